This is an optimization exercise on Yosys and OpenROAD, whose aim is small area, not a production implementation.
At most, simulation tests tie the RTL to the original design; equivalence was not proved.
Runs are listed by start time; runs that overlapped did not see each other's results, and the first one shown may already differ from the original design.
Not every run is shown, and edits may drop behaviour that the tests do not exercise.
Only the layout flow was run in runs 3 to 7; the RTL was not checked for function there.
Power and IR drop assume default switching activity.

===== flow/run.sh =====
#!/bin/bash
# synth_recipe.tcl (not shown) runs the flow's synth.tcl, then flattens the netlist and writes it again
# the make line also repeats each setting of config.mk as NAME=value (left out here)
make -C /OpenROAD-flow-scripts/flow DESIGN_CONFIG=/design/flow/config.mk WORK_HOME=/design/flow/orfs CLKGATE_MAP_FILE= SYNTH_SCRIPT=/design/flow/synth_recipe.tcl finish

===== flow/config.mk =====
export PLATFORM = sky130hd
export DESIGN_NAME = uart_frame_top
export DESIGN_NICKNAME = uart_frame_top
export VERILOG_FILES = /design/flow/design.v
export SDC_FILE = /design/flow/constraint.sdc
export NUM_CORES = 4
export LEC_CHECK = 0
export CAP_MARGIN = 20
export CORE_MARGIN = 2
export CORE_UTILIZATION = 40
export SLEW_MARGIN = 20

===== flow/constraint.sdc =====
create_clock -name core_clock -period 10.0 [get_ports {clk}]
set_input_delay 2.0000 -clock core_clock [delete_from_list [all_inputs] [get_ports {clk}]]
set_output_delay 2.0000 -clock core_clock [all_outputs]
set_load 0.01 [all_outputs]

===== flow/design.v =====
module uart_frame_top (
  input  logic        clk,
  input  logic        rst,        
  input  logic        key0,       
  input  logic        key1,       
  input  logic        sw0,        
  output logic        uart_tx
);
  logic [1:0] d;       
  logic [2:0] e;       
  logic [4:0] b;       
  logic [4:0] c;       
  logic [5:0] f;       
  logic [3:0] bidx;    
  wire d_wrap  = &d;
  wire e_wrap  = d_wrap & (&e);
  wire tick_ball   = e_wrap & (&b);
  wire tick_ai     = e_wrap & (&c);
  wire tick_paddle = tick_ball | (d == 2'd1 && e == 3'd5 && b == 5'd19);
  wire cap         = (d == 2'd2) && (f == 6'd23);
  always_ff @(posedge clk) begin
    if (rst) begin
      d <= 2'd0; e <= 3'd3; b <= 5'd7; c <= 5'd0; f <= 6'd62; bidx <= 4'd7;
    end else begin
      d <= d + 2'd1;
      if (d_wrap) begin
        e <= (&e) ? 3'd3 : e + 3'd1;
        f <= (&f) ? 6'd13 : f + 6'd1;
      end
      if (e_wrap) begin
        b <= (&b) ? 5'd7 : b + 5'd1;
        c <= c + 5'd1;
      end
      if (cap) bidx <= (&bidx) ? 4'd7 : bidx + 4'd1;
    end
  end
  logic [7:0] lfsr;
  logic       lfsr_fb;
  always_ff @(posedge clk) begin
    if (rst) begin
      lfsr    <= 8'hA5;
      lfsr_fb <= 1'b0;
    end else if (tick_ball) begin
      lfsr_fb <= lfsr[7] ^ lfsr[5] ^ lfsr[4] ^ lfsr[3];
      lfsr    <= {lfsr[6:0], lfsr_fb};
    end
  end
  logic       prev_sw;                
  logic [7:0] p1, p2;
  logic [8:0] bx;
  logic [7:0] by;                      
  logic       vxn, vyn;                
  logic [7:0] score1, score2;
  wire play_en = ~sw0;
  wire release_ev = play_en & prev_sw;
  always_ff @(posedge clk) begin
    if (rst) prev_sw <= 1'b1;
    else     prev_sw <= sw0;
  end
  wire [8:0] dp1 = {1'b0, by} - {1'b0, p1};    
  wire [8:0] dp2 = {1'b0, by} - {1'b0, p2};    
  wire hit1 = ~dp1[8] && dp1[7:0] < 8'd50;
  wire hit2 = ~dp2[8] && dp2[7:0] < 8'd50;
  wire miss_l = vxn & (bx == 9'd0);
  wire miss_r = ~vxn & (bx == 9'd399);
  always_ff @(posedge clk) begin
    if (rst) begin
      score1 <= 0; score2 <= 0;
      bx <= 9'd200; by <= 8'd128;
      vxn <= 1'b0; vyn <= 1'b0;
    end else if (release_ev) begin
      score1 <= 0; score2 <= 0;
      bx <= 9'd200; by <= 8'd128;
      vxn <= 1'b0; vyn <= ~lfsr[0];
    end else if (tick_ball && play_en) begin
      if (miss_l | miss_r) begin
        if (miss_l) score2 <= score2 + 8'd1;
        else        score1 <= score1 + 8'd1;
        bx <= 9'd200; by <= 8'd128;
        vxn <= miss_r; vyn <= ~lfsr[0];
      end else begin
        bx <= vxn ? bx - 9'd1 : bx + 9'd1;
        if (vyn ? (by == 8'd0) : (by == 8'd255))
          vyn <= ~vyn;
        else
          by <= vyn ? by - 8'd1 : by + 8'd1;
        if (vxn && bx == 9'd26 && hit1)
          vxn <= 1'b0;
        if (!vxn && bx >= 9'd373 && hit2)
          vxn <= 1'b1;
      end
    end
  end
  always_ff @(posedge clk) begin
    if (rst) begin
      p1 <= 8'd128;
    end else if (tick_paddle && play_en) begin
      if (~key0 && p1 < 8'd206)
        p1 <= p1 + 8'd1;
      else if (~key1 && p1 != 8'd0)
        p1 <= p1 - 8'd1;
    end
  end
  wire by_gt = ~dp2[8] && dp2[7:0] > 8'd25;    
  wire by_lt = dp2[8] || dp2[7:0] < 8'd25;     
  always_ff @(posedge clk) begin
    if (rst) begin
      p2 <= 8'd128;
    end else if (tick_ai && play_en && lfsr[0] && lfsr[1]) begin
      if (by_gt && p2 < 8'd206)
        p2 <= p2 + 8'd1;
      else if (by_lt && p2 != 8'd0)
        p2 <= p2 - 8'd1;
    end
  end
  logic [7:0] frame_byte;
  always_comb begin
    case (bidx)
      4'd7:    frame_byte = 8'hAA;
      4'd8:    frame_byte = p1;
      4'd9:    frame_byte = p2;
      4'd10:   frame_byte = {7'd0, bx[8]};
      4'd11:   frame_byte = bx[7:0];
      4'd12:   frame_byte = 8'h00;
      4'd13:   frame_byte = by;
      4'd14:   frame_byte = score1;
      default: frame_byte = score2;
    endcase
  end
  logic [7:0] hold;
  always_ff @(posedge clk) begin
    if (rst)      hold[7] <= 1'b1;
    else if (cap) hold[7] <= frame_byte[7];
  end
  always_ff @(posedge clk)
    if (cap) hold[6:0] <= frame_byte[6:0];
  assign uart_tx = f[5] ? hold[f[4:2]] : ~(&f[4:2]);
endmodule

==> results.tsv, run 1 <==
metric	value	unit
setup_viol	0	
die_y	129	um
ir_drop	0.106	mV
synth_area	6270	sq um
firstDrtPassIters	6	
worstHoldPathType	flip-flop to flip-flop	
drt_iter0_markers	477	
async_flop_share	0	%
critical_path_class	flip-flop to flip-flop	
critPathMaxStageDelay	550	ps
cts.sinks	94	
clockBufferDepth	2	
gr-usage-met1	24.3	%
hpwl	10.9	mm
mostFrequentLayoutCell	dfxtp_1	
post-route-period-util	45.6	%
post_synth.cell_area_avg	8.40	sq um
layout_min_cycle_time	4560	ps
worst_pin_slew	843	ps
stdcell_area	6820	sq um
core_area	15300	sq um
grt_max_degree	37	
path_cells	ha_1 -> inv_1 -> fa_1 -> a211oi_2 -> o21bai_2 -> a2111oi_4 -> o311a_1 -> o21ai_1 -> nand2_1 -> ha_1 -> a21oi_1 -> nor2b_1 -> o31a_1 -> nor2_1 -> o21bai_1 -> a21oi_1 -> mux2i_4 -> mux2i_1	
synthCells	747	
grtUsageMet2	30.6	%
yosys_warnings	1	
cp-start-kind	flip-flop	
clk_pin_slew_worst_paths	70	ps
powerDensity	117	nW/um^2
grtUsageMet3	4.38	%
synth_seq_cells	94	
ant_nets	0	
die_x	129	um
ys_seq_area_share	31.1	%
synth_flop_cell	dfxtp_1	
cts-root-buf	clkbuf_16	
drc	0	
track_usage	18.8	%
io_pins	6	
final_cells	950	
cap_violations	0	
grt_pass1_wl	25.2	mm
clock.fmax	219	MHz
total_leakage_power	2.67	nW
setup_ws	5440	ps
first_global_vias	5203	
antenna_found_initial	0	
grt.overflow.total	0	
rsz0062_at_grt	false	
wl	15.0	mm
area_growth	8.78	%
cp_num_buf_inv	1	
ys_types	70	
crit_fanout	7	
slowest_stage	dfxtp_1	
worst_setup_path_end_kind	flip-flop	
num_rows	45	
cp.required	10280	ps
cts_resized	0	
total_power	0.796	mW
dr_total_vias	5374	
final_nets	802	
setup_tns	0	ps
post-cts-setup-buffers	0	
finalClockSkew	6.71	ps
insertedDiodeCount	0	
timing.hold.ws	459	ps
cts_buffers	9	
slew_headroom	43.7	%
synthesis.nets	815	
finish.utilization	44.7	%
clkLatencyLatePin	350	ps
place_congestion	0.850	
vias_per_cell	5.66	
slew_viol_final	0	
place_inst	934	
fillerInstances	1436	
cts_max_level	3	
wl_per_cell	15.8	um
cts_tree	done	
pre_cts_slack	5070	ps
status	complete, no violations	
cp_data_arrival_time	4840	ps
io_buffers	5	
dieArea	16700	sq um
synth_edf_count	7	
top_usage_layer	met2	
hold_buffers	0	
hold_violations	0	
final_cell_mix	87 x dfxtp_1, 75 x nor2_1, 67 x a21oi_1, 67 x nand2_1, 57 x ha_1	
post_dp_cell_area	6480	sq um
drive_gt1_share	5.14	%
crit_family	compound AO/OA/AOI/OAI gates	
start_util	41.1	%
power by group:
group,leakage (nW),internal (mW),total (mW),switching [mW]
Combinational,1.75,0.0101,0.0269,0.0168
Sequential,0.756,0.381,0.384,0.00309
Clock,0.165,0.235,0.385,0.150
registers in the layout, summed over array words and instances (netlist names), 2 cells and up:
register / flops
p1: 8
lfsr: 8
hold: 8
score1: 8
bx: 9
f: 6
by: 8
e: 3
b: 5
score2: 8
p2: 8
d: 2
bidx: 4
c: 5
routing by layer:
layer  routed length (um)  share of wire (%)
met1                 7110                 47
met2                 6900                 46
met3                  626                4.2
met4                  362                2.4
met5                    0                  0
final cells by class:
| class | count | area (sq um) | share of cell area [%] |
|---|---|---|---|
| inverter | 35 | 131 | 1.93 |
| tap | 211 | 264 | 3.87 |
| clock inverter | 6 | 90.1 | 1.32 |
| clock buffer | 10 | 250 | 3.67 |
| sequential | 94 | 1950 | 28.6 |
| timing repair buffer | 8 | 72.6 | 1.06 |
| multi-input combinational | 586 | 4060 | 59.6 |
final timing paths:
kind / from / to / slack, ps / depth (start not counted)
setup / recovery: p2[0] / p2[7] / 5440 / 18
setup reg to reg: p2[0] / p2[7] / 5440 / 18
hold reg to reg: lfsr[2] / lfsr[3] / 460 / 2
hold / removal: lfsr[2] / lfsr[3] / 460 / 2
cells by family after synthesis:
family | count (synthesis) | synth area share, %
AND/OR/NAND/NOR | 252 | 19.1
multiplexers | 14 | 2.85
flip-flops | 94 | 31.1
adder cells (fa/ha/maj) | 63 | 13.3
XOR/XNOR | 50 | 6.98
buffers and inverters | 67 | 4.21
AO/OA/AOI/OAI | 207 | 22.5
cell usage after synthesis, types with 5 or more instances:
cell | instances | area (sq um)
nor2_1 | 75 | 282
xnor2_1 | 31 | 272
a211oi_1 | 7 | 52.6
nand2b_1 | 6 | 37.5
a222oi_1 | 7 | 70.1
dfxtp_1 | 87 | 1740
nand4_1 | 10 | 62.6
inv_1 | 35 | 131
fa_1 | 6 | 120
and2_1 | 5 | 31.3
o21ai_1 | 8 | 40.0
and3_1 | 10 | 62.6
a21oi_1 | 68 | 340
o21bai_1 | 5 | 37.5
o22ai_1 | 5 | 31.3
nor4_1 | 7 | 43.8
ha_1 | 57 | 713
a21o_1 | 15 | 113
mux2i_1 | 10 | 100
nand2_1 | 68 | 255
a22oi_1 | 11 | 82.6
clkbuf_1 | 24 | 90.1
nor3_1 | 13 | 65.1
nand3_1 | 28 | 140
o21a_1 | 6 | 45.0
edfxtp_1 | 7 | 210
a31oi_1 | 5 | 31.3
xor2_1 | 19 | 166
or3_1 | 7 | 43.8
o21ai_0 | 28 | 140
nor2b_1 | 9 | 56.3
worst min-delay path, delay by kind of cell (launching register included):
| kind | cells | cell delay (ps) |
|---|---|---|
| flip-flops | 1 | 310 |
| AND/OR/NAND/NOR | 1 | 50 |
| AO/OA/AOI/OAI | 1 | 50 |
==> run 2, diff against run 1 <==
==> flow/design.v (replaced) <==
module uart_frame_top (
  input  logic        clk,
  input  logic        rst,        
  input  logic        key0,       
  input  logic        key1,       
  input  logic        sw0,        
  output logic        uart_tx
);
  logic [3:0] k;       
  logic       h;       
  logic [4:0] b;       
  logic [4:0] c;       
  logic [6:0] f;       
  logic [3:0] bidx;    
  wire k9          = k[3] & k[0];
  wire w20         = k9 & h;
  wire tick_ball   = w20 & (&b);
  wire tick_ai     = w20 & (&c);
  wire tick_paddle = tick_ball | (k9 & ~h & (b == 5'd19));
  wire cap_end = k9 & (f == 7'd47 || f[6:2] == 5'b01100);
  wire t0      = (f == 7'd47) & ~k[0];
  logic capt;          
  always_ff @(posedge clk) begin
    if (rst) begin
      k <= 4'd0; h <= 1'b0; b <= 5'd7; c <= 5'd0; f <= 7'd124; bidx <= 4'd7;
      capt <= 1'b0;
    end else begin
      k <= k9 ? 4'd0 : k + 4'd1;
      if (k9) h <= ~h;
      if (w20) begin
        b <= (&b) ? 5'd7 : b + 5'd1;
        c <= c + 5'd1;
      end
      if (k[0]) f <= (&f) ? 7'd26 : f + 7'd1;
      if (k9) capt <= cap_end;
      if (k9 & capt) bidx <= (&bidx) ? 4'd7 : bidx + 4'd1;
    end
  end
  logic [7:0] lfsr;
  logic       lfsr_fb;
  always_ff @(posedge clk) begin
    if (rst) begin
      lfsr    <= 8'hA5;
      lfsr_fb <= 1'b0;
    end else if (tick_ball) begin
      lfsr_fb <= lfsr[7] ^ lfsr[5] ^ lfsr[4] ^ lfsr[3];
      lfsr    <= {lfsr[6:0], lfsr_fb};
    end
  end
  logic [9:0] rp1, rp2, rbx, rby, rs1, rs2;
  wire [7:0] p1v = rp1[8:1];
  wire [7:0] p2v = rp2[8:1];
  wire [8:0] bxv = rbx[9:1];
  wire [7:0] byv = rby[8:1];
  wire k_7   = (k == 4'd7);
  wire k_200 = k_7 | (k == 4'd3) | (k == 4'd6);
  logic prev_sw;       
  logic relp;          
  logic vxn, vyn;      
  logic hit1, hit2, gt2, lt2;    
  wire play_en = ~sw0;
  wire rel_now = play_en & prev_sw;
  wire p1_up = ~key0 && p1v != 8'd206;
  wire p1_dn = ~p1_up && ~key1 && p1v != 8'd0;
  wire p2_up = gt2 && p2v != 8'd206;
  wire p2_dn = ~p2_up && lt2 && p2v != 8'd0;
  wire miss_l = ~relp & vxn & (bxv == 9'd0);
  wire miss_r = ~relp & ~vxn & (bxv == 9'd399);
  wire miss   = miss_l | miss_r;
  wire bounce = ~relp & (vyn ? (byv == 8'd0) : (byv == 8'd255));
  wire h1     = ~relp & vxn & (bxv == 9'd26) & hit1;
  wire h2     = ~relp & ~vxn & (bxv >= 9'd373) & hit2;
  wire tbe    = tick_ball & play_en & ~rel_now;
  wire pad_go = tick_paddle & play_en & (p1_up | p1_dn);
  wire ai_go  = tick_ai & play_en & lfsr[0] & lfsr[1] & (p2_up | p2_dn);
  always_ff @(posedge clk) begin
    if (rst) begin
      prev_sw <= 1'b1;
      relp    <= 1'b0;
      vxn     <= 1'b0;
      vyn     <= 1'b0;
    end else begin
      prev_sw <= sw0;
      relp    <= ~k9 & (relp | rel_now);
      if (rel_now) begin
        vxn <= 1'b0;
        vyn <= ~lfsr[0];
      end else if (tbe) begin
        if (miss) begin
          vxn <= miss_r;
          vyn <= ~lfsr[0];
        end else begin
          if (bounce) vyn <= ~vyn;
          if (h1) vxn <= 1'b0;
          if (h2) vxn <= 1'b1;
        end
      end
    end
  end
  logic init;                  
  logic ballc, sclr;           
  logic bxdir, bydir, p1dir, p2dir;
  logic cy_p1, cy_p2, cy_bx, cy_by, cy_s1, cy_s2;
  always_ff @(posedge clk) begin
    if (rst) init <= 1'b1;
    else if (k9) init <= 1'b0;
  end
  always_ff @(posedge clk) begin
    if (k9) begin
      ballc <= rel_now | relp | (tbe & miss);
      sclr  <= rel_now | relp;
      bxdir <= vxn;
      bydir <= vyn;
      p1dir <= ~p1_up;
      p2dir <= ~p2_up;
    end
  end
  wire src_p = init;
  wire src_b = init | ballc;
  wire src_s = init | sclr;
  wire x_p1 = src_p ? k_7   : rp1[0];
  wire x_p2 = src_p ? k_7   : rp2[0];
  wire x_bx = src_b ? k_200 : rbx[0];
  wire x_by = src_b ? k_7   : rby[0];
  wire x_s1 = ~src_s & rs1[0];
  wire x_s2 = ~src_s & rs2[0];
  logic bw1, lt50a, bw2, lt50b, lt25, gt25;
  wire o_p1 = x_p1 ^ cy_p1;
  wire o_p2 = x_p2 ^ cy_p2;
  wire o_by = x_by ^ cy_by;
  wire dd1  = o_by ^ o_p1 ^ bw1;
  wire dd2  = o_by ^ o_p2 ^ bw2;
  wire k_50 = (k == 4'd1) | (k == 4'd4) | (k == 4'd5);
  wire k_25 = (k == 4'd0) | (k == 4'd3) | (k == 4'd4);
  always_ff @(posedge clk) begin
    if (k9) begin
      bw1 <= 1'b0; lt50a <= 1'b0; bw2 <= 1'b0; lt50b <= 1'b0; lt25 <= 1'b0; gt25 <= 1'b0;
    end else if (~k[3]) begin
      bw1   <= (~o_by & o_p1) | (~(o_by ^ o_p1) & bw1);
      bw2   <= (~o_by & o_p2) | (~(o_by ^ o_p2) & bw2);
      lt50a <= k_50 ? (~dd1 | lt50a) : (~dd1 & lt50a);
      lt50b <= k_50 ? (~dd2 | lt50b) : (~dd2 & lt50b);
      lt25  <= k_25 ? (~dd2 | lt25) : (~dd2 & lt25);
      gt25  <= k_25 ? (dd2 & gt25) : (dd2 | gt25);
    end
  end
  assign hit1 = ~bw1 & lt50a;
  assign hit2 = ~bw2 & lt50b;
  assign gt2  = relp ? (p2v < 8'd103) : (~bw2 & gt25);
  assign lt2  = relp ? (p2v > 8'd103) : (bw2 | lt25);
  always_ff @(posedge clk) begin
    if (rst) begin
      cy_p1 <= 1'b0; cy_p2 <= 1'b0; cy_bx <= 1'b0;
      cy_by <= 1'b0; cy_s1 <= 1'b0; cy_s2 <= 1'b0;
    end else if (k9) begin
      cy_p1 <= pad_go;
      cy_p2 <= ai_go;
      cy_bx <= tbe & ~miss;
      cy_by <= tbe & ~miss & ~bounce;
      cy_s1 <= tbe & miss_r;
      cy_s2 <= tbe & miss_l;
    end else begin
      cy_p1 <= cy_p1 & (x_p1 ^ p1dir);
      cy_p2 <= cy_p2 & (x_p2 ^ p2dir);
      cy_bx <= cy_bx & (x_bx ^ bxdir);
      cy_by <= cy_by & (x_by ^ bydir);
      cy_s1 <= cy_s1 & x_s1;
      cy_s2 <= cy_s2 & x_s2;
    end
  end
  always_ff @(posedge clk) begin
    rp1 <= {x_p1 ^ cy_p1, rp1[9:1]};
    rp2 <= {x_p2 ^ cy_p2, rp2[9:1]};
    rbx <= {x_bx ^ cy_bx, rbx[9:1]};
    rby <= {x_by ^ cy_by, rby[9:1]};
    rs1 <= {x_s1 ^ cy_s1, rs1[9:1]};
    rs2 <= {x_s2 ^ cy_s2, rs2[9:1]};
  end
  logic ovr;
  always_ff @(posedge clk)
    if (t0) ovr <= relp;
  logic stream;
  always_comb begin
    case (bidx)
      4'd7:    stream = k[0];                           
      4'd8:    stream = rp1[0];
      4'd9:    stream = rp2[0];
      4'd10:   stream = ~ovr & (k == 4'd0) & rbx[8];    
      4'd11:   stream = ovr ? k_200 : rbx[0];
      4'd12:   stream = 1'b0;                           
      4'd13:   stream = ovr ? k_7 : rby[0];
      4'd14:   stream = ~ovr & rs1[0];
      default: stream = ~ovr & rs2[0];
    endcase
  end
  logic [7:0] hold;
  wire hold_sh = (capt & ~k[3]) | (f[6] & (&f[2:0]) & k[0]);
  always_ff @(posedge clk) begin
    if (rst)          hold[0] <= 1'b1;
    else if (hold_sh) hold[0] <= hold[1];
  end
  always_ff @(posedge clk)
    if (hold_sh) hold[7:1] <= {stream, hold[7:2]};
  assign uart_tx = f[6] ? hold[0] : ~(&f[5:3]);
endmodule
==> run 2 against run 1 <==
Net effect: final cell count decreased by 34%; worst hold slack got worse by 130 ps; total power increased by 55%; still clean on timing, DRC and antenna; sequential power increased by 44%; largest power group unchanged.
==> results.tsv, run 2 <==
metric	value	unit
yosys.area.top_type	dfxtp_1	
synth_common_cells	114 x dfxtp_1, 55 x nand2_1, 42 x nor2_1	
worst_setup_path_end_kind	primary output	
hold_buffers	0	
crit_fanout	9	
multi_input_area	1930	sq um
drc	0	
cap_violations	0	
synth_area_leaders	dfxtp_1 48%, edfxtp_1 8.8%, nand2_1 4.3%	
rr_worst_depth	10	
final_cell_mix	114 x dfxtp_1, 55 x nand2_1, 42 x nor2_1, 21 x nand3_1	
post-cts-setup-buffers	0	
timing.hold.ws	324	ps
synth_top_family_by_area	simple AND/OR/NAND/NOR gates	
final_cells	630	
fillerInstances	1072	
startpoint	f[4]	
cp_data_arrival_time	1790	ps
synth_area	4750	sq um
r2r_end	lt25	
clkLatencyLatePin	420	ps
start_util	41.3	%
ir_drop	0.0933	mV
worstSetupEndpoint	uart_tx	
yosys.area.top_type_share	48.0	%
grt.overflow.total	0	
synthesis.nets	489	
grt_max_degree	34	
cts-root-buf	clkbuf_16	
antenna_found_initial	0	
drt_iter0_markers	157	
synth_seq_cells	128	
synth-xor-area-share	3.32	%
firstDrtPassIters	4	
slew_viol_final	0	
synth.area.mux_share	1.74	%
final_nets	497	
wl	9.01	mm
setup_viol	0	
slew_headroom	51.4	%
synthSimpleGateAreaFrac	19.4	%
finalClockSkew	7.56	ps
num_rows	39	
place_inst	598	
pre_cts_slack	6360	ps
status	complete, no violations	
grt_pass1_wl	15.5	mm
synthAdderAreaFrac	5.06	%
synth_flop_cell	dfxtp_1	
drive_gt1_share	8.83	%
reg2reg_slack	6790	ps
critical_path_class	flip-flop to primary output	
dr_total_vias	3319	
ys_types	63	
cts_max_level	4	
synth_compound_area_share	11.0	%
synthMostInstantiatedCell	dfxtp_1	
core_area	11500	sq um
ff_latch_area	2700	sq um
layout_min_cycle_time	3790	ps
cp-start-kind	flip-flop	
clk_pin_slew_worst_paths	60	ps
cp.required	8000	ps
clock.fmax	264	MHz
first_global_vias	3237	
worst_pin_slew	728	ps
path_cells	nand3_1 -> mux2_2 -> clkdlybuf4s50_1	
ant_nets	0	
post_synth.cell_area_avg	10.2	sq um
yosys_warnings	1	
worstHoldPathType	flip-flop to flip-flop	
die_y	113	um
synthCells	466	
mostFrequentLayoutCell	dfxtp_1	
setup_ws	6210	ps
total_power	1.24	mW
hold_violations	0	
critPathMaxStageDelay	490	ps
reg2reg_from	k[0]	
die_x	113	um
area_growth	16.4	%
total_leakage_power	2.16	nW
cts_buffers	17	
setup_tns	0	ps
place_congestion	0.809	
slowest_stage	dfxtp_1	
cts_resized	0	
dieArea	12800	sq um
vias_per_cell	5.27	
async_flop_share	0	%
io_pins	6	
powerDensity	223	nW/um^2
io_buffers	5	
cts_tree	done	
hpwl	5.97	mm
wl_per_cell	14.3	um
track_usage	15.6	%
synth_edf_count	14	
rsz0062_at_grt	false	
insertedDiodeCount	0	
ys_seq_area_share	56.9	%
clockBufferDepth	2	
cts.sinks	128	
post-route-period-util	37.9	%
-- run 2: cell count changes after synthesis, sizes merged, moves of 11 or more --
cell | previous run | this run
a21oi | 68 | 21
ha | 57 | 16
nor2 | 76 | 42
dfxtp | 87 | 114
inv | 35 | 12
xnor2 | 31 | 14
o21ai | 36 | 21
xor2 | 19 | 4
nand2 | 69 | 55
a21o | 15 | 2
clkbuf | 24 | 13
-- run 2: worst min-delay path by stage --
| stage | from | endpoint | slack, ps | cells after the start |
|---|---|---|---|---|
| floorplan | rby[9] | rby[8] | 310 | 0 |
| global placement | rs2[8] | rs2[7] | 310 | 0 |
| detailed placement | rs1[5] | rs1[4] | 310 | 0 |
| CTS | rs1[6] | rs1[5] | 320 | 0 |
| global route | rs1[8] | rs1[7] | 330 | 0 |
| finish | rs2[4] | rs2[3] | 320 | 0 |
-- run 2: report_power, final --
| part | switching [mW] | internal (mW) | leakage [nW] |
|---|---|---|---|
| Clock | 0.222 | 0.412 | 0.305 |
| Combinational | 0.0261 | 0.0227 | 0.804 |
| Sequential | 0.0172 | 0.536 | 1.05 |
-- run 2: worst max-delay path, delay by kind of cell, from the launching register on --
family / cells / cell delay [ps]
multiplexers: 1 / 280
buffers and inverters: 1 / 480
AND/OR/NAND/NOR: 1 / 130
flip-flops: 1 / 490
-- run 2: cell families after synthesis --
logic type / count (synthesis)
simple gates: 184
flops: 128
compound gates: 81
buf+inv: 29
xor+xnor: 18
fa+ha+maj: 18
mux: 8
-- run 2: metrics by stage --
step / instance area, sq um / utilization, %
floorplan: 4750 / -
global placement: 4910 / 42.7
detailed placement: 4910 / 42.7
CTS: 5530 / 48.0
global route: 5530 / 48.0
finish: 5530 / 48.0
-- run 2: cell type report --
type,count,share of cell area (%)
sequential,128,48.8
clock buffer,19,8.39
tap,143,3.23
timing repair buffer,6,1.04
multi-input combinational,309,34.8
clock inverter,13,2.83
inverter,12,0.814
-- run 2: per-layer routing --
metal  up-vias  share of wire (%)  GRT usage, %
met2        71                 44          23.7
met5         -                  0             0
met4         0                2.3          6.99
met1      1553                 49          20.2
met3        19                4.5          5.41
li1       1676                  -             -
==> run 3, diff against run 2 <==
--- a/flow/design.v
+++ b/flow/design.v
@@ -21,4 +21,26 @@
   wire t0      = (f == 7'd47) & ~k[0];
   logic capt;          
+  wire [3:0] tk = {k9 | (&k[2:0]), ~k[3] & (&k[1:0]), k[0] & ~k[3], 1'b1};
+  wire [4:0] tb, tc;
+  wire [6:0] tf;
+  wire [3:0] ti;
+  wire       ie = k9 & capt;
+  assign tb[0] = w20;
+  assign tc[0] = w20;
+  assign tf[0] = k[0];
+  assign ti[0] = ie;
+  for (genvar i = 1; i < 5; i++) begin : g_tb
+    assign tb[i] = tb[i-1] & b[i-1];
+    assign tc[i] = tc[i-1] & c[i-1];
+  end
+  for (genvar i = 1; i < 7; i++) begin : g_tf
+    assign tf[i] = tf[i-1] & f[i-1];
+  end
+  for (genvar i = 1; i < 4; i++) begin : g_ti
+    assign ti[i] = ti[i-1] & bidx[i-1];
+  end
+  wire wb = w20 & (&b);
+  wire wf = k[0] & (&f);
+  wire wi = ie & (&bidx);
   always_ff @(posedge clk) begin
     if (rst) begin
@@ -26,13 +48,11 @@
       capt <= 1'b0;
     end else begin
-      k <= k9 ? 4'd0 : k + 4'd1;
-      if (k9) h <= ~h;
-      if (w20) begin
-        b <= (&b) ? 5'd7 : b + 5'd1;
-        c <= c + 5'd1;
-      end
-      if (k[0]) f <= (&f) ? 7'd26 : f + 7'd1;
+      k    <= k ^ tk;
+      h    <= h ^ k9;
+      b    <= (b ^ tb) | {2'b0, {3{wb}}};
+      c    <= c ^ tc;
+      f    <= (f ^ tf) | {2'b0, wf, wf, 1'b0, wf, 1'b0};
+      bidx <= (bidx ^ ti) | {1'b0, {3{wi}}};
       if (k9) capt <= cap_end;
-      if (k9 & capt) bidx <= (&bidx) ? 4'd7 : bidx + 4'd1;
     end
   end
--- a/flow/config.mk
+++ b/flow/config.mk
@@ -9,3 +9,4 @@
 export CORE_MARGIN = 2
 export CORE_UTILIZATION = 40
+export CTS_BUF_LIST = sky130_fd_sc_hd__clkbuf_4
 export SLEW_MARGIN = 20
==> run 3 against run 2 <==
Net effect: synthesized area shrank 4.0%; worst hold slack gained 13 ps; combinational power shrank 22%; register-to-register slack lost 50 ps; synthesized cell count shrank 10%; setup slack gained 32 ps; clock skew grew 5.5 ps; routed wire length shrank 11%; flip-flop and latch count is the same; clock power shrank 39%; final cell count shrank 7.0%; total power shrank 21%; critical endpoint unchanged.
==> results.tsv, run 3 <==
metric	value	unit
finalClockSkew	13.1	ps
place_congestion	0.804	
yosys.area.top_type_share	50.0	%
cp.required	8000	ps
slew_viol_final	0	
status	complete, no violations	
powerDensity	193	nW/um^2
synth_area_leaders	dfxtp_1 50%, edfxtp_1 9.2%, ha_1 5.8%	
synth_edf_count	14	
total_leakage_power	1.97	nW
critPathMaxStageDelay	550	ps
post_synth.cell_area_avg	10.9	sq um
final_cell_mix	114 x dfxtp_1, 40 x nor2_1, 31 x nand2_1, 21 x ha_1, 20 x a21oi_1	
drive_gt1_share	10.6	%
clockBufferDepth	2	
layout_min_cycle_time	3760	ps
mostFrequentLayoutCell	dfxtp_1	
dr_total_vias	2954	
ir_drop	0.132	mV
yosys.area.top_type	dfxtp_1	
synthesis.nets	446	
post-cts-setup-buffers	0	
wl_per_cell	13.7	um
final_nets	459	
path_cells	nor2_1 -> a21oi_1 -> clkdlybuf4s50_1	
ff_latch_area	2700	sq um
hold_violations	0	
clkLatencyLatePin	520	ps
io_buffers	5	
rr_worst_depth	9	
worstHoldPathCells	0	
drt_iter0_markers	125	
setup_viol	0	
cts-root-buf	clkbuf_4	
hpwl	5.45	mm
first_global_vias	2795	
yosys_warnings	1	
hold_buffers	0	
ys_types	56	
cts_tree	done	
worstHoldPathType	flip-flop to flip-flop	
post_dp_cell_area	4740	sq um
synthMostInstantiatedCell	dfxtp_1	
grt_pass1_wl	13.7	mm
synthCells	418	
wl_met3	251	um
wl_met1	4.07	mm
synth_seq_cells	128	
vias_per_cell	5.04	
crit_fanout	6	
grt_max_degree	46	
dr_wl_met2	3.64	mm
total_power	0.974	mW
area_growth	10.8	%
die_x	111	um
cts_buffers	17	
ant_nets	0	
cts.sinks	128	
synth_area	4560	sq um
setup_tns	0	ps
clock.fmax	266	MHz
wl	8.05	mm
slowest_stage	clkdlybuf4s50_1	
worst_setup_path_end_kind	primary output	
core_area	11300	sq um
synth_common_cells	114 x dfxtp_1, 40 x nor2_1, 31 x nand2_1	
num_rows	39	
cap_violations	0	
antenna_found_initial	0	
rsz0062_at_grt	false	
top_layer_used	met4	
async_flop_share	0	%
ys_seq_area_share	59.2	%
worst_pin_slew	755	ps
multi_input_area	1760	sq um
clk_pin_slew_worst_paths	110	ps
dieArea	12300	sq um
synth_flop_cell	dfxtp_1	
grt.overflow.total	0	
firstDrtPassIters	4	
fillerInstances	1063	
crit_family	buffers and inverters	
cp_data_arrival_time	1760	ps
io_pins	6	
drc	0	
post-route-period-util	37.6	%
die_y	111	um
start_util	40.5	%
cts_resized	0	
stdcell_area	5060	sq um
cts_max_level	4	
insertedDiodeCount	0	
crit_cells	3	
cp_num_buf_inv	1	
critical_path_class	flip-flop to primary output	
track_usage	14.2	%
cp-start-kind	flip-flop	
slew_headroom	49.5	%
==> run 3: cell count changes in the layout (fill, tap and decap cells not counted), moves of 4 or more <==
cell and change:
o21ai_0 -13, or2_2 +4, ha_1 +5, nand3_1 -10, nor2b_1 +4, nor3_1 -7, or3_1 +6, nand2_1 -24
clkbuf_4 +17, clkbuf_16 -18
==> run 3: logic make-up (layout without fill, tap and decap cells) <==
logic type	count (synthesis)	count (layout)	synth area share [%]
compound gates	60	60	8.64
fa+ha+maj	23	23	6.64
flops	128	128	59.2
xor+xnor	16	16	3.07
simple gates	160	160	18.5
buf+inv	24	49	2.30
mux	7	7	1.59
==> run 3: per-layer routing <==
metal	GRT usage, %	vias up
met4	5.50	0
met2	20.9	32
li1	-	1508
met1	19.0	1406
met5	0	-
met3	5.25	8
==> run 3: worst register-to-register path: cells and delay by family (launching register included) <==
kind	cells	cell delay, ps
buffers and inverters	1	450
AOI/OAI and AO/OA	2	490
adders and majority gates	1	360
and+or+nand+nor	4	1080
muxes	1	80
DFF	1	730
==> run 3: cell type report <==
cell class              instances  area share, %
flip-flops and latches        128           53.4
multi-input cells             266           34.7
clock inverters                14           3.76
well taps                     143           3.54
clock buffers                  17           2.52
repair buffers                  6           1.14
inverters                      12          0.891
==> run 3: per-stage QoR <==
step	setup slack [ps]	hold slack, ps	std cells	util (%)
floorplan	6890	310	418	-
global placement	6330	310	555	42.0
detailed placement	6280	313	555	42.0
CTS	6170	337	586	44.9
global route	6100	344	586	44.9
finish	6240	338	586	44.9
==> run 3: worst paths after layout <==
| check | slack [ps] | to | from |
|---|---|---|---|
| worst max-delay path | 6240 | uart_tx | f[6] |
| worst min-delay path | 340 | rs1[4] | rs1[5] |
| worst max register to register | 6740 | vyn | k[3] |
| worst min register to register | 340 | rs1[4] | rs1[5] |
==> run 3: where the power goes <==
group / total, mW / switching, mW / internal (mW)
sequential: 0.546 / 0.0156 / 0.531
combinational: 0.0383 / 0.0196 / 0.0187
clock: 0.389 / 0.193 / 0.196
total: 0.974 / 0.228 / 0.746
==> run 4, diff against run 3 <==
--- a/flow/config.mk
+++ b/flow/config.mk
@@ -8,5 +8,5 @@
 export CAP_MARGIN = 20
 export CORE_MARGIN = 2
-export CORE_UTILIZATION = 40
+export CORE_UTILIZATION = 60
 export CTS_BUF_LIST = sky130_fd_sc_hd__clkbuf_4
 export SLEW_MARGIN = 20
==> run 4 against run 3 <==
Net effect: via count unchanged; fmax up 0.28%; clock-buffer cell count up 3; final area down 1.1%; synthesized cell count unchanged; total power down 0.91%; die area down 32%; flip-flop and latch count unchanged; sequential power about the same; critical path type unchanged; non-clock buffer count unchanged.
==> results.tsv, run 4 <==
metric	value	unit
drc	0	
synthesis.nets	446	
io_buffers	5	
hold_buffers	0	
status	complete, no violations	
io_pins	6	
insertedDiodeCount	0	
dr_wl_met2	3.67	mm
ff_latch_area	2700	sq um
timing.hold.ws	321	ps
clkLatencyLatePin	490	ps
hold_violations	0	
wl_per_cell	14.2	um
stdcell_area	5000	sq um
cts_tree	done	
clock.fmax	267	MHz
final_cell_mix	114 x dfxtp_1, 40 x nor2_1, 31 x nand2_1, 21 x ha_1	
wl	7.70	mm
worstHoldPathType	flip-flop to flip-flop	
first_global_vias	2890	
slew_viol_final	0	
yosys.area.top_type_share	50.0	%
drt_iter0_markers	194	
crit_fanout	5	
yosys.area.top_type	dfxtp_1	
critical_path_class	flip-flop to primary output	
top_layer_used	met4	
cts_resized	0	
synth_area_leaders	dfxtp_1 50%, edfxtp_1 9.2%, ha_1 5.8%	
place_congestion	0.792	
grt.overflow.total	0	
vias_per_cell	5.44	
synth_area	4560	sq um
slew_headroom	41.2	%
fillerInstances	604	
start_util	62.6	%
setup_tns	0	ps
grt_max_degree	46	
cts-root-buf	clkbuf_4	
post_dp_cell_area	4680	sq um
clockBufferDepth	2	
area_growth	9.57	%
mostFrequentLayoutCell	dfxtp_1	
wl_met3	236	um
cts_max_level	4	
powerDensity	193	nW/um^2
ys_seq_area_share	59.2	%
die_x	91.2	um
firstDrtPassIters	4	
grt_pass1_wl	13.2	mm
final_nets	459	
async_flop_share	0	%
drive_gt1_share	10.6	%
synth_common_cells	114 x dfxtp_1, 40 x nor2_1, 31 x nand2_1	
worst_setup_path_end_kind	primary output	
rsz0062_at_grt	false	
dieArea	8320	sq um
total_leakage_power	1.99	nW
cts_buffers	17	
cp.required	8000	ps
post-cts-setup-buffers	0	
ys_types	56	
ant_nets	0	
dr_total_vias	2954	
multi_input_area	1760	sq um
post-route-period-util	37.5	%
track_usage	20.3	%
synth_seq_cells	128	
post_synth.cell_area_avg	10.9	sq um
num_rows	31	
finalClockSkew	17.0	ps
cts.sinks	128	
synthCells	418	
die_y	91.2	um
cap_violations	0	
core_area	7290	sq um
wl_met1	3.66	mm
yosys_warnings	1	
synthMostInstantiatedCell	dfxtp_1	
antenna_found_initial	0	
synth_flop_cell	dfxtp_1	
cp_data_arrival_time	1750	ps
cp-start-kind	flip-flop	
worst_pin_slew	879	ps
synth_edf_count	14	
ir_drop	0.140	mV
clk_pin_slew_worst_paths	110	ps
setup_viol	0	
hpwl	5.39	mm
layout_min_cycle_time	3750	ps
==> run 4: cell counts after synthesis <==
No cell type changed its count.
==> run 4: layout make-up <==
cell class                 instances  share of cell area [%]
multi-input combinational        266                    35.1
clock inverter                    12                    3.30
tap                               99                    2.48
clock buffer                      20                    3.00
timing repair buffer               6                    1.15
inverter                          12                   0.901
sequential                       128                    54.1
==> run 4: power by group <==
group / internal (mW) / switching [mW] / total (mW)
Sequential: 0.531 / 0.0144 / 0.545
Combinational: 0.0187 / 0.0209 / 0.0396
Clock: 0.205 / 0.175 / 0.381
Total: 0.754 / 0.211 / 0.965
==> run 4: per-layer routing <==
metal / GRT usage (%) / up-vias
li1: - / 1521
met1: 25.9 / 1380
met2: 32.6 / 38
met3: 4.81 / 15
met4: 9.97 / 0
met5: 0 / -
==> run 4: stage by stage <==
stage	power (mW)	utilization, %	setup slack [ps]	cells
after floorplan	0.584	-	6890	418
after global placement	0.595	64.2	6310	511
after detailed placement	0.596	64.2	6260	511
after CTS	0.973	68.6	6210	543
after global routing	1.00	68.6	6160	543
final	0.965	68.6	6250	543
==> run 4: kinds of logic after synthesis <==
| kind of cell | count (synthesis) | share of synthesized area (%) |
|---|---|---|
| simple gates | 160 | 18.5 |
| flops | 128 | 59.2 |
| compound gates | 60 | 8.64 |
| buf+inv | 24 | 2.30 |
| fa+ha+maj | 23 | 6.64 |
| xor+xnor | 16 | 3.07 |
| mux | 7 | 1.59 |
==> run 4: worst max-delay path, stage by stage (launching register included) <==
cell and delay, ps:
dfxtp_1 360, nand3_1 110, nor2_1 50, a21oi_1 160, clkdlybuf4s50_1 590
==> run 4: worst paths after layout <==
kind,startpoint,to,slack (ps),depth (start not counted)
max,f[3],uart_tx,6250,4
min,rs2[7],rs2[6],320,0
max reg2reg,k[3],vyn,6810,9
min reg2reg,rs2[7],rs2[6],320,0
==> run 5, diff against run 4 <==
--- a/flow/config.mk
+++ b/flow/config.mk
@@ -8,5 +8,7 @@
 export CAP_MARGIN = 20
 export CORE_MARGIN = 2
-export CORE_UTILIZATION = 60
-export CTS_BUF_LIST = sky130_fd_sc_hd__clkbuf_4
+export CORE_UTILIZATION = 40
+export CTS_BUF_LIST = sky130_fd_sc_hd__clkbuf_8
+export CTS_CLUSTER_DIAMETER = 100
+export CTS_CLUSTER_SIZE = 50
 export SLEW_MARGIN = 20
==> run 5 against run 4 <==
Net effect: register-to-register slack got worse by 70 ps; final area rose by 3.3%; still clean; routed wire length increased by 5.1%; final cell count rose by 7.9%; critical path type unchanged; fmax up 2.5%; global-route usage fell by 6.2 points; first-iteration DRC count down 47%.
==> results.tsv, run 5 <==
metric	value	unit
core_area	11300	sq um
synth_flop_cell	dfxtp_1	
ys_seq_area_share	59.2	%
synth_area_leaders	dfxtp_1 50%, edfxtp_1 9.2%, ha_1 5.8%	
track_usage	14.1	%
antenna_found_initial	0	
synthesis.nets	446	
dieArea	12300	sq um
firstDrtPassIters	4	
cts_tree	done	
dr_total_vias	2941	
num_rows	39	
hold_violations	0	
synth_edf_count	14	
yosys.area.top_type	dfxtp_1	
cap_violations	0	
critPathMaxStageDelay	550	ps
die_x	111	um
vias_per_cell	5.02	
grt.overflow.total	0	
p_clk_share	44.8	%
synth_area	4560	sq um
die_y	111	um
fillerInstances	1048	
grt_max_degree	46	
critical_path_class	flip-flop to primary output	
slew_viol_final	0	
finish.utilization	45.8	%
drc	0	
synthCells	418	
clkLatencyLatePin	440	ps
clockBufferDepth	2	
wl_per_cell	13.8	um
clk_pin_slew_worst_paths	70	ps
io_buffers	5	
pwr-share-seq	51.6	%
yosys_warnings	1	
slew_headroom	50.0	%
final_nets	459	
cts_max_level	4	
ys_types	56	
yosys.area.top_type_share	50.0	%
setup_tns	0	ps
powerDensity	205	nW/um^2
synth_seq_cells	128	
grt_pass1_wl	13.6	mm
p_sw_share	22.6	%
area_growth	13.2	%
cp.required	8000	ps
worst_pin_slew	747	ps
insertedDiodeCount	0	
status	complete, no violations	
p_switching	0.240	mW
pre_cts_slack	6280	ps
setup_viol	0	
stdcell_area	5160	sq um
post_dp_cell_area	4740	sq um
worstHoldPathType	flip-flop to flip-flop	
start_util	40.5	%
drive_gt1_share	10.6	%
final_cells	586	
post-route-period-util	36.6	%
mostFrequentLayoutCell	dfxtp_1	
rsz0062_at_grt	false	
path_cells	nor2_1 -> a21oi_1 -> clkdlybuf4s50_1	
ant_nets	0	
slowest_stage	clkdlybuf4s50_1	
cp_num_buf_inv	1	
final_cell_mix	114 x dfxtp_1, 40 x nor2_1, 31 x nand2_1, 21 x ha_1, 20 x a21oi_1	
cts.sinks	128	
hpwl	5.45	mm
first_global_vias	2823	
cp-start-kind	flip-flop	
setup_ws	6340	ps
power_frac_comb	3.6	%
synth_common_cells	114 x dfxtp_1, 40 x nor2_1, 31 x nand2_1	
layout_min_cycle_time	3660	ps
total_leakage_power	2.02	nW
wl	8.10	mm
synthMostInstantiatedCell	dfxtp_1	
worst_setup_path_end_kind	primary output	
finalClockSkew	12.0	ps
cts_buffers	17	
async_flop_share	0	%
io_pins	6	
cp_data_arrival_time	1660	ps
cell_internal_pwr	0.819	mW
post-cts-setup-buffers	0	
place_congestion	0.804	
place_inst	555	
hold_buffers	0	
crit_fanout	6	
cts_resized	0	
drt_iter0_markers	102	
clock.fmax	273	MHz
crit_family	buffers and inverters	
post_synth.cell_area_avg	10.9	sq um
cts-root-buf	clkbuf_8	
ir_drop	0.132	mV
[run 5: cell counts after synthesis]
Identical to the previous run, type by type.
[run 5: worst register-to-register path: stages (launching register included)]
cell and delay [ps]:
dfxtp_1 730, nand2_1 400, inv_1 450, ha_1 350, nand3_1 180, or3_1 420
a2111o_1 310, nand3_1 80, mux2i_1 80, a211oi_2 180
[run 5: per-layer routing]
layer / part of all wire [%] / up-vias / global-route usage (%)
li1: - / 1508 / -
met1: 50 / 1382 / 18.8
met2: 45 / 37 / 21.1
met3: 3.2 / 14 / 4.59
met4: 1.7 / 0 / 6.25
met5: 0 / - / 0
[run 5: cell type report]
class,instances,area (sq um),share of cell area [%]
clock buffer,17,234,4.53
multi-input combinational,266,1760,34.0
inverter,12,45.0,0.872
tap,143,179,3.46
timing repair buffer,6,57.6,1.11
sequential,128,2700,52.3
clock inverter,14,190,3.68
[run 5: path summary, 6_finish.rpt]
kind                from      end  slack (ps)  depth (start not counted)
hold reg to reg   rs2[3]   rs2[2]         330                          0
setup / recovery    f[6]  uart_tx        6340                          3
hold / removal    rs2[3]   rs2[2]         330                          0
setup reg to reg    k[3]      vyn        6740                          9
[run 5: cell families (layout without fill, tap and decap cells)]
| family | after synthesis | count (layout) | share of synthesized area (%) |
|---|---|---|---|
| xor+xnor | 16 | 16 | 3.07 |
| fa+ha+maj | 23 | 23 | 6.64 |
| buf+inv | 24 | 49 | 2.30 |
| compound gates | 60 | 60 | 8.64 |
| simple gates | 160 | 160 | 18.5 |
| mux | 7 | 7 | 1.59 |
| flops | 128 | 128 | 59.2 |
[run 5: power by group through the flow]
stage / sequential (mW) / clock, mW / combinational [mW]
after global routing: 0.548 / 0.509 / 0.0440
after CTS: 0.546 / 0.486 / 0.0391
after global placement: 0.557 / 0 / 0.0377
after detailed placement: 0.558 / 0 / 0.0388
final: 0.546 / 0.474 / 0.0385
after floorplan: 0.551 / 0 / 0.0328
[run 5: through the flow]
stage	hold slack [ps]	total power, mW
after floorplan	310	0.584
after global placement	310	0.595
after detailed placement	313	0.596
after CTS	331	1.07
after global routing	333	1.10
final	328	1.06
==> run 6, diff against run 5 <==
--- a/flow/config.mk
+++ b/flow/config.mk
@@ -9,6 +9,6 @@
 export CORE_MARGIN = 2
 export CORE_UTILIZATION = 40
-export CTS_BUF_LIST = sky130_fd_sc_hd__clkbuf_8
-export CTS_CLUSTER_DIAMETER = 100
-export CTS_CLUSTER_SIZE = 50
+export CTS_BUF_LIST = sky130_fd_sc_hd__clkbuf_16
+export CTS_CLUSTER_DIAMETER = 200
+export CTS_CLUSTER_SIZE = 100
 export SLEW_MARGIN = 20
==> run 6 against run 5 <==
Net effect: first-iteration DRC count up 11%; die area unchanged; final area up 3.4%; routed wire length up 1.4%; setup slack better by 22 ps; via count up 0.27%; largest cell class unchanged; highest routed layer unchanged.
==> results.tsv, run 6 <==
metric	value	unit
status	complete, no violations	
synth_top_family_by_area	simple AND/OR/NAND/NOR gates	
worst_pin_slew	774	ps
yosys.area.top_type_share	50.0	%
worst_setup_path_end_kind	primary output	
area_growth	17.0	%
post_dp_cell_area	4740	sq um
first_global_vias	2887	
drive_gt1_share	10.6	%
clk_pin_slew_worst_paths	60	ps
ir_drop	0.151	mV
final_cells	586	
clockBufferDepth	2	
hold_path_end	rs1[4]	
synth_area_leaders	dfxtp_1 50%, edfxtp_1 9.2%, ha_1 5.8%	
vias_per_cell	5.03	
synth_edf_count	14	
stdcell_area	5340	sq um
slew_headroom	48.2	%
synthMostInstantiatedCell	dfxtp_1	
reg2reg_from	k[3]	
die_y	111	um
final_cell_mix	114 x dfxtp_1, 40 x nor2_1, 31 x nand2_1, 21 x ha_1	
cp_data_arrival_time	1640	ps
synthSimpleGateAreaFrac	18.5	%
hold_buffers	0	
place_congestion	0.804	
track_usage	14.4	%
insertedDiodeCount	0	
wl_per_cell	14.0	um
synth_common_cells	114 x dfxtp_1, 40 x nor2_1, 31 x nand2_1	
cp-start-kind	flip-flop	
r2r_end	vyn	
worstHoldPathCells	0	
cts_resized	0	
place_inst	555	
core_area	11300	sq um
cts_tree	done	
grt_max_degree	46	
hold_violations	0	
synth_seq_cells	128	
die_x	111	um
post-cts-setup-buffers	0	
antenna_found_initial	0	
synth_flop_cell	dfxtp_1	
rsz0062_at_grt	false	
worstHoldPathType	flip-flop to flip-flop	
synthCells	418	
reg2reg_slack	6760	ps
cts.sinks	128	
synth_compound_area_share	8.64	%
cts-root-buf	clkbuf_16	
setup_tns	0	ps
post_synth.cell_area_avg	10.9	sq um
ant_nets	0	
num_rows	39	
io_buffers	5	
total_power	1.19	mW
powerDensity	224	nW/um^2
rr_worst_depth	9	
synth.area.mux_share	1.59	%
cap_violations	0	
hpwl	5.45	mm
start_util	40.5	%
ys_types	56	
synthesis.nets	446	
slew_viol_final	0	
async_flop_share	0	%
wl	8.21	mm
setup_ws	6360	ps
drc	0	
grt.overflow.total	0	
mostFrequentLayoutCell	dfxtp_1	
clkLatencyLatePin	410	ps
yosys_warnings	1	
dieArea	12300	sq um
ys_seq_area_share	59.2	%
grt_pass1_wl	13.9	mm
synth-xor-area-share	3.07	%
firstDrtPassIters	4	
synth_area	4560	sq um
yosys.area.top_type	dfxtp_1	
finalClockSkew	9.62	ps
hold_start	rs1[5]	
crit_fanout	6	
synthAdderAreaFrac	6.64	%
total_leakage_power	2.10	nW
setup_viol	0	
drt_iter0_markers	113	
io_pins	6	
post-route-period-util	36.4	%
cts_max_level	4	
pre_cts_slack	6280	ps
layout_min_cycle_time	3640	ps
clock.fmax	275	MHz
cp.required	8000	ps
cts_buffers	17	
critical_path_class	flip-flop to primary output	
dr_total_vias	2949	
final_nets	459	
-- run 6: cell count changes in the layout (fill, tap and decap cells not counted) --
cell       change
clkbuf_8      -17
bufinv_16      -3
clkbuf_16     +20
-- run 6: how the worst max path moves through the flow --
stage	start	end	slack, ps	cells past startpoint
detailed placement	sw0	vyn	6280	6
floorplan	sw0	vyn	6890	5
CTS	f[6]	uart_tx	6340	3
finish	f[6]	uart_tx	6360	3
global route	f[5]	uart_tx	6320	4
global placement	sw0	vyn	6330	6
-- run 6: critical path: stages (launching register included) --
cell	delay [ps]
dfxtp_1	450
nor2_1	90
a21oi_1	140
clkdlybuf4s50_1	560
-- run 6: layout make-up --
class / instances / area, sq um
Clock buffer: 20 / 500
Clock inverter: 11 / 100
Fill cell: 1024 / 5930
Inverter: 12 / 45.0
Multi-Input combinational cell: 266 / 1760
Sequential cell: 128 / 2700
Tap cell: 143 / 179
Timing Repair Buffer: 6 / 57.6
-- run 6: through the flow --
stage | hold WS, ps | utilization, %
floorplan | 310 | -
global route | 328 | 47.4
global placement | 310 | 42.0
CTS | 326 | 47.4
finish | 325 | 47.4
detailed placement | 313 | 42.0
-- run 6: power breakdown --
part | switching (mW) | internal [mW]
combinational | 0.0198 | 0.0187
sequential | 0.0157 | 0.531
clock | 0.224 | 0.384
-- run 6: kinds of logic after synthesis --
kind of cell             Yosys count
AO/OA/AOI/OAI                     60
AND/OR/NAND/NOR                  160
XOR/XNOR                          16
buffers and inverters             24
multiplexers                       7
adder cells (fa/ha/maj)           23
flip-flops                       128
-- run 6: layer usage --
layer  wire, um  GRT usage [%]
met1       4140           19.0
met3        182           3.94
met4         98           6.75
met2       3790           21.9
met5          0              0
==> run 7, diff against run 6 <==
==> flow/flow/run.sh (new file) <==
#!/bin/bash
set -euo pipefail
export CTS_ARGS="-sink_clustering_enable -repair_clock_nets -dont_use_dummy_load -buf_list sky130_fd_sc_hd__clkbuf_4"
bash standard.sh > standard.log 2>&1
==> flow/standard.sh (new file) <==
#!/bin/bash
# synth_recipe.tcl (not shown) runs the flow's synth.tcl, then flattens the netlist and writes it again
# the make line also repeats each setting of config.mk as NAME=value (left out here)
make -C /OpenROAD-flow-scripts/flow DESIGN_CONFIG=/design/flow/config.mk WORK_HOME=/design/flow/orfs CLKGATE_MAP_FILE= SYNTH_SCRIPT=/design/flow/synth_recipe.tcl "${@:-finish}"
--- a/flow/config.mk
+++ b/flow/config.mk
@@ -9,6 +9,4 @@
 export CORE_MARGIN = 2
 export CORE_UTILIZATION = 40
-export CTS_BUF_LIST = sky130_fd_sc_hd__clkbuf_16
-export CTS_CLUSTER_DIAMETER = 200
-export CTS_CLUSTER_SIZE = 100
+export CTS_BUF_LIST = sky130_fd_sc_hd__clkbuf_4
 export SLEW_MARGIN = 20
removed: flow/run.sh
==> run 7 against run 6 <==
Net effect: critical path type unchanged; largest cell class unchanged; final area is 8.9% lower; final cell count decreased by 2.4%; worst hold slack got worse by 9.2 ps.
==> results.tsv, run 7 <==
metric	value	unit
synthesis.nets	446	
synthMostInstantiatedCell	dfxtp_1	
powerDensity	167	nW/um^2
vias_per_cell	5.10	
core_area	11300	sq um
clock.fmax	268	MHz
cp_num_buf_inv	1	
insertedDiodeCount	0	
cts_resized	0	
slew_viol_final	0	
worstHoldPathType	flip-flop to flip-flop	
worst_pin_slew	771	ps
critPathMaxStageDelay	550	ps
clkLatencyLatePin	510	ps
num_rows	39	
slowest_stage	clkdlybuf4s50_1	
synth_area	4560	sq um
ys_types	56	
yosys.area.top_type_share	50.0	%
cp-start-kind	flip-flop	
firstDrtPassIters	4	
wl	7.92	mm
hold_buffers	0	
hold_violations	0	
crit_family	buffers and inverters	
cts_max_level	4	
p_clk_share	28.0	%
setup_viol	0	
drc	0	
cts_buffers	17	
post-route-period-util	37.3	%
yosys.area.top_type	dfxtp_1	
drt_iter0_markers	100	
clk_pin_slew_worst_paths	90	ps
synthCells	418	
slew_headroom	48.4	%
cts-root-buf	clkbuf_4	
ir_drop	0.0868	mV
cts.sinks	128	
synth_flop_cell	dfxtp_1	
yosys_warnings	1	
finish.utilization	43.2	%
final_cells	572	
die_y	111	um
finalClockSkew	44.7	ps
synth_common_cells	114 x dfxtp_1, 40 x nor2_1, 31 x nand2_1	
hpwl	5.45	mm
area_growth	6.66	%
dr_total_vias	2916	
ant_nets	0	
wl_per_cell	13.8	um
async_flop_share	0	%
p_sw_share	22.7	%
pwr-share-seq	67.3	%
cap_violations	0	
power_frac_comb	4.7	%
antenna_found_initial	0	
post_synth.cell_area_avg	10.9	sq um
layout_min_cycle_time	3730	ps
cts_tree	done	
io_buffers	5	
synth_edf_count	14	
mostFrequentLayoutCell	dfxtp_1	
start_util	40.5	%
setup_tns	0	ps
post-cts-setup-buffers	0	
place_congestion	0.804	
final_nets	459	
cp.required	8000	ps
cp_data_arrival_time	1730	ps
final_cell_mix	114 x dfxtp_1, 40 x nor2_1, 31 x nand2_1, 21 x ha_1, 20 x a21oi_1	
dieArea	12300	sq um
post_dp_cell_area	4740	sq um
track_usage	13.8	%
crit_fanout	6	
synth_seq_cells	128	
p_switching	0.184	mW
die_x	111	um
fillerInstances	1073	
cell_internal_pwr	0.627	mW
path_cells	nor2_1 -> a21oi_1 -> clkdlybuf4s50_1	
io_pins	6	
status	complete, no violations	
critical_path_class	flip-flop to primary output	
first_global_vias	2774	
drive_gt1_share	7.69	%
grt_max_degree	46	
total_leakage_power	1.89	nW
clockBufferDepth	2	
stdcell_area	4870	sq um
grt.overflow.total	0	
rsz0062_at_grt	false	
ys_seq_area_share	59.2	%
worst_setup_path_end_kind	primary output	
grt_pass1_wl	13.4	mm
synth_area_leaders	dfxtp_1 50%, edfxtp_1 9.2%, ha_1 5.8%	
place_inst	555	
-- run 7: cell types whose count changed in the layout (fill, tap and decap cells not counted), moves of 3 or more --
| cell | delta |
|---|---|
| clkbuf_16 | -20 |
| clkinv_2 | -3 |
| clkbuf_4 | +17 |
| clkinvlp_4 | -5 |
-- run 7: per-layer routing --
| layer | track usage, % | vias to the layer above | share of wire [%] |
|---|---|---|---|
| met5 | 0 | - | 0 |
| met3 | 5.25 | 2 | 3.7 |
| met1 | 18.8 | 1374 | 50 |
| met2 | 20.3 | 43 | 46 |
| li1 | - | 1497 | - |
| met4 | 4.75 | 0 | 0.44 |
-- run 7: power by group through the flow --
stage	combinational (mW)	clock (mW)	sequential (mW)
2_1_floorplan	0.0328	0	0.551
6_report	0.0383	0.227	0.546
4_1_cts	0.0391	0.241	0.546
3_5_place_dp	0.0388	0	0.558
3_3_place_gp	0.0377	0	0.557
5_1_grt	0.0440	0.262	0.549
-- run 7: cell families after synthesis --
| logic type | after synthesis | share of synthesized area [%] |
|---|---|---|
| muxes | 7 | 1.59 |
| adders and majority gates | 23 | 6.64 |
| AOI/OAI and AO/OA | 60 | 8.64 |
| xor gates and xnor gates | 16 | 3.07 |
| DFF | 128 | 59.2 |
| and+or+nand+nor | 160 | 18.5 |
| buffers and inverters | 24 | 2.30 |
-- run 7: final timing paths --
kind / startpoint / endpoint / slack (ps) / cells after the start
max: f[6] / uart_tx / 6270 / 3
max reg2reg: k[3] / vyn / 6760 / 9
min: rs1[8] / rs1[7] / 320 / 0
min reg2reg: rs1[8] / rs1[7] / 320 / 0
-- run 7: final cells by class --
type / instances / area [sq um] / area share [%]
flip-flops and latches: 128 / 2700 / 55.5
inverters: 12 / 45.0 / 0.925
clock buffers: 17 / 128 / 2.62
multi-input cells: 266 / 1760 / 36.1
well taps: 143 / 179 / 3.68
repair buffers: 6 / 57.6 / 1.18
-- run 7: through the flow --
step	power [mW]	hold slack, ps	worst slack, ps
floorplan	0.584	310	6890
global placement	0.595	310	6330
detailed placement	0.596	313	6280
CTS	0.826	322	6210
global route	0.855	317	6160
finish	0.811	316	6270
-- run 7: worst register-to-register path, stage by stage, from the launching register on --
cell      delay, ps
dfxtp_1         730
nand2_1         380
inv_1           450
ha_1            350
nand3_1         180
or3_1           420
a2111o_1        310
nand3_1          80
mux2i_1          80
a211oi_2        180
==> run 8, diff against run 7 <==
==> flow/design.v (replaced) <==
module uart_frame_top (
  input  logic        clk,
  input  logic        rst,        
  input  logic        key0,       
  input  logic        key1,       
  input  logic        sw0,        
  output logic        uart_tx
);
  logic [3:0] k;       
  logic       h;       
  logic [6:0] f;       
  logic [3:0] bidx;    
  logic       capt;    
  wire k9 = k[3] & k[0];
  wire k0 = (k == 4'd0);
  wire k4 = (k == 4'd4);
  wire cap_end = k9 & (f == 7'd47 || f[6:2] == 5'b01100);
  wire t0      = (f == 7'd47) & ~k[0];
  wire [3:0] tk = {k9 | (&k[2:0]), ~k[3] & (&k[1:0]), k[0] & ~k[3], 1'b1};
  wire [6:0] tf;
  wire [3:0] ti;
  wire       ie = k9 & capt;
  assign tf[0] = k[0];
  assign ti[0] = ie;
  for (genvar i = 1; i < 7; i++) begin : g_tf
    assign tf[i] = tf[i-1] & f[i-1];
  end
  for (genvar i = 1; i < 4; i++) begin : g_ti
    assign ti[i] = ti[i-1] & bidx[i-1];
  end
  wire wf = k[0] & (&f);
  wire wi = ie & (&bidx);
  always_ff @(posedge clk) begin
    if (rst) begin
      k <= 4'd0; h <= 1'b0; f <= 7'd124; bidx <= 4'd7; capt <= 1'b0;
    end else begin
      k    <= k ^ tk;
      h    <= h ^ k9;
      f    <= (f ^ tf) | {2'b0, wf, wf, 1'b0, wf, 1'b0};
      bidx <= (bidx ^ ti) | {1'b0, {3{wi}}};
      if (k9) capt <= cap_end;
    end
  end
  logic [9:0] rt;
  logic       cyt;
  logic       bstep;       
  logic       init;        
  wire [4:0] bv = rt[5:1];
  wire [4:0] cv = {rt[0], rt[9:6]};
  wire tick_ball   = k9 & h & (&bv);
  wire tick_ai     = k9 & h & (&cv);
  wire tick_paddle = tick_ball | (k9 & ~h & (bv == 5'd19));
  wire x_t = init | rt[0];
  wire k_le2 = ~k[3] & ~k[2] & ~(k[1] & k[0]);
  always_ff @(posedge clk) begin
    if (rst)     cyt <= 1'b1;
    else if (k9) cyt <= h;
    else if (k4) cyt <= ~h;
    else         cyt <= cyt & x_t;
  end
  always_ff @(posedge clk)
    rt <= {(bstep & ~k[3] & ~(k[2] & (k[1] | k[0]))) ? k_le2 : (x_t ^ cyt), rt[9:1]};
  logic [9:0] rl;
  logic       rl_d;
  wire lf0 = rl[2];                    
  wire lf1 = rl[3];                    
  wire k_a5 = (k == 4'd1) | (k == 4'd3) | (k == 4'd6) | (k == 4'd8);
  always_ff @(posedge clk) begin
    rl_d <= rl[0];
    rl   <= {init ? k_a5 : (bstep ? (k0 ? (rl[4] ^ rl[5] ^ rl[6] ^ rl[8]) : rl_d) : rl[0]),
             rl[9:1]};
  end
  logic [9:0] rp1, rp2, rbx, rby, rs1, rs2;
  wire [7:0] p1v = rp1[8:1];
  wire [7:0] p2v = rp2[8:1];
  wire [8:0] bxv = rbx[9:1];
  wire [7:0] byv = rby[8:1];
  wire k_7   = (k == 4'd7);
  wire k_200 = k_7 | (k == 4'd3) | (k == 4'd6);
  logic prev_sw;       
  logic relp;          
  logic vxn, vyn;      
  logic hit1, hit2, gt2, lt2;    
  wire play_en = ~sw0;
  wire rel_now = play_en & prev_sw;
  wire rel_any = relp | rel_now;
  wire p1_up = ~key0 && p1v != 8'd206;
  wire p1_dn = ~p1_up && ~key1 && p1v != 8'd0;
  wire p2_up = gt2 && p2v != 8'd206;
  wire p2_dn = ~p2_up && lt2 && p2v != 8'd0;
  wire miss_l = ~relp & vxn & (bxv == 9'd0);
  wire miss_r = ~relp & ~vxn & (bxv == 9'd399);
  wire miss   = miss_l | miss_r;
  wire bounce = ~relp & (vyn ? (byv == 8'd0) : (byv == 8'd255));
  wire h1     = ~relp & vxn & (bxv == 9'd26) & hit1;
  wire h2     = ~relp & ~vxn & (bxv >= 9'd373) & hit2;
  wire tbe    = tick_ball & play_en & ~rel_now;
  wire pad_go = tick_paddle & play_en & (p1_up | p1_dn);
  wire ai_go  = tick_ai & play_en & lf0 & lf1 & (p2_up | p2_dn);
  always_ff @(posedge clk) begin
    if (rst) begin
      prev_sw <= 1'b1;
      relp    <= 1'b0;
      vxn     <= 1'b0;
      vyn     <= 1'b0;
    end else begin
      prev_sw <= sw0;
      relp    <= ~k9 & rel_any;
      if (k9) begin
        if (rel_now) begin
          vxn <= 1'b0;
          vyn <= ~lf0;
        end else if (tbe & miss) begin
          vxn <= miss_r;
          vyn <= ~lf0;
        end else begin
          if (relp) begin
            vxn <= 1'b0;
            vyn <= ~lf0;
          end
          if (tbe & bounce) vyn <= ~vyn;
          if (tbe & h1) vxn <= 1'b0;
          if (tbe & h2) vxn <= 1'b1;
        end
      end
    end
  end
  logic ballc, sclr;           
  logic bxdir, p1dir, p2dir;
  logic cy_p1, cy_p2, cy_bx, cy_by, cy_s1, cy_s2;
  always_ff @(posedge clk) begin
    if (rst) begin
      init  <= 1'b1;
      bstep <= 1'b1;
    end else if (k9) begin
      init  <= 1'b0;
      bstep <= tick_ball;
    end
  end
  always_ff @(posedge clk) begin
    if (k9) begin
      ballc <= rel_any | (tbe & miss);
      sclr  <= rel_any;
      bxdir <= ~relp & vxn;
      p1dir <= ~p1_up;
      p2dir <= ~p2_up;
    end
  end
  wire src_p = init;
  wire src_b = init | ballc;
  wire src_s = init | sclr;
  wire x_p1 = src_p ? k_7   : rp1[0];
  wire x_p2 = src_p ? k_7   : rp2[0];
  wire x_bx = src_b ? k_200 : rbx[0];
  wire x_by = src_b ? k_7   : rby[0];
  wire x_s1 = ~src_s & rs1[0];
  wire x_s2 = ~src_s & rs2[0];
  always_ff @(posedge clk) begin
    if (rst) begin
      cy_p1 <= 1'b0; cy_p2 <= 1'b0; cy_bx <= 1'b0;
      cy_by <= 1'b0; cy_s1 <= 1'b0; cy_s2 <= 1'b0;
    end else if (k9) begin
      cy_p1 <= pad_go;
      cy_p2 <= ai_go;
      cy_bx <= tbe & ~miss;
      cy_by <= tbe & ~miss & ~bounce;
      cy_s1 <= tbe & miss_r;
      cy_s2 <= tbe & miss_l;
    end else begin
      cy_p1 <= cy_p1 & (x_p1 ^ p1dir);
      cy_p2 <= cy_p2 & (x_p2 ^ p2dir);
      cy_bx <= cy_bx & (x_bx ^ bxdir);
      cy_by <= cy_by & (x_by ^ vyn);
      cy_s1 <= cy_s1 & x_s1;
      cy_s2 <= cy_s2 & x_s2;
    end
  end
  wire o_p1 = x_p1 ^ cy_p1;
  wire o_p2 = x_p2 ^ cy_p2;
  wire o_by = x_by ^ cy_by;
  always_ff @(posedge clk) begin
    rp1 <= {o_p1, rp1[9:1]};
    rp2 <= {o_p2, rp2[9:1]};
    rbx <= {x_bx ^ cy_bx, rbx[9:1]};
    rby <= {o_by, rby[9:1]};
    rs1 <= {x_s1 ^ cy_s1, rs1[9:1]};
    rs2 <= {x_s2 ^ cy_s2, rs2[9:1]};
  end
  logic bw1, lt50a, bw2, lt50b, lt25, gt25;
  wire dd1  = o_by ^ o_p1 ^ bw1;
  wire dd2  = o_by ^ o_p2 ^ bw2;
  wire k_50 = (k == 4'd1) | (k == 4'd4) | (k == 4'd5);
  wire k_25 = k0 | (k == 4'd3) | k4;
  always_ff @(posedge clk) begin
    if (k9) begin
      bw1 <= 1'b0; lt50a <= 1'b0; bw2 <= 1'b0; lt50b <= 1'b0; lt25 <= 1'b0; gt25 <= 1'b0;
    end else if (~k[3]) begin
      bw1   <= (~o_by & o_p1) | (~(o_by ^ o_p1) & bw1);
      bw2   <= (~o_by & o_p2) | (~(o_by ^ o_p2) & bw2);
      lt50a <= k_50 ? (~dd1 | lt50a) : (~dd1 & lt50a);
      lt50b <= k_50 ? (~dd2 | lt50b) : (~dd2 & lt50b);
      lt25  <= k_25 ? (~dd2 | lt25) : (~dd2 & lt25);
      gt25  <= k_25 ? (dd2 & gt25) : (dd2 | gt25);
    end
  end
  assign hit1 = ~bw1 & lt50a;
  assign hit2 = ~bw2 & lt50b;
  assign gt2  = relp ? (p2v < 8'd103) : (~bw2 & gt25);
  assign lt2  = relp ? (p2v > 8'd103) : (bw2 | lt25);
  logic ovr;
  always_ff @(posedge clk)
    if (t0) ovr <= relp;
  logic stream;
  always_comb begin
    case (bidx)
      4'd7:    stream = k[0];                           
      4'd8:    stream = rp1[0];
      4'd9:    stream = rp2[0];
      4'd10:   stream = ~ovr & k0 & rbx[8];             
      4'd11:   stream = ovr ? k_200 : rbx[0];
      4'd12:   stream = 1'b0;                           
      4'd13:   stream = ovr ? k_7 : rby[0];
      4'd14:   stream = ~ovr & rs1[0];
      default: stream = ~ovr & rs2[0];
    endcase
  end
  logic [7:0] hold;
  wire hold_sh = (capt & ~k[3]) | (f[6] & (&f[2:0]) & k[0]);
  always_ff @(posedge clk) begin
    if (rst)          hold[0] <= 1'b1;
    else if (hold_sh) hold[0] <= hold[1];
  end
  always_ff @(posedge clk)
    if (hold_sh) hold[7:1] <= {stream, hold[7:2]};
  assign uart_tx = f[6] ? hold[0] : ~(&f[5:3]);
endmodule
==> run 8 against run 7 <==
Net effect: still clean; clock power is essentially flat; via count shrank 2.7%; first-iteration DRC count grew 75%; clock-buffer cell count is the same; synthesized area shrank 2.2%; final area shrank 1.8%; fmax grew 1.6%; utilization grew 0.72 points; routed wire length shrank 0.27%; global-route usage grew 1.1 points; worst hold slack lost 17 ps; total power grew 5.2%; critical path type unchanged; highest routed layer unchanged.
==> results.tsv, run 8 <==
metric	value	unit
hpwl	5.57	mm
grt.overflow.total	0	
ant_nets	0	
cp.required	8000	ps
status	complete, no violations	
clock.fmax	273	MHz
first_global_vias	2680	
ff_latch_area	2750	sq um
ir_drop	0.0818	mV
post_synth.cell_area_avg	11.4	sq um
pre_cts_slack	6160	ps
finalClockSkew	35.6	ps
stdcell_area	4780	sq um
reg2reg_from	k[3]	
r2r_end	vyn	
grt_pass1_wl	13.1	mm
startpoint	f[5]	
cts-root-buf	clkbuf_4	
firstDrtPassIters	4	
ys_types	61	
p_switching	0.199	mW
p_sw_share	23.3	%
layout_min_cycle_time	3670	ps
grt_max_degree	31	
worstHoldPathType	flip-flop to flip-flop	
wl_per_cell	14.5	um
dieArea	12000	sq um
core_area	10900	sq um
p_clk_share	26.7	%
clkLatencyLatePin	510	ps
cts_max_level	4	
synth_flop_cell	dfxtp_1	
fillerInstances	1010	
final_cell_mix	118 x dfxtp_1, 32 x nor2_1, 21 x a21oi_1, 19 x nand2_1, 17 x clkbuf_4	
synthMostInstantiatedCell	dfxtp_1	
gr-usage-met1	19.3	%
synthesis.nets	414	
area_growth	7.06	%
antenna_found_initial	0	
top_usage_layer	met2	
track_usage	14.9	%
post-route-period-util	36.7	%
vias_per_cell	5.20	
yosys.area.top_type	dfxtp_1	
hold_violations	0	
post_dp_cell_area	4650	sq um
io_pins	6	
hold_buffers	0	
setup_ws	6330	ps
cts_buffers	17	
timing.hold.ws	299	ps
synth_seq_cells	131	
insertedDiodeCount	0	
setup_tns	0	ps
setup_viol	0	
cell_internal_pwr	0.655	mW
grtUsageMet2	21.1	%
io_buffers	5	
cts_tree	done	
die_y	110	um
async_flop_share	0	%
clk_pin_slew_worst_paths	110	ps
cts_resized	0	
worstHoldPathCells	0	
synthCells	393	
drive_gt1_share	8.64	%
cts.sinks	131	
powerDensity	179	nW/um^2
total_leakage_power	1.79	nW
grtUsageMet3	6.11	%
drt_iter0_markers	175	
die_x	110	um
dr_total_vias	2836	
rr_worst_depth	7	
slew_viol_final	0	
num_rows	38	
start_util	41.0	%
worstSetupEndpoint	uart_tx	
clockBufferDepth	2	
final_nets	428	
power_frac_comb	6.0	%
reg2reg_slack	6590	ps
ys_seq_area_share	61.7	%
synth_area	4460	sq um
synth_common_cells	118 x dfxtp_1, 32 x nor2_1, 21 x a21oi_1	
drc	0	
slew_headroom	43.8	%
worst_pin_slew	841	ps
multi_input_area	1610	sq um
critical_path_class	flip-flop to primary output	
cp_data_arrival_time	1670	ps
yosys_warnings	1	
yosys.area.top_type_share	52.9	%
pwr-share-seq	67.3	%
finish.utilization	43.9	%
synth_area_leaders	dfxtp_1 53%, edfxtp_1 8.7%, ha_1 3.9%	
synth_edf_count	13	
cp-start-kind	flip-flop	
crit_fanout	4	
cap_violations	0	
wl	7.90	mm
rsz0062_at_grt	false	
post-cts-setup-buffers	0	
mostFrequentLayoutCell	dfxtp_1	
place_congestion	0.797	
worst_setup_path_end_kind	primary output	
run 8: logic make-up (layout without fill, tap and decap cells):
family / Yosys count / in the layout / synth area share, %
simple gates: 136 / 136 / 17.0
flops: 131 / 131 / 61.7
compound gates: 65 / 65 / 9.92
buf+inv: 25 / 37 / 2.19
fa+ha+maj: 16 / 16 / 4.82
xor+xnor: 14 / 14 / 2.75
mux: 6 / 6 / 1.68
run 8: layout make-up:
cell class | instances | area share [%]
Sequential cell | 131 | 57.6
Multi-Input combinational cell | 237 | 33.8
Tap cell | 140 | 3.66
Clock buffer | 17 | 2.67
Timing Repair Buffer | 6 | 1.20
Inverter | 14 | 1.10
run 8: worst max-delay path, stage by stage, from the launching register on:
cell and delay (ps):
dfxtp_1 340, nand3_1 130, nor2_1 60, a21oi_1 110, clkdlybuf4s50_1 540
run 8: through the flow:
stage	std cells	power [mW]
global route	545	0.898
global placement	528	0.635
detailed placement	528	0.637
CTS	545	0.867
finish	545	0.853
floorplan	393	0.619
run 8: power groups by stage:
stage               sequential, mW  combinational, mW  clock, mW
finish                       0.574             0.0514      0.228
global route                 0.578             0.0589      0.262
CTS                          0.574             0.0514      0.241
detailed placement           0.586             0.0513          0
global placement             0.586             0.0494          0
floorplan                    0.577             0.0427          0
run 8: how the worst min path moves through the flow:
stage / slack [ps] / to / start
floorplan: 310 / rby[8] / rby[9]
global route: 300 / rs1[3] / rs1[4]
detailed placement: 310 / rs2[8] / rs2[9]
finish: 300 / rs1[3] / rs1[4]
CTS: 300 / rs1[3] / rs1[4]
global placement: 310 / rs1[1] / rs1[2]
run 8: per-layer routing:
metal / routed length, um / up-vias
li1: - / 1429
met1: 3800 / 1340
met2: 3510 / 53
met3: 389 / 14
met4: 201 / 0
met5: 0 / -
==> run 9, diff against run 8 <==
==> flow/flow/run.sh (replaced) <==
#!/bin/bash
set -euo pipefail
export CTS_ARGS="-sink_clustering_enable -repair_clock_nets -dont_use_dummy_load -sink_clustering_size 32 -sink_clustering_max_diameter 200 -buf_list sky130_fd_sc_hd__clkbuf_8"
bash standard.sh > standard.log 2>&1
==> run 9 against run 8 <==
Net effect: still clean on timing, DRC and antenna; worst hold slack improved by 9.7 ps; synthesized area did not move; register-to-register slack worse by 20 ps; total power up 9.9%; clock-buffer cell count did not move; global-route usage increased by 0.18 points; utilization is 0.98 points higher; synthesized cell count unchanged; largest power group unchanged; highest routed layer unchanged.
==> results.tsv, run 9 <==
metric	value	unit
status	complete, no violations	
post-cts-setup-buffers	0	
synth_area	4460	sq um
pwr-share-seq	61.3	%
ff_latch_area	2750	sq um
cp_data_arrival_time	1570	ps
synthMostInstantiatedCell	dfxtp_1	
slew_headroom	43.9	%
drt_iter0_markers	186	
rr_worst_depth	7	
area_growth	9.45	%
grt_pass1_wl	13.2	mm
ys_types	61	
critPathMaxStageDelay	540	ps
clkLatencyLatePin	430	ps
place_congestion	0.797	
total_leakage_power	1.83	nW
wl_per_cell	14.5	um
ir_drop	0.0833	mV
die_y	110	um
worst_setup_path_end_kind	primary output	
fillerInstances	993	
hold_violations	0	
dieArea	12000	sq um
layout_min_cycle_time	3570	ps
synth_area_leaders	dfxtp_1 53%, edfxtp_1 8.7%, ha_1 3.9%	
cts_buffers	17	
cts.sinks	131	
slew_viol_final	0	
finalClockSkew	25.2	ps
io_buffers	5	
cts_tree	done	
path_cells	nand3_1 -> nor2_1 -> a21oi_1 -> clkdlybuf4s50_1	
num_rows	38	
reg2reg_slack	6570	ps
cp-start-kind	flip-flop	
synthCells	393	
clock.fmax	280	MHz
core_area	10900	sq um
synth_seq_cells	131	
clk_pin_slew_worst_paths	70	ps
p_sw_share	22.5	%
insertedDiodeCount	0	
r2r_end	cy_by	
synth_edf_count	13	
yosys_warnings	1	
yosys.area.top_type_share	52.9	%
mostFrequentLayoutCell	dfxtp_1	
setup_tns	0	ps
grt.overflow.total	0	
critical_path_class	flip-flop to primary output	
place_inst	528	
track_usage	15.1	%
io_pins	6	
startpoint	f[5]	
clockBufferDepth	2	
first_global_vias	2674	
synth_flop_cell	dfxtp_1	
final_nets	428	
power_frac_comb	5.5	%
crit_fanout	4	
firstDrtPassIters	5	
worstSetupEndpoint	uart_tx	
dr_total_vias	2823	
p_clk_share	33.3	%
setup_viol	0	
worst_pin_slew	840	ps
p_switching	0.211	mW
wl	7.91	mm
hold_buffers	0	
start_util	41.0	%
post_synth.cell_area_avg	11.4	sq um
cts_max_level	4	
cell_internal_pwr	0.727	mW
yosys.area.top_type	dfxtp_1	
drc	0	
rsz0062_at_grt	false	
cap_violations	0	
worstHoldPathType	flip-flop to flip-flop	
cp.required	8000	ps
drive_gt1_share	8.64	%
cts_resized	0	
grt_max_degree	31	
multi_input_area	1610	sq um
ant_nets	0	
reg2reg_from	k[3]	
die_x	110	um
final_cell_mix	118 x dfxtp_1, 32 x nor2_1, 21 x a21oi_1, 19 x nand2_1, 17 x clkbuf_8	
antenna_found_initial	0	
vias_per_cell	5.18	
hpwl	5.57	mm
powerDensity	192	nW/um^2
ys_seq_area_share	61.7	%
synthesis.nets	414	
slowest_stage	clkdlybuf4s50_1	
post-route-period-util	35.7	%
final_cells	545	
synth_common_cells	118 x dfxtp_1, 32 x nor2_1, 21 x a21oi_1	
total_power	0.938	mW
async_flop_share	0	%
cts-root-buf	clkbuf_8	
run 9: cell counts after synthesis:
No cell type changed its count.
run 9: stage by stage:
stage	area, sq um	util [%]	hold slack, ps	setup slack (ps)
6_report	4890	44.9	309	6430
5_1_grt	4890	44.9	305	6230
4_1_cts	4890	44.9	307	6380
3_5_place_dp	4650	42.7	312	6160
3_3_place_gp	4650	42.7	310	6230
2_1_floorplan	4460	-	310	7000
run 9: how the worst min path moves through the flow:
stage	start	to	cells past startpoint	slack, ps
after floorplan	rby[9]	rby[8]	0	310
after global placement	rs1[2]	rs1[1]	0	310
after detailed placement	rs2[9]	rs2[8]	0	310
after CTS	rs1[4]	rs1[3]	0	310
after global routing	rs1[4]	rs1[3]	0	310
final	rs1[4]	rs1[3]	0	310
run 9: critical path: cells and delay by family, from the launching register on:
family	cells	cell delay (ps)
DFF	1	340
and+or+nand+nor	2	170
buffers and inverters	1	540
AOI/OAI and AO/OA	1	110
run 9: power groups by stage:
| stage | Clock (mW) | Combinational [mW] | Sequential [mW] |
|---|---|---|---|
| floorplan | 0 | 0.0427 | 0.577 |
| global placement | 0 | 0.0494 | 0.586 |
| detailed placement | 0 | 0.0513 | 0.586 |
| CTS | 0.325 | 0.0514 | 0.575 |
| global route | 0.345 | 0.0588 | 0.578 |
| finish | 0.312 | 0.0513 | 0.575 |
run 9: kinds of logic (layout without fill, tap and decap cells):
family	after synthesis	after routing	synth area share, %
simple gates	136	136	17.0
buf+inv	25	37	2.19
compound gates	65	65	9.92
flops	131	131	61.7
mux	6	6	1.68
fa+ha+maj	16	16	4.82
xor+xnor	14	14	2.75
run 9: area by class of cell:
| cell class | count | share of cell area, % |
|---|---|---|
| multi-input combinational | 237 | 33.0 |
| clock buffer | 17 | 4.79 |
| sequential | 131 | 56.3 |
| tap | 140 | 3.59 |
| timing repair buffer | 6 | 1.18 |
| inverter | 14 | 1.08 |
run 9: metal layers:
layer / GRT usage [%] / vias to the layer above / wire (um)
li1: - / 1422 / -
met1: 19.4 / 1326 / 3820
met2: 21.4 / 61 / 3530
met3: 6.28 / 14 / 374
met4: 8.50 / 0 / 180
met5: 0 / - / 0
==> run 10, diff against run 9 <==
==> flow/flow/run.sh (replaced) <==
#!/bin/bash
set -euo pipefail
export CTS_ARGS="-sink_clustering_enable -repair_clock_nets -dont_use_dummy_load -sink_buffer_max_cap_derate 0.05 -buf_list sky130_fd_sc_hd__clkbuf_4"
bash standard.sh > standard.log 2>&1
==> run 10 against run 9 <==
Net effect: final cell count did not move; utilization down 0.98 points; fmax is 2.5% lower; sequential share of layout area is 1.3 points higher; via count rose by 0.46%; worst hold slack lost 9.7 ps; critical endpoint unchanged; register-to-register slack gained 20 ps.
==> results.tsv, run 10 <==
metric	value	unit
grt.overflow.total	0	
cap_violations	0	
grt_max_degree	31	
area_growth	7.06	%
dr_total_vias	2836	
setup_tns	0	ps
final_cell_mix	118 x dfxtp_1, 32 x nor2_1, 21 x a21oi_1, 19 x nand2_1, 17 x clkbuf_4	
start_util	41.0	%
synthesis.nets	414	
clk_pin_slew_worst_paths	110	ps
post-route-period-util	36.7	%
yosys_warnings	1	
total_leakage_power	1.79	nW
post_synth.cell_area_avg	11.4	sq um
die_y	110	um
wl	7.90	mm
multi_input_area	1610	sq um
slew_headroom	43.8	%
critical_path_class	flip-flop to primary output	
ys_types	61	
synth_flop_cell	dfxtp_1	
vias_per_cell	5.20	
worst_pin_slew	841	ps
post-cts-setup-buffers	0	
crit_cells	4	
finalClockSkew	35.6	ps
worst_setup_path_end_kind	primary output	
setup_ws	6330	ps
antenna_found_initial	0	
drc	0	
layout_min_cycle_time	3670	ps
rsz0062_at_grt	false	
dieArea	12000	sq um
synth_area_leaders	dfxtp_1 53%, edfxtp_1 8.7%, ha_1 3.9%	
cp_data_arrival_time	1670	ps
path_cells	nand3_1 -> nor2_1 -> a21oi_1 -> clkdlybuf4s50_1	
num_rows	38	
clockBufferDepth	2	
cts_resized	0	
ir_drop	0.0818	mV
cts_tree	done	
powerDensity	179	nW/um^2
status	complete, no violations	
fillerInstances	1010	
io_buffers	5	
slowest_stage	clkdlybuf4s50_1	
slew_viol_final	0	
synth_seq_cells	131	
track_usage	14.9	%
cp.required	8000	ps
crit_fanout	4	
clock.fmax	273	MHz
clkLatencyLatePin	510	ps
cp-start-kind	flip-flop	
firstDrtPassIters	4	
hold_violations	0	
ant_nets	0	
synthMostInstantiatedCell	dfxtp_1	
cp_num_buf_inv	1	
ys_seq_area_share	61.7	%
drive_gt1_share	8.64	%
grtUsageMet2	21.1	%
mostFrequentLayoutCell	dfxtp_1	
rr_worst_depth	7	
gr-usage-met1	19.3	%
async_flop_share	0	%
cts_max_level	4	
synthCells	393	
stdcell_area	4780	sq um
wl_per_cell	14.5	um
hold_buffers	0	
cts.sinks	131	
cts-root-buf	clkbuf_4	
setup_viol	0	
synth_edf_count	13	
die_x	110	um
cts_buffers	17	
final_nets	428	
drt_iter0_markers	175	
ff_latch_area	2750	sq um
worstHoldPathCells	0	
yosys.area.top_type	dfxtp_1	
place_congestion	0.797	
crit_family	buffers and inverters	
insertedDiodeCount	0	
grtUsageMet3	6.11	%
top_usage_layer	met2	
pre_cts_slack	6160	ps
core_area	10900	sq um
grt_pass1_wl	13.1	mm
hpwl	5.57	mm
post_dp_cell_area	4650	sq um
io_pins	6	
yosys.area.top_type_share	52.9	%
worstHoldPathType	flip-flop to flip-flop	
critPathMaxStageDelay	540	ps
total_power	0.853	mW
synth_common_cells	118 x dfxtp_1, 32 x nor2_1, 21 x a21oi_1	
first_global_vias	2680	
synth_area	4460	sq um
[run 10: logic make-up (layout without fill, tap and decap cells)]
group,Yosys count,after routing,synth area share [%]
fa+ha+maj,16,16,4.82
flops,131,131,61.7
buf+inv,25,37,2.19
compound gates,65,65,9.92
mux,6,6,1.68
simple gates,136,136,17.0
xor+xnor,14,14,2.75
[run 10: final cells by class]
| cell class | count | share of cell area (%) |
|---|---|---|
| clock buffer | 17 | 2.67 |
| timing repair buffer | 6 | 1.20 |
| inverter | 14 | 1.10 |
| tap | 140 | 3.66 |
| multi-input combinational | 237 | 33.8 |
| sequential | 131 | 57.6 |
[run 10: path summary, 6_finish.rpt]
path           from  endpoint  slack [ps]
max            f[5]   uart_tx        6330
min          rs1[4]    rs1[3]         300
max reg2reg    k[3]       vyn        6590
min reg2reg  rs1[4]    rs1[3]         300
[run 10: metrics by stage]
| step | utilization (%) | hold slack (ps) | std cells |
|---|---|---|---|
| after global routing | 43.9 | 297 | 545 |
| after floorplan | - | 310 | 393 |
| after global placement | 42.7 | 310 | 528 |
| after CTS | 43.9 | 304 | 545 |
| after detailed placement | 42.7 | 312 | 528 |
| final | 43.9 | 299 | 545 |
[run 10: report_power, final]
group / internal [mW] / total [mW] / leakage, nW / switching, mW
Clock: 0.0776 / 0.228 / 0.0782 / 0.150
Combinational: 0.0253 / 0.0514 / 0.632 / 0.0261
Sequential: 0.552 / 0.574 / 1.08 / 0.0222
Total: 0.655 / 0.853 / 1.79 / 0.199
[run 10: per-layer routing]
metal,vias to the layer above,share of wire [%]
met4,0,2.5
li1,1429,-
met1,1340,48
met3,14,4.9
met5,-,0
met2,53,44
==> run 11, diff against run 10 <==
==> flow/flow/run.sh (replaced) <==
#!/bin/bash
set -euo pipefail
export CTS_ARGS="-sink_clustering_enable -repair_clock_nets -dont_use_dummy_load -sink_buffer_max_cap_derate 1.0 -buf_list sky130_fd_sc_hd__clkbuf_4"
bash standard.sh > standard.log 2>&1
==> run 11 against run 10 <==
Net effect: still clean on timing, DRC and antenna; non-clock buffer count did not move; sequential power hardly changed; synthesized area unchanged; final cell count unchanged; worst hold slack unchanged; clock power is essentially flat; die area is the same; sequential share of layout area is the same; critical path depth unchanged; fmax unchanged; combinational power about the same; clock-buffer cell count unchanged.
==> results.tsv, run 11 <==
metric	value	unit
post-route-period-util	36.7	%
synth_area_leaders	dfxtp_1 53%, edfxtp_1 8.7%, ha_1 3.9%	
wl_per_cell	14.5	um
first_global_vias	2680	
final_cell_mix	118 x dfxtp_1, 32 x nor2_1, 21 x a21oi_1, 19 x nand2_1, 17 x clkbuf_4	
top_usage_layer	met2	
area_growth	7.06	%
synthCells	393	
hold_start	rs1[4]	
synth_flop_cell	dfxtp_1	
dieArea	12000	sq um
insertedDiodeCount	0	
status	complete, no violations	
cts_tree	done	
io_pins	6	
grt_max_degree	31	
yosys.area.top_type_share	52.9	%
worst_setup_path_end_kind	primary output	
yosys.area.top_type	dfxtp_1	
cts_max_level	4	
finish.utilization	43.9	%
worstHoldPathCells	0	
worst_pin_slew	841	ps
r2r_end	vyn	
final_nets	428	
post_synth.cell_area_avg	11.4	sq um
clkLatencyLatePin	510	ps
hold_violations	0	
start_util	41.0	%
worstHoldPathType	flip-flop to flip-flop	
cts.sinks	131	
core_area	10900	sq um
async_flop_share	0	%
cts_buffers	17	
finalClockSkew	35.6	ps
post-cts-setup-buffers	0	
grtUsageMet3	6.11	%
slew_headroom	43.8	%
cap_violations	0	
drc	0	
cts_resized	0	
reg2reg_slack	6590	ps
ant_nets	0	
grtUsageMet2	21.1	%
critical_path_class	flip-flop to primary output	
synthMostInstantiatedCell	dfxtp_1	
antenna_found_initial	0	
place_congestion	0.797	
wl	7.90	mm
io_buffers	5	
crit_fanout	4	
powerDensity	179	nW/um^2
clk_pin_slew_worst_paths	110	ps
grt_pass1_wl	13.1	mm
gr-usage-met1	19.3	%
drt_iter0_markers	175	
hold_buffers	0	
track_usage	14.9	%
slew_viol_final	0	
setup_viol	0	
total_leakage_power	1.79	nW
die_y	110	um
cp_data_arrival_time	1670	ps
ir_drop	0.0818	mV
grt.overflow.total	0	
reg2reg_from	k[3]	
cp-start-kind	flip-flop	
synth_seq_cells	131	
firstDrtPassIters	4	
synth_edf_count	13	
dr_total_vias	2836	
hold_path_end	rs1[3]	
num_rows	38	
rsz0062_at_grt	false	
cts-root-buf	clkbuf_4	
yosys_warnings	1	
setup_tns	0	ps
drive_gt1_share	8.64	%
rr_worst_depth	7	
clock.fmax	273	MHz
hpwl	5.57	mm
ys_types	61	
synth_common_cells	118 x dfxtp_1, 32 x nor2_1, 21 x a21oi_1	
clockBufferDepth	2	
layout_min_cycle_time	3670	ps
synthesis.nets	414	
ys_seq_area_share	61.7	%
mostFrequentLayoutCell	dfxtp_1	
die_x	110	um
synth_area	4460	sq um
cp.required	8000	ps
vias_per_cell	5.20	
## run 11: cell counts in the layout (fill, tap and decap cells not counted)
No cell type changed its count.
## run 11: cell type report
type | instances | area (sq um)
fillers | 1010 | 6110
flip-flops and latches | 131 | 2750
multi-input cells | 237 | 1610
well taps | 140 | 175
clock buffers | 17 | 128
repair buffers | 6 | 57.6
inverters | 14 | 52.6
## run 11: critical path, stage by stage, from the launching register on
cell             delay (ps)
dfxtp_1                 340
nand3_1                 130
nor2_1                   60
a21oi_1                 110
clkdlybuf4s50_1         540
## run 11: layer usage
| metal | wire length, um | vias to the layer above |
|---|---|---|
| met5 | 0 | - |
| met4 | 201 | 0 |
| met3 | 389 | 14 |
| met2 | 3510 | 53 |
| met1 | 3800 | 1340 |
| li1 | - | 1429 |
## run 11: how the worst max path moves through the flow
stage	from	to	slack [ps]	cells past startpoint
6_report	f[5]	uart_tx	6330	4
5_1_grt	f[3]	uart_tx	6160	4
4_1_cts	f[6]	uart_tx	6280	3
3_5_place_dp	sw0	vyn	6160	6
3_3_place_gp	sw0	vyn	6230	6
2_1_floorplan	sw0	vyn	7000	5
## run 11: stage by stage
step / worst slack, ps / hold WS, ps / power [mW] / area, sq um / cells
global placement: 6230 / 310 / 0.635 / 4650 / 528
detailed placement: 6160 / 312 / 0.637 / 4650 / 528
floorplan: 7000 / 310 / 0.619 / 4460 / 393
CTS: 6280 / 304 / 0.867 / 4780 / 545
global route: 6160 / 297 / 0.898 / 4780 / 545
finish: 6330 / 299 / 0.853 / 4780 / 545
## run 11: cell families (layout without fill, tap and decap cells)
kind of cell,after synthesis,in the layout,share of synthesized area (%)
and+or+nand+nor,136,136,17.0
DFF,131,131,61.7
AOI/OAI and AO/OA,65,65,9.92
buffers and inverters,25,37,2.19
adders and majority gates,16,16,4.82
xor gates and xnor gates,14,14,2.75
muxes,6,6,1.68
## run 11: where the power goes
part	leakage, nW	total (mW)	internal, mW	switching (mW)
registers	1.08	0.574	0.552	0.0222
clock network	0.0782	0.228	0.0776	0.150
logic	0.632	0.0514	0.0253	0.0261
total	1.79	0.853	0.655	0.199
==> run 12, diff against run 11 <==
==> flow/flow/run.sh (replaced) <==
#!/bin/bash
set -euo pipefail
export CTS_ARGS="-sink_clustering_enable -repair_clock_nets -dont_use_dummy_load -buf_list sky130_fd_sc_hd__clkbuf_4"
export BUFFER_PORTS_ARGS="-buffer_cell sky130_fd_sc_hd__buf_1"
bash standard.sh > standard.log 2>&1
==> run 12 against run 11 <==
Net effect: routed wire length about the same; largest cell class unchanged; total power is essentially flat; final cell count did not move; die area is the same; sequential share of layout area rose by 0.38 points; global-route usage up 0.42 points; synthesized cell count unchanged; clock-buffer cell count did not move; first-iteration DRC count increased by 32%; via count decreased by 1.7%; final area down 0.65%; still clean; flip-flop and latch count did not move.
==> results.tsv, run 12 <==
metric	value	unit
reg2reg_from	k[3]	
setup_viol	0	
hold_violations	0	
io_pins	6	
status	complete, no violations	
gr-usage-met1	20.0	%
die_x	110	um
drc	0	
wl_per_cell	14.5	um
hpwl	5.56	mm
final_nets	428	
dr_total_vias	2789	
ir_drop	0.0897	mV
post-cts-setup-buffers	0	
finish.utilization	43.6	%
total_leakage_power	1.77	nW
slew_headroom	49.5	%
core_area	10900	sq um
antenna_found_initial	0	
hold_buffers	0	
first_global_vias	2715	
firstDrtPassIters	4	
ant_nets	0	
critical_path_class	flip-flop to flip-flop	
start_util	41.0	%
fillerInstances	1023	
top_usage_layer	met2	
synth_edf_count	13	
rsz0062_at_grt	false	
finalClockSkew	42.3	ps
cpMostUsedCell	nand2_1	
setup_tns	0	ps
grt_pass1_wl	13.6	mm
vias_per_cell	5.12	
grt.overflow.total	0	
rr_worst_depth	7	
startpoint	k[3]	
grt_max_degree	31	
synthCells	393	
ys_seq_area_share	61.7	%
clock.fmax	298	MHz
post-route-period-util	33.6	%
powerDensity	180	nW/um^2
synth_area	4460	sq um
area_growth	6.36	%
cp.required	10370	ps
worst_setup_path_end_kind	flip-flop	
track_usage	15.4	%
slew_viol_final	0	
synth_seq_cells	131	
synth_area_leaders	dfxtp_1 53%, edfxtp_1 8.7%, ha_1 3.9%	
worstSetupEndpoint	vyn	
insertedDiodeCount	0	
yosys.area.top_type_share	52.9	%
clkLatencyLatePin	500	ps
cts_max_level	4	
cts-root-buf	clkbuf_4	
synth_flop_cell	dfxtp_1	
place_congestion	0.820	
slowest_stage	dfxtp_1	
mostFrequentLayoutCell	dfxtp_1	
synth_common_cells	118 x dfxtp_1, 32 x nor2_1, 21 x a21oi_1	
synthMostInstantiatedCell	dfxtp_1	
dieArea	12000	sq um
num_rows	38	
ys_types	61	
synthesis.nets	414	
cts_tree	done	
worst_pin_slew	752	ps
yosys_warnings	1	
die_y	110	um
timing.hold.ws	328	ps
cts_resized	0	
cp-start-kind	flip-flop	
reg2reg_slack	6640	ps
async_flop_share	0	%
layout_min_cycle_time	3360	ps
critPathMaxStageDelay	820	ps
grtUsageMet2	23.1	%
yosys.area.top_type	dfxtp_1	
cts.sinks	131	
post_synth.cell_area_avg	11.4	sq um
drive_gt1_share	8.64	%
drt_iter0_markers	231	
cts_buffers	17	
stdcell_area	4750	sq um
r2r_end	vyn	
clockBufferDepth	2	
crit_fanout	24	
grtUsageMet3	5.45	%
io_buffers	5	
final_cell_mix	118 x dfxtp_1, 32 x nor2_1, 21 x a21oi_1, 19 x nand2_1, 17 x clkbuf_4	
path_cells	nand2_1 -> inv_1 -> ha_1 -> nand4_2 -> nor4_1 -> nand2_1 -> a22o_1	
cap_violations	0	
wl	7.90	mm
post_dp_cell_area	4620	sq um
clk_pin_slew_worst_paths	90	ps
worstHoldPathType	flip-flop to flip-flop	
cp_data_arrival_time	3730	ps
## run 12: cell counts after synthesis
No cell type changed its count.
## run 12: worst max-delay path: cells and delay by family, from the launching register on
| kind | cells | cell delay [ps] |
|---|---|---|
| buf+inv | 1 | 440 |
| compound gates | 1 | 260 |
| fa+ha+maj | 1 | 270 |
| simple gates | 4 | 1470 |
| flops | 1 | 820 |
## run 12: worst min-delay path by stage
| stage | endpoint | slack, ps | cells past startpoint | from |
|---|---|---|---|---|
| after CTS | rs2[1] | 330 | 0 | rs2[2] |
| after floorplan | rby[8] | 310 | 0 | rby[9] |
| after global routing | rl[6] | 340 | 0 | rl[7] |
| after global placement | rs2[3] | 310 | 0 | rs2[4] |
| final | rs2[1] | 330 | 0 | rs2[2] |
| after detailed placement | rs1[1] | 310 | 0 | rs1[2] |
## run 12: kinds of logic after synthesis
logic type,count (synthesis),synth area share [%]
compound gates,65,9.92
xor+xnor,14,2.75
fa+ha+maj,16,4.82
buf+inv,25,2.19
flops,131,61.7
mux,6,1.68
simple gates,136,17.0
## run 12: report_power, final
group          leakage (nW)  switching, mW  internal, mW
Sequential             1.08         0.0229         0.552
Clock                0.0782          0.150        0.0778
Combinational         0.618         0.0258        0.0243
Total                  1.77          0.199         0.654
## run 12: area by class of cell
type / instances / area, sq um / area share [%]
Sequential cell: 131 / 2750 / 58.0
Tap cell: 140 / 175 / 3.69
Inverter: 14 / 52.6 / 1.11
Clock buffer: 17 / 128 / 2.69
Multi-Input combinational cell: 237 / 1610 / 34.0
Timing Repair Buffer: 6 / 26.3 / 0.553
## run 12: metrics by stage
step / instances / worst slack [ps] / power [mW]
5_1_grt: 545 / 6190 / 0.903
6_report: 545 / 6640 / 0.853
3_5_place_dp: 528 / 6530 / 0.638
3_3_place_gp: 528 / 6620 / 0.636
4_1_cts: 545 / 6670 / 0.868
2_1_floorplan: 393 / 7000 / 0.619
## run 12: metal layers
layer	up-vias	part of all wire, %
li1	1416	-
met2	55	46
met5	-	0
met4	0	0.91
met1	1312	49
met3	6	4.5
==> run 13, diff against run 12 <==
==> flow/flow/run.sh (replaced) <==
#!/bin/bash
set -euo pipefail
export CTS_ARGS="-sink_clustering_enable -repair_clock_nets -dont_use_dummy_load -buf_list sky130_fd_sc_hd__clkbuf_4"
export BUFFER_PORTS_ARGS="-buffer_cell sky130_fd_sc_hd__buf_1"
export RECOVER_POWER=100
bash standard.sh > standard.log 2>&1
==> run 13 against run 12 <==
Net effect: clock power is essentially flat; fmax rose by 1.2%; combinational power decreased by 3%; synthesized cell count is the same; largest cell class unchanged; global-route usage did not move; final area decreased by 0.79%; register-to-register slack better by 40 ps; flip-flop and latch count unchanged; synthesized area stayed put; non-clock buffer count did not move; worst hold slack lost 3.2 ps; first-iteration DRC count decreased by 15%; still clean on timing, DRC and antenna.
==> results.tsv, run 13 <==
metric	value	unit
status	complete, no violations	
ir_drop	0.0901	mV
total_leakage_power	1.75	nW
die_y	110	um
ys_types	61	
synthCells	393	
crit_fanout	30	
clkLatencyLatePin	510	ps
hpwl	5.56	mm
synth_area_leaders	dfxtp_1 53%, edfxtp_1 8.7%, ha_1 3.9%	
wl	7.95	mm
ant_nets	0	
critPathMaxStageDelay	590	ps
worstHoldPathType	flip-flop to flip-flop	
slew_headroom	9.55	%
post_synth.cell_area_avg	11.4	sq um
start_util	41.0	%
firstDrtPassIters	5	
synth_flop_cell	dfxtp_1	
finalClockSkew	45.2	ps
mostFrequentLayoutCell	dfxtp_1	
ys_seq_area_share	61.7	%
hold_start	rs1[2]	
cp_num_buf_inv	2	
dr_total_vias	2777	
power_frac_comb	5.7	%
die_x	110	um
async_flop_share	0	%
cp-start-kind	primary input	
io_pins	6	
insertedDiodeCount	0	
slew_viol_final	0	
wl_per_cell	14.6	um
setup_viol	0	
grt_pass1_wl	13.6	mm
yosys.area.top_type	dfxtp_1	
reg2reg_slack	6680	ps
rsz0062_at_grt	false	
worst_pin_slew	1360	ps
cp.required	10420	ps
cts-root-buf	clkbuf_4	
hold_violations	0	
finish.utilization	43.3	%
p_sw_share	23.4	%
final_nets	428	
hold_buffers	0	
synthMostInstantiatedCell	dfxtp_1	
antenna_found_initial	0	
clock.fmax	301	MHz
cts_resized	0	
synth_area	4460	sq um
hold_path_end	rs1[1]	
cp_data_arrival_time	3740	ps
cts_max_level	4	
dieArea	12000	sq um
first_global_vias	2715	
yosys_warnings	1	
post-route-period-util	33.2	%
worstHoldPathCells	0	
r2r_end	vyn	
synth_edf_count	13	
cap_violations	0	
num_rows	38	
yosys.area.top_type_share	52.9	%
track_usage	15.4	%
p_switching	0.199	mW
rr_worst_depth	7	
io_buffers	5	
p_clk_share	26.9	%
core_area	10900	sq um
vias_per_cell	5.10	
slowest_stage	or3_1	
cts_tree	done	
drc	0	
grt.overflow.total	0	
clockBufferDepth	2	
final_cell_mix	118 x dfxtp_1, 32 x nor2_1, 21 x a21oi_1, 19 x nand2_1, 17 x clkbuf_4	
pwr-share-seq	67.4	%
reg2reg_from	k[3]	
critical_path_class	primary input to flip-flop	
post-cts-setup-buffers	0	
cell_internal_pwr	0.653	mW
synthesis.nets	414	
area_growth	5.52	%
place_congestion	0.820	
worst_setup_path_end_kind	flip-flop	
grt_max_degree	31	
drt_iter0_markers	197	
powerDensity	181	nW/um^2
path_cells	buf_1 -> clkbuf_1 -> or3_1 -> a2111oi_0 -> a31o_2	
clk_pin_slew_worst_paths	120	ps
synth_seq_cells	131	
drive_gt1_share	7.41	%
crit_family	buffers and inverters	
cts_buffers	17	
setup_tns	0	ps
cts.sinks	131	
layout_min_cycle_time	3320	ps
synth_common_cells	118 x dfxtp_1, 32 x nor2_1, 21 x a21oi_1	
==> run 13: cell families after synthesis <==
kind of cell / synth area share, %
AO/OA/AOI/OAI: 9.92
XOR/XNOR: 2.75
adder cells (fa/ha/maj): 4.82
buffers and inverters: 2.19
flip-flops: 61.7
multiplexers: 1.68
AND/OR/NAND/NOR: 17.0
==> run 13: per-stage QoR <==
stage                     power [mW]  std cells  worst slack, ps  hold WS, ps  area [sq um]
after floorplan                0.619        393             7000          310          4460
after CTS                      0.868        545             6670          332          4750
after global placement         0.636        528             6620          310          4620
final                          0.852        545             6680          325          4710
after detailed placement       0.638        528             6530          312          4620
after global routing           0.901        545             6210          338          4710
==> run 13: worst max-delay path by stage <==
stage / startpoint / end / slack (ps) / depth (start not counted)
CTS: f[6] / uart_tx / 6670 / 3
floorplan: sw0 / vyn / 7000 / 5
global route: k[3] / cy_by / 6210 / 7
global placement: sw0 / vyn / 6620 / 6
finish: rst / cy_p2 / 6680 / 5
detailed placement: sw0 / vyn / 6530 / 6
==> run 13: layer usage <==
layer	part of all wire, %	global-route usage [%]	vias to the layer above
met5	0	0	-
met4	0.92	6.51	0
met3	3.7	5.45	5
met2	45	23.1	45
met1	50	20.0	1312
li1	-	-	1415
==> run 13: power groups by stage <==
stage | sequential (mW) | clock, mW | combinational [mW]
final | 0.575 | 0.229 | 0.0489
after CTS | 0.575 | 0.242 | 0.0507
after floorplan | 0.577 | 0 | 0.0427
after global routing | 0.579 | 0.266 | 0.0566
after global placement | 0.587 | 0 | 0.0492
after detailed placement | 0.587 | 0 | 0.0505
==> run 13: layout make-up <==
type / count / area [sq um]
fill: 1029 / 6180
sequential: 131 / 2750
multi-input combinational: 237 / 1580
tap: 140 / 175
clock buffer: 17 / 128
inverter: 14 / 52.6
timing repair buffer: 6 / 22.5
==> run 14, diff against run 13 <==
--- a/flow/config.mk
+++ b/flow/config.mk
@@ -8,5 +8,5 @@
 export CAP_MARGIN = 20
 export CORE_MARGIN = 2
-export CORE_UTILIZATION = 40
+export CORE_UTILIZATION = 60
 export CTS_BUF_LIST = sky130_fd_sc_hd__clkbuf_4
 export SLEW_MARGIN = 20
==> run 14 against run 13 <==
Net effect: synthesized area stayed put; worst hold slack worse by 11 ps; final area is 0.66% lower; flip-flop and latch count stayed put; synthesized cell count stayed put; register-to-register slack hardly changed; largest power group unchanged; highest routed layer unchanged; global-route usage is 6.2 points higher; setup slack worse by 11 ps.
==> results.tsv, run 14 <==
metric	value	unit
status	complete, no violations	
track_usage	21.6	%
slew_viol_final	0	
setup_tns	0	ps
yosys.area.top_type_share	52.9	%
yosys_warnings	1	
grt_max_degree	31	
io_pins	6	
hpwl	5.68	mm
die_y	90.3	um
post-cts-setup-buffers	0	
post_dp_cell_area	4570	sq um
ys_seq_area_share	61.7	%
core_area	7210	sq um
firstDrtPassIters	4	
insertedDiodeCount	0	
pwr-share-seq	67.4	%
start_util	61.9	%
place_inst	487	
vias_per_cell	5.50	
wl	8.09	mm
stdcell_area	4680	sq um
cts.sinks	131	
synth_seq_cells	131	
ys_types	61	
drt_iter0_markers	172	
power_frac_comb	5.8	%
clock.fmax	300	MHz
mostFrequentLayoutCell	dfxtp_1	
dr_total_vias	2773	
cts_buffers	17	
total_leakage_power	1.76	nW
pre_cts_slack	6550	ps
io_buffers	5	
timing.hold.ws	314	ps
powerDensity	183	nW/um^2
synthMostInstantiatedCell	dfxtp_1	
synth_common_cells	118 x dfxtp_1, 32 x nor2_1, 21 x a21oi_1	
final_nets	428	
cell_internal_pwr	0.653	mW
finalClockSkew	43.0	ps
dieArea	8150	sq um
wl_per_cell	16.0	um
cp.required	10400	ps
cts_max_level	4	
hold_buffers	0	
setup_ws	6670	ps
synthesis.nets	414	
p_sw_share	23.6	%
rsz0062_at_grt	false	
clk_pin_slew_worst_paths	90	ps
synth_flop_cell	dfxtp_1	
ant_nets	0	
first_global_vias	2756	
reg2reg_slack	6670	ps
cap_violations	0	
place_congestion	0.817	
num_rows	31	
grt.overflow.total	0	
finish.utilization	64.9	%
yosys.area.top_type	dfxtp_1	
slew_headroom	8.77	%
synth_area	4460	sq um
cts_tree	done	
synth_area_leaders	dfxtp_1 53%, edfxtp_1 8.7%, ha_1 3.9%	
async_flop_share	0	%
cts_resized	0	
drive_gt1_share	7.90	%
hold_violations	0	
clkLatencyLatePin	520	ps
layout_min_cycle_time	3330	ps
crit_fanout	24	
grt_pass1_wl	13.5	mm
post-route-period-util	33.3	%
p_switching	0.202	mW
final_cell_mix	118 x dfxtp_1, 32 x nor2_1, 21 x a21oi_1, 19 x nand2_1, 17 x clkbuf_4	
ir_drop	0.149	mV
antenna_found_initial	0	
total_power	0.856	mW
drc	0	
cp_data_arrival_time	3730	ps
synth_edf_count	13	
critical_path_class	flip-flop to flip-flop	
area_growth	4.82	%
clockBufferDepth	2	
synthCells	393	
die_x	90.3	um
cp-start-kind	flip-flop	
post_synth.cell_area_avg	11.4	sq um
worst_pin_slew	1370	ps
p_clk_share	26.8	%
final_cells	504	
worstHoldPathType	flip-flop to flip-flop	
worst_setup_path_end_kind	flip-flop	
setup_viol	0	
cts-root-buf	clkbuf_4	
## run 14: changes by cell type in the layout (fill, tap and decap cells not counted)
cell	before	now
o41ai_1	1	0
and2b_1	1	0
and2b_2	0	1
o41ai_4	0	1
## run 14: path summary, 6_finish.rpt
| check | cells past startpoint | start | to |
|---|---|---|---|
| max | 7 | k[3] | cy_by |
| min | 0 | rs2[6] | rs2[5] |
| max reg2reg | 7 | k[3] | cy_by |
| min reg2reg | 0 | rs2[6] | rs2[5] |
## run 14: layout make-up
cell class	count	area [sq um]
Clock buffer	17	128
Fill cell	593	2530
Inverter	14	52.6
Multi-Input combinational cell	237	1600
Sequential cell	131	2750
Tap cell	99	124
Timing Repair Buffer	6	22.5
## run 14: kinds of logic after synthesis
group                    count (synthesis)  share of synthesized area, %
AO/OA/AOI/OAI                           65                          9.92
XOR/XNOR                                14                          2.75
adder cells (fa/ha/maj)                 16                          4.82
buffers and inverters                   25                          2.19
flip-flops                             131                          61.7
multiplexers                             6                          1.68
AND/OR/NAND/NOR                        136                          17.0
## run 14: routing by layer
layer  track usage, %  vias up  routed length, um
met1             28.5     1298               3910
li1                 -     1416                  -
met2             34.0       50               3720
met4             8.46        0                136
met5                0        -                  0
met3             6.01        9                320
## run 14: worst max-delay path, cell delays in order, from the launching register on
cell     delay (ps)
dfxtp_1         780
nand2_1         520
inv_1           430
ha_1            260
nand4_1         300
nor4_1          570
nand2_1         160
o31ai_1         230
## run 14: power groups by stage
stage / Combinational (mW) / Sequential [mW] / Clock (mW)
floorplan: 0.0427 / 0.577 / 0
finish: 0.0498 / 0.577 / 0.229
global route: 0.0578 / 0.580 / 0.257
detailed placement: 0.0505 / 0.588 / 0
global placement: 0.0492 / 0.588 / 0
CTS: 0.0505 / 0.577 / 0.236
==> run 15, diff against run 14 <==
--- a/flow/config.mk
+++ b/flow/config.mk
@@ -8,5 +8,5 @@
 export CAP_MARGIN = 20
 export CORE_MARGIN = 2
-export CORE_UTILIZATION = 60
+export CORE_UTILIZATION = 75
 export CTS_BUF_LIST = sky130_fd_sc_hd__clkbuf_4
 export SLEW_MARGIN = 20
==> run 15 against run 14 <==
Net effect: non-clock buffer count unchanged; worst hold slack got worse by 6.7 ps; first-iteration DRC count rose by 45%; fmax about the same; final cell count decreased by 4.8%; critical path depth unchanged; synthesized area is the same; critical path type unchanged; register-to-register slack about the same; global-route usage rose by 7.1 points; clock power hardly changed; still clean on timing, DRC and antenna; largest cell class unchanged; clock skew fell by 5.0 ps.
==> results.tsv, run 15 <==
metric	value	unit
status	complete, no violations	
place_congestion	0.844	
insertedDiodeCount	0	
synth_top_family_by_area	simple AND/OR/NAND/NOR gates	
synth_common_cells	118 x dfxtp_1, 32 x nor2_1, 21 x a21oi_1	
p_switching	0.199	mW
r2r_end	cy_by	
clockBufferDepth	2	
antenna_found_initial	0	
worst_pin_slew	1320	ps
yosys.area.top_type_share	52.9	%
cell_internal_pwr	0.653	mW
critPathMaxStageDelay	790	ps
setup_viol	0	
clkLatencyLatePin	510	ps
worst_setup_path_end_kind	flip-flop	
drt_iter0_markers	250	
power_frac_comb	6.0	%
cp_num_buf_inv	1	
wl_met1	3.56	mm
p_sw_share	23.4	%
slew_headroom	12.2	%
cts.sinks	131	
clock.fmax	300	MHz
io_pins	6	
grt.overflow.total	0	
ff_latch_area	2750	sq um
layout_min_cycle_time	3330	ps
yosys_warnings	1	
grt_pass1_wl	13.7	mm
clk_pin_slew_worst_paths	110	ps
mostFrequentLayoutCell	dfxtp_1	
crit_family	simple AND/OR/NAND/NOR gates	
wl	8.25	mm
cts_resized	0	
cp-start-kind	flip-flop	
cp_data_arrival_time	3740	ps
synthMostInstantiatedCell	dfxtp_1	
first_global_vias	2915	
worstHoldPathType	flip-flop to flip-flop	
crit_fanout	24	
start_util	76.3	%
grt_max_degree	31	
ant_nets	0	
slew_viol_final	0	
hpwl	5.96	mm
track_usage	28.7	%
die_y	81.2	um
synth_seq_cells	131	
area_growth	3.73	%
critical_path_class	flip-flop to flip-flop	
pwr-share-seq	67.5	%
synthesis.nets	414	
hold_buffers	0	
synth.area.mux_share	1.68	%
cpMostUsedCell	nand2_1	
async_flop_share	0	%
powerDensity	184	nW/um^2
synth_area	4460	sq um
cp.required	10410	ps
cts_tree	done	
ys_types	61	
io_buffers	5	
multi_input_area	1580	sq um
setup_tns	0	ps
startpoint	k[3]	
yosys.area.top_type	dfxtp_1	
ir_drop	0.143	mV
finalClockSkew	38.0	ps
synthCells	393	
reg2reg_slack	6670	ps
wl_per_cell	17.2	um
die_x	81.2	um
slowest_stage	dfxtp_1	
cts_buffers	17	
rr_worst_depth	7	
hold_violations	0	
synth_edf_count	13	
cap_violations	0	
synth_compound_area_share	9.92	%
dr_total_vias	2885	
top_layer_used	met4	
reg2reg_from	k[3]	
synth_area_leaders	dfxtp_1 53%, edfxtp_1 8.7%, ha_1 3.9%	
drc	0	
total_leakage_power	1.75	nW
vias_per_cell	6.01	
ys_seq_area_share	61.7	%
post-cts-setup-buffers	0	
path_cells	nand2_1 -> inv_1 -> ha_1 -> nand4_1 -> nor4_1 -> nand2_1 -> o31ai_1	
worstSetupEndpoint	cy_by	
dr_wl_met2	3.95	mm
drive_gt1_share	7.65	%
worstHoldPathCells	0	
final_nets	428	
total_power	0.852	mW
final_cell_mix	118 x dfxtp_1, 32 x nor2_1, 21 x a21oi_1, 19 x nand2_1, 17 x clkbuf_4	
fillerInstances	363	
synthAdderAreaFrac	4.82	%
post-route-period-util	33.3	%
core_area	5850	sq um
dieArea	6590	sq um
p_clk_share	26.5	%
firstDrtPassIters	4	
synth_flop_cell	dfxtp_1	
rsz0062_at_grt	false	
synth-xor-area-share	2.75	%
wl_met3	437	um
num_rows	28	
cts-root-buf	clkbuf_4	
cts_max_level	4	
post_synth.cell_area_avg	11.4	sq um
crit_cells	7	
synthSimpleGateAreaFrac	17.0	%
## run 15: layout make-up
class	instances	share of cell area, %
inverters	14	1.13
well taps	75	2.03
multi-input cells	237	34.2
flip-flops and latches	131	59.4
repair buffers	6	0.486
clock buffers	17	2.76
## run 15: metrics by stage
stage / hold slack, ps / std cells / worst slack [ps] / utilization, % / area [sq um]
after floorplan: 310 / 393 / 7000 / - / 4460
after global placement: 310 / 463 / 6630 / 77.6 / 4540
after detailed placement: 312 / 463 / 6520 / 77.6 / 4540
after CTS: 310 / 480 / 6690 / 79.8 / 4670
after global routing: 305 / 480 / 6310 / 79.1 / 4630
final: 307 / 480 / 6670 / 79.1 / 4630
## run 15: how the worst min path moves through the flow
stage / from / to
6_report: rp2[9] / rp2[8]
5_1_grt: rp2[9] / rp2[8]
4_1_cts: rp2[9] / rp2[8]
3_5_place_dp: rs1[3] / rs1[2]
3_3_place_gp: rp2[9] / rp2[8]
2_1_floorplan: rby[9] / rby[8]
## run 15: per-layer routing
layer	up-vias	GRT usage (%)
met5	-	0
met4	0	14.1
met3	32	9.44
met2	68	47.3
met1	1363	33.6
li1	1422	-
## run 15: logic make-up (layout without fill, tap and decap cells)
| family | after synthesis | in the layout |
|---|---|---|
| AOI/OAI and AO/OA | 65 | 65 |
| xor gates and xnor gates | 14 | 14 |
| adders and majority gates | 16 | 16 |
| buffers and inverters | 25 | 37 |
| DFF | 131 | 131 |
| muxes | 6 | 6 |
| and+or+nand+nor | 136 | 136 |
## run 15: power groups by stage
stage	Clock (mW)	Combinational, mW	Sequential (mW)
floorplan	0	0.0427	0.577
global placement	0	0.0488	0.586
detailed placement	0	0.0518	0.587
CTS	0.232	0.0521	0.576
global route	0.251	0.0586	0.579
finish	0.226	0.0510	0.576
## run 15: worst register-to-register path, cell delays in order (launching register included)
cell and delay (ps):
dfxtp_1 790, nand2_1 530, inv_1 450, ha_1 250
nand4_1 230, nor4_1 630, nand2_1 160, o31ai_1 240
==> run 16, diff against run 15 <==
--- a/flow/flow/run.sh
+++ b/flow/flow/run.sh
@@ -1,3 +1,10 @@
 #!/bin/bash
+# The standard layout (standard.sh: ORFS synthesis to final layout), with
+# three settings passed to ORFS through its environment:
+# - clock tree synthesis adds no dummy load cells,
+# - the input and output ports are buffered with buf_1,
+# - after global routing, gates off the critical paths are downsized.
+# Each ORFS step writes its own log under orfs/logs; make's output goes to
+# standard.log.
 set -euo pipefail
 export CTS_ARGS="-sink_clustering_enable -repair_clock_nets -dont_use_dummy_load -buf_list sky130_fd_sc_hd__clkbuf_4"
==> run 16 against run 15 <==
Net effect: synthesized area is the same; critical path depth unchanged; global-route usage stayed put; non-clock buffer count is the same; worst hold slack unchanged; utilization unchanged; via count is the same; final cell count unchanged; largest cell class unchanged.
==> results.tsv, run 16 <==
metric	value	unit
status	complete, no violations	
final_nets	428	
dr_total_vias	2885	
ir_drop	0.143	mV
reg2reg_from	k[3]	
cts.sinks	131	
yosys.area.top_type	dfxtp_1	
synth_edf_count	13	
setup_ws	6670	ps
synthCells	393	
drt_iter0_markers	250	
rr_worst_depth	7	
ys_types	61	
cp-start-kind	flip-flop	
final_cell_mix	118 x dfxtp_1, 32 x nor2_1, 21 x a21oi_1, 19 x nand2_1, 17 x clkbuf_4	
startpoint	k[3]	
cap_violations	0	
crit_fanout	24	
clock.fmax	300	MHz
worst_setup_path_end_kind	flip-flop	
start_util	76.3	%
multi_input_area	1580	sq um
place_inst	463	
yosys_warnings	1	
antenna_found_initial	0	
drive_gt1_share	7.65	%
drc	0	
total_leakage_power	1.75	nW
setup_viol	0	
insertedDiodeCount	0	
num_rows	28	
synth_seq_cells	131	
r2r_end	cy_by	
stdcell_area	4630	sq um
grt.overflow.total	0	
path_cells	nand2_1 -> inv_1 -> ha_1 -> nand4_1 -> nor4_1 -> nand2_1 -> o31ai_1	
dieArea	6590	sq um
synth_flop_cell	dfxtp_1	
clkLatencyLatePin	510	ps
grt_max_degree	31	
post_dp_cell_area	4540	sq um
ff_latch_area	2750	sq um
cts_buffers	17	
io_buffers	5	
hold_buffers	0	
worstHoldPathType	flip-flop to flip-flop	
cp.required	10410	ps
powerDensity	184	nW/um^2
post_synth.cell_area_avg	11.4	sq um
worstSetupEndpoint	cy_by	
first_global_vias	2915	
rsz0062_at_grt	false	
place_congestion	0.844	
die_x	81.2	um
fillerInstances	363	
synth_common_cells	118 x dfxtp_1, 32 x nor2_1, 21 x a21oi_1	
yosys.area.top_type_share	52.9	%
layout_min_cycle_time	3330	ps
post-cts-setup-buffers	0	
cp_num_buf_inv	1	
pre_cts_slack	6520	ps
grt_pass1_wl	13.7	mm
die_y	81.2	um
firstDrtPassIters	4	
reg2reg_slack	6670	ps
critPathMaxStageDelay	790	ps
ant_nets	0	
crit_cells	7	
cts-root-buf	clkbuf_4	
cts_resized	0	
cts_max_level	4	
track_usage	28.7	%
synth_area	4460	sq um
slowest_stage	dfxtp_1	
cts_tree	done	
critical_path_class	flip-flop to flip-flop	
slew_headroom	12.2	%
mostFrequentLayoutCell	dfxtp_1	
crit_family	simple AND/OR/NAND/NOR gates	
hold_violations	0	
async_flop_share	0	%
ys_seq_area_share	61.7	%
wl	8.25	mm
worst_pin_slew	1320	ps
slew_viol_final	0	
synthesis.nets	414	
total_power	0.852	mW
synthMostInstantiatedCell	dfxtp_1	
post-route-period-util	33.3	%
synth_area_leaders	dfxtp_1 53%, edfxtp_1 8.7%, ha_1 3.9%	
area_growth	3.73	%
finalClockSkew	38.0	ps
vias_per_cell	6.01	
setup_tns	0	ps
core_area	5850	sq um
final_cells	480	
clk_pin_slew_worst_paths	110	ps
hpwl	5.96	mm
cpMostUsedCell	nand2_1	
cp_data_arrival_time	3740	ps
clockBufferDepth	2	
io_pins	6	
wl_per_cell	17.2	um
==> run 16: cell counts in the layout (fill, tap and decap cells not counted) <==
Identical to the previous run, type by type.
==> run 16: report_power, final <==
| group | total (mW) | internal (mW) | switching (mW) |
|---|---|---|---|
| clock network | 0.226 | 0.0776 | 0.148 |
| registers | 0.576 | 0.552 | 0.0237 |
| logic | 0.0510 | 0.0236 | 0.0274 |
==> run 16: through the flow <==
step                util (%)  hold slack (ps)
finish                  79.1              307
global placement        77.6              310
CTS                     79.8              310
detailed placement      77.6              312
global route            79.1              305
floorplan                  -              310
==> run 16: layout make-up <==
class                   count  share of cell area [%]
clock buffers              17                    2.76
inverters                  14                    1.13
well taps                  75                    2.03
flip-flops and latches    131                    59.4
repair buffers              6                   0.486
multi-input cells         237                    34.2
==> run 16: metal layers <==
metal / track usage [%] / vias up / part of all wire (%)
li1: - / 1422 / -
met1: 33.6 / 1363 / 43
met2: 47.3 / 68 / 48
met3: 9.44 / 32 / 5.3
met4: 14.1 / 0 / 3.6
met5: 0 / - / 0
==> run 16: cell families after synthesis <==
| family | synth area share, % |
|---|---|
| AND/OR/NAND/NOR | 17.0 |
| flip-flops | 61.7 |
| AO/OA/AOI/OAI | 9.92 |
| buffers and inverters | 2.19 |
| adder cells (fa/ha/maj) | 4.82 |
| XOR/XNOR | 2.75 |
| multiplexers | 1.68 |
==> run 16: worst min-delay path by stage <==
stage,from,depth (start not counted),end
after floorplan,rby[9],0,rby[8]
after detailed placement,rs1[3],0,rs1[2]
after global placement,rp2[9],0,rp2[8]
final,rp2[9],0,rp2[8]
after global routing,rp2[9],0,rp2[8]
after CTS,rp2[9],0,rp2[8]
==> run 17, diff against run 16 <==
--- a/flow/design.v
+++ b/flow/design.v
@@ -127,5 +127,4 @@
   end
   logic ballc, sclr;           
-  logic bxdir, p1dir, p2dir;
   logic cy_p1, cy_p2, cy_bx, cy_by, cy_s1, cy_s2;
   always_ff @(posedge clk) begin
@@ -142,7 +141,4 @@
       ballc <= rel_any | (tbe & miss);
       sclr  <= rel_any;
-      bxdir <= ~relp & vxn;
-      p1dir <= ~p1_up;
-      p2dir <= ~p2_up;
     end
   end
@@ -168,7 +164,7 @@
       cy_s2 <= tbe & miss_l;
     end else begin
-      cy_p1 <= cy_p1 & (x_p1 ^ p1dir);
-      cy_p2 <= cy_p2 & (x_p2 ^ p2dir);
-      cy_bx <= cy_bx & (x_bx ^ bxdir);
+      cy_p1 <= cy_p1 & (x_p1 ^ rp1[9]);
+      cy_p2 <= cy_p2 & (x_p2 ^ rp2[9]);
+      cy_bx <= cy_bx & (x_bx ^ rbx[9]);
       cy_by <= cy_by & (x_by ^ vyn);
       cy_s1 <= cy_s1 & x_s1;
@@ -180,7 +176,7 @@
   wire o_by = x_by ^ cy_by;
   always_ff @(posedge clk) begin
-    rp1 <= {o_p1, rp1[9:1]};
-    rp2 <= {o_p2, rp2[9:1]};
-    rbx <= {x_bx ^ cy_bx, rbx[9:1]};
+    rp1 <= {k9 ? ~p1_up : o_p1, rp1[9:1]};
+    rp2 <= {k9 ? ~p2_up : o_p2, rp2[9:1]};
+    rbx <= {k9 ? (~relp & vxn) : (x_bx ^ cy_bx), rbx[9:1]};
     rby <= {o_by, rby[9:1]};
     rs1 <= {x_s1 ^ cy_s1, rs1[9:1]};
==> run 17 against run 16 <==
Net effect: clock-buffer cell count unchanged; worst hold slack better by 19 ps; global-route usage up 0.051 points; register-to-register slack worse by 180 ps; via count up 5.4%; critical path type unchanged; critical endpoint is now vyn; largest power group unchanged.
==> results.tsv, run 17 <==
metric	value	unit
cts_resized	0	
slew_viol_final	0	
io_pins	6	
status	complete, no violations	
reg2reg_slack	6490	ps
track_usage	28.7	%
setup_tns	0	ps
cts_max_level	4	
fillerInstances	358	
drc	0	
worst_setup_path_end_kind	flip-flop	
yosys.area.top_type	dfxtp_1	
cap_violations	0	
core_area	5820	sq um
crit_fanout	25	
grtUsageMet3	8.44	%
hpwl	5.92	mm
grt_max_degree	31	
clk_pin_slew_worst_paths	80	ps
total_leakage_power	1.77	nW
place_inst	478	
synth_edf_count	10	
place_congestion	0.887	
cp_data_arrival_time	3920	ps
synth_common_cells	118 x dfxtp_1, 31 x nor2_1, 25 x nand2_1	
cts.sinks	128	
post-route-period-util	35.1	%
post-cts-setup-buffers	0	
post_synth.cell_area_avg	10.8	sq um
cts_buffers	17	
clkLatencyLatePin	510	ps
grt.overflow.total	0	
wl_per_cell	16.9	um
layout_min_cycle_time	3510	ps
crit_family	simple AND/OR/NAND/NOR gates	
mostFrequentLayoutCell	dfxtp_1	
grt_pass1_wl	13.8	mm
cts-root-buf	clkbuf_4	
drt_iter0_markers	216	
synth_flop_cell	dfxtp_1	
timing.hold.ws	327	ps
dr_total_vias	3041	
slew_headroom	12.2	%
yosys.area.top_type_share	53.1	%
final_cell_mix	118 x dfxtp_1, 31 x nor2_1, 25 x nand2_1, 23 x a21oi_1, 17 x clkbuf_4	
dieArea	6560	sq um
die_y	81.0	um
firstDrtPassIters	5	
slowest_stage	dfxtp_1	
antenna_found_initial	0	
worstHoldPathType	flip-flop to flip-flop	
ys_seq_area_share	59.8	%
powerDensity	186	nW/um^2
synth_seq_cells	128	
start_util	76.5	%
ys_types	60	
num_rows	28	
ant_nets	0	
rsz0062_at_grt	false	
grtUsageMet2	46.8	%
synth_area_leaders	dfxtp_1 53%, edfxtp_1 6.7%, ha_1 3.9%	
insertedDiodeCount	0	
cp_num_buf_inv	1	
synthMostInstantiatedCell	dfxtp_1	
async_flop_share	0	%
clockBufferDepth	2	
top_usage_layer	met2	
clock.fmax	285	MHz
gr-usage-met1	36.9	%
setup_viol	0	
wl	8.37	mm
synthCells	411	
io_buffers	5	
hold_violations	0	
hold_buffers	0	
synth_area	4450	sq um
critPathMaxStageDelay	790	ps
path_cells	nand2_1 -> inv_1 -> ha_1 -> nand3_1 -> or2_0 -> or4b_1 -> mux2_1 -> o22ai_1	
ir_drop	0.175	mV
finalClockSkew	40.3	ps
drive_gt1_share	6.19	%
worst_pin_slew	1320	ps
cp.required	10400	ps
yosys_warnings	1	
die_x	81.0	um
area_growth	3.94	%
total_power	0.859	mW
multi_input_area	1670	sq um
synthesis.nets	432	
final_cells	495	
vias_per_cell	6.14	
cp-start-kind	flip-flop	
final_nets	443	
cts_tree	done	
first_global_vias	2847	
ff_latch_area	2660	sq um
critical_path_class	flip-flop to flip-flop	
==> run 17: changes by cell type after synthesis, moves of 4 or more <==
cell     delta
nand3_1     +4
a31oi_1     +4
o21ai_0     -4
or2_1       +4
nor2b_1     +4
o21ai_1     +7
nand2_1     +6
==> run 17: routing by layer <==
| metal | up-vias | share of wire [%] | wire, um |
|---|---|---|---|
| li1 | 1479 | - | - |
| met2 | 94 | 49 | 4100 |
| met3 | 16 | 5.1 | 425 |
| met1 | 1452 | 45 | 3730 |
| met5 | - | 0 | 0 |
| met4 | 0 | 1.3 | 111 |
==> run 17: worst paths after layout <==
kind         startpoint     end  depth (start not counted)
max reg2reg        k[3]     vyn                          8
max                k[3]     vyn                          8
min reg2reg      rs2[2]  rs2[1]                          0
min              rs2[2]  rs2[1]                          0
==> run 17: per-stage QoR <==
step	setup slack, ps	utilization [%]	cell area [sq um]
after detailed placement	6660	77.5	4500
after global routing	6260	79.5	4620
after floorplan	6930	-	4450
after CTS	6630	79.6	4630
after global placement	6710	77.5	4500
final	6490	79.5	4620
==> run 17: worst reg2reg max path: stages (launching register included) <==
cell	delay, ps
dfxtp_1	790
nand2_1	670
inv_1	440
ha_1	250
nand3_1	100
or2_0	280
or4b_1	490
mux2_1	300
o22ai_1	120
==> run 17: where the power goes <==
part	switching, mW	internal, mW	leakage (nW)
clock	0.147	0.0777	0.0782
sequential	0.0273	0.540	1.05
combinational	0.0339	0.0333	0.640
==> run 17: cell type report <==
class | count | area share, %
clock buffers | 17 | 2.76
inverters | 13 | 1.06
multi-input cells | 256 | 36.1
flip-flops and latches | 128 | 57.6
well taps | 75 | 2.03
repair buffers | 6 | 0.487
==> run 17: kinds of logic after synthesis <==
family | share of synthesized area, %
simple gates | 18.4
mux | 1.27
xor+xnor | 2.76
flops | 59.8
fa+ha+maj | 4.84
compound gates | 10.4
buf+inv | 2.56
==> run 18, diff against run 17 <==
--- a/flow/design.v
+++ b/flow/design.v
@@ -8,5 +8,4 @@
 );
   logic [3:0] k;       
-  logic       h;       
   logic [6:0] f;       
   logic [3:0] bidx;    
@@ -33,8 +32,7 @@
   always_ff @(posedge clk) begin
     if (rst) begin
-      k <= 4'd0; h <= 1'b0; f <= 7'd124; bidx <= 4'd7; capt <= 1'b0;
+      k <= 4'd0; f <= 7'd124; bidx <= 4'd7; capt <= 1'b0;
     end else begin
       k    <= k ^ tk;
-      h    <= h ^ k9;
       f    <= (f ^ tf) | {2'b0, wf, wf, 1'b0, wf, 1'b0};
       bidx <= (bidx ^ ti) | {1'b0, {3{wi}}};
@@ -48,13 +46,16 @@
   wire [4:0] bv = rt[5:1];
   wire [4:0] cv = {rt[0], rt[9:6]};
-  wire tick_ball   = k9 & h & (&bv);
-  wire tick_ai     = k9 & h & (&cv);
-  wire tick_paddle = tick_ball | (k9 & ~h & (bv == 5'd19));
+  logic [9:0] rs2;
+  wire h9 = ~init & rs2[0];
+  wire h4 = ~init & rs2[5];
+  wire tick_ball   = k9 & h9 & (&bv);
+  wire tick_ai     = k9 & h9 & (&cv);
+  wire tick_paddle = tick_ball | (k9 & ~h9 & (bv == 5'd19));
   wire x_t = init | rt[0];
   wire k_le2 = ~k[3] & ~k[2] & ~(k[1] & k[0]);
   always_ff @(posedge clk) begin
     if (rst)     cyt <= 1'b1;
-    else if (k9) cyt <= h;
-    else if (k4) cyt <= ~h;
+    else if (k9) cyt <= h9;
+    else if (k4) cyt <= ~h4;
     else         cyt <= cyt & x_t;
   end
@@ -71,5 +72,5 @@
              rl[9:1]};
   end
-  logic [9:0] rp1, rp2, rbx, rby, rs1, rs2;
+  logic [9:0] rp1, rp2, rbx, rby, rs1;
   wire [7:0] p1v = rp1[8:1];
   wire [7:0] p2v = rp2[8:1];
@@ -80,5 +81,7 @@
   logic prev_sw;       
   logic relp;          
-  logic vxn, vyn;      
+  wire vxn = ~init & rs1[0];
+  wire vyn = ~init & rby[0];
+  logic vxn_n, vyn_n;
   logic hit1, hit2, gt2, lt2;    
   wire play_en = ~sw0;
@@ -102,26 +105,26 @@
       prev_sw <= 1'b1;
       relp    <= 1'b0;
-      vxn     <= 1'b0;
-      vyn     <= 1'b0;
     end else begin
       prev_sw <= sw0;
       relp    <= ~k9 & rel_any;
-      if (k9) begin
-        if (rel_now) begin
-          vxn <= 1'b0;
-          vyn <= ~lf0;
-        end else if (tbe & miss) begin
-          vxn <= miss_r;
-          vyn <= ~lf0;
-        end else begin
-          if (relp) begin
-            vxn <= 1'b0;
-            vyn <= ~lf0;
-          end
-          if (tbe & bounce) vyn <= ~vyn;
-          if (tbe & h1) vxn <= 1'b0;
-          if (tbe & h2) vxn <= 1'b1;
-        end
+    end
+  end
+  always_comb begin
+    vxn_n = vxn;
+    vyn_n = vyn;
+    if (rel_now) begin
+      vxn_n = 1'b0;
+      vyn_n = ~lf0;
+    end else if (tbe & miss) begin
+      vxn_n = miss_r;
+      vyn_n = ~lf0;
+    end else begin
+      if (relp) begin
+        vxn_n = 1'b0;
+        vyn_n = ~lf0;
       end
+      if (tbe & bounce) vyn_n = ~vyn;
+      if (tbe & h1) vxn_n = 1'b0;
+      if (tbe & h2) vxn_n = 1'b1;
     end
   end
@@ -167,5 +170,5 @@
       cy_p2 <= cy_p2 & (x_p2 ^ rp2[9]);
       cy_bx <= cy_bx & (x_bx ^ rbx[9]);
-      cy_by <= cy_by & (x_by ^ vyn);
+      cy_by <= cy_by & (x_by ^ rby[9]);
       cy_s1 <= cy_s1 & x_s1;
       cy_s2 <= cy_s2 & x_s2;
@@ -179,7 +182,7 @@
     rp2 <= {k9 ? ~p2_up : o_p2, rp2[9:1]};
     rbx <= {k9 ? (~relp & vxn) : (x_bx ^ cy_bx), rbx[9:1]};
-    rby <= {o_by, rby[9:1]};
-    rs1 <= {x_s1 ^ cy_s1, rs1[9:1]};
-    rs2 <= {x_s2 ^ cy_s2, rs2[9:1]};
+    rby <= {k9 ? vyn_n : o_by, rby[9:1]};
+    rs1 <= {k9 ? vxn_n : (x_s1 ^ cy_s1), rs1[9:1]};
+    rs2 <= {k9 ? ~h9 : (x_s2 ^ cy_s2), rs2[9:1]};
   end
   logic bw1, lt50a, bw2, lt50b, lt25, gt25;
==> run 18 against run 17 <==
Net effect: total power is 3.6% lower; worst hold slack better by 2.7 ps; synthesized cell count is 5.1% lower; flip-flop and latch count is 3 lower; highest routed layer unchanged; critical path depth is 1 lower; clock power is 2% lower; first-iteration DRC count is 25% lower; final cell count is 4.2% lower; die area is 1.7% lower; still clean on timing, DRC and antenna; setup slack better by 220 ps.
==> results.tsv, run 18 <==
metric	value	unit
status	complete, no violations	
synthesis.nets	409	
yosys.area.top_type_share	52.7	%
clkLatencyLatePin	520	ps
cp-start-kind	primary input	
grt.overflow.total	0	
rsz0062_at_grt	false	
track_usage	28.8	%
slowest_stage	nor4_1	
crit_fanout	6	
hold_buffers	0	
final_cells	474	
drt_iter0_markers	162	
start_util	78.4	%
die_x	80.3	um
ir_drop	0.185	mV
hold_violations	0	
antenna_found_initial	0	
cp_data_arrival_time	3670	ps
critical_path_class	primary input to flip-flop	
mostFrequentLayoutCell	dfxtp_1	
worstHoldPathType	flip-flop to flip-flop	
cts_tree	done	
insertedDiodeCount	0	
setup_viol	0	
crit_family	simple AND/OR/NAND/NOR gates	
post-route-period-util	32.9	%
dieArea	6450	sq um
synth_area_leaders	dfxtp_1 53%, edfxtp_1 6.9%, ha_1 3.4%	
cts.sinks	125	
clock.fmax	304	MHz
dr_total_vias	2867	
synth_seq_cells	125	
ant_nets	0	
vias_per_cell	6.05	
crit_cells	7	
grt_pass1_wl	13.4	mm
worst_pin_slew	1190	ps
final_nets	423	
total_leakage_power	1.73	nW
layout_min_cycle_time	3290	ps
cp.required	10380	ps
io_buffers	5	
post-cts-setup-buffers	0	
clockBufferDepth	2	
cts_buffers	17	
finalClockSkew	51.1	ps
powerDensity	183	nW/um^2
cap_violations	0	
firstDrtPassIters	6	
slew_viol_final	0	
drc	0	
synth_common_cells	115 x dfxtp_1, 34 x nor2_1, 21 x a21oi_1	
slew_headroom	19.9	%
grt_max_degree	26	
rr_worst_depth	7	
path_cells	buf_1 -> or2_1 -> nor4_1 -> inv_1 -> o21bai_1 -> a311oi_1 -> a21o_1	
yosys_warnings	1	
drive_gt1_share	7.21	%
worstHoldPathCells	0	
synth_area	4370	sq um
num_rows	27	
synth_edf_count	10	
cts_max_level	4	
place_congestion	0.823	
place_inst	457	
cts-root-buf	clkbuf_4	
wl	8.07	mm
die_y	80.3	um
cts_resized	0	
synthMostInstantiatedCell	dfxtp_1	
synthCells	390	
ys_types	69	
worst_setup_path_end_kind	flip-flop	
synth_flop_cell	dfxtp_1	
critPathMaxStageDelay	710	ps
setup_tns	0	ps
ys_seq_area_share	59.6	%
hpwl	5.77	mm
cp_num_buf_inv	2	
core_area	5570	sq um
async_flop_share	0	%
clk_pin_slew_worst_paths	100	ps
io_pins	6	
first_global_vias	2838	
area_growth	3.70	%
wl_per_cell	17.0	um
post_synth.cell_area_avg	11.2	sq um
yosys.area.top_type	dfxtp_1	
final_cell_mix	115 x dfxtp_1, 34 x nor2_1, 21 x a21oi_1, 17 x clkbuf_4, 16 x inv_1	
run 18: cell types whose count changed in the layout (fill, tap and decap cells not counted), moves of 4 or more:
cell / before / now
nor3_1: 13 / 8
o21ai_0: 13 / 9
nand2_1: 25 / 15
mux2i_1: 3 / 10
nor4b_1: 4 / 0
nor3b_1: 5 / 0
run 18: path summary, 6_finish.rpt:
| kind | start | endpoint | slack (ps) |
|---|---|---|---|
| max | sw0 | rby[9] | 6710 |
| min | rs1[7] | rs1[6] | 330 |
| max reg2reg | k[3] | lt50b | 6920 |
| min reg2reg | rs1[7] | rs1[6] | 330 |
run 18: area by class of cell:
type,instances,area (sq um)
flip-flops and latches,125,2600
well taps,72,90.1
clock buffers,17,128
fillers,328,1040
inverters,16,60.1
repair buffers,6,22.5
multi-input cells,238,1630
run 18: routing by layer:
metal / vias up / track usage, % / wire (um)
li1: 1411 / - / -
met1: 1351 / 35.7 / 3530
met2: 90 / 44.8 / 3910
met3: 15 / 11.1 / 485
met4: 0 / 12.7 / 142
met5: - / 0 / 0
run 18: cells by family (layout without fill, tap and decap cells):
family | count (synthesis) | count (layout) | synth area share (%)
xor+xnor | 14 | 14 | 2.81
fa+ha+maj | 16 | 16 | 4.81
flops | 125 | 125 | 59.6
buf+inv | 27 | 39 | 2.66
compound gates | 70 | 70 | 10.8
mux | 11 | 11 | 2.81
simple gates | 127 | 127 | 16.5
run 18: through the flow:
| stage | worst slack [ps] | util (%) | area (sq um) | power [mW] | hold WS [ps] |
|---|---|---|---|---|---|
| final | 6710 | 81.3 | 4530 | 0.828 | 329 |
| after detailed placement | 6590 | 79.4 | 4430 | 0.621 | 312 |
| after floorplan | 6850 | - | 4370 | 0.601 | 310 |
| after CTS | 6690 | 81.7 | 4560 | 0.832 | 327 |
| after global routing | 6610 | 81.3 | 4530 | 0.862 | 327 |
| after global placement | 6660 | 79.4 | 4430 | 0.616 | 310 |
run 18: power by group:
| part | internal (mW) | switching [mW] | total (mW) | leakage, nW |
|---|---|---|---|---|
| sequential | 0.528 | 0.0211 | 0.549 | 1.03 |
| clock | 0.0775 | 0.141 | 0.219 | 0.0782 |
| combinational | 0.0270 | 0.0326 | 0.0596 | 0.623 |
==> run 19, diff against run 18 <==
--- a/flow/config.mk
+++ b/flow/config.mk
@@ -8,5 +8,5 @@
 export CAP_MARGIN = 20
 export CORE_MARGIN = 2
-export CORE_UTILIZATION = 75
+export CORE_UTILIZATION = 85
 export CTS_BUF_LIST = sky130_fd_sc_hd__clkbuf_4
 export SLEW_MARGIN = 20
==> run 19 against run 18 <==
Net effect: still clean; combinational power up 3%; total power grew 1.3%; clock skew decreased by 17 ps; sequential share of layout area is essentially flat; largest power group unchanged.
==> results.tsv, run 19 <==
metric	value	unit
path_cells	nand3_1 -> nor2_1 -> a21oi_1 -> buf_1	
synth_area_leaders	dfxtp_1 53%, edfxtp_1 6.9%, ha_1 3.4%	
grt_pass1_wl	15.5	mm
r2r_end	lt50b	
synthAdderAreaFrac	4.81	%
total_leakage_power	1.73	nW
die_y	75.7	um
cap_violations	0	
synth_area	4370	sq um
total_power	0.838	mW
insertedDiodeCount	0	
synthSimpleGateAreaFrac	16.5	%
setup_viol	0	
place_inst	455	
drc	0	
cp-start-kind	flip-flop	
stdcell_area	4530	sq um
synth_compound_area_share	10.8	%
die_x	75.7	um
synthCells	390	
drive_gt1_share	7.21	%
finish.utilization	89.8	%
dieArea	5730	sq um
hold_path_end	rs1[8]	
hpwl	6.65	mm
first_global_vias	3071	
wl_per_cell	20.9	um
synth-xor-area-share	2.81	%
io_pins	6	
hold_buffers	0	
powerDensity	185	nW/um^2
yosys_warnings	1	
start_util	86.6	%
cp_data_arrival_time	1340	ps
setup_ws	6660	ps
synth.area.mux_share	2.81	%
clock.fmax	299	MHz
final_cell_mix	115 x dfxtp_1, 34 x nor2_1, 21 x a21oi_1, 17 x clkbuf_4, 16 x inv_1	
crit_cells	4	
rr_worst_depth	7	
cts_resized	0	
layout_min_cycle_time	3340	ps
cp_num_buf_inv	1	
yosys.area.top_type_share	52.7	%
grt_max_degree	26	
final_cells	472	
worst_setup_path_end_kind	primary output	
firstDrtPassIters	5	
synth_seq_cells	125	
final_nets	423	
slew_headroom	22.2	%
ant_nets	0	
yosys.area.top_type	dfxtp_1	
cts_buffers	17	
cts_max_level	4	
hold_start	rs1[9]	
track_usage	38.7	%
drt_iter0_markers	275	
dr_total_vias	3081	
synth_common_cells	115 x dfxtp_1, 34 x nor2_1, 21 x a21oi_1	
clkLatencyLatePin	510	ps
area_growth	3.64	%
worstHoldPathType	flip-flop to flip-flop	
cts.sinks	125	
antenna_found_initial	0	
io_buffers	5	
ir_drop	0.149	mV
slowest_stage	dfxtp_1	
status	complete, no violations	
cts-root-buf	clkbuf_4	
place_congestion	0.847	
crit_fanout	4	
hold_violations	0	
critical_path_class	flip-flop to primary output	
reg2reg_from	k[3]	
synth_edf_count	10	
reg2reg_slack	6820	ps
clockBufferDepth	2	
wl	9.86	mm
worstHoldPathCells	0	
num_rows	26	
post_dp_cell_area	4430	sq um
finalClockSkew	34.2	ps
post_synth.cell_area_avg	11.2	sq um
rsz0062_at_grt	false	
synth_top_family_by_area	simple AND/OR/NAND/NOR gates	
core_area	5040	sq um
pre_cts_slack	6600	ps
synthMostInstantiatedCell	dfxtp_1	
clk_pin_slew_worst_paths	100	ps
synth_flop_cell	dfxtp_1	
cts_tree	done	
cp.required	8000	ps
worst_pin_slew	1150	ps
post-cts-setup-buffers	0	
vias_per_cell	6.53	
slew_viol_final	0	
crit_family	flip-flops	
ys_seq_area_share	59.6	%
grt.overflow.total	0	
timing.hold.ws	306	ps
setup_tns	0	ps
synthesis.nets	409	
ys_types	69	
mostFrequentLayoutCell	dfxtp_1	
critPathMaxStageDelay	340	ps
post-route-period-util	33.4	%
async_flop_share	0	%
-- run 19: routing by layer --
layer | wire (um) | up-vias | track usage, %
li1 | - | 1414 | -
met1 | 3730 | 1451 | 45.3
met2 | 5020 | 171 | 63.5
met3 | 677 | 45 | 13.2
met4 | 445 | 0 | 19.7
met5 | 0 | - | 0
-- run 19: cells by family after synthesis --
group	Yosys count
adder cells (fa/ha/maj)	16
multiplexers	11
AO/OA/AOI/OAI	70
XOR/XNOR	14
buffers and inverters	27
AND/OR/NAND/NOR	127
flip-flops	125
-- run 19: worst register-to-register path: cells and delay by family (launching register included) --
family	cells	cell delay (ps)
fa+ha+maj	2	940
flops	1	790
simple gates	2	620
mux	1	320
xor+xnor	1	300
compound gates	1	150
-- run 19: power breakdown --
group / switching (mW) / internal, mW
Sequential: 0.0233 / 0.528
Clock: 0.148 / 0.0777
Combinational: 0.0345 / 0.0269
-- run 19: cell type report --
cell class / count / area, sq um
clock buffers: 17 / 128
fillers: 207 / 515
inverters: 16 / 60.1
multi-input cells: 238 / 1630
flip-flops and latches: 125 / 2600
well taps: 70 / 87.6
repair buffers: 6 / 22.5
-- run 19: worst max path at each step --
stage          start       to  slack [ps]
2_1_floorplan    sw0    cy_by        6850
3_3_place_gp     sw0   rby[9]        6660
3_5_place_dp     sw0    cy_by        6600
4_1_cts         f[3]  uart_tx        6640
5_1_grt          sw0   rby[9]        6470
6_report        f[3]  uart_tx        6660
==> run 20, diff against run 19 <==
--- a/flow/design.v
+++ b/flow/design.v
@@ -14,4 +14,5 @@
   wire k0 = (k == 4'd0);
   wire k4 = (k == 4'd4);
+  wire k_7 = (k == 4'd7);
   wire cap_end = k9 & (f == 7'd47 || f[6:2] == 5'b01100);
   wire t0      = (f == 7'd47) & ~k[0];
@@ -63,13 +64,13 @@
     rt <= {(bstep & ~k[3] & ~(k[2] & (k[1] | k[0]))) ? k_le2 : (x_t ^ cyt), rt[9:1]};
   logic [9:0] rl;
-  logic       rl_d;
-  wire lf0 = rl[2];                    
-  wire lf1 = rl[3];                    
-  wire k_a5 = (k == 4'd1) | (k == 4'd3) | (k == 4'd6) | (k == 4'd8);
-  always_ff @(posedge clk) begin
-    rl_d <= rl[0];
-    rl   <= {init ? k_a5 : (bstep ? (k0 ? (rl[4] ^ rl[5] ^ rl[6] ^ rl[8]) : rl_d) : rl[0]),
-             rl[9:1]};
-  end
+  wire lf0 = rl[8];                    
+  wire lf1 = rl[7];                    
+  wire k_a5 = k0 | (k == 4'd2) | (k == 4'd5) | k_7;
+  wire k8 = k[3] & ~k[0];
+  always_ff @(posedge clk)
+    rl <= {init ? k_a5 :
+           (k9 | (bstep & ~k[3])) ? rl[1] :
+           (bstep & k8) ? (rl[1] ^ rl[3] ^ rl[4] ^ rl[5]) : rl[0],
+           rl[9:1]};
   logic [9:0] rp1, rp2, rbx, rby, rs1;
   wire [7:0] p1v = rp1[8:1];
@@ -77,5 +78,4 @@
   wire [8:0] bxv = rbx[9:1];
   wire [7:0] byv = rby[8:1];
-  wire k_7   = (k == 4'd7);
   wire k_200 = k_7 | (k == 4'd3) | (k == 4'd6);
   logic prev_sw;       
==> run 20 against run 19 <==
Net effect: flip-flop and latch count decreased by 1; clock skew decreased by 1.4 ps; combinational power is 13% higher; global-route usage is 3.1 points higher; final cell count rose by 1.3%; register-to-register slack got worse by 200 ps; clock power hardly changed; sequential power fell by 0.9%; routed wire length increased by 8.4%; utilization is 3.5 points higher; worst hold slack improved by 27 ps.
==> results.tsv, run 20 <==
metric	value	unit
synthesis.nets	418	
setup_tns	0	ps
yosys.area.top_type	dfxtp_1	
pre_cts_slack	6390	ps
synth_area_leaders	dfxtp_1 53%, edfxtp_1 6.9%, ha_1 3.5%	
cp.required	10350	ps
first_global_vias	3383	
cts-root-buf	clkbuf_4	
path_cells	buf_1 -> or2_2 -> nor4_1 -> a31oi_1 -> a21oi_1 -> o31ai_1	
hpwl	6.69	mm
vias_per_cell	7.09	
clk_pin_slew_worst_paths	90	ps
final_nets	432	
critical_path_class	primary input to flip-flop	
wl_per_cell	22.4	um
synth_flop_cell	dfxtp_1	
finalClockSkew	32.8	ps
dieArea	5680	sq um
cp-start-kind	primary input	
insertedDiodeCount	0	
hold_violations	0	
track_usage	41.8	%
grt.overflow.total	0	
worst_pin_slew	1230	ps
setup_ws	6590	ps
cap_violations	0	
slowest_stage	nor4_1	
total_power	0.840	mW
final_cells	478	
drt_iter0_markers	569	
layout_min_cycle_time	3410	ps
timing.hold.ws	333	ps
ys_seq_area_share	59.7	%
post-cts-setup-buffers	0	
num_rows	25	
finish.utilization	93.3	%
ys_types	63	
cp_data_arrival_time	3760	ps
area_growth	3.84	%
synth_edf_count	10	
worst_setup_path_end_kind	flip-flop	
post_synth.cell_area_avg	10.9	sq um
firstDrtPassIters	12	
clockBufferDepth	2	
fillerInstances	166	
yosys.area.top_type_share	52.7	%
start_util	89.9	%
ir_drop	0.192	mV
core_area	4820	sq um
io_pins	6	
slew_headroom	17.7	%
post-route-period-util	34.1	%
ant_nets	0	
cp_num_buf_inv	1	
slew_viol_final	0	
place_congestion	0.872	
stdcell_area	4500	sq um
antenna_found_initial	0	
mostFrequentLayoutCell	dfxtp_1	
post_dp_cell_area	4380	sq um
die_y	75.4	um
critPathMaxStageDelay	880	ps
rsz0062_at_grt	false	
synth_seq_cells	124	
cts.sinks	124	
synthCells	399	
hold_buffers	0	
dr_total_vias	3391	
wl	10.7	mm
yosys_warnings	1	
cts_tree	done	
cts_resized	0	
powerDensity	187	nW/um^2
crit_fanout	6	
grt_max_degree	26	
setup_viol	0	
status	complete, no violations	
cts_buffers	17	
ff_latch_area	2580	sq um
synthMostInstantiatedCell	dfxtp_1	
io_buffers	5	
total_leakage_power	1.70	nW
place_inst	461	
cts_max_level	4	
worstHoldPathType	flip-flop to flip-flop	
grt_pass1_wl	16.6	mm
multi_input_area	1620	sq um
drive_gt1_share	7.54	%
clkLatencyLatePin	500	ps
clock.fmax	293	MHz
final_cell_mix	114 x dfxtp_1, 38 x nor2_1, 27 x nand2_1, 22 x a21oi_1, 17 x clkbuf_4	
synth_area	4330	sq um
die_x	75.4	um
crit_family	simple AND/OR/NAND/NOR gates	
drc	0	
async_flop_share	0	%
synth_common_cells	114 x dfxtp_1, 38 x nor2_1, 26 x nand2_1	
run 20: path summary, 6_finish.rpt:
kind,start,end,slack (ps),cells past startpoint
worst max-delay path,sw0,rs1[9],6590,6
worst min register to register,rs1[5],rs1[4],330,0
worst min-delay path,rs1[5],rs1[4],330,0
worst max register to register,k[3],rl[9],6620,5
run 20: cell families (layout without fill, tap and decap cells):
group	count (synthesis)	in the layout	synth area share (%)
and+or+nand+nor	141	141	17.5
DFF	124	124	59.7
adders and majority gates	16	16	4.86
muxes	10	10	2.37
AOI/OAI and AO/OA	69	69	10.3
buffers and inverters	25	37	2.49
xor gates and xnor gates	14	14	2.83
run 20: power breakdown:
group	switching, mW	leakage, nW	internal (mW)
combinational	0.0411	0.603	0.0280
sequential	0.0225	1.02	0.525
clock	0.146	0.0782	0.0776
run 20: final cells by class:
class | count | share of cell area [%]
tap | 67 | 1.86
sequential | 124 | 57.4
clock buffer | 17 | 2.84
inverter | 14 | 1.17
multi-input combinational | 250 | 36.1
timing repair buffer | 6 | 0.584
run 20: per-layer routing:
metal	GRT usage [%]	up-vias	wire length [um]
li1	-	1431	-
met1	46.6	1545	3690
met2	64.1	315	5050
met3	18.8	100	1250
met4	29.0	0	702
met5	0	-	0

separate check: timing with driven ports:
No port has a modelled driver above. Below, the same layouts with a new extraction and two added sets of constraints.
Step 1 (the two cells are an assumption about what drives the block):
set clk [get_ports {clk}]
set_driving_cell -lib_cell sky130_fd_sc_hd__clkbuf_16 $clk
set_driving_cell -lib_cell sky130_fd_sc_hd__buf_2 [delete_from_list [all_inputs] $clk]
Step 2 times the ports against the registers' clock, not the clock port: input delays grow and output delays shrink by t, the midpoint of the rising clock arrivals with the driver on.
Three values: ideal, step 1, step 2; two values: the first two.
run	shift t [ns]	setup WS [ns]	worst setup path after step 2	worst register clock-pin slew, ns	cell pins on the clock port's net
run 1	0.387	5.440 / 5.440 / 5.362	input to register	0.07 / 0.07	1
run 2	0.451	6.207 / 6.168 / 6.340	input to register	0.06 / 0.06	1
run 3	0.544	6.239 / 6.207 / 6.285	input to register	0.12 / 0.12	1
run 4	0.513	6.250 / 6.221 / 6.267	input to register	0.11 / 0.11	1
run 5	0.462	6.342 / 6.308 / 6.278	input to register	0.08 / 0.08	1
run 6	0.442	6.364 / 6.326 / 6.271	input to register	0.06 / 0.06	1
run 7	0.515	6.274 / 6.243 / 6.268	input to register	0.12 / 0.12	1
run 8	0.528	6.333 / 6.303 / 6.161	input to register	0.11 / 0.11	1
run 9	0.453	6.426 / 6.394 / 6.163	input to register	0.07 / 0.07	1
run 10	0.528	6.333 / 6.303 / 6.161	input to register	0.11 / 0.11	1
run 11	0.528	6.333 / 6.303 / 6.161	input to register	0.11 / 0.11	1
run 12	0.508	6.639 / 6.639 / 6.522	input to register	0.12 / 0.12	1
run 13	0.516	6.680 / 6.683 / 6.173	input to register	0.12 / 0.12	1
run 14	0.524	6.670 / 6.670 / 6.200	input to register	0.12 / 0.12	1
run 15	0.522	6.670 / 6.670 / 6.230	input to register	0.11 / 0.11	1
run 16	0.522	6.670 / 6.670 / 6.230	input to register	0.11 / 0.11	1
run 17	0.512	6.486 / 6.486 / 6.425	input to register	0.12 / 0.12	1
run 18	0.522	6.709 / 6.705 / 6.183	input to register	0.12 / 0.12	1
run 19	0.518	6.655 / 6.629 / 6.197	input to register	0.11 / 0.11	1
run 20	0.518	6.592 / 6.601 / 6.082	input to register	0.10 / 0.10	1
After both steps every run listed still meets setup and hold. The setup slack of run 18, which loses most, moves by -0.004 ns with the drivers and by -0.526 ns with both steps.
